From an optimization exercise on the open Yosys and OpenROAD flow, aimed at small area, a short achievable clock period and few clock cycles; shortcuts taken in it are not production practice. Function was checked by simulation only, so behaviour that the tests miss may differ from the original. Order is by start time. A run may have started before the one above it ended, and the first run may already hold edits. Some runs may be left out. An edit can pass the tests and still lose a function that they never use. No activity file was given, so power comes from the tool's default toggle rates.

==> design.v <==
function [3:0] S1( input [3:0] x );
  begin
    case(x)
      4'd00: S1 = 4'hC;
      4'd01: S1 = 4'h4;
      4'd02: S1 = 4'h6;
      4'd03: S1 = 4'h2;
      4'd04: S1 = 4'hA;
      4'd05: S1 = 4'h5;
      4'd06: S1 = 4'hB;
      4'd07: S1 = 4'h9;
      4'd08: S1 = 4'hE;
      4'd09: S1 = 4'h8;
      4'd10: S1 = 4'hD;
      4'd11: S1 = 4'h7;
      4'd12: S1 = 4'h0;
      4'd13: S1 = 4'h3;
      4'd14: S1 = 4'hF;
      4'd15: S1 = 4'h1;
      default: S1 = 4'hX;
    endcase
  end
endfunction
function [3:0] S2( input [3:0] x );
  begin
    case(x)
      4'd00: S2 = 4'h6;
      4'd01: S2 = 4'h8;
      4'd02: S2 = 4'h2;
      4'd03: S2 = 4'h3;
      4'd04: S2 = 4'h9;
      4'd05: S2 = 4'hA;
      4'd06: S2 = 4'h5;
      4'd07: S2 = 4'hC;
      4'd08: S2 = 4'h1;
      4'd09: S2 = 4'hE;
      4'd10: S2 = 4'h4;
      4'd11: S2 = 4'h7;
      4'd12: S2 = 4'hB;
      4'd13: S2 = 4'hD;
      4'd14: S2 = 4'h0;
      4'd15: S2 = 4'hF;
      default: S2 = 4'hX;
    endcase
  end
endfunction
function [3:0] S3( input [3:0] x );
  begin
    case(x)
      4'd00: S3 = 4'hB;
      4'd01: S3 = 4'h3;
      4'd02: S3 = 4'h5;
      4'd03: S3 = 4'h8;
      4'd04: S3 = 4'h2;
      4'd05: S3 = 4'hF;
      4'd06: S3 = 4'hA;
      4'd07: S3 = 4'hD;
      4'd08: S3 = 4'hE;
      4'd09: S3 = 4'h1;
      4'd10: S3 = 4'h7;
      4'd11: S3 = 4'h4;
      4'd12: S3 = 4'hC;
      4'd13: S3 = 4'h9;
      4'd14: S3 = 4'h6;
      4'd15: S3 = 4'h0;
      default: S3 = 4'hX;
    endcase
  end
endfunction
function [3:0] S4( input [3:0] x );
  begin
    case(x)
      4'd00: S4 = 4'hC;
      4'd01: S4 = 4'h8;
      4'd02: S4 = 4'h2;
      4'd03: S4 = 4'h1;
      4'd04: S4 = 4'hD;
      4'd05: S4 = 4'h4;
      4'd06: S4 = 4'hF;
      4'd07: S4 = 4'h6;
      4'd08: S4 = 4'h7;
      4'd09: S4 = 4'h0;
      4'd10: S4 = 4'hA;
      4'd11: S4 = 4'h5;
      4'd12: S4 = 4'h3;
      4'd13: S4 = 4'hE;
      4'd14: S4 = 4'h9;
      4'd15: S4 = 4'hB;
      default: S4 = 4'hX;
    endcase
  end
endfunction
function [3:0] S5( input [3:0] x );
  begin
    case(x)
      4'd00: S5 = 4'h7;
      4'd01: S5 = 4'hF;
      4'd02: S5 = 4'h5;
      4'd03: S5 = 4'hA;
      4'd04: S5 = 4'h8;
      4'd05: S5 = 4'h1;
      4'd06: S5 = 4'h6;
      4'd07: S5 = 4'hD;
      4'd08: S5 = 4'h0;
      4'd09: S5 = 4'h9;
      4'd10: S5 = 4'h3;
      4'd11: S5 = 4'hE;
      4'd12: S5 = 4'hB;
      4'd13: S5 = 4'h4;
      4'd14: S5 = 4'h2;
      4'd15: S5 = 4'hC;
      default: S5 = 4'hX;
    endcase
  end
endfunction
function [3:0] S6( input [3:0] x );
  begin
    case(x)
      4'd00: S6 = 4'h5;
      4'd01: S6 = 4'hD;
      4'd02: S6 = 4'hF;
      4'd03: S6 = 4'h6;
      4'd04: S6 = 4'h9;
      4'd05: S6 = 4'h2;
      4'd06: S6 = 4'hC;
      4'd07: S6 = 4'hA;
      4'd08: S6 = 4'hB;
      4'd09: S6 = 4'h7;
      4'd10: S6 = 4'h8;
      4'd11: S6 = 4'h1;
      4'd12: S6 = 4'h4;
      4'd13: S6 = 4'h3;
      4'd14: S6 = 4'hE;
      4'd15: S6 = 4'h0;
      default: S6 = 4'hX;
    endcase
  end
endfunction
function [3:0] S7( input [3:0] x );
  begin
    case(x)
      4'd00: S7 = 4'h8;
      4'd01: S7 = 4'hE;
      4'd02: S7 = 4'h2;
      4'd03: S7 = 4'h5;
      4'd04: S7 = 4'h6;
      4'd05: S7 = 4'h9;
      4'd06: S7 = 4'h1;
      4'd07: S7 = 4'hC;
      4'd08: S7 = 4'hF;
      4'd09: S7 = 4'h4;
      4'd10: S7 = 4'hB;
      4'd11: S7 = 4'h0;
      4'd12: S7 = 4'hD;
      4'd13: S7 = 4'hA;
      4'd14: S7 = 4'h3;
      4'd15: S7 = 4'h7;
      default: S7 = 4'hX;
    endcase
  end
endfunction
function [3:0] S8( input [3:0] x );
  begin
    case(x)
      4'd00: S8 = 4'h1;
      4'd01: S8 = 4'h7;
      4'd02: S8 = 4'hE;
      4'd03: S8 = 4'hD;
      4'd04: S8 = 4'h0;
      4'd05: S8 = 4'h5;
      4'd06: S8 = 4'h8;
      4'd07: S8 = 4'h3;
      4'd08: S8 = 4'h4;
      4'd09: S8 = 4'hF;
      4'd10: S8 = 4'hA;
      4'd11: S8 = 4'h6;
      4'd12: S8 = 4'h9;
      4'd13: S8 = 4'hC;
      4'd14: S8 = 4'hB;
      4'd15: S8 = 4'h2;
      default: S8 = 4'hX;
    endcase
  end
endfunction
`timescale 1ns / 100ps
module gost_28147_89 (clk, rst, mode, load, done, key, pdata, cdata);
  input  clk;     
  input  rst;     
  input  mode;    
  input  load;    
  output done;    
  input [255:0] key;    
  input  [63:0] pdata;  
  output [63:0] cdata;  
function [3:0] S1( input [3:0] x );
  begin
    case(x)
      4'd00: S1 = 4'hC;
      4'd01: S1 = 4'h4;
      4'd02: S1 = 4'h6;
      4'd03: S1 = 4'h2;
      4'd04: S1 = 4'hA;
      4'd05: S1 = 4'h5;
      4'd06: S1 = 4'hB;
      4'd07: S1 = 4'h9;
      4'd08: S1 = 4'hE;
      4'd09: S1 = 4'h8;
      4'd10: S1 = 4'hD;
      4'd11: S1 = 4'h7;
      4'd12: S1 = 4'h0;
      4'd13: S1 = 4'h3;
      4'd14: S1 = 4'hF;
      4'd15: S1 = 4'h1;
      default: S1 = 4'hX;
    endcase
  end
endfunction
function [3:0] S2( input [3:0] x );
  begin
    case(x)
      4'd00: S2 = 4'h6;
      4'd01: S2 = 4'h8;
      4'd02: S2 = 4'h2;
      4'd03: S2 = 4'h3;
      4'd04: S2 = 4'h9;
      4'd05: S2 = 4'hA;
      4'd06: S2 = 4'h5;
      4'd07: S2 = 4'hC;
      4'd08: S2 = 4'h1;
      4'd09: S2 = 4'hE;
      4'd10: S2 = 4'h4;
      4'd11: S2 = 4'h7;
      4'd12: S2 = 4'hB;
      4'd13: S2 = 4'hD;
      4'd14: S2 = 4'h0;
      4'd15: S2 = 4'hF;
      default: S2 = 4'hX;
    endcase
  end
endfunction
function [3:0] S3( input [3:0] x );
  begin
    case(x)
      4'd00: S3 = 4'hB;
      4'd01: S3 = 4'h3;
      4'd02: S3 = 4'h5;
      4'd03: S3 = 4'h8;
      4'd04: S3 = 4'h2;
      4'd05: S3 = 4'hF;
      4'd06: S3 = 4'hA;
      4'd07: S3 = 4'hD;
      4'd08: S3 = 4'hE;
      4'd09: S3 = 4'h1;
      4'd10: S3 = 4'h7;
      4'd11: S3 = 4'h4;
      4'd12: S3 = 4'hC;
      4'd13: S3 = 4'h9;
      4'd14: S3 = 4'h6;
      4'd15: S3 = 4'h0;
      default: S3 = 4'hX;
    endcase
  end
endfunction
function [3:0] S4( input [3:0] x );
  begin
    case(x)
      4'd00: S4 = 4'hC;
      4'd01: S4 = 4'h8;
      4'd02: S4 = 4'h2;
      4'd03: S4 = 4'h1;
      4'd04: S4 = 4'hD;
      4'd05: S4 = 4'h4;
      4'd06: S4 = 4'hF;
      4'd07: S4 = 4'h6;
      4'd08: S4 = 4'h7;
      4'd09: S4 = 4'h0;
      4'd10: S4 = 4'hA;
      4'd11: S4 = 4'h5;
      4'd12: S4 = 4'h3;
      4'd13: S4 = 4'hE;
      4'd14: S4 = 4'h9;
      4'd15: S4 = 4'hB;
      default: S4 = 4'hX;
    endcase
  end
endfunction
function [3:0] S5( input [3:0] x );
  begin
    case(x)
      4'd00: S5 = 4'h7;
      4'd01: S5 = 4'hF;
      4'd02: S5 = 4'h5;
      4'd03: S5 = 4'hA;
      4'd04: S5 = 4'h8;
      4'd05: S5 = 4'h1;
      4'd06: S5 = 4'h6;
      4'd07: S5 = 4'hD;
      4'd08: S5 = 4'h0;
      4'd09: S5 = 4'h9;
      4'd10: S5 = 4'h3;
      4'd11: S5 = 4'hE;
      4'd12: S5 = 4'hB;
      4'd13: S5 = 4'h4;
      4'd14: S5 = 4'h2;
      4'd15: S5 = 4'hC;
      default: S5 = 4'hX;
    endcase
  end
endfunction
function [3:0] S6( input [3:0] x );
  begin
    case(x)
      4'd00: S6 = 4'h5;
      4'd01: S6 = 4'hD;
      4'd02: S6 = 4'hF;
      4'd03: S6 = 4'h6;
      4'd04: S6 = 4'h9;
      4'd05: S6 = 4'h2;
      4'd06: S6 = 4'hC;
      4'd07: S6 = 4'hA;
      4'd08: S6 = 4'hB;
      4'd09: S6 = 4'h7;
      4'd10: S6 = 4'h8;
      4'd11: S6 = 4'h1;
      4'd12: S6 = 4'h4;
      4'd13: S6 = 4'h3;
      4'd14: S6 = 4'hE;
      4'd15: S6 = 4'h0;
      default: S6 = 4'hX;
    endcase
  end
endfunction
function [3:0] S7( input [3:0] x );
  begin
    case(x)
      4'd00: S7 = 4'h8;
      4'd01: S7 = 4'hE;
      4'd02: S7 = 4'h2;
      4'd03: S7 = 4'h5;
      4'd04: S7 = 4'h6;
      4'd05: S7 = 4'h9;
      4'd06: S7 = 4'h1;
      4'd07: S7 = 4'hC;
      4'd08: S7 = 4'hF;
      4'd09: S7 = 4'h4;
      4'd10: S7 = 4'hB;
      4'd11: S7 = 4'h0;
      4'd12: S7 = 4'hD;
      4'd13: S7 = 4'hA;
      4'd14: S7 = 4'h3;
      4'd15: S7 = 4'h7;
      default: S7 = 4'hX;
    endcase
  end
endfunction
function [3:0] S8( input [3:0] x );
  begin
    case(x)
      4'd00: S8 = 4'h1;
      4'd01: S8 = 4'h7;
      4'd02: S8 = 4'hE;
      4'd03: S8 = 4'hD;
      4'd04: S8 = 4'h0;
      4'd05: S8 = 4'h5;
      4'd06: S8 = 4'h8;
      4'd07: S8 = 4'h3;
      4'd08: S8 = 4'h4;
      4'd09: S8 = 4'hF;
      4'd10: S8 = 4'hA;
      4'd11: S8 = 4'h6;
      4'd12: S8 = 4'h9;
      4'd13: S8 = 4'hC;
      4'd14: S8 = 4'hB;
      4'd15: S8 = 4'h2;
      default: S8 = 4'hX;
    endcase
  end
endfunction
reg [4:0] i;  
always @(posedge clk)
  if(rst || load)
    i <= 5'h0;
  else  
    i <= i + 1;
wire [2:0] enc_index = (&i[4:3]) ? ~i[2:0] : i[2:0];  
wire [2:0] dec_index = (|i[4:3]) ? ~i[2:0] : i[2:0];  
wire [2:0] kindex    = mode ? dec_index : enc_index;  
wire [31:0] K [0:7];  
assign {K[0],K[1],K[2],K[3],K[4],K[5],K[6],K[7]} = key;
wire [31:0] k0,k1,k2,k3,k4,k5,k6,k7;
assign {k0,k1,k2,k3,k4,k5,k6,k7} = {K[0], K[1], K[2], K[3], K[4], K[5], K[6], K[7]};
reg   [31:0] b, a;  
wire  [31:0] state_addmod32 = a + K[kindex];   
wire [31:0] Kkindex = K[kindex];
wire  [31:0] state_sbox     = {S8(state_addmod32[31:28]),S7(state_addmod32[27:24]),S6(state_addmod32[23:20]),S5(state_addmod32[19:16]),S4(state_addmod32[15:12]),S3(state_addmod32[11:8]),S2(state_addmod32[7:4]),S1(state_addmod32[3:0])};  
wire  [31:0] state_shift11  = {state_sbox[20:0],state_sbox[31:21]};  
always @(posedge clk)
  if(rst)
    {b,a} <= {64{1'b0}};
  else if(load)
    {b,a} <= pdata;
  else   begin
    a <= b ^ state_shift11;
    b <= a;
  end
reg r_done;
always @(posedge clk)
  if(rst)
    r_done <= 1'b0;
  else
    r_done <= (&i) & ~load;
assign done  = r_done;   
assign cdata = {a,b};
endmodule
`timescale 1ns / 100ps
module mul (clk, rst, load, done, v1, v2, v);
input  clk;     
input  rst;     
input  load;    
output reg done; 
input [64-1:0] v1;
input [64-1:0] v2;
output reg [64-1:0] v;
reg [64-1:0] next_v, next_v2, v2_tmp;
reg dummy;    
reg signed [6+1:0] i, j, k, next_i;  
reg [1:0] next_state, state;   
localparam STATE_LAZY = 0;
localparam STATE_PREPARE = 1;
localparam STATE_COUNT = 2;
always @(*) begin
    next_state = STATE_LAZY;
    next_i = 0;
    next_v = v;
    next_v2 = v2;
    done = 0;
    dummy = 0;
    j = 0;
    case (state)
        STATE_LAZY: begin
            next_i = 0;
            next_v2 = v2;
            next_v = v; 
            if (load) next_state = STATE_PREPARE;
            else next_state = STATE_LAZY;             
            done = 0;            
        end
        STATE_PREPARE: begin
            next_state = STATE_COUNT;
            next_v = 64'h0;
            next_i = 0;
            next_v2 = v2;
            done = 0;
        end
        STATE_COUNT: begin 
            if (i < 64) begin
                next_i = i + 1;
                next_state = STATE_COUNT;
                done = 0;
                next_v = v;
            end else begin
                done = 1;
                next_state = STATE_LAZY;
                next_i = 0;
                next_v = v;
            end
            dummy = v[64-1];
            for (j = 64-1; j >= 1; j = j - 1) begin
                if (j == 1 | j == 3 | j == 4) begin
                    next_v[j] = v[j-1] ^ dummy ^ (v1[j] & v2_tmp[64-1]);
                end else begin
                    next_v[j] = v[j-1] ^ (v1[j] & v2_tmp[64-1]);
                end
            end
            next_v[0] = 0 ^ dummy ^ (v1[0] & v2_tmp[64-1]);
            next_v2 = v2_tmp << 1;
        end  
    endcase
end
always @(posedge clk) begin
  if(rst) begin 
    state <= STATE_LAZY;
    i <= 0; 
    v <= 64'h0;
  end else begin
    v <= next_v; 
    state <= next_state;
    i <= next_i; 
    v2_tmp <= next_v2;
  end
end
endmodule
`timescale 1ns / 100ps
module mgm(clk, rst, len_A, len_M, cmd, done, key, A, M, C, T, nonce);
    input clk;
    input rst;
    input [32-1:0] len_A; 
    input [32-1:0] len_M; 
    input [5:0] cmd;
    output reg done;
    input [256-1:0] key;
    input [64-1:0] A;
    input [64-1:0] M;  
    output reg [64-1:0] C;
    output reg [64-1:0] T;
    input [64-2:0] nonce;
wire enc_done, mul_done;
reg enc_load, mul_load;
reg [64-1:0] pdata;
wire [64-1:0] cdata;  
reg [64-1:0] v1,v2, next_v;
reg [64-1:0] v1_q, v2_q;  
wire [64-1:0] v;
gost_28147_89 enc(
    .clk(clk),
    .key(key),
    .mode(1'h0),
    .rst(rst),
    .load(enc_load),
    .done(enc_done),
    .pdata(pdata),
    .cdata(cdata)
);
mul m(
    .clk(clk), 
    .rst(rst),
    .load(mul_load),
    .done(mul_done),
    .v1(v1_q),
    .v2(v2_q),
    .v(v)
);
localparam STATE_LAZY = 1;
localparam STATE_PREPARE_1 = 2;
localparam STATE_EXTRA_1 = 3;
localparam STATE_ENCRYPT = 4;
localparam STATE_PROC_Z = 5;
localparam STATE_PROC_A = 6;
localparam STATE_FIN_PROC_Z = 7;
localparam STATE_FIN_A = 8;
localparam STATE_PREPARE_2 = 9;
localparam STATE_EXTRA_2 = 10;
localparam STATE_PROC_DOUBLE_Z = 11;
localparam STATE_PROC_Y = 12;
localparam STATE_PROC_M = 13; 
localparam STATE_FIN_PROC_DOUBLE_Z = 14;
localparam STATE_FIN_PROC_Y = 15;
localparam STATE_FIN_M = 16;
localparam STATE_LAST_PROC_Z = 17;
localparam STATE_PROC_LEN = 18;
localparam STATE_PROC_LEN_FIN = 19; 
localparam STATE_FIN = 20; 
localparam STATE_MULNXOR = 21;
reg [7-1:0] state;
reg lazy;
reg [64-1:0] tmp;  
reg [32-1:0] total_len_A; 
reg [32-1:0] total_len_M; 
reg [64-1:0] H; 
reg [64-1:0] Z;
reg [64-1:0] Y; 
reg [64-1:0] res; 
reg [7-1:0] next_state;
reg [7-1:0] state_after_encrypt;
reg [7-1:0] next_state_after_encrypt;
reg [64-1:0] next_tmp; 
reg [64-1:0] next_res;   
reg [32-1:0] next_total_len_A; 
reg [32-1:0] next_total_len_M;
reg [64-1:0] next_H; 
reg [64-1:0] next_Z;
reg [64-1:0] next_Y; 
reg [64-1:0] next_C;
reg [64-1:0] next_T;  
reg next_done; 
always @(*) begin
    next_state = state;
    next_state_after_encrypt = state_after_encrypt;
    next_tmp = tmp;
    next_res = res;
    next_total_len_A = total_len_A;
    next_total_len_M = total_len_M;
    next_H = H;
    next_Z = Z;
    next_Y = Y;
    next_C = C;
    next_T = T;
    next_done = 0;
    pdata = 64'h0;
    enc_load = 0;
    mul_load = 0;
    v1 = v1_q;
    v2 = v2_q;
    case (state)
        STATE_LAZY: begin
            case (cmd)
                0: next_state = STATE_LAZY;
                1: next_state = STATE_PREPARE_1;
                2: next_state = STATE_PROC_Z; 
                3: next_state = STATE_FIN_PROC_Z;
                4: next_state = STATE_PREPARE_2;
                5: next_state = STATE_PROC_DOUBLE_Z;  
                6: next_state = STATE_FIN_PROC_DOUBLE_Z;
                7: next_state = STATE_LAST_PROC_Z; 
            endcase       
            next_done = 0;
            next_state_after_encrypt = state_after_encrypt;
            next_C = 64'h0;
            next_T = 64'h0;
            next_tmp = tmp;            
            next_total_len_A = total_len_A; 
            next_total_len_M = total_len_M;  
            next_res = res;
            next_Z = Z;
            next_Y = Y; 
            next_H = H;   
        end
        STATE_PREPARE_1: begin 
            pdata = {1'h1,nonce};
            next_tmp = 64'h0;
            enc_load = 1;
            next_state = STATE_ENCRYPT; 
            next_state_after_encrypt = STATE_EXTRA_1;
            next_C = 64'h0;
            next_T = 64'h0;
            next_total_len_M = 0;
            next_total_len_A = 0;
            next_res = 64'h0;
            next_Z = 64'h0;
            next_Y = 64'h0; 
            next_H = 64'h0; 
            next_done = 0;
            mul_load = 0;
        end
        STATE_EXTRA_1: begin
        	next_Z = tmp;
            next_state = STATE_LAZY;
            next_C = 64'h0;
            next_T = 64'h0;
            enc_load = 1;
            next_state_after_encrypt = 0;
            next_total_len_M = 0;
            next_total_len_A = 0;
            next_res = res;
            next_tmp = tmp;  
            next_Y = 64'h0; 
            next_H = 64'h0;
            next_done = 1;
            mul_load = 0;
        end
        STATE_ENCRYPT: begin
            enc_load = 0;
            mul_load = 0;
            next_state_after_encrypt = state_after_encrypt;            
            next_C = 64'h0;
            next_T = 64'h0;           
            next_total_len_A = total_len_A; 
            next_total_len_M = total_len_M; 
            next_res = res;
            if (enc_done) begin
                next_tmp = cdata;
                next_done = done;
                next_state = state_after_encrypt; 
            end else begin
                next_state = STATE_ENCRYPT;
                next_done = 0;
                next_tmp = tmp;  
            end
            next_Z = Z;
            next_Y = Y;  
            next_H = H; 
        end
        STATE_PROC_Z: begin
        	pdata = Z; 
        	next_Z = {Z[64-1:64/2]+32'h1,Z[64/2-1:0]};
        	enc_load = 1;
            next_state = STATE_ENCRYPT;
        	next_state_after_encrypt = STATE_PROC_A;
            next_C = 64'h0;
            next_T = 64'h0;
            next_total_len_M = total_len_M;
            next_total_len_A = total_len_A; 
            next_tmp = tmp; 
            next_Y = 64'h0;  
            next_H = 64'h0; 
            next_res = res;
            next_done = 0;
            mul_load = 0;
        end
		STATE_PROC_A: begin 
            v1 = tmp;
            v2 = A;
            mul_load = 1;
        	next_res = res; 
            next_state = STATE_MULNXOR;
            next_total_len_A = total_len_A + len_A;
            next_C = 64'h0;
            next_T = 64'h0;
            enc_load = 0;
            next_state_after_encrypt = STATE_LAZY;
            next_total_len_M = 0;
            next_tmp = tmp;
            next_Z = Z;
            next_Y = 64'h0;  
            next_H = tmp; 
            next_done = 0;  
        end 
        STATE_FIN_PROC_Z: begin
            pdata = Z; 
            next_Z = {Z[64-1:64/2]+32'h1,Z[64/2-1:0]};
            enc_load = 1;
            next_state = STATE_ENCRYPT;
            next_state_after_encrypt = STATE_FIN_A; 
            next_C = 64'h0;
            next_T = 64'h0;
            next_total_len_M = total_len_M;
            next_total_len_A = total_len_A;
            next_res = res;
            next_tmp = tmp;  
            next_Y = 64'h0; 
            next_done = 0;
            mul_load = 0;
        end
        STATE_FIN_A: begin   
            v1 = tmp;
            v2 = A;
            mul_load = 1;
            next_res = res; 
            next_state = STATE_MULNXOR; 
            next_total_len_A = total_len_A + len_A;
            next_C = 64'h0;
            next_T = 64'h0;
            enc_load = 0;
            next_state_after_encrypt = STATE_LAZY;
            next_total_len_M = total_len_M;
            next_tmp = tmp;
            next_Z = Z;
            next_Y = 64'h0;  
            next_H = tmp;
            next_done = 0; 
        end
        STATE_PREPARE_2: begin 
            pdata = {1'h0,nonce};
            enc_load = 1;
            next_state = STATE_ENCRYPT;
            next_state_after_encrypt = STATE_EXTRA_2;
            next_C = 64'h0;
            next_T = 64'h0;
            next_total_len_M = total_len_M;
            next_total_len_A = total_len_A;
            next_res = res;
            next_tmp = tmp;
            next_Z = Z;
            next_Y = 64'h0;  
            next_H = 64'h0;
            next_done = 0;
            mul_load = 0;
        end
        STATE_EXTRA_2: begin
            next_Y = tmp;
            next_state = STATE_LAZY;
            next_C = 64'h0;
            next_T = 64'h0;
            enc_load = 0;
            next_state_after_encrypt = 0;
            next_total_len_M = total_len_M;
            next_total_len_A = total_len_A;
            next_res = res;
            next_tmp = tmp;
            next_Z = Z;   
            next_H = 64'h0; 
            next_done = 1;
            mul_load = 0;
        end
        STATE_PROC_DOUBLE_Z: begin 
        	pdata = Z; 
        	next_Z = {Z[64-1:64/2]+32'h1,Z[64/2-1:0]};
        	enc_load = 1;
            next_state = STATE_ENCRYPT;
        	next_state_after_encrypt = STATE_PROC_Y; 
            next_C = 64'h0;
            next_T = 64'h0;
            next_total_len_M = total_len_M;
            next_total_len_A = total_len_A;
            next_res = res;
            next_tmp = tmp; 
            next_Y = Y;  
            next_H = 64'h0;
            next_done = 0;
            mul_load = 0;
        end
        STATE_PROC_Y: begin 
            next_H = tmp;
            pdata = Y;  
            next_Y = {Y[64-1:64/2],Y[64/2-1:0]+32'h1};
            enc_load = 1;
            next_state = STATE_ENCRYPT;
            next_state_after_encrypt = STATE_PROC_M;
            next_C = 64'h0;
            next_T = 64'h0;
            next_total_len_M = total_len_M;
            next_total_len_A = total_len_A;
            next_res = res;
            next_tmp = tmp;
            next_Z = Z;  
            next_done = 0;
            mul_load = 0;
        end 
        STATE_PROC_M: begin 
            next_C = tmp ^ M;
            v1 = H;
            v2 = tmp ^ M;
            mul_load = 1;
            next_res = res;  
            next_state = STATE_MULNXOR;
            next_total_len_M = total_len_M + len_M;
            next_T = 64'h0;
            enc_load = 0;
            next_state_after_encrypt = STATE_LAZY;
            next_total_len_A = total_len_A; 
            next_Z = Z;
            next_Y = Y;  
            next_H = H;
            next_done = 0; 
        end 
        STATE_FIN_PROC_DOUBLE_Z: begin
        	pdata = Z; 
        	next_Z = {Z[64-1:64/2]+32'h1,Z[64/2-1:0]};
        	enc_load = 1;
            next_state = STATE_ENCRYPT;
        	next_state_after_encrypt = STATE_FIN_PROC_Y; 
            next_C = 64'h0;
            next_T = 64'h0;
            next_total_len_M = total_len_M;
            next_total_len_A = total_len_A;
            next_res = res;
            next_tmp = tmp; 
            next_H = H;
            next_done = 0;
            mul_load = 0;
        end
        STATE_FIN_PROC_Y: begin 
			next_H = tmp;
        	pdata = Y;  
        	next_Y = {Y[64-1:64/2],Y[64/2-1:0]+32'h1};
        	enc_load = 1;
            next_state = STATE_ENCRYPT;
        	next_state_after_encrypt = STATE_FIN_M;
            next_C = 64'h0;
            next_T = 64'h0;
            next_total_len_M = total_len_M;
            next_total_len_A = total_len_A;
            next_res = res; 
            next_Y = Y;
            next_done = 0;
            next_tmp = tmp;
            mul_load = 0;
        end
		STATE_FIN_M: begin   
			next_C = (tmp ^ M) & (~((64'h1 << (64 -len_M)) - 64'h1));
            v1 = H;
            v2 = (tmp ^ M) & (~((64'h1 << (64 -len_M)) - 64'h1));
            mul_load = 1;
        	next_res = res;  
            next_state = STATE_MULNXOR;  
            next_total_len_M = total_len_M + len_M; 
            next_T = 64'h0;   
            enc_load = 0;      
            next_state_after_encrypt = STATE_LAZY; 
            next_total_len_A = total_len_A;    
            next_tmp = tmp;
            next_Z = Z;
            next_Y = Y; 
            next_H = H; 
            next_done = 0; 
        end
        STATE_LAST_PROC_Z: begin
        	pdata = Z; 
        	next_Z = {Z[64-1:64/2]+32'h1,Z[64/2-1:0]};
        	enc_load = 1;
            next_state = STATE_ENCRYPT;
        	next_state_after_encrypt = STATE_PROC_LEN; 
            next_C = 64'h0;
            next_T = 64'h0;
            next_total_len_M = total_len_M;
            next_total_len_A = total_len_A;
            next_res = res;
            next_Z = Z;  
            next_H = H;
            next_done = 0;
            next_tmp = tmp;
            mul_load = 0;
        end
        STATE_PROC_LEN: begin
            v1 = tmp;
            v2 = {total_len_A, total_len_M}; 
            mul_load = 1;
        	enc_load = 0;
            next_state = STATE_MULNXOR;
        	next_state_after_encrypt = STATE_PROC_LEN_FIN; 
            next_C = 64'h0;
            next_T = 64'h0;
            next_total_len_M = total_len_M;
            next_total_len_A = total_len_A;
            next_res = res;
            next_tmp = tmp;
            next_Z = Z;
            next_Y = Y; 
            next_H = tmp;
            next_done = 0;
        end
        STATE_PROC_LEN_FIN: begin 
            pdata = res; 
            enc_load = 1;
            next_state = STATE_ENCRYPT;
            next_state_after_encrypt = STATE_FIN; 
            next_C = 64'h0;
            next_T = 64'h0;
            next_total_len_M = total_len_M;
            next_total_len_A = total_len_A;
            next_res = res;
            next_tmp = tmp;
            next_Z = Z;
            next_Y = Y; 
            next_H = tmp;
            next_done = 0;
            mul_load = 0;
        end
        STATE_FIN: begin
        	next_T = tmp;
            next_state = STATE_LAZY;
            next_C = 64'h0; 
            enc_load = 0;
            next_state_after_encrypt = 0;
            next_total_len_M = total_len_M;
            next_total_len_A = total_len_A;
            next_res = res;
            next_tmp = tmp;
            next_Z = Z;
            next_Y = Y; 
            next_H = H;
            next_done = 1;
            mul_load = 0;
        end
        STATE_MULNXOR: begin 
            if (mul_done) begin
                next_state = state_after_encrypt;
                next_res = res ^ v;
                if (state_after_encrypt == STATE_PROC_LEN_FIN) next_done = 0;
                else next_done = 1;
            end else begin
                next_state = STATE_MULNXOR;
                next_res = res;
                next_done = 0;
            end
            next_C = C;
            next_T = T; 
            enc_load = 0;
            mul_load = 0;
            next_state_after_encrypt = state_after_encrypt;
            next_total_len_M = total_len_M;
            next_total_len_A = total_len_A;
            next_tmp = tmp;
            next_Z = Z;
            next_Y = Y; 
            next_H = H;
        end
    endcase
end  
always @(posedge clk) begin
    if (rst) begin 
        state <= STATE_LAZY;
        done <= 0;
        state_after_encrypt <= 0; 
    end else begin
    state <= next_state;
    tmp <= next_tmp;   
    res <= next_res;
    total_len_A <= next_total_len_A;
    total_len_M <= next_total_len_M; 
    state_after_encrypt <= next_state_after_encrypt;
    Z <= next_Z;
    Y <= next_Y;
    H <= next_H;
    done <= next_done;
    C <= next_C;
    T <= next_T; 
    end
end
always @(posedge clk)
    if (mul_load) begin
        v1_q <= v1;
        v2_q <= v2;
    end
endmodule
==> run.sh <==
#!/bin/bash
# synth_recipe.tcl (not shown) runs the flow's synth.tcl, then flattens the netlist and writes it again
# the make line also repeats each setting of config.mk as NAME=value (left out here)
make -C /OpenROAD-flow-scripts/flow DESIGN_CONFIG=/design/flow/config.mk WORK_HOME=/design/flow/orfs CLKGATE_MAP_FILE= SYNTH_SCRIPT=/design/flow/synth_recipe.tcl finish
==> config.mk <==
export PLATFORM = sky130hd
export DESIGN_NAME = mgm
export DESIGN_NICKNAME = mgm
export VERILOG_FILES = /design/flow/design.v
export SDC_FILE = /design/flow/constraint.sdc
export NUM_CORES = 4
export LEC_CHECK = 0
export CAP_MARGIN = 20
export CORE_MARGIN = 2
export CORE_UTILIZATION = 40
export SLEW_MARGIN = 20
==> constraint.sdc <==
create_clock -name core_clock -period 7.5 [get_ports {clk}]
set_input_delay 1.5000 -clock core_clock [delete_from_list [all_inputs] [get_ports {clk}]]
set_output_delay 1.5000 -clock core_clock [all_outputs]
set_load 0.01 [all_outputs]
==> out/qor_table.md, run 1 <==
| Quantity | Reported |
|:---|:---|
| Core area | 119,000 um2 |
| Syn avg cell area | 10.5 um2 |
| Filler cells | 11,000 |
| Total number of H-tree levels | 3 |
| Cell area power density | 327 nW/um2 |
| Reg-to-Reg Start | enc.i[3] |
| Count of endpoints failing setup in the final report | 0 |
| Clock transition at path regs | 0.07 ns |
| Leading area contributor after synthesis | edfxtp_1 |
| Post-detailed-route count of antenna-violating nets | 0 |
| Global route overflow | 0 |
| Area of the multi-input gates | 22,800 um2 |
| Hold Path Class | flip-flop to flip-flop |
| CP arrival | 7.04 ns |
| Cells along the critical path | nand2_1, xor2_4, buf_12, o21ai_0, a21oi_1, o22a_1, ha_1, a21oi_1, o221ai_1, a32o_1, o21bai_1, a21o_1, a21oi_1, o2111ai_1, or3b_2, ha_1, nor2b_1, a21oi_1, a211oi_1, a211o_1 |
| Setup slack of the most critical reg-to-reg path | 1.03 ns |
| GRT Total Usage | 30.5% |
| Pre-antenna DRT Iters | 8 |
| Max clock buf depth | 3 |
| Number of global-route vias before repair | 38,200 |
| Cell family contributing the most delay on the critical path | compound AO/OA/AOI/OAI gates |
| Clock Skew | 0.0363 ns |
| Sequential area share after synthesis | 50.5% |
| Net count after synthesis | 5,261 |
| Transition time at the pin with the least slew margin | 1.09 ns |
| Port Buffers | 647 |
| Setup repair after global routing missed its margin | no |
| Most area-consuming cells after synthesis | edfxtp_1, dfxtp_1, xnor2_1 |
| Number of buffers added by the clock tree synthesis step | 94 |
| Number of warnings reported in the yosys synthesis log | 3 |
| Number of antenna violations at the first check in global routing | 23 |
| Detailed-route vias per instance | 5.87 |
| Crit path required time | 8.07 ns |
| Number of cells on the worst hold path | 1 |
| Buffers inserted during post-CTS setup optimization | 0 |
| Setup Crit Path Kind | flip-flop to flip-flop |
| Y dimension of the die | 350 um |
| Most instantiated flip-flop cell in the synthesis netlist | edfxtp_1 |
| Synthesis-stage register bit count | 859 |
| DR vias | 40,300 |
| Delay of the slowest cell on the worst path | 0.76 ns |
| Synth async-reset ratio | 0% |
| EDFF count, synth | 704 |
| Total length of routed wires | 193,000 um |
| Horizontal die dimension | 350 um |
| I/O pin cnt | 648 |
| Result of the run | finished clean |
| Worst supply voltage drop on vdd | 0.213 mV |
| Routability congestion estimate | 0.981 |
| Commonest cells in the netlist | edfxtp_1, nand2_1, nor2_1 |
| Origin of the worst min-delay path | m.i[0] |
| Highest fanout seen on the critical path | 41 |
| Later-pin clock latency in the skew report | 0.69 ns |
| CTS-repair resized insts | 0 |
| Leading cell type by number of instances after synthesis | edfxtp_1 |
| Core Rows | 127 |
| Accumulated negative setup slack | 0 ns |
| Reg-to-reg critical path endpoint | enc.a[10] |
| Count of mapped cells out of synthesis | 4,594 |
| Post-synthesis cell area | 48,000 um2 |
| Final number of hold-violating endpoints | 0 |
| Highest achievable clock rate | 0.155 GHz |
| R2R cell count | 20 |
| Final critical delay including setup and external delays | 6.47 ns |
| Final core utilization | 49.9% |
| Total leakage power | 0.0213 uW |
| Wire length per cell | 28.1 um |
| Max Cap Violations | 0 |
| Hold_buf cts | 0 |
| Share of layout cells above drive strength 1 | 8.90% |
| First-pass GRT wire length | 271,000 um |
| Slew Limit Fails | 0 |
| Net count, final | 5,835 |
| CTS tree | built |
| Critical path buffer and inverter count | 1 |
| DRT iter0 DRCs | 4,816 |
| Starting Density | 40.2% |
| Count of unique library cells instantiated by Yosys | 83 |
| Most frequent CP cell | a21oi_1 |
| Largest net degree at the start of global routing | 73 |
| Master of the slowest instance on the critical path | xor2_4 |
| CP Launch Type | flip-flop |
| Num Clock Sinks | 859 |
| Endpoint of the worst hold path | m.i[0] |
| Flip-flop and latch area | 24,200 um2 |
| Total DRC errors in the routed layout | 0 |
| Detail Placement HPWL | 142,000 um |
| Area share of the leading cell type in the synthesized netlist | 44.0% |
| Signed area change from the synthesized netlist to the final layout | 24.3% |
| Max transition margin | 27.1% |
| Final Cycle Share | 86.3% |
| Path length in cells of the critical path | 20 |
| Root buffer cell | clkbuf_16 |
| Endpoint class of the critical path | flip-flop |
| Die area | 123,000 um2 |
==> cells by family (layout without fill, tap and decap cells) <==
group                    count (synthesis)  in the layout  share of synthesized area (%)
AND/OR/NAND/NOR                       1580           1580                           16.0
AO/OA/AOI/OAI                         1073           1073                           14.5
flip-flops                             859            859                           50.5
multiplexers                           194            194                           5.33
XOR/XNOR                               388            388                           7.08
adder cells (fa/ha/maj)                148            148                           3.90
other                                    0              9                              0
buffers and inverters                  352           1005                           2.76
==> metrics by stage <==
step	total power, uW	cells	area, um2	setup slack [ns]	hold WS (ns)
global placement	14700	6682	56600	0.438	0.461
finish	19500	6868	59700	1.03	0.473
detailed placement	14800	6683	56600	0.433	0.465
CTS	19500	6858	59600	1.11	0.478
floorplan	11900	4594	48000	0.597	0.438
global route	20500	6862	59700	0.675	0.530
==> per-layer routing <==
metal	track usage [%]	vias to the layer above	routed length, um
met3	5.80	366	18200
met5	0	-	13
li1	-	18000	-
met1	37.8	19700	73200
met2	51.3	2218	91800
met4	14.3	2	10000
==> layout make-up <==
type	instances	share of cell area, %
Sequential cell	859	40.6
Timing Repair Buffer	742	12.1
Tap cell	1612	3.38
Clock inverter	44	0.719
Multi-Input combinational cell	3383	38.2
Antenna cell	9	0.0377
Inverter	88	0.553
Clock buffer	131	4.42
==> worst max-delay path by stage <==
stage	startpoint	endpoint	slack, ns
after floorplan	rst	Y[0]	0.60
after global placement	len_M[1]	v2_q[18]	0.44
after detailed placement	len_M[1]	v2_q[46]	0.43
after CTS	enc.i[3]	enc.a[7]	1.11
after global routing	len_M[1]	v2_q[46]	0.67
final	enc.i[3]	enc.a[10]	1.03
==> power breakdown <==
part	internal [uW]	switching (uW)
sequential	5940	483
clock	2700	2000
combinational	3480	4920
==> placed cells by master (no fill, tap or decap), types with 61 or more instances in the layout <==
master / synthesis / final
nor3_1: 70 / 69
inv_1: 87 / 86
edfxtp_1: 704 / 704
clkdlybuf4s50_1: 0 / 646
nor2b_1: 152 / 152
buf_4: 0 / 94
xnor2_1: 277 / 274
xor2_1: 111 / 108
nor2_1: 409 / 398
a21oi_1: 326 / 318
ha_1: 145 / 143
dfxtp_1: 155 / 155
nand3_1: 101 / 101
mux2_2: 133 / 133
a21boi_0: 61 / 61
nand2_1: 440 / 437
o21ai_0: 235 / 235
and2_1: 147 / 146
a222oi_1: 72 / 72
clkbuf_16: 0 / 97
and3_1: 106 / 105
==> state kept, by name, summed over array words and instances, names as in the netlist, 64 cells and up <==
register and count:
v1_q 64, C 64, v2_q 64, m.v 64
res 64, T 64, Z 64, m.v2_tmp 64
tmp 64, H 64, Y 64
Testbench counts, summed over its fixed seeds: cycles 34,228.
==> inputs of run 2 (changes only) <==
==> design.v (replaced) <==
function [3:0] S1( input [3:0] x );
  begin
    case(x)
      4'd00: S1 = 4'hC;
      4'd01: S1 = 4'h4;
      4'd02: S1 = 4'h6;
      4'd03: S1 = 4'h2;
      4'd04: S1 = 4'hA;
      4'd05: S1 = 4'h5;
      4'd06: S1 = 4'hB;
      4'd07: S1 = 4'h9;
      4'd08: S1 = 4'hE;
      4'd09: S1 = 4'h8;
      4'd10: S1 = 4'hD;
      4'd11: S1 = 4'h7;
      4'd12: S1 = 4'h0;
      4'd13: S1 = 4'h3;
      4'd14: S1 = 4'hF;
      4'd15: S1 = 4'h1;
      default: S1 = 4'hX;
    endcase
  end
endfunction
function [3:0] S2( input [3:0] x );
  begin
    case(x)
      4'd00: S2 = 4'h6;
      4'd01: S2 = 4'h8;
      4'd02: S2 = 4'h2;
      4'd03: S2 = 4'h3;
      4'd04: S2 = 4'h9;
      4'd05: S2 = 4'hA;
      4'd06: S2 = 4'h5;
      4'd07: S2 = 4'hC;
      4'd08: S2 = 4'h1;
      4'd09: S2 = 4'hE;
      4'd10: S2 = 4'h4;
      4'd11: S2 = 4'h7;
      4'd12: S2 = 4'hB;
      4'd13: S2 = 4'hD;
      4'd14: S2 = 4'h0;
      4'd15: S2 = 4'hF;
      default: S2 = 4'hX;
    endcase
  end
endfunction
function [3:0] S3( input [3:0] x );
  begin
    case(x)
      4'd00: S3 = 4'hB;
      4'd01: S3 = 4'h3;
      4'd02: S3 = 4'h5;
      4'd03: S3 = 4'h8;
      4'd04: S3 = 4'h2;
      4'd05: S3 = 4'hF;
      4'd06: S3 = 4'hA;
      4'd07: S3 = 4'hD;
      4'd08: S3 = 4'hE;
      4'd09: S3 = 4'h1;
      4'd10: S3 = 4'h7;
      4'd11: S3 = 4'h4;
      4'd12: S3 = 4'hC;
      4'd13: S3 = 4'h9;
      4'd14: S3 = 4'h6;
      4'd15: S3 = 4'h0;
      default: S3 = 4'hX;
    endcase
  end
endfunction
function [3:0] S4( input [3:0] x );
  begin
    case(x)
      4'd00: S4 = 4'hC;
      4'd01: S4 = 4'h8;
      4'd02: S4 = 4'h2;
      4'd03: S4 = 4'h1;
      4'd04: S4 = 4'hD;
      4'd05: S4 = 4'h4;
      4'd06: S4 = 4'hF;
      4'd07: S4 = 4'h6;
      4'd08: S4 = 4'h7;
      4'd09: S4 = 4'h0;
      4'd10: S4 = 4'hA;
      4'd11: S4 = 4'h5;
      4'd12: S4 = 4'h3;
      4'd13: S4 = 4'hE;
      4'd14: S4 = 4'h9;
      4'd15: S4 = 4'hB;
      default: S4 = 4'hX;
    endcase
  end
endfunction
function [3:0] S5( input [3:0] x );
  begin
    case(x)
      4'd00: S5 = 4'h7;
      4'd01: S5 = 4'hF;
      4'd02: S5 = 4'h5;
      4'd03: S5 = 4'hA;
      4'd04: S5 = 4'h8;
      4'd05: S5 = 4'h1;
      4'd06: S5 = 4'h6;
      4'd07: S5 = 4'hD;
      4'd08: S5 = 4'h0;
      4'd09: S5 = 4'h9;
      4'd10: S5 = 4'h3;
      4'd11: S5 = 4'hE;
      4'd12: S5 = 4'hB;
      4'd13: S5 = 4'h4;
      4'd14: S5 = 4'h2;
      4'd15: S5 = 4'hC;
      default: S5 = 4'hX;
    endcase
  end
endfunction
function [3:0] S6( input [3:0] x );
  begin
    case(x)
      4'd00: S6 = 4'h5;
      4'd01: S6 = 4'hD;
      4'd02: S6 = 4'hF;
      4'd03: S6 = 4'h6;
      4'd04: S6 = 4'h9;
      4'd05: S6 = 4'h2;
      4'd06: S6 = 4'hC;
      4'd07: S6 = 4'hA;
      4'd08: S6 = 4'hB;
      4'd09: S6 = 4'h7;
      4'd10: S6 = 4'h8;
      4'd11: S6 = 4'h1;
      4'd12: S6 = 4'h4;
      4'd13: S6 = 4'h3;
      4'd14: S6 = 4'hE;
      4'd15: S6 = 4'h0;
      default: S6 = 4'hX;
    endcase
  end
endfunction
function [3:0] S7( input [3:0] x );
  begin
    case(x)
      4'd00: S7 = 4'h8;
      4'd01: S7 = 4'hE;
      4'd02: S7 = 4'h2;
      4'd03: S7 = 4'h5;
      4'd04: S7 = 4'h6;
      4'd05: S7 = 4'h9;
      4'd06: S7 = 4'h1;
      4'd07: S7 = 4'hC;
      4'd08: S7 = 4'hF;
      4'd09: S7 = 4'h4;
      4'd10: S7 = 4'hB;
      4'd11: S7 = 4'h0;
      4'd12: S7 = 4'hD;
      4'd13: S7 = 4'hA;
      4'd14: S7 = 4'h3;
      4'd15: S7 = 4'h7;
      default: S7 = 4'hX;
    endcase
  end
endfunction
function [3:0] S8( input [3:0] x );
  begin
    case(x)
      4'd00: S8 = 4'h1;
      4'd01: S8 = 4'h7;
      4'd02: S8 = 4'hE;
      4'd03: S8 = 4'hD;
      4'd04: S8 = 4'h0;
      4'd05: S8 = 4'h5;
      4'd06: S8 = 4'h8;
      4'd07: S8 = 4'h3;
      4'd08: S8 = 4'h4;
      4'd09: S8 = 4'hF;
      4'd10: S8 = 4'hA;
      4'd11: S8 = 4'h6;
      4'd12: S8 = 4'h9;
      4'd13: S8 = 4'hC;
      4'd14: S8 = 4'hB;
      4'd15: S8 = 4'h2;
      default: S8 = 4'hX;
    endcase
  end
endfunction
`timescale 1ns / 100ps
module gost_round (a, b, k, a_n, b_n);
  input  [31:0] a, b, k;
  output [31:0] a_n, b_n;
function [3:0] S1( input [3:0] x );
  begin
    case(x)
      4'd00: S1 = 4'hC;
      4'd01: S1 = 4'h4;
      4'd02: S1 = 4'h6;
      4'd03: S1 = 4'h2;
      4'd04: S1 = 4'hA;
      4'd05: S1 = 4'h5;
      4'd06: S1 = 4'hB;
      4'd07: S1 = 4'h9;
      4'd08: S1 = 4'hE;
      4'd09: S1 = 4'h8;
      4'd10: S1 = 4'hD;
      4'd11: S1 = 4'h7;
      4'd12: S1 = 4'h0;
      4'd13: S1 = 4'h3;
      4'd14: S1 = 4'hF;
      4'd15: S1 = 4'h1;
      default: S1 = 4'hX;
    endcase
  end
endfunction
function [3:0] S2( input [3:0] x );
  begin
    case(x)
      4'd00: S2 = 4'h6;
      4'd01: S2 = 4'h8;
      4'd02: S2 = 4'h2;
      4'd03: S2 = 4'h3;
      4'd04: S2 = 4'h9;
      4'd05: S2 = 4'hA;
      4'd06: S2 = 4'h5;
      4'd07: S2 = 4'hC;
      4'd08: S2 = 4'h1;
      4'd09: S2 = 4'hE;
      4'd10: S2 = 4'h4;
      4'd11: S2 = 4'h7;
      4'd12: S2 = 4'hB;
      4'd13: S2 = 4'hD;
      4'd14: S2 = 4'h0;
      4'd15: S2 = 4'hF;
      default: S2 = 4'hX;
    endcase
  end
endfunction
function [3:0] S3( input [3:0] x );
  begin
    case(x)
      4'd00: S3 = 4'hB;
      4'd01: S3 = 4'h3;
      4'd02: S3 = 4'h5;
      4'd03: S3 = 4'h8;
      4'd04: S3 = 4'h2;
      4'd05: S3 = 4'hF;
      4'd06: S3 = 4'hA;
      4'd07: S3 = 4'hD;
      4'd08: S3 = 4'hE;
      4'd09: S3 = 4'h1;
      4'd10: S3 = 4'h7;
      4'd11: S3 = 4'h4;
      4'd12: S3 = 4'hC;
      4'd13: S3 = 4'h9;
      4'd14: S3 = 4'h6;
      4'd15: S3 = 4'h0;
      default: S3 = 4'hX;
    endcase
  end
endfunction
function [3:0] S4( input [3:0] x );
  begin
    case(x)
      4'd00: S4 = 4'hC;
      4'd01: S4 = 4'h8;
      4'd02: S4 = 4'h2;
      4'd03: S4 = 4'h1;
      4'd04: S4 = 4'hD;
      4'd05: S4 = 4'h4;
      4'd06: S4 = 4'hF;
      4'd07: S4 = 4'h6;
      4'd08: S4 = 4'h7;
      4'd09: S4 = 4'h0;
      4'd10: S4 = 4'hA;
      4'd11: S4 = 4'h5;
      4'd12: S4 = 4'h3;
      4'd13: S4 = 4'hE;
      4'd14: S4 = 4'h9;
      4'd15: S4 = 4'hB;
      default: S4 = 4'hX;
    endcase
  end
endfunction
function [3:0] S5( input [3:0] x );
  begin
    case(x)
      4'd00: S5 = 4'h7;
      4'd01: S5 = 4'hF;
      4'd02: S5 = 4'h5;
      4'd03: S5 = 4'hA;
      4'd04: S5 = 4'h8;
      4'd05: S5 = 4'h1;
      4'd06: S5 = 4'h6;
      4'd07: S5 = 4'hD;
      4'd08: S5 = 4'h0;
      4'd09: S5 = 4'h9;
      4'd10: S5 = 4'h3;
      4'd11: S5 = 4'hE;
      4'd12: S5 = 4'hB;
      4'd13: S5 = 4'h4;
      4'd14: S5 = 4'h2;
      4'd15: S5 = 4'hC;
      default: S5 = 4'hX;
    endcase
  end
endfunction
function [3:0] S6( input [3:0] x );
  begin
    case(x)
      4'd00: S6 = 4'h5;
      4'd01: S6 = 4'hD;
      4'd02: S6 = 4'hF;
      4'd03: S6 = 4'h6;
      4'd04: S6 = 4'h9;
      4'd05: S6 = 4'h2;
      4'd06: S6 = 4'hC;
      4'd07: S6 = 4'hA;
      4'd08: S6 = 4'hB;
      4'd09: S6 = 4'h7;
      4'd10: S6 = 4'h8;
      4'd11: S6 = 4'h1;
      4'd12: S6 = 4'h4;
      4'd13: S6 = 4'h3;
      4'd14: S6 = 4'hE;
      4'd15: S6 = 4'h0;
      default: S6 = 4'hX;
    endcase
  end
endfunction
function [3:0] S7( input [3:0] x );
  begin
    case(x)
      4'd00: S7 = 4'h8;
      4'd01: S7 = 4'hE;
      4'd02: S7 = 4'h2;
      4'd03: S7 = 4'h5;
      4'd04: S7 = 4'h6;
      4'd05: S7 = 4'h9;
      4'd06: S7 = 4'h1;
      4'd07: S7 = 4'hC;
      4'd08: S7 = 4'hF;
      4'd09: S7 = 4'h4;
      4'd10: S7 = 4'hB;
      4'd11: S7 = 4'h0;
      4'd12: S7 = 4'hD;
      4'd13: S7 = 4'hA;
      4'd14: S7 = 4'h3;
      4'd15: S7 = 4'h7;
      default: S7 = 4'hX;
    endcase
  end
endfunction
function [3:0] S8( input [3:0] x );
  begin
    case(x)
      4'd00: S8 = 4'h1;
      4'd01: S8 = 4'h7;
      4'd02: S8 = 4'hE;
      4'd03: S8 = 4'hD;
      4'd04: S8 = 4'h0;
      4'd05: S8 = 4'h5;
      4'd06: S8 = 4'h8;
      4'd07: S8 = 4'h3;
      4'd08: S8 = 4'h4;
      4'd09: S8 = 4'hF;
      4'd10: S8 = 4'hA;
      4'd11: S8 = 4'h6;
      4'd12: S8 = 4'h9;
      4'd13: S8 = 4'hC;
      4'd14: S8 = 4'hB;
      4'd15: S8 = 4'h2;
      default: S8 = 4'hX;
    endcase
  end
endfunction
  wire [31:0] s  = a + k;
  wire [31:0] sb = {S8(s[31:28]),S7(s[27:24]),S6(s[23:20]),S5(s[19:16]),S4(s[15:12]),S3(s[11:8]),S2(s[7:4]),S1(s[3:0])};
  assign a_n = b ^ {sb[20:0], sb[31:21]};
  assign b_n = a;
endmodule
`timescale 1ns / 100ps
module mul (x, y, t, xn);
  input  [64-1:0] x;
  input  [1:0]        y;
  output [64-1:0] t;
  output [64-1:0] xn;
  wire [64-1:0] x1 = {x[62:0], 1'b0} ^ (x[63] ? 64'h1B : 64'h0);
  assign xn = {x1[62:0], 1'b0} ^ (x1[63] ? 64'h1B : 64'h0);
  assign t  = (y[0] ? x : 64'h0) ^ (y[1] ? x1 : 64'h0);
endmodule
`timescale 1ns / 100ps
module mgm(clk, rst, len_A, len_M, cmd, done, key, A, M, C, T, nonce);
    input clk;
    input rst;
    input [32-1:0] len_A;
    input [32-1:0] len_M;
    input [5:0] cmd;
    output reg done;
    input [256-1:0] key;
    input [64-1:0] A;
    input [64-1:0] M;
    output [64-1:0] C;
    output [64-1:0] T;
    input [64-2:0] nonce;
localparam S_IDLE = 4'd0, S_N1 = 4'd1, S_N1B = 4'd2, S_ZA = 4'd3, S_N0 = 4'd4,
           S_ZM = 4'd5, S_YM = 4'd6, S_ZF = 4'd7, S_WF = 4'd8, S_SF = 4'd9;
localparam P_N1 = 3'd0, P_N0 = 3'd1, P_Z = 3'd2, P_Y = 3'd3, P_S = 3'd4;
reg [3:0]  st, st_n;
reg [2:0]  pc;           
reg        run, rdy;     
reg [4:0]  rc;           
reg [31:0] a, b, kreg;   
reg [63:0] Z, Y, S, x, y;
reg [31:0] LA, LM;
reg        mbusy;
reg [4:0]  mc;
reg load, clr_rdy, clr_pc, done_n, ld_z, ld_y, ld_h, ld_ya, ld_yc, ld_yl, mstart, clr_acc;
reg [2:0] psel;
always @(*) begin
    st_n = st; load = 0; psel = P_Z; clr_rdy = 0; clr_pc = 0; done_n = 0;
    ld_z = 0; ld_y = 0; ld_h = 0; ld_ya = 0; ld_yc = 0; ld_yl = 0; mstart = 0; clr_acc = 0;
    case (st)
        S_IDLE: if (pc == 1) begin
            load = 1; psel = P_N1; clr_acc = 1; st_n = S_N1;
        end
        S_N1: if (rdy) begin
            ld_z = 1; clr_rdy = 1; done_n = 1; clr_pc = 1; st_n = S_N1B;
        end
        S_N1B: begin
            load = 1; psel = P_Z; st_n = S_ZA;
        end
        S_ZA: if (rdy && !mbusy && (pc == 2 || pc == 3)) begin
            ld_h = 1; ld_ya = 1; mstart = 1; done_n = 1; clr_pc = 1; load = 1;
            if (pc == 2) begin psel = P_Z; st_n = S_ZA; end
            else begin psel = P_N0; st_n = S_N0; end
        end
        S_N0: if (rdy && pc == 4) begin
            ld_y = 1; done_n = 1; clr_pc = 1; load = 1; psel = P_Z; st_n = S_ZM;
        end
        S_ZM: if (rdy && !mbusy) begin
            ld_h = 1; load = 1; psel = P_Y; st_n = S_YM;
        end
        S_YM: if (rdy && (pc == 5 || pc == 6)) begin
            ld_yc = 1; mstart = 1; done_n = 1; clr_pc = 1; load = 1; psel = P_Z;
            st_n = (pc == 5) ? S_ZM : S_ZF;
        end
        S_ZF: if (rdy && !mbusy && pc == 7) begin
            ld_h = 1; ld_yl = 1; mstart = 1; clr_rdy = 1; st_n = S_WF;
        end
        S_WF: if (!mbusy) begin
            load = 1; psel = P_S; st_n = S_SF;
        end
        S_SF: if (run && rc == 5'd31) begin
            done_n = 1; clr_pc = 1; st_n = S_IDLE;
        end
        default: st_n = S_IDLE;
    endcase
end
always @(posedge clk) begin
    if (rst) begin
        st <= S_IDLE;
        pc <= 3'd0;
        done <= 1'b0;
    end else begin
        st <= st_n;
        done <= done_n;
        if (cmd != 6'd0) pc <= cmd[2:0];
        else if (clr_pc) pc <= 3'd0;
    end
end
wire [31:0] K [0:7];
assign {K[0],K[1],K[2],K[3],K[4],K[5],K[6],K[7]} = key;
reg [63:0] pdata;
always @(*) begin
    case (psel)
        P_N1: pdata = {1'b1, nonce};
        P_N0: pdata = {1'b0, nonce};
        P_Y:  pdata = Y;
        P_S:  pdata = S;
        default: pdata = Z;
    endcase
end
wire [4:0] rc_n = load ? 5'd0 : rc + 5'd1;
wire [2:0] kidx = (&rc_n[4:3]) ? ~rc_n[2:0] : rc_n[2:0];
wire [31:0] ra, rb;
gost_round rnd(.a(a), .b(b), .k(kreg), .a_n(ra), .b_n(rb));
always @(posedge clk) begin
    if (rst) begin
        run <= 1'b0;
        rdy <= 1'b0;
    end else if (load) begin
        run <= 1'b1;
        rdy <= 1'b0;
    end else if (run && rc == 5'd31) begin
        run <= 1'b0;
        rdy <= 1'b1;
    end else if (clr_rdy) begin
        rdy <= 1'b0;
    end
end
always @(posedge clk) begin
    if (load || run) begin
        rc <= rc_n;
        kreg <= K[kidx];
    end
    if (load) {b, a} <= pdata;
    else if (run) {a, b} <= {ra, rb};
end
assign T = {a, b};
wire [63:0] mask = ~((64'h1 << (64 - len_M)) - 64'h1);
wire [63:0] cval = (pc == 6) ? (({a, b} ^ M) & mask) : ({a, b} ^ M);
wire [63:0] mt, xn;
mul m(.x(x), .y(y[1:0]), .t(mt), .xn(xn));
always @(posedge clk) begin
    if (rst) begin
        mbusy <= 1'b0;
    end else if (mstart) begin
        mbusy <= 1'b1;
    end else if (mbusy && mc == 5'd31) begin
        mbusy <= 1'b0;
    end
    if (mstart) mc <= 5'd0;
    else if (mbusy) mc <= mc + 5'd1;
    if (ld_z) Z <= {a, b};
    else if (load && psel == P_Z) Z[63:32] <= Z[63:32] + 32'h1;
    if (ld_y) Y <= {a, b};
    else if (load && psel == P_Y) Y[31:0] <= Y[31:0] + 32'h1;
    if (ld_h) x <= {a, b};
    else if (mbusy) x <= xn;
    if (ld_ya) y <= A;
    else if (ld_yc) y <= cval;
    else if (ld_yl) y <= {LA, LM};
    else if (mbusy) y <= {2'b00, y[63:2]};
    if (clr_acc) S <= 64'h0;
    else if (mbusy) S <= S ^ mt;
    if (clr_acc) LA <= 32'h0;
    else if (ld_ya) LA <= LA + len_A;
    if (clr_acc) LM <= 32'h0;
    else if (ld_yc) LM <= LM + len_M;
end
assign C = y;
endmodule
==> run 2 against run 1 <==
Still clean on timing, DRC and antenna. Clock skew grew 0.018 ns. Sequential power decreased by about 30%. Critical path depth stayed put. Largest cell class is now multi-input gates. Critical endpoint is now y[38]. Non-clock buffer count rose by 6.
==> out/qor_table.md, run 2 <==
| Quantity | Reported | Change |
|:---|:---|:---|
| Count of mapped cells out of synthesis | 4,103 | -11% |
| Setup slack of the most critical reg-to-reg path | 2.07 ns | +1.04 ns |
| Summed area of non-filler cells in the final layout | 45,300 um2 | -24% |
| Cell area power density | 432 nW/um2 | +32% |
| Detailed-route vias per instance | 5.91 | +0.80% |
| Final critical delay including setup and external delays | 6.56 ns | +0.0900 ns |
| Origin of the worst min-delay path | LA[11] |  |
| Final number of hold-violating endpoints | 0 | unchanged |
| Setup Crit Path Kind | primary input to flip-flop |  |
| Most common cell after layout, fill and taps aside | nand2_1 |  |
| Reg-to-reg critical path endpoint | a[10] |  |
| Later-pin clock latency in the skew report | 0.69 ns | about the same |
| Highest fanout seen on the critical path | 13 | -68% |
| Core Rows | 108 | -15% |
| Core area | 87,000 um2 | -27% |
| GRT Total Usage | 34.1% | +3.6 points |
| Max transition margin | 15.2% | -12 points |
| Number of warnings reported in the yosys synthesis log | 2 | -1 |
| Post-synthesis cell area | 35,200 um2 | -27% |
| Total leakage power | 0.0167 uW | -22% |
| Number of cells on the worst hold path | 2 | +1 |
| First-pass GRT wire length | 228,000 um | -16% |
| Proportion of power drawn by combinational gates | 60.8% | +18 points |
| Horizontal die dimension | 301 um | -14% |
| Count of endpoints failing setup in the final report | 0 | unchanged |
| Endpoint of the worst hold path | LA[11] |  |
| Routability congestion estimate | 0.997 | +1.6% |
| Port Buffers | 647 | unchanged |
| DRT iter0 DRCs | 4,010 | -17% |
| Slew Limit Fails | 0 | unchanged |
| Hold_buf cts | 0 | unchanged |
| Clock Skew | 0.0538 ns | +0.0175 ns |
| Commonest cells in the netlist | nand2_1, edfxtp_1, nor2_1 |  |
| R2R cell count | 16 | -20% |
| Die area | 90,500 um2 | -26% |
| Accumulated negative setup slack | 0 ns | unchanged |
| Highest-count cells in the layout ignoring fill and taps | nand2_1, clkdlybuf4s50_1, edfxtp_1 |  |
| Area share of the leading cell type in the synthesized netlist | 30.4% | -14 points |
| Min Hold Slack | 0.477 ns | +0.00361 ns |
| Flip-flop and latch area | 13,600 um2 | -44% |
| Clock transition at path regs | 0.06 ns | about the same |
| Most instantiated flip-flop cell in the synthesis netlist | edfxtp_1 |  |
| Net count, final | 5,339 | -8.5% |
| Result of the run | finished clean |  |
| Y dimension of the die | 301 um | -14% |
| Number of antenna violations at the first check in global routing | 11 | -52% |
| Synthesis-stage register bit count | 501 | -42% |
| Portion of total power attributed to sequential cells | 22.9% | -10 points |
| Post-Place Cell Area | 43,100 um2 | -24% |
| Synth async-reset ratio | 0% | unchanged |
| Number of buffers added by the clock tree synthesis step | 60 | -36% |
| Switching share of power | 48.4% | +10 points |
| Post-detailed-route count of antenna-violating nets | 0 | unchanged |
| CTS tree | built |  |
| Wire length per cell | 27.1 um | -3.7% |
| Number of global-route vias before repair | 32,700 | -14% |
| Syn avg cell area | 8.59 um2 | -18% |
| Most area-consuming cells after synthesis | edfxtp_1, nand2_1, dfxtp_1 |  |
| Setup repair after global routing missed its margin | no |  |
| Num Clock Sinks | 501 | -42% |
| Total length of routed wires | 159,000 um | -17% |
| Highest achievable clock rate | 0.152 GHz | -1.4% |
| First element of the critical path | len_M[1] |  |
| Sw power | 9460 uW | +28% |
| Reg-to-Reg Start | a[0] |  |
| Detail Placement HPWL | 122,000 um | -14% |
| Final Cycle Share | 87.5% | +1.2 points |
| Signed area change from the synthesized netlist to the final layout | 28.5% |  |
| Pint | 10,100 uW | -17% |
| I/O pin cnt | 648 | unchanged |
| Endpoint class of the critical path | flip-flop |  |
| Net count after synthesis | 4,768 | -9.4% |
| Count of unique library cells instantiated by Yosys | 95 | +14% |
| Filler cells | 8,274 | -25% |
| Total Power | 19,600 uW | +0.15% |
| Leading cell type by number of instances after synthesis | nand2_1 |  |
| Total DRC errors in the routed layout | 0 | unchanged |
| Crit path required time | 8.02 ns | -0.05 ns |
| Leading area contributor after synthesis | edfxtp_1 |  |
| Largest net degree at the start of global routing | 88 | +21% |
| Hold Path Class | flip-flop to flip-flop |  |
| Pre-antenna DRT Iters | 7 | -1 |
| CP Launch Type | primary input |  |
| Global route overflow | 0 | unchanged |
| Total number of H-tree levels | 2 | -1 |
| EDFF count, synth | 357 | -49% |
| CP arrival | 7.08 ns | +0.04 ns |
| Area of the multi-input gates | 20,500 um2 | -9.8% |
| Sequential area share after synthesis | 38.6% | -12 points |
| Worst supply voltage drop on vdd | 0.365 mV | +71% |
| Clock group share of total power | 16.3% | -7.8 points |
| Transition time at the pin with the least slew margin | 1.27 ns | +0.174 ns |
| Share of layout cells above drive strength 1 | 7.43% | -1.5 points |
| DR vias | 34,800 | -14% |
| Max clock buf depth | 3 | unchanged |
| Root buffer cell | clkbuf_16 |  |
| Buffers inserted during post-CTS setup optimization | 0 | unchanged |
| Max Cap Violations | 0 | unchanged |
| Starting Density | 40.5% | +0.30 points |
| CTS-repair resized insts | 0 | unchanged |
-- run 2: kinds of logic (layout without fill, tap and decap cells) --
kind of cell | after synthesis | count (layout) | share of synthesized area, %
DFF | 501 | 501 | 38.6
and+or+nand+nor | 1566 | 1566 | 19.5
other | 0 | 3 | 0
muxes | 138 | 138 | 4.43
buffers and inverters | 315 | 938 | 3.39
adders and majority gates | 146 | 146 | 5.25
xor gates and xnor gates | 403 | 403 | 10.0
AOI/OAI and AO/OA | 1034 | 1034 | 18.8
-- run 2: metal layers --
metal	vias up	track usage, %	wire, um
met4	16	15.0	7840
met2	1883	56.2	74100
met5	-	0	109
met3	300	5.97	14800
li1	16000	-	-
met1	16600	43.7	62700
-- run 2: cell type report --
class	instances	area share (%)
repair buffers	748	16.0
diodes	3	0.0166
inverters	76	0.630
flip-flops and latches	501	30.1
clock buffers	79	3.76
well taps	1155	3.19
multi-input cells	3287	45.4
clock inverters	35	0.978
-- run 2: how the worst max path moves through the flow --
stage                     slack, ns  cells past startpoint    end
after floorplan                1.34                     19  y[54]
after global placement         0.52                     20  y[38]
after detailed placement       0.45                     20  y[38]
after CTS                      1.12                     18  y[54]
after global routing           0.68                     18  y[54]
final                          0.94                     20  y[38]
-- run 2: worst max-delay path, stage by stage --
cell	delay (ns)
clkdlybuf4s50_1	0.49
inv_1	0.15
ha_1	0.27
or4b_1	0.50
o21ai_2	0.29
nand4_1	0.25
and3_1	0.26
a311o_1	0.38
and4b_1	0.27
nand3_4	0.20
nor3_1	0.07
buf_4	0.18
nand2_1	0.07
ha_1	0.56
inv_1	0.25
a31oi_1	0.61
a21boi_0	0.31
xor2_1	0.25
o21ai_1	0.09
o21ai_1	0.12
-- run 2: power by group through the flow --
stage                     logic [uW]  clock network (uW)  registers [uW]
after floorplan                 7480                   0            4330
after global placement         11600                   0            4510
after detailed placement       11800                   0            4520
after CTS                      11800                3200            4460
after global routing           12900                3290            4490
final                          11900                3180            4480
-- run 2: per-stage QoR --
step                      instances  util (%)  setup WS (ns)
after floorplan                4103         -           1.34
after global placement         5767      49.5          0.517
after detailed placement       5767      49.5          0.447
after CTS                      5881      52.0           1.12
after global routing           5882      52.0          0.675
final                          5884      52.0          0.941
Testbench counts for the RTL of run 2, summed over its fixed seeds: cycles 17,356.
==> inputs of run 3 (changes only) <==
--- a/design.v
+++ b/design.v
@@ -372,4 +372,33 @@
 endfunction
-  wire [31:0] s  = a + k;
-  wire [31:0] sb = {S8(s[31:28]),S7(s[27:24]),S6(s[23:20]),S5(s[19:16]),S4(s[15:12]),S3(s[11:8]),S2(s[7:4]),S1(s[3:0])};
+  wire [31:0] g = a & k;
+  wire [31:0] p = a ^ k;
+  wire [7:0] G, P;
+  genvar n;
+  generate for (n = 0; n < 8; n = n + 1) begin : nib
+    assign G[n] = g[4*n+3] | (p[4*n+3] & g[4*n+2]) | (p[4*n+3] & p[4*n+2] & g[4*n+1]) |
+                  (p[4*n+3] & p[4*n+2] & p[4*n+1] & g[4*n]);
+    assign P[n] = &p[4*n+3:4*n];
+  end endgenerate
+  wire g01 = G[1] | (P[1] & G[0]);
+  wire p01 = P[1] & P[0];
+  wire g23 = G[3] | (P[3] & G[2]);
+  wire p23 = P[3] & P[2];
+  wire g45 = G[5] | (P[5] & G[4]);
+  wire p45 = P[5] & P[4];
+  wire g03 = g23 | (p23 & g01);
+  wire g02 = G[2] | (P[2] & g01);
+  wire g04 = G[4] | (P[4] & g03);
+  wire g05 = g45 | (p45 & g03);
+  wire g06 = G[6] | (P[6] & g05);
+  wire [7:0] c = {g06, g05, g04, g03, g02, g01, G[0], 1'b0};
+  wire [3:0] s0 [0:7];
+  wire [3:0] s1 [0:7];
+  generate for (n = 0; n < 8; n = n + 1) begin : sum
+    assign s0[n] = a[4*n+3:4*n] + k[4*n+3:4*n];
+    assign s1[n] = a[4*n+3:4*n] + k[4*n+3:4*n] + 4'd1;
+  end endgenerate
+  wire [31:0] x0 = {S8(s0[7]), S7(s0[6]), S6(s0[5]), S5(s0[4]), S4(s0[3]), S3(s0[2]), S2(s0[1]), S1(s0[0])};
+  wire [31:0] x1 = {S8(s1[7]), S7(s1[6]), S6(s1[5]), S5(s1[4]), S4(s1[3]), S3(s1[2]), S2(s1[1]), S1(s1[0])};
+  wire [31:0] cm = {{4{c[7]}}, {4{c[6]}}, {4{c[5]}}, {4{c[4]}}, {4{c[3]}}, {4{c[2]}}, {4{c[1]}}, {4{c[0]}}};
+  wire [31:0] sb = (x1 & cm) | (x0 & ~cm);
   assign a_n = b ^ {sb[20:0], sb[31:21]};
@@ -377,2 +406,48 @@
 endmodule
+module gost_28147_89 (clk, rst, key, load, take, pdata, q, rdy, fin);
+  input clk, rst;
+  input [255:0] key;
+  input load;           
+  input take;           
+  input [63:0] pdata;
+  output [63:0] q;      
+  output reg rdy;
+  output fin;           
+  reg run;
+  reg [4:0] rc;
+  reg [31:0] a, b, kreg;
+  wire [31:0] K [0:7];
+  assign {K[0],K[1],K[2],K[3],K[4],K[5],K[6],K[7]} = key;
+  wire [4:0] rc1 = rc + 5'd1;
+  wire [2:0] kidx = (&rc1[4:3]) ? ~rc1[2:0] : rc1[2:0];
+  assign fin = run & (&rc);
+  always @(posedge clk) begin
+    if (rst) begin
+      run <= 1'b0;
+      rdy <= 1'b0;
+    end else if (load) begin
+      run <= 1'b1;
+      rdy <= 1'b0;
+    end else if (fin) begin
+      run <= 1'b0;
+      rdy <= 1'b1;
+    end else if (take) begin
+      rdy <= 1'b0;
+    end
+  end
+  wire [31:0] ra, rb;
+  gost_round rnd(.a(a), .b(b), .k(kreg), .a_n(ra), .b_n(rb));
+  always @(posedge clk) begin
+    if (load) begin
+      rc <= 5'd0;
+      kreg <= K[0];
+      {b, a} <= pdata;
+    end else if (run) begin
+      rc <= rc1;
+      kreg <= K[kidx];
+      {a, b} <= {ra, rb};
+    end
+  end
+  assign q = {a, b};
+endmodule
 `timescale 1ns / 100ps
@@ -380,3 +455,3 @@
   input  [64-1:0] x;
-  input  [1:0]        y;
+  input  [3:0]        y;
   output [64-1:0] t;
@@ -384,4 +459,6 @@
   wire [64-1:0] x1 = {x[62:0], 1'b0} ^ (x[63] ? 64'h1B : 64'h0);
-  assign xn = {x1[62:0], 1'b0} ^ (x1[63] ? 64'h1B : 64'h0);
-  assign t  = (y[0] ? x : 64'h0) ^ (y[1] ? x1 : 64'h0);
+  wire [64-1:0] x2 = {x1[62:0], 1'b0} ^ (x1[63] ? 64'h1B : 64'h0);
+  wire [64-1:0] x3 = {x2[62:0], 1'b0} ^ (x2[63] ? 64'h1B : 64'h0);
+  assign xn = {x3[62:0], 1'b0} ^ (x3[63] ? 64'h1B : 64'h0);
+  assign t  = ({64{y[0]}} & x) ^ ({64{y[1]}} & x1) ^ ({64{y[2]}} & x2) ^ ({64{y[3]}} & x3);
 endmodule
@@ -401,10 +478,7 @@
     input [64-2:0] nonce;
-localparam S_IDLE = 4'd0, S_N1 = 4'd1, S_N1B = 4'd2, S_ZA = 4'd3, S_N0 = 4'd4,
-           S_ZM = 4'd5, S_YM = 4'd6, S_ZF = 4'd7, S_WF = 4'd8, S_SF = 4'd9;
-localparam P_N1 = 3'd0, P_N0 = 3'd1, P_Z = 3'd2, P_Y = 3'd3, P_S = 3'd4;
-reg [3:0]  st, st_n;
+localparam S_IDLE = 3'd0, S_INIT = 3'd1, S_INIT2 = 3'd2, S_INIT3 = 3'd3,
+           S_RUN = 3'd4, S_FINW = 3'd5, S_FINS = 3'd6;
+reg [2:0]  st, st_n;
 reg [2:0]  pc;           
-reg        run, rdy;     
-reg [4:0]  rc;           
-reg [31:0] a, b, kreg;   
+reg        hp, gp;       
 reg [63:0] Z, Y, S, x, y;
@@ -412,40 +486,50 @@
 reg        mbusy;
-reg [4:0]  mc;
-reg load, clr_rdy, clr_pc, done_n, ld_z, ld_y, ld_h, ld_ya, ld_yc, ld_yl, mstart, clr_acc;
-reg [2:0] psel;
+reg [3:0]  mc;
+reg [6:0]  lenq;         
+reg        lenok;
+wire [63:0] h0q, h1q, g0q, g1q;
+wire h0r, h1r, g0r, g1r, h0f, h1f, g0f, g1f;
+wire [63:0] hq = hp ? h1q : h0q;
+wire [63:0] gq = gp ? g1q : g0q;
+wire hr = hp ? h1r : h0r;
+wire gr = gp ? g1r : g0r;
+reg clr_pc, done_n, init, ld_zy, ld_h0, ld_h1, ld_g0, ld_g1, tk_h, tk_g,
+    ld_a, ld_c, ld_l, clr_acc, h0_s, h0_n, g0_n;
 always @(*) begin
-    st_n = st; load = 0; psel = P_Z; clr_rdy = 0; clr_pc = 0; done_n = 0;
-    ld_z = 0; ld_y = 0; ld_h = 0; ld_ya = 0; ld_yc = 0; ld_yl = 0; mstart = 0; clr_acc = 0;
+    st_n = st; clr_pc = 0; done_n = 0; init = 0; ld_zy = 0;
+    ld_h0 = 0; ld_h1 = 0; ld_g0 = 0; ld_g1 = 0; tk_h = 0; tk_g = 0;
+    ld_a = 0; ld_c = 0; ld_l = 0; clr_acc = 0; h0_s = 0; h0_n = 0; g0_n = 0;
     case (st)
         S_IDLE: if (pc == 1) begin
-            load = 1; psel = P_N1; clr_acc = 1; st_n = S_N1;
-        end
-        S_N1: if (rdy) begin
-            ld_z = 1; clr_rdy = 1; done_n = 1; clr_pc = 1; st_n = S_N1B;
+            ld_h0 = 1; h0_n = 1; ld_g0 = 1; g0_n = 1; clr_acc = 1; st_n = S_INIT;
         end
-        S_N1B: begin
-            load = 1; psel = P_Z; st_n = S_ZA;
+        S_INIT: if (h0r) begin
+            ld_zy = 1; done_n = 1; clr_pc = 1; st_n = S_INIT2;
         end
-        S_ZA: if (rdy && !mbusy && (pc == 2 || pc == 3)) begin
-            ld_h = 1; ld_ya = 1; mstart = 1; done_n = 1; clr_pc = 1; load = 1;
-            if (pc == 2) begin psel = P_Z; st_n = S_ZA; end
-            else begin psel = P_N0; st_n = S_N0; end
+        S_INIT2: begin
+            ld_h0 = 1; ld_g0 = 1; st_n = S_INIT3;
         end
-        S_N0: if (rdy && pc == 4) begin
-            ld_y = 1; done_n = 1; clr_pc = 1; load = 1; psel = P_Z; st_n = S_ZM;
+        S_INIT3: begin
+            ld_h1 = 1; ld_g1 = 1; st_n = S_RUN;
+        end
+        S_RUN: case (pc)
+            2, 3: if (hr && !mbusy) begin
+                ld_a = 1; tk_h = 1; ld_h0 = !hp; ld_h1 = hp; done_n = 1; clr_pc = 1;
+            end
+            4: begin
+                done_n = 1; clr_pc = 1;
+            end
+            5, 6: if (hr && gr && !mbusy) begin
+                ld_c = 1; tk_h = 1; tk_g = 1; ld_h0 = !hp; ld_h1 = hp; ld_g0 = !gp; ld_g1 = gp;
+                done_n = 1; clr_pc = 1;
+            end
+            7: if (hr && !mbusy) begin
+                ld_l = 1; tk_h = 1; st_n = S_FINW;
+            end
+            default: ;
+        endcase
+        S_FINW: if (!mbusy) begin
+            ld_h0 = 1; h0_s = 1; st_n = S_FINS;
         end
-        S_ZM: if (rdy && !mbusy) begin
-            ld_h = 1; load = 1; psel = P_Y; st_n = S_YM;
-        end
-        S_YM: if (rdy && (pc == 5 || pc == 6)) begin
-            ld_yc = 1; mstart = 1; done_n = 1; clr_pc = 1; load = 1; psel = P_Z;
-            st_n = (pc == 5) ? S_ZM : S_ZF;
-        end
-        S_ZF: if (rdy && !mbusy && pc == 7) begin
-            ld_h = 1; ld_yl = 1; mstart = 1; clr_rdy = 1; st_n = S_WF;
-        end
-        S_WF: if (!mbusy) begin
-            load = 1; psel = P_S; st_n = S_SF;
-        end
-        S_SF: if (run && rc == 5'd31) begin
+        S_FINS: if (h0f) begin
             done_n = 1; clr_pc = 1; st_n = S_IDLE;
@@ -466,66 +550,52 @@
     end
-end
-wire [31:0] K [0:7];
-assign {K[0],K[1],K[2],K[3],K[4],K[5],K[6],K[7]} = key;
-reg [63:0] pdata;
-always @(*) begin
-    case (psel)
-        P_N1: pdata = {1'b1, nonce};
-        P_N0: pdata = {1'b0, nonce};
-        P_Y:  pdata = Y;
-        P_S:  pdata = S;
-        default: pdata = Z;
-    endcase
-end
-wire [4:0] rc_n = load ? 5'd0 : rc + 5'd1;
-wire [2:0] kidx = (&rc_n[4:3]) ? ~rc_n[2:0] : rc_n[2:0];
-wire [31:0] ra, rb;
-gost_round rnd(.a(a), .b(b), .k(kreg), .a_n(ra), .b_n(rb));
-always @(posedge clk) begin
-    if (rst) begin
-        run <= 1'b0;
-        rdy <= 1'b0;
-    end else if (load) begin
-        run <= 1'b1;
-        rdy <= 1'b0;
-    end else if (run && rc == 5'd31) begin
-        run <= 1'b0;
-        rdy <= 1'b1;
-    end else if (clr_rdy) begin
-        rdy <= 1'b0;
-    end
-end
-always @(posedge clk) begin
-    if (load || run) begin
-        rc <= rc_n;
-        kreg <= K[kidx];
+    if (clr_acc) begin
+        hp <= 1'b0;
+        gp <= 1'b0;
+    end else begin
+        if (tk_h) hp <= !hp;
+        if (tk_g) gp <= !gp;
     end
-    if (load) {b, a} <= pdata;
-    else if (run) {a, b} <= {ra, rb};
 end
-assign T = {a, b};
-wire [63:0] mask = ~((64'h1 << (64 - len_M)) - 64'h1);
-wire [63:0] cval = (pc == 6) ? (({a, b} ^ M) & mask) : ({a, b} ^ M);
+wire [63:0] h0d = h0_n ? {1'b1, nonce} : h0_s ? S : Z;
+wire [63:0] g0d = g0_n ? {1'b0, nonce} : Y;
+gost_28147_89 h0(.clk(clk), .rst(rst), .key(key), .load(ld_h0), .take(tk_h & !hp),
+                 .pdata(h0d), .q(h0q), .rdy(h0r), .fin(h0f));
+gost_28147_89 h1(.clk(clk), .rst(rst), .key(key), .load(ld_h1), .take(tk_h & hp),
+                 .pdata(Z), .q(h1q), .rdy(h1r), .fin(h1f));
+gost_28147_89 g0(.clk(clk), .rst(rst), .key(key), .load(ld_g0), .take(tk_g & !gp),
+                 .pdata(g0d), .q(g0q), .rdy(g0r), .fin(g0f));
+gost_28147_89 g1(.clk(clk), .rst(rst), .key(key), .load(ld_g1), .take(tk_g & gp),
+                 .pdata(Y), .q(g1q), .rdy(g1r), .fin(g1f));
+assign T = h0q;
+wire [63:0] mask;
+genvar i;
+generate for (i = 0; i < 64; i = i + 1) begin : msk
+    assign mask[i] = lenok && (lenq >= 7'd64 - i);
+end endgenerate
+wire [63:0] cval = (pc == 6) ? ((gq ^ M) & mask) : (gq ^ M);
 wire [63:0] mt, xn;
-mul m(.x(x), .y(y[1:0]), .t(mt), .xn(xn));
+mul m(.x(x), .y(y[3:0]), .t(mt), .xn(xn));
+wire ld_x = ld_a | ld_c | ld_l;
 always @(posedge clk) begin
+    lenq <= len_M[6:0];
+    lenok <= (len_M[31:7] == 25'd0) && (len_M[6:0] <= 7'd64);
     if (rst) begin
         mbusy <= 1'b0;
-    end else if (mstart) begin
+    end else if (ld_x) begin
         mbusy <= 1'b1;
-    end else if (mbusy && mc == 5'd31) begin
+    end else if (mbusy && mc == 4'd15) begin
         mbusy <= 1'b0;
     end
-    if (mstart) mc <= 5'd0;
-    else if (mbusy) mc <= mc + 5'd1;
-    if (ld_z) Z <= {a, b};
-    else if (load && psel == P_Z) Z[63:32] <= Z[63:32] + 32'h1;
-    if (ld_y) Y <= {a, b};
-    else if (load && psel == P_Y) Y[31:0] <= Y[31:0] + 32'h1;
-    if (ld_h) x <= {a, b};
+    if (ld_x) mc <= 4'd0;
+    else if (mbusy) mc <= mc + 4'd1;
+    if (ld_zy) Z <= h0q;
+    else if (ld_h0 && !h0_n && !h0_s || ld_h1) Z[63:32] <= Z[63:32] + 32'h1;
+    if (ld_zy) Y <= g0q;
+    else if (ld_g0 && !g0_n || ld_g1) Y[31:0] <= Y[31:0] + 32'h1;
+    if (ld_x) x <= hq;
     else if (mbusy) x <= xn;
-    if (ld_ya) y <= A;
-    else if (ld_yc) y <= cval;
-    else if (ld_yl) y <= {LA, LM};
-    else if (mbusy) y <= {2'b00, y[63:2]};
+    if (ld_a) y <= A;
+    else if (ld_c) y <= cval;
+    else if (ld_l) y <= {LA, LM};
+    else if (mbusy) y <= {4'b0000, y[63:4]};
     if (clr_acc) S <= 64'h0;
@@ -533,5 +603,5 @@
     if (clr_acc) LA <= 32'h0;
-    else if (ld_ya) LA <= LA + len_A;
+    else if (ld_a) LA <= LA + len_A;
     if (clr_acc) LM <= 32'h0;
-    else if (ld_yc) LM <= LM + len_M;
+    else if (ld_c) LM <= LM + len_M;
 end
--- a/config.mk
+++ b/config.mk
@@ -9,3 +9,4 @@
 export CORE_MARGIN = 2
-export CORE_UTILIZATION = 40
+export CORE_UTILIZATION = 55
+export SETUP_SLACK_MARGIN = 4
 export SLEW_MARGIN = 20
==> run 3 against run 2 <==
Non-clock buffer count rose by 212. Combinational power rose by 81%. Clock power up about 60%. Largest cell class unchanged. Clock skew shrank 0.0030 ns. Total power up 70%. Largest power group unchanged. Flip-flop and latch count rose by 317.
==> out/qor_table.md, run 3 <==
| Quantity | Reported | Change |
|:---|:---|:---|
| Number of antenna violations at the first check in global routing | 56 | +45 |
| Setup repair after global routing missed its margin | yes |  |
| Syn avg cell area | 8.52 um2 | -0.77% |
| Reg-to-reg critical path endpoint | h0.kreg[1] |  |
| Total length of routed wires | 330,000 um | +110% |
| I/O pin cnt | 648 | unchanged |
| Setup Crit Path Kind | flip-flop to flip-flop |  |
| EDFF count, synth | 640 | +79% |
| Max clock buf depth | 3 | unchanged |
| Die area | 128,000 um2 | +41% |
| Num Clock Sinks | 818 | +63% |
| DR vias | 72,200 | +110% |
| Endpoint of the worst hold path | LA[11] |  |
| R2R cell count | 12 | -4 |
| Detail Placement HPWL | 238,000 um | +95% |
| Final core utilization | 68.5% | +17 points |
| Detailed-route vias per instance | 6.94 | +17% |
| Accumulated negative setup slack | 0 ns | unchanged |
| Filler cells | 9,714 | +17% |
| Number of cells on the worst hold path | 2 | unchanged |
| GRT Total Usage | 48.9% | +15 points |
| Most common cell after layout, fill and taps aside | nand2_1 |  |
| Setup slack of the most critical reg-to-reg path | 3.90 ns | +1.83 ns |
| Y dimension of the die | 357 um | +19% |
| Highest fanout seen on the critical path | 12 | -1 |
| Highest achievable clock rate | 0.278 GHz | +82% |
| Synth async-reset ratio | 0% | unchanged |
| Endpoint class of the critical path | flip-flop |  |
| Highest-count cells in the layout ignoring fill and taps | nand2_1, a21oi_1, edfxtp_1 |  |
| Hold_buf cts | 0 | unchanged |
| Count of mapped cells out of synthesis | 8,050 | +96% |
| Core Rows | 129 | +19% |
| Core area | 124,000 um2 | +42% |
| Pre-antenna DRT Iters | 13 | +6 |
| Port Buffers | 647 | unchanged |
| Origin of the worst min-delay path | LA[11] |  |
| Number of buffers added by the clock tree synthesis step | 94 | +57% |
| Clock Skew | 0.0508 ns | -0.00296 ns |
| Crit path required time | 7.99 ns | -0.03 ns |
| CP arrival | 4.09 ns | -2.99 ns |
| DRT iter0 DRCs | 13,400 | +230% |
| Net count after synthesis | 9,008 | +89% |
| Max transition margin | 33.3% | +18 points |
| Final critical delay including setup and external delays | 3.60 ns | -2.96 ns |
| Commonest cells in the netlist | nand2_1, a21oi_1, edfxtp_1 |  |
| Number of global-route vias before repair | 64,500 | +97% |
| Clock transition at path regs | 0.06 ns | about the same |
| Area of the multi-input gates | 46,100 um2 | +120% |
| Total leakage power | 0.0317 uW | +90% |
| Flip-flop and latch area | 22,800 um2 | +68% |
| CTS tree | built |  |
| Wire length per cell | 31.8 um | +17% |
| Worst setup slack after placement | 2.54 ns | +2.09 ns |
| Count of unique library cells instantiated by Yosys | 98 | +3.2% |
| First-pass GRT wire length | 453,000 um | +99% |
| Post-synthesis cell area | 68,600 um2 | +95% |
| Leading area contributor after synthesis | edfxtp_1 |  |
| CP Launch Type | flip-flop |  |
| Routability congestion estimate | 1.06 | +6.2% |
| Synthesis-stage register bit count | 818 | +63% |
| Cell area power density | 391 nW/um2 | -9.4% |
| Worst supply voltage drop on vdd | 0.825 mV | +130% |
| Horizontal die dimension | 357 um | +19% |
| Transition time at the pin with the least slew margin | 1.00 ns | -0.266 ns |
| Area share of the leading cell type in the synthesized netlist | 28.0% | -2.4 points |
| Most area-consuming cells after synthesis | edfxtp_1, nand2_1, ha_1 |  |
| Root buffer cell | clkbuf_16 |  |
| Net count, final | 9,590 | +80% |
| Total DRC errors in the routed layout | 0 | unchanged |
| Share of layout cells above drive strength 1 | 12.3% | +4.9 points |
| Starting Density | 55.5% | +15 points |
| Hold Path Class | flip-flop to flip-flop |  |
| Count of endpoints failing setup in the final report | 0 | unchanged |
| Final Cycle Share | 48.0% | -39 points |
| Worst-case setup margin in the final layout | 3.90 ns | +2.96 ns |
| Total Power | 33,200 uW | +70% |
| Slew Limit Fails | 0 | unchanged |
| Signed area change from the synthesized netlist to the final layout | 23.6% |  |
| Later-pin clock latency in the skew report | 0.78 ns | +0.09 ns |
| Result of the run | finished clean |  |
| Max Cap Violations | 0 | unchanged |
| Reg-to-Reg Start | h0.rc[1] |  |
| Total number of H-tree levels | 3 | +1 |
| Post-detailed-route count of antenna-violating nets | 0 | unchanged |
| Number of warnings reported in the yosys synthesis log | 3 | +1 |
| Global route overflow | 0 | unchanged |
| Most instantiated flip-flop cell in the synthesis netlist | edfxtp_1 |  |
| Largest net degree at the start of global routing | 151 | +72% |
| Final number of hold-violating endpoints | 0 | unchanged |
| Sequential area share after synthesis | 33.2% | -5.4 points |
| Leading cell type by number of instances after synthesis | nand2_1 |  |
## run 3: changes by cell type after synthesis, moves of 77 or more
cell / previous run / this run
nor2_1: 339 / 616
mux2i_1: 66 / 277
edfxtp_1: 357 / 640
o21ai_0: 260 / 527
mux4_2: 8 / 101
clkbuf_1: 185 / 396
a21oi_1: 319 / 791
a211oi_1: 32 / 109
xor2_1: 257 / 352
a22oi_1: 11 / 94
ha_1: 143 / 405
nand2_1: 782 / 1548
inv_1: 75 / 196
xnor2_1: 146 / 385
## run 3: worst max-delay path by stage
| stage | startpoint | to | slack, ns | depth (start not counted) |
|---|---|---|---|---|
| floorplan | len_M[0] | LM[28] | 3.82 | 12 |
| global placement | gp | h1.kreg[1] | 1.83 | 7 |
| detailed placement | h0.rc[0] | h0.kreg[1] | 2.54 | 11 |
| CTS | h0.rc[0] | h0.kreg[1] | 3.93 | 12 |
| global route | h0.rc[1] | h0.kreg[1] | 3.85 | 13 |
| finish | h0.rc[1] | h0.kreg[1] | 3.90 | 12 |
## run 3: kinds of logic after synthesis
kind of cell | synth area share [%]
and+or+nand+nor | 16.5
AOI/OAI and AO/OA | 20.2
DFF | 33.2
xor gates and xnor gates | 9.83
buffers and inverters | 3.82
adders and majority gates | 8.41
muxes | 8.03
## run 3: layout make-up
| cell class | instances | area share, % |
|---|---|---|
| clock buffer | 136 | 3.20 |
| timing repair buffer | 960 | 11.3 |
| multi-input combinational | 6562 | 54.5 |
| antenna | 41 | 0.121 |
| tap | 1637 | 2.42 |
| clock inverter | 41 | 0.732 |
| sequential | 818 | 26.9 |
| inverter | 196 | 0.873 |
## run 3: timing repair
| action | 4_1_cts | 5_1_grt |
|---|---|---|
| buffers inserted | 92 | 103 |
| endpoints found under the setup margin | 902 | 537 |
| cloned | 14 | 7 |
| pin swaps | 46 | 77 |
| gates resized for setup | 297 | 299 |
## run 3: critical path: stages, from the launching register on
cell	delay, ns
dfxtp_1	0.46
ha_2	0.36
and3_1	0.19
ha_2	0.34
a21oi_1	0.36
a32oi_1	0.12
buf_4	0.26
nor2_1	0.20
buf_4	0.30
a22oi_1	0.13
o21ai_0	0.09
a21oi_1	0.09
a21oi_4	0.44
## run 3: routing by layer
layer,track usage (%),part of all wire (%),up-vias
met2,69.0,40,6500
met5,0,0.052,-
met4,37.7,10,26
met1,60.2,33,33700
met3,18.6,16,1630
li1,-,-,30300
## run 3: where the power goes
part	internal [uW]	switching [uW]	leakage, uW
Clock	2860	2230	0.00159
Combinational	8700	12800	0.0228
Sequential	5840	762	0.00729
## run 3: per-stage QoR
stage / cells / hold slack, ns / cell area [um2]
6_report: 10400 / 0.476 / 84700
5_1_grt: 10400 / 0.494 / 84700
4_1_cts: 10200 / 0.477 / 82300
3_5_place_dp: 9957 / 0.469 / 76600
3_3_place_gp: 9956 / 0.462 / 76600
2_1_floorplan: 8050 / 0.447 / 68800
Testbench counts for the RTL of run 3, summed over its fixed seeds: cycles 7,567.
==> inputs of run 4 (changes only) <==
--- a/design.v
+++ b/design.v
@@ -185,5 +185,5 @@
 `timescale 1ns / 100ps
-module gost_round (a, b, k, a_n, b_n);
-  input  [31:0] a, b, k;
-  output [31:0] a_n, b_n;
+module gost_round (a, k, f);
+  input  [31:0] a, k;
+  output [31:0] f;       
 function [3:0] S1( input [3:0] x );
@@ -403,6 +403,5 @@
   wire [31:0] sb = (x1 & cm) | (x0 & ~cm);
-  assign a_n = b ^ {sb[20:0], sb[31:21]};
-  assign b_n = a;
+  assign f = {sb[20:0], sb[31:21]};
 endmodule
-module gost_28147_89 (clk, rst, key, load, take, pdata, q, rdy, fin);
+module gost_28147_89 (clk, rst, key, load, take, pdata, q, rdy, fin, rdy_n, fin_n);
   input clk, rst;
@@ -415,4 +414,5 @@
   output fin;           
+  output rdy_n, fin_n;
   reg run;
-  reg [4:0] rc;
+  reg [4:0] rn;         
   reg [31:0] a, b, kreg;
@@ -420,31 +420,21 @@
   assign {K[0],K[1],K[2],K[3],K[4],K[5],K[6],K[7]} = key;
-  wire [4:0] rc1 = rc + 5'd1;
-  wire [2:0] kidx = (&rc1[4:3]) ? ~rc1[2:0] : rc1[2:0];
-  assign fin = run & (&rc);
+  wire [2:0] kidx = (&rn[4:3]) ? ~rn[2:0] : rn[2:0];
+  assign fin = run & (rn == 5'd0);
+  wire run_n = rst ? 1'b0 : load ? 1'b1 : fin ? 1'b0 : run;
+  assign rdy_n = rst ? 1'b0 : load ? 1'b0 : fin ? 1'b1 : take ? 1'b0 : rdy;
+  wire [4:0] rn_n = load ? 5'd1 : rn + 5'd1;
+  assign fin_n = run_n & (rn_n == 5'd0);
   always @(posedge clk) begin
-    if (rst) begin
-      run <= 1'b0;
-      rdy <= 1'b0;
-    end else if (load) begin
-      run <= 1'b1;
-      rdy <= 1'b0;
-    end else if (fin) begin
-      run <= 1'b0;
-      rdy <= 1'b1;
-    end else if (take) begin
-      rdy <= 1'b0;
-    end
+    run <= run_n;
+    rdy <= rdy_n;
   end
-  wire [31:0] ra, rb;
-  gost_round rnd(.a(a), .b(b), .k(kreg), .a_n(ra), .b_n(rb));
+  wire [31:0] f;
+  gost_round rnd(.a(a), .k(kreg), .f(f));
+  wire        fen = run & ~load;
+  wire [31:0] X = load ? pdata[31:0] : (run ? b : a);
   always @(posedge clk) begin
-    if (load) begin
-      rc <= 5'd0;
-      kreg <= K[0];
-      {b, a} <= pdata;
-    end else if (run) begin
-      rc <= rc1;
-      kreg <= K[kidx];
-      {a, b} <= {ra, rb};
-    end
+    rn <= rn_n;
+    kreg <= load ? K[0] : K[kidx];
+    a <= X ^ (f & {32{fen}});
+    b <= load ? pdata[63:32] : (run ? a : b);
   end
@@ -480,3 +470,3 @@
            S_RUN = 3'd4, S_FINW = 3'd5, S_FINS = 3'd6;
-reg [2:0]  st, st_n;
+reg [2:0]  st;
 reg [2:0]  pc;           
@@ -486,43 +476,53 @@
 reg        mbusy;
-reg [3:0]  mc;
 reg [6:0]  lenq;         
 reg        lenok;
+reg c_done, c_clr_pc, c_ld_zy, c_ld_h0, c_ld_h1, c_ld_g0, c_ld_g1, c_tk_h, c_tk_g,
+    c_ld_a, c_ld_c, c_ld_l, c_clr_acc, c_h0_s, c_h0_n, c_g0_n, c_zinc, c_yinc;
+reg [2:0] c_st;          
 wire [63:0] h0q, h1q, g0q, g1q;
 wire h0r, h1r, g0r, g1r, h0f, h1f, g0f, g1f;
+wire h0r_n, h1r_n, g0r_n, g1r_n, h0f_n, h1f_n, g0f_n, g1f_n;
 wire [63:0] hq = hp ? h1q : h0q;
 wire [63:0] gq = gp ? g1q : g0q;
-wire hr = hp ? h1r : h0r;
-wire gr = gp ? g1r : g0r;
-reg clr_pc, done_n, init, ld_zy, ld_h0, ld_h1, ld_g0, ld_g1, tk_h, tk_g,
-    ld_a, ld_c, ld_l, clr_acc, h0_s, h0_n, g0_n;
+wire       c_ld_x = c_ld_a | c_ld_c | c_ld_l;
+wire [2:0] st_n = rst ? S_IDLE : c_st;
+wire [2:0] pc_n = rst ? 3'd0 : (cmd != 6'd0) ? cmd[2:0] : c_clr_pc ? 3'd0 : pc;
+wire       hp_n = c_clr_acc ? 1'b0 : c_tk_h ? !hp : hp;
+wire       gp_n = c_clr_acc ? 1'b0 : c_tk_g ? !gp : gp;
+wire       mbusy_n = rst ? 1'b0 : c_ld_x ? 1'b1 : (mbusy && y[63:4] == 60'd0) ? 1'b0 : mbusy;
+wire       hr_n = hp_n ? h1r_n : h0r_n;
+wire       gr_n = gp_n ? g1r_n : g0r_n;
+reg d_done, d_clr_pc, d_ld_zy, d_ld_h0, d_ld_h1, d_ld_g0, d_ld_g1, d_tk_h, d_tk_g,
+    d_ld_a, d_ld_c, d_ld_l, d_clr_acc, d_h0_s, d_h0_n, d_g0_n;
+reg [2:0] d_st;
 always @(*) begin
-    st_n = st; clr_pc = 0; done_n = 0; init = 0; ld_zy = 0;
-    ld_h0 = 0; ld_h1 = 0; ld_g0 = 0; ld_g1 = 0; tk_h = 0; tk_g = 0;
-    ld_a = 0; ld_c = 0; ld_l = 0; clr_acc = 0; h0_s = 0; h0_n = 0; g0_n = 0;
-    case (st)
-        S_IDLE: if (pc == 1) begin
-            ld_h0 = 1; h0_n = 1; ld_g0 = 1; g0_n = 1; clr_acc = 1; st_n = S_INIT;
+    d_st = st_n; d_clr_pc = 0; d_done = 0; d_ld_zy = 0;
+    d_ld_h0 = 0; d_ld_h1 = 0; d_ld_g0 = 0; d_ld_g1 = 0; d_tk_h = 0; d_tk_g = 0;
+    d_ld_a = 0; d_ld_c = 0; d_ld_l = 0; d_clr_acc = 0; d_h0_s = 0; d_h0_n = 0; d_g0_n = 0;
+    case (st_n)
+        S_IDLE: if (pc_n == 1) begin
+            d_ld_h0 = 1; d_h0_n = 1; d_ld_g0 = 1; d_g0_n = 1; d_clr_acc = 1; d_st = S_INIT;
         end
-        S_INIT: if (h0r) begin
-            ld_zy = 1; done_n = 1; clr_pc = 1; st_n = S_INIT2;
+        S_INIT: if (h0r_n) begin
+            d_ld_zy = 1; d_done = 1; d_clr_pc = 1; d_st = S_INIT2;
         end
         S_INIT2: begin
-            ld_h0 = 1; ld_g0 = 1; st_n = S_INIT3;
+            d_ld_h0 = 1; d_ld_g0 = 1; d_st = S_INIT3;
         end
         S_INIT3: begin
-            ld_h1 = 1; ld_g1 = 1; st_n = S_RUN;
+            d_ld_h1 = 1; d_ld_g1 = 1; d_st = S_RUN;
         end
-        S_RUN: case (pc)
-            2, 3: if (hr && !mbusy) begin
-                ld_a = 1; tk_h = 1; ld_h0 = !hp; ld_h1 = hp; done_n = 1; clr_pc = 1;
+        S_RUN: case (pc_n)
+            2, 3: if (hr_n && !mbusy_n) begin
+                d_ld_a = 1; d_tk_h = 1; d_ld_h0 = !hp_n; d_ld_h1 = hp_n; d_done = 1; d_clr_pc = 1;
             end
             4: begin
-                done_n = 1; clr_pc = 1;
+                d_done = 1; d_clr_pc = 1;
             end
-            5, 6: if (hr && gr && !mbusy) begin
-                ld_c = 1; tk_h = 1; tk_g = 1; ld_h0 = !hp; ld_h1 = hp; ld_g0 = !gp; ld_g1 = gp;
-                done_n = 1; clr_pc = 1;
+            5, 6: if (hr_n && gr_n && !mbusy_n) begin
+                d_ld_c = 1; d_tk_h = 1; d_tk_g = 1; d_ld_h0 = !hp_n; d_ld_h1 = hp_n;
+                d_ld_g0 = !gp_n; d_ld_g1 = gp_n; d_done = 1; d_clr_pc = 1;
             end
-            7: if (hr && !mbusy) begin
-                ld_l = 1; tk_h = 1; st_n = S_FINW;
+            7: if (hr_n && !mbusy_n) begin
+                d_ld_l = 1; d_tk_h = 1; d_st = S_FINW;
             end
@@ -530,9 +530,9 @@
         endcase
-        S_FINW: if (!mbusy) begin
-            ld_h0 = 1; h0_s = 1; st_n = S_FINS;
+        S_FINW: if (!mbusy_n) begin
+            d_ld_h0 = 1; d_h0_s = 1; d_st = S_FINS;
         end
-        S_FINS: if (h0f) begin
-            done_n = 1; clr_pc = 1; st_n = S_IDLE;
+        S_FINS: if (h0f_n) begin
+            d_done = 1; d_clr_pc = 1; d_st = S_IDLE;
         end
-        default: st_n = S_IDLE;
+        default: d_st = S_IDLE;
     endcase
@@ -540,30 +540,34 @@
 always @(posedge clk) begin
+    st <= st_n;
+    pc <= pc_n;
+    mbusy <= mbusy_n;
+    hp <= hp_n;
+    gp <= gp_n;
     if (rst) begin
-        st <= S_IDLE;
-        pc <= 3'd0;
         done <= 1'b0;
+        {c_done, c_clr_pc, c_ld_zy, c_ld_h0, c_ld_h1, c_ld_g0, c_ld_g1, c_tk_h, c_tk_g,
+         c_ld_a, c_ld_c, c_ld_l, c_clr_acc, c_h0_s, c_h0_n, c_g0_n, c_zinc, c_yinc} <= 18'd0;
+        c_st <= S_IDLE;
     end else begin
-        st <= st_n;
-        done <= done_n;
-        if (cmd != 6'd0) pc <= cmd[2:0];
-        else if (clr_pc) pc <= 3'd0;
-    end
-    if (clr_acc) begin
-        hp <= 1'b0;
-        gp <= 1'b0;
-    end else begin
-        if (tk_h) hp <= !hp;
-        if (tk_g) gp <= !gp;
+        done <= c_done;
+        c_done <= d_done; c_clr_pc <= d_clr_pc; c_ld_zy <= d_ld_zy;
+        c_ld_h0 <= d_ld_h0; c_ld_h1 <= d_ld_h1; c_ld_g0 <= d_ld_g0; c_ld_g1 <= d_ld_g1;
+        c_tk_h <= d_tk_h; c_tk_g <= d_tk_g;
+        c_ld_a <= d_ld_a; c_ld_c <= d_ld_c; c_ld_l <= d_ld_l; c_clr_acc <= d_clr_acc;
+        c_h0_s <= d_h0_s; c_h0_n <= d_h0_n; c_g0_n <= d_g0_n;
+        c_zinc <= d_ld_h0 && !d_h0_n && !d_h0_s || d_ld_h1;
+        c_yinc <= d_ld_g0 && !d_g0_n || d_ld_g1;
+        c_st <= d_st;
     end
 end
-wire [63:0] h0d = h0_n ? {1'b1, nonce} : h0_s ? S : Z;
-wire [63:0] g0d = g0_n ? {1'b0, nonce} : Y;
-gost_28147_89 h0(.clk(clk), .rst(rst), .key(key), .load(ld_h0), .take(tk_h & !hp),
-                 .pdata(h0d), .q(h0q), .rdy(h0r), .fin(h0f));
-gost_28147_89 h1(.clk(clk), .rst(rst), .key(key), .load(ld_h1), .take(tk_h & hp),
-                 .pdata(Z), .q(h1q), .rdy(h1r), .fin(h1f));
-gost_28147_89 g0(.clk(clk), .rst(rst), .key(key), .load(ld_g0), .take(tk_g & !gp),
-                 .pdata(g0d), .q(g0q), .rdy(g0r), .fin(g0f));
-gost_28147_89 g1(.clk(clk), .rst(rst), .key(key), .load(ld_g1), .take(tk_g & gp),
-                 .pdata(Y), .q(g1q), .rdy(g1r), .fin(g1f));
+wire [63:0] h0d = c_h0_n ? {1'b1, nonce} : c_h0_s ? S : Z;
+wire [63:0] g0d = c_g0_n ? {1'b0, nonce} : Y;
+gost_28147_89 h0(.clk(clk), .rst(rst), .key(key), .load(c_ld_h0), .take(c_tk_h & !hp),
+                 .pdata(h0d), .q(h0q), .rdy(h0r), .fin(h0f), .rdy_n(h0r_n), .fin_n(h0f_n));
+gost_28147_89 h1(.clk(clk), .rst(rst), .key(key), .load(c_ld_h1), .take(c_tk_h & hp),
+                 .pdata(Z), .q(h1q), .rdy(h1r), .fin(h1f), .rdy_n(h1r_n), .fin_n(h1f_n));
+gost_28147_89 g0(.clk(clk), .rst(rst), .key(key), .load(c_ld_g0), .take(c_tk_g & !gp),
+                 .pdata(g0d), .q(g0q), .rdy(g0r), .fin(g0f), .rdy_n(g0r_n), .fin_n(g0f_n));
+gost_28147_89 g1(.clk(clk), .rst(rst), .key(key), .load(c_ld_g1), .take(c_tk_g & gp),
+                 .pdata(Y), .q(g1q), .rdy(g1r), .fin(g1f), .rdy_n(g1r_n), .fin_n(g1f_n));
 assign T = h0q;
@@ -577,3 +581,2 @@
 mul m(.x(x), .y(y[3:0]), .t(mt), .xn(xn));
-wire ld_x = ld_a | ld_c | ld_l;
 always @(posedge clk) begin
@@ -581,27 +584,18 @@
     lenok <= (len_M[31:7] == 25'd0) && (len_M[6:0] <= 7'd64);
-    if (rst) begin
-        mbusy <= 1'b0;
-    end else if (ld_x) begin
-        mbusy <= 1'b1;
-    end else if (mbusy && mc == 4'd15) begin
-        mbusy <= 1'b0;
-    end
-    if (ld_x) mc <= 4'd0;
-    else if (mbusy) mc <= mc + 4'd1;
-    if (ld_zy) Z <= h0q;
-    else if (ld_h0 && !h0_n && !h0_s || ld_h1) Z[63:32] <= Z[63:32] + 32'h1;
-    if (ld_zy) Y <= g0q;
-    else if (ld_g0 && !g0_n || ld_g1) Y[31:0] <= Y[31:0] + 32'h1;
-    if (ld_x) x <= hq;
+    if (c_ld_zy) Z <= h0q;
+    else if (c_zinc) Z[63:32] <= Z[63:32] + 32'h1;
+    if (c_ld_zy) Y <= g0q;
+    else if (c_yinc) Y[31:0] <= Y[31:0] + 32'h1;
+    if (c_ld_x) x <= hq;
     else if (mbusy) x <= xn;
-    if (ld_a) y <= A;
-    else if (ld_c) y <= cval;
-    else if (ld_l) y <= {LA, LM};
+    if (c_ld_a) y <= A;
+    else if (c_ld_c) y <= cval;
+    else if (c_ld_l) y <= {LA, LM};
     else if (mbusy) y <= {4'b0000, y[63:4]};
-    if (clr_acc) S <= 64'h0;
+    if (c_clr_acc) S <= 64'h0;
     else if (mbusy) S <= S ^ mt;
-    if (clr_acc) LA <= 32'h0;
-    else if (ld_a) LA <= LA + len_A;
-    if (clr_acc) LM <= 32'h0;
-    else if (ld_c) LM <= LM + len_M;
+    if (c_clr_acc) LA <= 32'h0;
+    else if (c_ld_a) LA <= LA + len_A;
+    if (c_clr_acc) LM <= 32'h0;
+    else if (c_ld_c) LM <= LM + len_M;
 end
==> flow/run.sh (new file) <==
#!/bin/bash
# The standard layout (standard.sh: ORFS synthesis, floorplan,
# placement, CTS and routing, unchanged), except that the port buffers that
# global placement puts on every input and output are the smallest buffer
# cell, sky130_fd_sc_hd__buf_1, instead of the slow 10 um2 delay buffer that
# buffer_ports picks by default. Timing repair still resizes them where a
# path needs it.
set -euo pipefail
export BUFFER_PORTS_ARGS="-buffer_cell sky130_fd_sc_hd__buf_1"
bash standard.sh > standard_flow.log 2>&1
==> standard.sh (new file) <==
#!/bin/bash
# synth_recipe.tcl (not shown) runs the flow's synth.tcl, then flattens the netlist and writes it again
# the make line also repeats each setting of config.mk as NAME=value (left out here)
make -C /OpenROAD-flow-scripts/flow DESIGN_CONFIG=/design/flow/config.mk WORK_HOME=/design/flow/orfs CLKGATE_MAP_FILE= SYNTH_SCRIPT=/design/flow/synth_recipe.tcl "${@:-finish}"
--- a/config.mk
+++ b/config.mk
@@ -9,3 +9,3 @@
 export CORE_MARGIN = 2
-export CORE_UTILIZATION = 55
+export CORE_UTILIZATION = 42
 export SETUP_SLACK_MARGIN = 4
removed: run.sh
==> run 4 against run 3 <==
Die area rose by 25%. Hold slack lost 0.0012 ns. Sequential share of layout area increased by 0.40 points. Register-to-register slack better by 0.17 ns. Via count fell by 8.4%. Total power rose by 16%. Non-clock buffer count is 187 lower. Setup slack better by 0.17 ns. Clock skew shrank 0.0079 ns. Clock-buffer cell count rose by 4.
==> out/qor_table.md, run 4 <==
| Quantity | Reported | Change |
|:---|:---|:---|
| DRT iter0 DRCs | 10,800 | -20% |
| Worst-case setup margin in the final layout | 4.07 ns | +0.167 ns |
| Setup repair after global routing missed its margin | yes |  |
| Crit path required time | 8.10 ns | +0.11 ns |
| Highest achievable clock rate | 0.291 GHz | +4.9% |
| Delay of the slowest cell on the worst path | 0.35 ns | -0.11 ns |
| Total number of H-tree levels | 3 | unchanged |
| Later-pin clock latency in the skew report | 0.75 ns | -0.03 ns |
| Slew Limit Fails | 0 | unchanged |
| Number of warnings reported in the yosys synthesis log | 3 | unchanged |
| Final number of hold-violating endpoints | 0 | unchanged |
| Highest fanout seen on the critical path | 4 | -8 |
| Routability congestion estimate | 1.05 | -1.3% |
| Cells along the critical path | buf_1, ha_1, a211o_1, a21oi_4, o21ai_2, a31oi_4, nor3_1, or2_4, o41ai_2, mux2i_1, mux2_2 |  |
| Starting Density | 42.2% | -13 points |
| Pre-antenna DRT Iters | 14 | +1 |
| Net count after synthesis | 8,531 | -5.3% |
| Post-detailed-route count of antenna-violating nets | 0 | unchanged |
| Share of layout cells above drive strength 1 | 9.51% | -2.8 points |
| Y dimension of the die | 399 um | +12% |
| Leading cell type by number of instances after synthesis | nand2_1 |  |
| Worst supply voltage drop on vdd | 0.390 mV | -53% |
| Setup Crit Path Kind | primary input to flip-flop |  |
| Min Hold Slack | 0.475 ns | -0.00116 ns |
| Core Rows | 145 | +12% |
| Dominant combinational cell family by area after synthesis | compound AO/OA/AOI/OAI gates |  |
| Net count, final | 8,959 | -6.6% |
| Number of global-route vias before repair | 59,800 | -7.2% |
| Cell family contributing the most delay on the critical path | compound AO/OA/AOI/OAI gates |  |
| Syn avg cell area | 8.67 um2 | +1.8% |
| Synth async-reset ratio | 0% | unchanged |
| CP arrival | 4.03 ns | -0.06 ns |
| Count of unique library cells instantiated by Yosys | 95 | -3.1% |
| Post-synthesis cell area | 65,700 um2 | -4.3% |
| Total leakage power | 0.0276 uW | -13% |
| Worst setup slack after placement | 3.12 ns | +0.586 ns |
| Master of the slowest instance on the critical path | mux2_2 |  |
| Total Power | 38,600 uW | +16% |
| I/O pin cnt | 648 | unchanged |
| CP Launch Type | primary input |  |
| Detail Placement HPWL | 242,000 um | +2.0% |
| Core area | 156,000 um2 | +26% |
| Post-Place Cell Area | 70,300 um2 | -8.2% |
| Final critical delay including setup and external delays | 3.43 ns | -0.167 ns |
| Adder-cell share of the synthesized area | 8.86% | +0.45 points |
| Highest-count cells in the layout ignoring fill and taps | nand2_1, buf_1, nor2_1 |  |
| Signed area change from the synthesized netlist to the final layout | 14.4% |  |
| Most area-consuming cells after synthesis | edfxtp_1, dfxtp_1, ha_1 |  |
| Synthesis-stage register bit count | 828 | +1.2% |
| Count of endpoints failing setup in the final report | 0 | unchanged |
| Synthesized-area fraction occupied by ao, oa, aoi and oai cells | 22.1% | +1.8 points |
| Final Cycle Share | 45.8% | -2.2 points |
| Max clock buf depth | 3 | unchanged |
| Most common cell after layout, fill and taps aside | nand2_1 |  |
| Die area | 160,000 um2 | +25% |
| Most instantiated flip-flop cell in the synthesis netlist | dfxtp_1 |  |
| Number of antenna violations at the first check in global routing | 87 | +55% |
| Leading area contributor after synthesis | edfxtp_1 |  |
| EDFF count, synth | 384 | -40% |
| GRT Total Usage | 38.2% | -11 points |
| Sequential area share after synthesis | 31.1% | -2.1 points |
| Commonest cells in the netlist | nand2_1, nor2_1, o21ai_0 |  |
| Critical path buffer and inverter count | 1 | -1 |
| Count of mapped cells out of synthesis | 7,570 | -6.0% |
| Port Buffers | 647 | unchanged |
| First-pass GRT wire length | 443,000 um | -2.3% |
| Clock transition at path regs | 0.06 ns | about the same |
| Post-synthesis mux area share | 9.68% | +1.6 points |
| Transition time at the pin with the least slew margin | 1.21 ns | +0.213 ns |
| Area share of and/or/nand/nor cells after synthesis | 14.6% | -1.9 points |
| Largest net degree at the start of global routing | 179 | +19% |
| Total length of routed wires | 319,000 um | -3.3% |
| Area share of the leading cell type in the synthesized netlist | 17.6% | -10 points |
| DR vias | 66,100 | -8.4% |
| Wire length per cell | 31.3 um | -1.5% |
| Hold Path Class | flip-flop to flip-flop |  |
| Number of buffers added by the clock tree synthesis step | 98 | +4.3% |
| Cell area power density | 513 nW/um2 | +31% |
| Summed area of non-filler cells in the final layout | 75,100 um2 | -11% |
| Accumulated negative setup slack | 0 ns | unchanged |
| Max transition margin | 18.7% | -15 points |
| Total DRC errors in the routed layout | 0 | unchanged |
| Endpoint class of the critical path | flip-flop |  |
| Clock Skew | 0.0430 ns | -0.00787 ns |
| Result of the run | finished clean |  |
| Horizontal die dimension | 399 um | +12% |
| Detailed-route vias per instance | 6.48 | -6.6% |
| Root buffer cell | clkbuf_16 |  |
| Global route overflow | 0 | unchanged |
| Num Clock Sinks | 828 | +1.2% |
| Synthesized-area fraction occupied by xor and xnor cells | 9.61% | -0.22 points |
| CTS tree | built |  |
| Max Cap Violations | 0 | unchanged |
## run 4: cell types whose count changed in the layout (fill, tap and decap cells not counted), moves of 232 or more
cell / before / now
clkdlybuf4s50_1: 626 / 0
dfxtp_1: 166 / 398
a21oi_1: 753 / 366
buf_1: 0 / 647
edfxtp_1: 640 / 384
nand2_1: 1542 / 854
## run 4: cell type report
cell class | count | area, um2
clock inverter | 46 | 561
sequential | 828 | 20500
fill | 15100 | 80500
tap | 2058 | 2570
multi-input combinational | 6024 | 44000
inverter | 273 | 1030
clock buffer | 140 | 2850
antenna | 57 | 143
timing repair buffer | 773 | 3450
## run 4: through the flow
step | std cells | util, %
floorplan | 7570 | -
global placement | 9931 | 45.1
detailed placement | 9932 | 45.1
CTS | 10100 | 47.6
global route | 10200 | 48.2
finish | 10200 | 48.3
## run 4: worst paths after layout
path | cells past startpoint | from | slack [ns] | to
setup / recovery | 11 | len_M[1] | 4.07 | LM[31]
hold / removal | 1 | h1.rn[0] | 0.48 | h1.rn[0]
setup reg to reg | 6 | h1.rn[3] | 4.07 | h1.kreg[2]
hold reg to reg | 1 | h1.rn[0] | 0.48 | h1.rn[0]
## run 4: cell families after synthesis
family,Yosys count
and+or+nand+nor,2161
AOI/OAI and AO/OA,2149
DFF,828
buffers and inverters,719
xor gates and xnor gates,704
muxes,564
adders and majority gates,445
## run 4: worst reg2reg max path: cells and delay by family (launching register included)
family | cells | cell delay, ns
buffers and inverters | 1 | 0.50
AOI/OAI and AO/OA | 3 | 1.84
and+or+nand+nor | 2 | 0.47
DFF | 1 | 0.43
## run 4: metal layers
layer  track usage [%]  part of all wire [%]  up-vias
met2              54.9                    41     4614
met5                 0                  0.11        -
li1                  -                     -    28800
met4              25.5                   8.0       52
met3              10.9                    13      905
met1              49.8                    38    31700
## run 4: repair_timing
item                       CTS  global route
pin swaps                    6            15
gates cloned                 0             2
setup endpoints to repair   90            98
gates resized for setup     97           134
hold buffers                 0             0
buffers inserted             8            14
## run 4: power by group
group / internal, uW / switching [uW] / total [uW]
Sequential: 5540 / 1540 / 7080
Combinational: 10100 / 16200 / 26300
Clock: 2950 / 2220 / 5170
Testbench counts for the RTL of run 4, summed over its fixed seeds: cycles 7,364.
==> inputs of run 5 (changes only) <==
--- a/design.v
+++ b/design.v
@@ -405,15 +405,11 @@
 endmodule
-module gost_28147_89 (clk, rst, key, load, take, pdata, q, rdy, fin, rdy_n, fin_n);
+module gost_ku (clk, rst, key, load, run, fin, fin_n, kreg);
   input clk, rst;
   input [255:0] key;
-  input load;           
-  input take;           
-  input [63:0] pdata;
-  output [63:0] q;      
-  output reg rdy;
+  input load;
+  output reg run;
   output fin;           
-  output rdy_n, fin_n;
-  reg run;
+  output fin_n;         
+  output reg [31:0] kreg;
   reg [4:0] rn;         
-  reg [31:0] a, b, kreg;
   wire [31:0] K [0:7];
@@ -423,3 +419,2 @@
   wire run_n = rst ? 1'b0 : load ? 1'b1 : fin ? 1'b0 : run;
-  assign rdy_n = rst ? 1'b0 : load ? 1'b0 : fin ? 1'b1 : take ? 1'b0 : rdy;
   wire [4:0] rn_n = load ? 5'd1 : rn + 5'd1;
@@ -428,2 +423,24 @@
     run <= run_n;
+    rn <= rn_n;
+    kreg <= load ? K[0] : K[kidx];
+  end
+endmodule
+module gost_28147_89 (clk, rst, load, take, pdata, kreg, krun, kfin, q, rdy, rdy_n);
+  input clk, rst;
+  input load;           
+  input take;           
+  input [63:0] pdata;
+  input [31:0] kreg;
+  input krun, kfin;
+  output [63:0] q;      
+  output reg rdy;
+  output rdy_n;
+  reg act;
+  reg [31:0] a, b;
+  wire run = act & krun;
+  wire fin = act & kfin;
+  wire act_n = rst ? 1'b0 : load ? 1'b1 : fin ? 1'b0 : act;
+  assign rdy_n = rst ? 1'b0 : load ? 1'b0 : fin ? 1'b1 : take ? 1'b0 : rdy;
+  always @(posedge clk) begin
+    act <= act_n;
     rdy <= rdy_n;
@@ -435,4 +452,2 @@
   always @(posedge clk) begin
-    rn <= rn_n;
-    kreg <= load ? K[0] : K[kidx];
     a <= X ^ (f & {32{fen}});
@@ -472,3 +487,3 @@
 reg [2:0]  pc;           
-reg        hp, gp;       
+reg        hp;           
 reg [63:0] Z, Y, S, x, y;
@@ -480,8 +495,10 @@
     c_ld_a, c_ld_c, c_ld_l, c_clr_acc, c_h0_s, c_h0_n, c_g0_n, c_zinc, c_yinc;
+wire k0run, k1run, k0fin, k1fin, k0fin_n, k1fin_n;
+wire [31:0] k0reg, k1reg;
 reg [2:0] c_st;          
 wire [63:0] h0q, h1q, g0q, g1q;
-wire h0r, h1r, g0r, g1r, h0f, h1f, g0f, g1f;
-wire h0r_n, h1r_n, g0r_n, g1r_n, h0f_n, h1f_n, g0f_n, g1f_n;
+wire h0r, h1r, g0r, g1r;
+wire h0r_n, h1r_n, g0r_n, g1r_n;
 wire [63:0] hq = hp ? h1q : h0q;
-wire [63:0] gq = gp ? g1q : g0q;
+wire [63:0] gq = hp ? g1q : g0q;
 wire       c_ld_x = c_ld_a | c_ld_c | c_ld_l;
@@ -490,8 +507,7 @@
 wire       hp_n = c_clr_acc ? 1'b0 : c_tk_h ? !hp : hp;
-wire       gp_n = c_clr_acc ? 1'b0 : c_tk_g ? !gp : gp;
 wire       mbusy_n = rst ? 1'b0 : c_ld_x ? 1'b1 : (mbusy && y[63:4] == 60'd0) ? 1'b0 : mbusy;
 wire       hr_n = hp_n ? h1r_n : h0r_n;
-wire       gr_n = gp_n ? g1r_n : g0r_n;
+wire       gr_n = hp_n ? g1r_n : g0r_n;
 reg d_done, d_clr_pc, d_ld_zy, d_ld_h0, d_ld_h1, d_ld_g0, d_ld_g1, d_tk_h, d_tk_g,
-    d_ld_a, d_ld_c, d_ld_l, d_clr_acc, d_h0_s, d_h0_n, d_g0_n;
+    d_ld_a, d_ld_c, d_ld_l, d_clr_acc, d_h0_s, d_h0_n, d_g0_n, d_yinc;
 reg [2:0] d_st;
@@ -501,2 +517,3 @@
     d_ld_a = 0; d_ld_c = 0; d_ld_l = 0; d_clr_acc = 0; d_h0_s = 0; d_h0_n = 0; d_g0_n = 0;
+    d_yinc = 0;
     case (st_n)
@@ -512,3 +529,3 @@
         S_INIT3: begin
-            d_ld_h1 = 1; d_ld_g1 = 1; d_st = S_RUN;
+            d_ld_h1 = 1; d_ld_g1 = 1; d_yinc = 1; d_st = S_RUN;
         end
@@ -517,2 +534,5 @@
                 d_ld_a = 1; d_tk_h = 1; d_ld_h0 = !hp_n; d_ld_h1 = hp_n; d_done = 1; d_clr_pc = 1;
+                if (pc_n == 3) begin
+                    d_ld_g0 = !hp_n; d_ld_g1 = hp_n; d_yinc = 1;
+                end
             end
@@ -523,3 +543,3 @@
                 d_ld_c = 1; d_tk_h = 1; d_tk_g = 1; d_ld_h0 = !hp_n; d_ld_h1 = hp_n;
-                d_ld_g0 = !gp_n; d_ld_g1 = gp_n; d_done = 1; d_clr_pc = 1;
+                d_ld_g0 = !hp_n; d_ld_g1 = hp_n; d_yinc = 1; d_done = 1; d_clr_pc = 1;
             end
@@ -533,3 +553,3 @@
         end
-        S_FINS: if (h0f_n) begin
+        S_FINS: if (k0fin_n) begin
             d_done = 1; d_clr_pc = 1; d_st = S_IDLE;
@@ -544,3 +564,2 @@
     hp <= hp_n;
-    gp <= gp_n;
     if (rst) begin
@@ -558,3 +577,3 @@
         c_zinc <= d_ld_h0 && !d_h0_n && !d_h0_s || d_ld_h1;
-        c_yinc <= d_ld_g0 && !d_g0_n || d_ld_g1;
+        c_yinc <= d_yinc;
         c_st <= d_st;
@@ -564,10 +583,14 @@
 wire [63:0] g0d = c_g0_n ? {1'b0, nonce} : Y;
-gost_28147_89 h0(.clk(clk), .rst(rst), .key(key), .load(c_ld_h0), .take(c_tk_h & !hp),
-                 .pdata(h0d), .q(h0q), .rdy(h0r), .fin(h0f), .rdy_n(h0r_n), .fin_n(h0f_n));
-gost_28147_89 h1(.clk(clk), .rst(rst), .key(key), .load(c_ld_h1), .take(c_tk_h & hp),
-                 .pdata(Z), .q(h1q), .rdy(h1r), .fin(h1f), .rdy_n(h1r_n), .fin_n(h1f_n));
-gost_28147_89 g0(.clk(clk), .rst(rst), .key(key), .load(c_ld_g0), .take(c_tk_g & !gp),
-                 .pdata(g0d), .q(g0q), .rdy(g0r), .fin(g0f), .rdy_n(g0r_n), .fin_n(g0f_n));
-gost_28147_89 g1(.clk(clk), .rst(rst), .key(key), .load(c_ld_g1), .take(c_tk_g & gp),
-                 .pdata(Y), .q(g1q), .rdy(g1r), .fin(g1f), .rdy_n(g1r_n), .fin_n(g1f_n));
+gost_ku ku0(.clk(clk), .rst(rst), .key(key), .load(c_ld_h0 | c_ld_g0), .run(k0run),
+            .fin(k0fin), .fin_n(k0fin_n), .kreg(k0reg));
+gost_ku ku1(.clk(clk), .rst(rst), .key(key), .load(c_ld_h1 | c_ld_g1), .run(k1run),
+            .fin(k1fin), .fin_n(k1fin_n), .kreg(k1reg));
+gost_28147_89 h0(.clk(clk), .rst(rst), .load(c_ld_h0), .take(c_tk_h & !hp), .pdata(h0d),
+                 .kreg(k0reg), .krun(k0run), .kfin(k0fin), .q(h0q), .rdy(h0r), .rdy_n(h0r_n));
+gost_28147_89 g0(.clk(clk), .rst(rst), .load(c_ld_g0), .take(c_tk_g & !hp), .pdata(g0d),
+                 .kreg(k0reg), .krun(k0run), .kfin(k0fin), .q(g0q), .rdy(g0r), .rdy_n(g0r_n));
+gost_28147_89 h1(.clk(clk), .rst(rst), .load(c_ld_h1), .take(c_tk_h & hp), .pdata(Z),
+                 .kreg(k1reg), .krun(k1run), .kfin(k1fin), .q(h1q), .rdy(h1r), .rdy_n(h1r_n));
+gost_28147_89 g1(.clk(clk), .rst(rst), .load(c_ld_g1), .take(c_tk_g & hp), .pdata(Y),
+                 .kreg(k1reg), .krun(k1run), .kfin(k1fin), .q(g1q), .rdy(g1r), .rdy_n(g1r_n));
 assign T = h0q;
@@ -588,4 +611,3 @@
     else if (c_yinc) Y[31:0] <= Y[31:0] + 32'h1;
-    if (c_ld_x) x <= hq;
-    else if (mbusy) x <= xn;
+    x <= c_ld_x ? hq : xn;
     if (c_ld_a) y <= A;
@@ -593,5 +615,5 @@
     else if (c_ld_l) y <= {LA, LM};
-    else if (mbusy) y <= {4'b0000, y[63:4]};
-    if (c_clr_acc) S <= 64'h0;
-    else if (mbusy) S <= S ^ mt;
+    else if (c_clr_acc) y <= 64'h0;
+    else y <= {4'b0000, y[63:4]};
+    S <= c_clr_acc ? 64'h0 : S ^ mt;
     if (c_clr_acc) LA <= 32'h0;
--- a/config.mk
+++ b/config.mk
@@ -9,3 +9,3 @@
 export CORE_MARGIN = 2
-export CORE_UTILIZATION = 42
+export CORE_UTILIZATION = 50
 export SETUP_SLACK_MARGIN = 4
==> run 5 against run 4 <==
Critical path type is now flip-flop to flip-flop. Sequential power is about 10% lower. Flip-flop and latch count shrank 73. Synthesized cell count down 8.7%. Final cell count decreased by 12%. Clock skew fell by 0.020 ns. Cell area shrank 11%. Global-route usage is 4.7 points higher. Largest power group unchanged. Combinational power decreased by 7.6%. Setup slack worse by 0.033 ns. Critical endpoint is now h1.a[25].
==> out/qor_table.md, run 5 <==
| Quantity | Reported | Change |
|:---|:---|:---|
| Result of the run | finished clean |  |
| Detailed-route vias per instance | 6.52 | +0.65% |
| Most area-consuming cells after synthesis | dfxtp_1, edfxtp_1, ha_1 |  |
| Leading area contributor after synthesis | dfxtp_1 |  |
| Total number of H-tree levels | 3 | unchanged |
| Worst supply voltage drop on vdd | 0.662 mV | +70% |
| Setup Crit Path Kind | flip-flop to flip-flop |  |
| Die area | 120,000 um2 | -25% |
| Pre-antenna DRT Iters | 13 | -1 |
| Max clock buf depth | 3 | unchanged |
| Cell area power density | 527 nW/um2 | +2.7% |
| Signed area change from the synthesized netlist to the final layout | 14.1% |  |
| Port Buffers | 647 | unchanged |
| Total length of routed wires | 271,000 um | -15% |
| Wire length per cell | 30.1 um | -3.9% |
| Synth async-reset ratio | 0% | unchanged |
| First-pass GRT wire length | 379,000 um | -14% |
| Total DRC errors in the routed layout | 0 | unchanged |
| Synthesis-stage register bit count | 755 | -8.8% |
| Slew Limit Fails | 0 | unchanged |
| CP Launch Type | flip-flop |  |
| Final standard cell count with taps included and fillers excluded | 9,002 | -12% |
| Horizontal die dimension | 347 um | -13% |
| Highest fanout seen on the critical path | 11 | +7 |
| Starting Density | 50.4% | +8.2 points |
| Setup repair after global routing missed its margin | yes |  |
| Final core utilization | 57.5% | +9.3 points |
| Max transition margin | 17.9% | -0.77 points |
| Post-detailed-route count of antenna-violating nets | 0 | unchanged |
| Commonest cells in the netlist | nand2_1, nor2_1, dfxtp_1 |  |
| Hold_buf cts | 0 | unchanged |
| Total Power | 35,300 uW | -8.5% |
| Share of layout cells above drive strength 1 | 9.13% | -0.38 points |
| Max Cap Violations | 0 | unchanged |
| DR vias | 58,700 | -11% |
| Final critical delay including setup and external delays | 3.47 ns | +0.0332 ns |
| Routability congestion estimate | 1.04 | -0.29% |
| Detail Placement HPWL | 210,000 um | -14% |
| Count of unique library cells instantiated by Yosys | 92 | -3.2% |
| Worst-case setup margin in the final layout | 4.03 ns | -0.0332 ns |
| DRT iter0 DRCs | 7,732 | -28% |
| Leading cell type by number of instances after synthesis | nand2_1 |  |
| Core area | 116,000 um2 | -25% |
| Cell Count Post-Placement | 8,776 | -12% |
| Global route overflow | 0 | unchanged |
| Number of buffers added by the clock tree synthesis step | 89 | -9.2% |
| Count of mapped cells out of synthesis | 6,912 | -8.7% |
| Origin of the worst min-delay path | ku1.rn[0] |  |
| Later-pin clock latency in the skew report | 0.70 ns | -0.05 ns |
| Clock transition at path regs | 0.06 ns | about the same |
| GRT Total Usage | 42.9% | +4.7 points |
| Num Clock Sinks | 755 | -8.8% |
| Most common cell after layout, fill and taps aside | nand2_1 |  |
| Final Cycle Share | 46.2% | +0.44 points |
| Filler cells | 10,800 | -29% |
| Reg-to-reg critical path endpoint | h1.a[25] |  |
| Syn avg cell area | 8.49 um2 | -2.1% |
| R2R cell count | 13 | +7 |
| CP arrival | 4.09 ns | +0.06 ns |
| Number of cells on the worst hold path | 1 | unchanged |
| I/O pin cnt | 648 | unchanged |
| Net count, final | 8,327 | -7.1% |
| Number of global-route vias before repair | 53,300 | -11% |
| Number of antenna violations at the first check in global routing | 54 | -38% |
| Highest achievable clock rate | 0.288 GHz | -0.96% |
| Sequential area share after synthesis | 30.1% | -0.97 points |
| Endpoint of the worst hold path | ku1.rn[0] |  |
| Post-synthesis cell area | 58,700 um2 | -11% |
| Clock Skew | 0.0229 ns | -0.0201 ns |
| Y dimension of the die | 347 um | -13% |
| Count of endpoints failing setup in the final report | 0 | unchanged |
| Highest-count cells in the layout ignoring fill and taps | nand2_1, buf_1, nor2_1 |  |
| Worst setup slack after placement | 3.28 ns | +0.157 ns |
| Largest net degree at the start of global routing | 150 | -16% |
| Hold Path Class | flip-flop to flip-flop |  |
| Transition time at the pin with the least slew margin | 1.22 ns | +0.00591 ns |
| Root buffer cell | clkbuf_16 |  |
| Core Rows | 125 | -14% |
| Crit path required time | 8.12 ns | +0.02 ns |
| Setup slack of the most critical reg-to-reg path | 4.03 ns | -0.03 ns |
| Endpoint class of the critical path | flip-flop |  |
| Most instantiated flip-flop cell in the synthesis netlist | dfxtp_1 |  |
| Number of warnings reported in the yosys synthesis log | 4 | +1 |
| Accumulated negative setup slack | 0 ns | unchanged |
| EDFF count, synth | 256 | -33% |
| Net count after synthesis | 7,867 | -7.8% |
| Area share of the leading cell type in the synthesized netlist | 17.0% | -0.53 points |
| Final number of hold-violating endpoints | 0 | unchanged |
| Total leakage power | 0.0248 uW | -10% |
| CTS tree | built |  |
| Reg-to-Reg Start | ku1.kreg[12] |  |
run 5: changes by cell type in the layout (fill, tap and decap cells not counted), sizes merged, moves of 58 or more:
cell    previous run  this run
a31oi            229       159
mux2i            402       344
nor2             653       553
xnor2            392       450
a222oi           128        69
nand2            854       951
inv              278       215
a22o             131        63
edfxtp           384       256
run 5: what timing repair did:
item,in CTS,in global routing
endpoints found under the setup margin,87,98
gates cloned,0,0
pin swaps,5,31
buffers inserted,9,19
gates resized for setup,108,119
run 5: cells by family after synthesis:
logic type | Yosys count | synth area share (%)
compound gates | 1888 | 21.2
xor+xnor | 729 | 11.0
fa+ha+maj | 438 | 9.77
buf+inv | 594 | 3.81
flops | 755 | 30.1
mux | 468 | 9.04
simple gates | 2040 | 15.1
run 5: how the worst max path moves through the flow:
| stage | start | end | slack, ns | cells after the start |
|---|---|---|---|---|
| after detailed placement | len_M[0] | LM[30] | 3.28 | 14 |
| final | ku1.kreg[12] | h1.a[25] | 4.03 | 13 |
| after CTS | ku1.kreg[24] | g1.a[5] | 3.89 | 12 |
| after global placement | len_M[0] | LM[30] | 3.29 | 14 |
| after floorplan | len_M[24] | LM[31] | 3.84 | 11 |
| after global routing | ku1.kreg[12] | h1.a[25] | 3.94 | 13 |
run 5: final cells by class:
cell class / count / area [um2] / share of cell area, %
Timing Repair Buffer: 752 / 3270 / 4.88
Multi-Input combinational cell: 5563 / 40100 / 59.9
Clock buffer: 128 / 2550 / 3.80
Inverter: 211 / 805 / 1.20
Clock inverter: 38 / 462 / 0.689
Tap cell: 1524 / 1910 / 2.85
Antenna cell: 31 / 77.6 / 0.116
Sequential cell: 755 / 17800 / 26.6
run 5: through the flow:
step                      hold WS, ns  area, um2
after floorplan                 0.411      59000
after global placement          0.438      62600
after detailed placement        0.450      62600
after CTS                       0.463      66200
after global routing            0.489      66900
final                           0.468      67000
run 5: worst max-delay path, stage by stage (launching register included):
cell	delay [ns]
dfxtp_2	0.51
ha_1	0.31
inv_1	0.10
fa_2	0.67
inv_1	0.12
ha_1	0.23
inv_1	0.09
ha_1	0.31
o311ai_0	0.38
o21ai_0	0.16
mux2i_1	0.21
xnor2_1	0.15
nor2_1	0.05
a21oi_1	0.13
run 5: metal layers:
metal | vias to the layer above | global-route usage, % | part of all wire [%]
li1 | 26100 | - | -
met1 | 28200 | 55.2 | 38
met2 | 3593 | 62.5 | 42
met3 | 822 | 12.6 | 12
met4 | 34 | 27.9 | 7.8
met5 | - | 0 | 0.085
run 5: where the power goes:
group	switching [uW]	internal (uW)
Combinational	14800	9530
Sequential	1490	4860
Clock	1960	2630
Testbench counts for the RTL of run 5, summed over its fixed seeds: cycles 7,364.
==> inputs of run 6 (changes only) <==
--- a/config.mk
+++ b/config.mk
@@ -9,3 +9,3 @@
 export CORE_MARGIN = 2
-export CORE_UTILIZATION = 50
+export CORE_UTILIZATION = 42
 export SETUP_SLACK_MARGIN = 4
==> run 6 against run 5 <==
Clock power is 6.3% higher. Wire length is 4.6% higher. Maximum frequency is 2.3% lower. Highest routed layer unchanged.
==> out/qor_table.md, run 6 <==
| Quantity | Reported | Change |
|:---|:---|:---|
| Port Buffers | 647 | unchanged |
| Syn avg cell area | 8.49 um2 | unchanged |
| Commonest cells in the netlist | nand2_1, nor2_1, dfxtp_1 |  |
| Y dimension of the die | 378 um | +9.0% |
| Area share of the leading cell type in the synthesized netlist | 17.0% | unchanged |
| Signed area change from the synthesized netlist to the final layout | 15.2% |  |
| Clock transition at path regs | 0.07 ns | about the same |
| CP Launch Type | flip-flop |  |
| CP arrival | 4.13 ns | +0.04 ns |
| Final critical delay including setup and external delays | 3.55 ns | +0.0822 ns |
| GRT Total Usage | 38.1% | -4.8 points |
| Number of warnings reported in the yosys synthesis log | 4 | unchanged |
| Worst supply voltage drop on vdd | 0.297 mV | -55% |
| Starting Density | 42.2% | -8.2 points |
| Routability congestion estimate | 1.02 | -2.5% |
| Highest-count cells in the layout ignoring fill and taps | nand2_1, buf_1, nor2_1 |  |
| Total Power | 35,100 uW | -0.38% |
| Share of layout cells above drive strength 1 | 9.21% | +0.077 points |
| Core Rows | 137 | +9.6% |
| Setup repair after global routing missed its margin | yes |  |
| Setup Crit Path Kind | flip-flop to flip-flop |  |
| Most instantiated flip-flop cell in the synthesis netlist | dfxtp_1 |  |
| Die area | 143,000 um2 | +19% |
| Final Cycle Share | 47.3% | +1.1 points |
| Net count after synthesis | 7,867 | unchanged |
| Final standard cell count with taps included and fillers excluded | 9,355 | +3.9% |
| Highest achievable clock rate | 0.282 GHz | -2.3% |
| Leading area contributor after synthesis | dfxtp_1 |  |
| Synthesis-stage register bit count | 755 | unchanged |
| Post-detailed-route count of antenna-violating nets | 0 | unchanged |
| Number of cells on the worst hold path | 1 | unchanged |
| Leading cell type by number of instances after synthesis | nand2_1 |  |
| Root buffer cell | clkbuf_16 |  |
| Horizontal die dimension | 378 um | +9.0% |
| Max Cap Violations | 0 | unchanged |
| Endpoint class of the critical path | flip-flop |  |
| Total number of H-tree levels | 3 | unchanged |
| Slew Limit Fails | 0 | unchanged |
| Crit path required time | 8.08 ns | -0.04 ns |
| Core area | 139,000 um2 | +19% |
| DRT iter0 DRCs | 7,936 | +2.6% |
| Reg-to-Reg Start | ku1.kreg[24] |  |
| DR vias | 58,400 | -0.61% |
| Sequential area share after synthesis | 30.1% | unchanged |
| Number of antenna violations at the first check in global routing | 24 | -56% |
| Accumulated negative setup slack | 0 ns | unchanged |
| First-pass GRT wire length | 392,000 um | +3.5% |
| Count of mapped cells out of synthesis | 6,912 | unchanged |
| Detailed-route vias per instance | 6.24 | -4.4% |
| Detail Placement HPWL | 222,000 um | +5.8% |
| Count of unique library cells instantiated by Yosys | 92 | unchanged |
| Transition time at the pin with the least slew margin | 1.30 ns | +0.0757 ns |
| Hold Path Class | flip-flop to flip-flop |  |
| Setup slack of the most critical reg-to-reg path | 3.95 ns | -0.08 ns |
| Total leakage power | 0.0249 uW | +0.45% |
| Final number of hold-violating endpoints | 0 | unchanged |
| Num Clock Sinks | 755 | unchanged |
| Count of endpoints failing setup in the final report | 0 | unchanged |
| Cell area power density | 520 nW/um2 | -1.3% |
| CTS tree | built |  |
| Most common cell after layout, fill and taps aside | nand2_1 |  |
| Post-synthesis cell area | 58,700 um2 | unchanged |
| Pre-antenna DRT Iters | 10 | -3 |
| Global route overflow | 0 | unchanged |
| Clock Skew | 0.0449 ns | +0.0220 ns |
| Final core utilization | 48.6% | -8.9 points |
| Most area-consuming cells after synthesis | dfxtp_1, edfxtp_1, ha_1 |  |
| Highest fanout seen on the critical path | 11 | unchanged |
| Later-pin clock latency in the skew report | 0.75 ns | +0.05 ns |
| Net count, final | 8,337 | +0.12% |
| Max transition margin | 13.6% | -4.3 points |
| Total DRC errors in the routed layout | 0 | unchanged |
| Origin of the worst min-delay path | ku1.rn[0] |  |
| EDFF count, synth | 256 | unchanged |
| Endpoint of the worst hold path | ku1.rn[0] |  |
| Filler cells | 13,600 | +27% |
| Wire length per cell | 30.3 um | +0.63% |
| Cell Count Post-Placement | 9,135 | +4.1% |
| Reg-to-reg critical path endpoint | g1.a[5] |  |
| I/O pin cnt | 648 | unchanged |
| Largest net degree at the start of global routing | 113 | -25% |
| Result of the run | finished clean |  |
| Synth async-reset ratio | 0% | unchanged |
| Total length of routed wires | 283,000 um | +4.6% |
| Hold_buf cts | 0 | unchanged |
| Number of global-route vias before repair | 53,500 | +0.30% |
| Max clock buf depth | 3 | unchanged |
| Number of buffers added by the clock tree synthesis step | 92 | +3.4% |
| R2R cell count | 12 | -1 |
## run 6: cell counts after synthesis
No cell type changed its count.
## run 6: repair_timing
item / CTS / global route
pin swaps: 3 / 18
resized for setup: 83 / 121
setup buffers: 3 / 25
setup endpoints to repair: 84 / 96
## run 6: logic make-up (layout without fill, tap and decap cells)
logic type                 after synthesis  after routing  share of synthesized area, %
buffers and inverters                  594           1143                          3.81
DFF                                    755            755                          30.1
AOI/OAI and AO/OA                     1888           1888                          21.2
xor gates and xnor gates               729            729                          11.0
muxes                                  468            468                          9.04
other                                    0             18                             0
adders and majority gates              438            438                          9.77
and+or+nand+nor                       2040           2040                          15.1
## run 6: area by class of cell
| cell class | instances | area (um2) | area share, % |
|---|---|---|---|
| inverter | 211 | 797 | 1.18 |
| timing repair buffer | 759 | 3320 | 4.91 |
| multi-input combinational | 5563 | 40100 | 59.3 |
| tap | 1876 | 2350 | 3.47 |
| clock inverter | 55 | 697 | 1.03 |
| antenna | 18 | 45.0 | 0.0666 |
| sequential | 755 | 17800 | 26.3 |
| clock buffer | 118 | 2520 | 3.73 |
## run 6: through the flow
stage	hold WS [ns]	setup slack (ns)	area, um2
floorplan	0.411	3.84	59000
global placement	0.431	3.35	63200
detailed placement	0.444	3.35	63200
CTS	0.457	3.73	66800
global route	0.491	3.80	67600
finish	0.459	3.95	67600
## run 6: power by group
| part | internal, uW | switching, uW | total, uW |
|---|---|---|---|
| combinational | 9360 | 14500 | 23800 |
| sequential | 4860 | 1560 | 6420 |
| clock | 2840 | 2040 | 4880 |
## run 6: worst max path at each step
| stage | endpoint | slack (ns) | startpoint | cells after the start |
|---|---|---|---|---|
| after global placement | LA[27] | 3.35 | len_A[2] | 12 |
| after detailed placement | LM[30] | 3.35 | len_M[0] | 14 |
| final | g1.a[5] | 3.95 | ku1.kreg[24] | 12 |
| after CTS | g1.a[5] | 3.73 | ku1.kreg[24] | 12 |
| after floorplan | LM[31] | 3.84 | len_M[24] | 11 |
| after global routing | g1.a[5] | 3.80 | ku1.kreg[24] | 12 |
## run 6: metal layers
layer  vias up  wire [um]  track usage (%)  part of all wire [%]
li1      26100          -                -                     -
met1     28000     105000             45.8                    37
met2      3520     122000             58.5                    43
met3       764      31100             10.2                    11
met4        16      24600             27.8                   8.7
met5         -        105                0                 0.037
## run 6: worst max-delay path: stages (launching register included)
cell,delay (ns)
dfxtp_1,0.35
ha_1,0.25
fa_2,0.74
ha_4,0.25
xnor2_2,0.18
mux2_2,0.41
o21ai_0,0.15
o221ai_1,0.13
nand2_1,0.08
o311ai_0,0.15
mux2i_2,0.39
xnor2_1,0.17
o221ai_1,0.12
==> inputs of run 7 (changes only) <==
--- a/design.v
+++ b/design.v
@@ -414,5 +414,5 @@
   reg [4:0] rn;         
+  reg [7:0] ksel;       
   wire [31:0] K [0:7];
   assign {K[0],K[1],K[2],K[3],K[4],K[5],K[6],K[7]} = key;
-  wire [2:0] kidx = (&rn[4:3]) ? ~rn[2:0] : rn[2:0];
   assign fin = run & (rn == 5'd0);
@@ -421,2 +421,10 @@
   assign fin_n = run_n & (rn_n == 5'd0);
+  wire [2:0] kidx_n = (&rn_n[4:3]) ? ~rn_n[2:0] : rn_n[2:0];
+  integer j;
+  reg [31:0] kw;
+  always @(*) begin
+    kw = 32'h0;
+    for (j = 0; j < 8; j = j + 1)
+      kw = kw | (K[j] & {32{ksel[j]}});
+  end
   always @(posedge clk) begin
@@ -424,3 +432,4 @@
     rn <= rn_n;
-    kreg <= load ? K[0] : K[kidx];
+    ksel <= 8'd1 << kidx_n;
+    kreg <= load ? K[0] : kw;
   end
@@ -491,4 +500,3 @@
 reg        mbusy;
-reg [6:0]  lenq;         
-reg        lenok;
+reg [31:0] lenAq, lenMq;
 reg c_done, c_clr_pc, c_ld_zy, c_ld_h0, c_ld_h1, c_ld_g0, c_ld_g1, c_tk_h, c_tk_g,
@@ -597,5 +605,6 @@
 wire [63:0] mask;
+wire lenok = (lenMq[31:7] == 25'd0) && (lenMq[6:0] <= 7'd64);
 genvar i;
 generate for (i = 0; i < 64; i = i + 1) begin : msk
-    assign mask[i] = lenok && (lenq >= 7'd64 - i);
+    assign mask[i] = lenok && (lenMq[6:0] >= 7'd64 - i);
 end endgenerate
@@ -605,4 +614,4 @@
 always @(posedge clk) begin
-    lenq <= len_M[6:0];
-    lenok <= (len_M[31:7] == 25'd0) && (len_M[6:0] <= 7'd64);
+    lenAq <= len_A;
+    lenMq <= len_M;
     if (c_ld_zy) Z <= h0q;
@@ -619,5 +628,5 @@
     if (c_clr_acc) LA <= 32'h0;
-    else if (c_ld_a) LA <= LA + len_A;
+    else if (c_ld_a) LA <= LA + lenAq;
     if (c_clr_acc) LM <= 32'h0;
-    else if (c_ld_c) LM <= LM + len_M;
+    else if (c_ld_c) LM <= LM + lenMq;
 end
--- a/config.mk
+++ b/config.mk
@@ -9,3 +9,3 @@
 export CORE_MARGIN = 2
-export CORE_UTILIZATION = 42
+export CORE_UTILIZATION = 50
 export SETUP_SLACK_MARGIN = 4
==> run 7 against run 6 <==
Via count rose by 0.39%. Utilization increased by 8.4 points. Final cell count shrank 3.0%. Global-route usage grew 4.5 points. Sequential share of layout area rose by 1.9 points. Clock skew is 0.0060 ns lower. Non-clock buffer count is 1 lower. Sequential power grew 11%. Register-to-register slack gained 0.09 ns. Die area is 14% lower. Largest power group unchanged.
==> out/qor_table.md, run 7 <==
| Quantity | Reported | Change |
|:---|:---|:---|
| Result of the run | finished clean |  |
| Number of warnings reported in the yosys synthesis log | 4 | unchanged |
| Share of layout cells above drive strength 1 | 8.73% | -0.47 points |
| Count of endpoints failing setup in the final report | 0 | unchanged |
| Clock transition at path regs | 0.06 ns | about the same |
| Setup repair after global routing missed its margin | yes |  |
| Signed area change from the synthesized netlist to the final layout | 13.5% |  |
| DR vias | 58,600 | +0.39% |
| Max transition margin | 16.7% | +3.0 points |
| I/O pin cnt | 648 | unchanged |
| Final Cycle Share | 46.2% | -1.1 points |
| Summed area of non-filler cells in the final layout | 68,100 um2 | +0.75% |
| Clock Skew | 0.0389 ns | -0.00597 ns |
| Root buffer cell | clkbuf_16 |  |
| Most common cell after layout, fill and taps aside | nand2_1 |  |
| Count of mapped cells out of synthesis | 6,865 | -0.68% |
| Leading area contributor after synthesis | dfxtp_1 |  |
| CTS tree | built |  |
| Port Buffers | 647 | unchanged |
| Core area | 119,000 um2 | -14% |
| Horizontal die dimension | 350 um | -7.2% |
| Highest-count cells in the layout ignoring fill and taps | nand2_1, buf_1, dfxtp_1 |  |
| CP Launch Type | flip-flop |  |
| DRT iter0 DRCs | 8,612 | +8.5% |
| Leading cell type by number of instances after synthesis | nand2_1 |  |
| Number of global-route vias before repair | 52,900 | -0.99% |
| Commonest cells in the netlist | nand2_1, dfxtp_1, nor2_1 |  |
| Die area | 123,000 um2 | -14% |
| Num Clock Sinks | 827 | +9.5% |
| Max Cap Violations | 0 | unchanged |
| Total length of routed wires | 273,000 um | -3.5% |
| Y dimension of the die | 350 um | -7.2% |
| Later-pin clock latency in the skew report | 0.71 ns | -0.04 ns |
| Area share of the leading cell type in the synthesized netlist | 19.0% | +2.0 points |
| Most area-consuming cells after synthesis | dfxtp_1, edfxtp_1, ha_1 |  |
| Worst setup slack after placement | 3.60 ns | +0.254 ns |
| Synth async-reset ratio | 0% | unchanged |
| GRT Total Usage | 42.6% | +4.5 points |
| Post-detailed-route count of antenna-violating nets | 0 | unchanged |
| Final number of hold-violating endpoints | 0 | unchanged |
| Crit path required time | 8.06 ns | -0.02 ns |
| Core Rows | 127 | -7.3% |
| Worst supply voltage drop on vdd | 0.676 mV | +130% |
| Slew Limit Fails | 0 | unchanged |
| Total number of H-tree levels | 3 | unchanged |
| Hold Path Class | flip-flop to flip-flop |  |
| Pre-antenna DRT Iters | 10 | unchanged |
| Detail Placement HPWL | 211,000 um | -5.0% |
| First-pass GRT wire length | 379,000 um | -3.5% |
| Most instantiated flip-flop cell in the synthesis netlist | dfxtp_1 |  |
| Total DRC errors in the routed layout | 0 | unchanged |
| Number of buffers added by the clock tree synthesis step | 96 | +4.3% |
| Endpoint class of the critical path | flip-flop |  |
| CP arrival | 4.02 ns | -0.11 ns |
| EDFF count, synth | 256 | unchanged |
| Net count, final | 8,304 | -0.40% |
| Accumulated negative setup slack | 0 ns | unchanged |
| Final critical delay including setup and external delays | 3.46 ns | -0.0857 ns |
| Net count after synthesis | 7,820 | -0.60% |
| Highest fanout seen on the critical path | 40 | +29 |
| Post-synthesis cell area | 60,000 um2 | +2.3% |
| Cell Count Post-Placement | 8,836 | -3.3% |
| Final standard cell count with taps included and fillers excluded | 9,071 | -3.0% |
| Setup Crit Path Kind | flip-flop to flip-flop |  |
| Largest net degree at the start of global routing | 142 | +26% |
| Wire length per cell | 30.1 um | -0.50% |
| Global route overflow | 0 | unchanged |
| Worst-case setup margin in the final layout | 4.04 ns | +0.0857 ns |
| Total leakage power | 0.0259 uW | +3.9% |
| Sequential area share after synthesis | 31.9% | +1.7 points |
| Highest achievable clock rate | 0.289 GHz | +2.5% |
| Routability congestion estimate | 1.01 | -0.19% |
| Transition time at the pin with the least slew margin | 1.22 ns | -0.0804 ns |
| Count of unique library cells instantiated by Yosys | 104 | +13% |
| Max clock buf depth | 3 | unchanged |
| Starting Density | 50.2% | +8.0 points |
| Cell area power density | 515 nW/um2 | -0.91% |
| Number of antenna violations at the first check in global routing | 43 | +79% |
| Syn avg cell area | 8.74 um2 | +3.0% |
| Post-Place Cell Area | 63,800 um2 | +0.91% |
| Detailed-route vias per instance | 6.46 | +3.5% |
| Hold_buf cts | 0 | unchanged |
| Synthesis-stage register bit count | 827 | +9.5% |
[run 7: area by class of cell]
type | count | area, um2
inverters | 273 | 1040
fillers | 11100 | 51400
repair buffers | 758 | 3330
clock inverters | 39 | 340
multi-input cells | 5393 | 39200
clock buffers | 140 | 2880
flip-flops and latches | 827 | 19200
well taps | 1612 | 2020
diodes | 29 | 72.6
[run 7: metal layers]
layer	vias up	part of all wire [%]	global-route usage [%]
met5	-	0.094	0
met4	16	7.8	27.9
met3	771	13	11.2
met2	3993	42	62.5
met1	27900	38	55.1
li1	25900	-	-
[run 7: logic make-up (layout without fill, tap and decap cells)]
| logic type | count (synthesis) | count (layout) | share of synthesized area (%) |
|---|---|---|---|
| compound gates | 1815 | 1815 | 20.1 |
| xor+xnor | 720 | 720 | 10.7 |
| fa+ha+maj | 437 | 437 | 9.53 |
| buf+inv | 645 | 1210 | 4.08 |
| flops | 827 | 827 | 31.9 |
| mux | 514 | 514 | 9.84 |
| other cells | 0 | 29 | 0 |
| simple gates | 1907 | 1907 | 13.9 |
[run 7: path summary, 6_finish.rpt]
kind | end | cells past startpoint | slack [ns] | startpoint
worst min-delay path | done | 1 | 0.48 | c_clr_pc
worst max register to register | h0.a[10] | 7 | 4.04 | c_ld_h0
worst max-delay path | h0.a[10] | 7 | 4.04 | c_ld_h0
worst min register to register | done | 1 | 0.48 | c_clr_pc
[run 7: stage by stage]
step	utilization, %	hold WS (ns)	power [uW]
5_1_grt	57.0	0.505	37200
3_3_place_gp	53.4	0.464	28600
4_1_cts	56.4	0.485	33800
6_report	57.0	0.484	35100
3_5_place_dp	53.4	0.471	28500
2_1_floorplan	-	0.428	22100
[run 7: power breakdown]
group          switching, uW  internal [uW]  total, uW
combinational          13900           9150      23000
sequential              1710           5420       7120
clock                   2130           2800       4930
total                  17700          17400      35100
[run 7: repair_timing]
item | CTS | global route
setup endpoints to repair | 69 | 98
setup buffers | 5 | 21
pin swaps | 3 | 11
resized for setup | 57 | 116
[run 7: worst max-delay path, stage by stage, from the launching register on]
cell      delay [ns]
dfxtp_2         0.62
buf_4           0.60
nor2_4          0.06
buf_4           0.36
nand2_1         0.16
o21ai_0         0.36
a221oi_1        0.93
xor2_1          0.15
Testbench counts for the RTL of run 7, summed over its fixed seeds: cycles 7,364.
==> inputs of run 8 (changes only) <==
--- a/config.mk
+++ b/config.mk
@@ -9,3 +9,3 @@
 export CORE_MARGIN = 2
-export CORE_UTILIZATION = 50
+export CORE_UTILIZATION = 58
 export SETUP_SLACK_MARGIN = 4
==> run 8 against run 7 <==
Clock-buffer cell count fell by 9. Clock skew rose by 0.011 ns. Flip-flop and latch count did not move. Non-clock buffer count fell by 35. Area after synthesis did not move. Synthesized cell count did not move. Via count fell by 0.41%. Total power fell by 2.7%. Critical endpoint is now C[2]. Largest power group unchanged. Highest routed layer unchanged.
==> out/qor_table.md, run 8 <==
| Quantity | Reported | Change |
|:---|:---|:---|
| Y dimension of the die | 326 um | -7.1% |
| Total leakage power | 0.0257 uW | -0.56% |
| Synthesized-area fraction occupied by xor and xnor cells | 10.7% | unchanged |
| Final Cycle Share | 46.2% | about the same |
| Core area | 103,000 um2 | -14% |
| Clock Skew | 0.0496 ns | +0.0106 ns |
| Max Cap Violations | 0 | unchanged |
| Share of layout cells above drive strength 1 | 8.08% | -0.66 points |
| Area share of the leading cell type in the synthesized netlist | 19.0% | unchanged |
| Later-pin clock latency in the skew report | 0.72 ns | about the same |
| Number of global-route vias before repair | 52,300 | -1.2% |
| Dominant combinational cell family by area after synthesis | compound AO/OA/AOI/OAI gates |  |
| Horizontal die dimension | 326 um | -7.1% |
| Pint | 17,100 uW | -1.5% |
| Slew Limit Fails | 0 | unchanged |
| Reg-to-reg critical path endpoint | h0.a[5] |  |
| Crit path required time | 6.00 ns | -2.06 ns |
| Synthesized-area fraction occupied by ao, oa, aoi and oai cells | 20.1% | unchanged |
| Adder-cell share of the synthesized area | 9.53% | unchanged |
| CTS tree | built |  |
| Count of unique library cells instantiated by Yosys | 104 | unchanged |
| Die area | 106,000 um2 | -14% |
| Sequential area share after synthesis | 31.9% | unchanged |
| I/O pin cnt | 648 | unchanged |
| Cell area power density | 506 nW/um2 | -1.7% |
| Num Clock Sinks | 827 | unchanged |
| Master of the slowest instance on the critical path | buf_4 |  |
| Worst setup slack after placement | 3.71 ns | +0.102 ns |
| Largest net degree at the start of global routing | 116 | -18% |
| Net count, final | 8,267 | -0.45% |
| CP Launch Type | flip-flop |  |
| Core Rows | 118 | -7.1% |
| Proportion of power drawn by combinational gates | 64.8% | -0.8 points |
| Pre-antenna DRT Iters | 9 | -1 |
| First element of the critical path | y[2] |  |
| EDFF count, synth | 256 | unchanged |
| Detail Placement HPWL | 192,000 um | -8.9% |
| Number of warnings reported in the yosys synthesis log | 4 | unchanged |
| Most area-consuming cells after synthesis | dfxtp_1, edfxtp_1, ha_1 |  |
| CP arrival | 1.96 ns | -2.06 ns |
| Count of mapped cells out of synthesis | 6,865 | unchanged |
| Leading cell type by number of instances after synthesis | nand2_1 |  |
| Area share of and/or/nand/nor cells after synthesis | 13.9% | unchanged |
| Synth async-reset ratio | 0% | unchanged |
| Post-detailed-route count of antenna-violating nets | 0 | unchanged |
| Total DRC errors in the routed layout | 0 | unchanged |
| Routability congestion estimate | 1.07 | +5.6% |
| Leading area contributor after synthesis | dfxtp_1 |  |
| Count of endpoints failing setup in the final report | 0 | unchanged |
| Net count after synthesis | 7,820 | unchanged |
| DR vias | 58,400 | -0.41% |
| Switching share of power | 49.9% | -0.60 points |
| Clock group share of total power | 14.2% | +0.2 points |
| Setup Crit Path Kind | flip-flop to primary output |  |
| Total Power | 34,100 uW | -2.7% |
| Reg-to-Reg Start | h0.a[24] |  |
| Setup repair after global routing missed its margin | yes |  |
| Most instantiated flip-flop cell in the synthesis netlist | dfxtp_1 |  |
| Worst supply voltage drop on vdd | 0.601 mV | -11% |
| Post-synthesis mux area share | 9.84% | unchanged |
| Most common cell after layout, fill and taps aside | nand2_1 |  |
| Hold Path Class | flip-flop to flip-flop |  |
| Sw power | 17,000 uW | -3.9% |
| First-pass GRT wire length | 355,000 um | -6.4% |
| Accumulated negative setup slack | 0 ns | unchanged |
| Port Buffers | 647 | unchanged |
| Cells along the critical path | buf_4, buf_1 |  |
| Detailed-route vias per instance | 6.63 | +2.7% |
| Post-synthesis cell area | 60,000 um2 | unchanged |
| GRT Total Usage | 45.0% | +2.4 points |
| Portion of total power attributed to sequential cells | 21.0% | +0.7 points |
| Starting Density | 58.2% | +8.0 points |
| Max clock buf depth | 3 | unchanged |
| Worst-case setup margin in the final layout | 4.04 ns | -0.000800 ns |
| Max transition margin | 19.2% | +2.5 points |
| DRT iter0 DRCs | 9,346 | +8.5% |
| Final critical delay including setup and external delays | 3.46 ns | +0.000800 ns |
| Highest fanout seen on the critical path | 66 | +65% |
| Setup slack of the most critical reg-to-reg path | 4.08 ns | +0.04 ns |
| Delay of the slowest cell on the worst path | 0.72 ns | -0.21 ns |
| Number of antenna violations at the first check in global routing | 27 | -37% |
| Synthesis-stage register bit count | 827 | unchanged |
| Syn avg cell area | 8.74 um2 | unchanged |
| Total length of routed wires | 251,000 um | -8.1% |
| Global route overflow | 0 | unchanged |
| R2R cell count | 10 | +3 |
| Wire length per cell | 28.5 um | -5.2% |
| Endpoint of the worst setup timing path | C[2] |  |
| Result of the run | finished clean |  |
| Total number of H-tree levels | 3 | unchanged |
| Transition time at the pin with the least slew margin | 1.20 ns | -0.0159 ns |
| Hold_buf cts | 0 | unchanged |
| Highest achievable clock rate | 0.289 GHz | about the same |
| Signed area change from the synthesized netlist to the final layout | 12.3% |  |
| Clock transition at path regs | 0.06 ns | about the same |
| Number of buffers added by the clock tree synthesis step | 94 | -2.1% |
| Endpoint class of the critical path | primary output |  |
| Commonest cells in the netlist | nand2_1, dfxtp_1, nor2_1 |  |
| Root buffer cell | clkbuf_16 |  |
| Highest-count cells in the layout ignoring fill and taps | nand2_1, buf_1, dfxtp_1 |  |
| Final number of hold-violating endpoints | 0 | unchanged |
run 8: cell type report:
class                   instances  area (um2)
diodes                         25        62.6
inverters                     273        1020
multi-input cells            5393       39200
fillers                      8813       35600
flip-flops and latches        827       19200
clock buffers                 131        2750
repair buffers                723        3030
well taps                    1380        1730
clock inverters                45         453
run 8: per-layer routing:
| metal | GRT usage, % | share of wire (%) |
|---|---|---|
| met1 | 58.4 | 37 |
| met3 | 12.3 | 13 |
| met5 | 0 | 0.022 |
| met4 | 30.2 | 8.0 |
| met2 | 65.5 | 42 |
run 8: how the worst min path moves through the flow:
| stage | from | end | slack (ns) | cells after the start |
|---|---|---|---|---|
| 2_1_floorplan | c_ld_h1 | h1.rdy | 0.43 | 1 |
| 6_report | Z[26] | h1.a[26] | 0.49 | 2 |
| 5_1_grt | c_clr_pc | done | 0.52 | 1 |
| 3_5_place_dp | c_clr_pc | done | 0.48 | 1 |
| 4_1_cts | c_clr_pc | done | 0.49 | 1 |
| 3_3_place_gp | Z[26] | h1.a[26] | 0.48 | 2 |
run 8: what timing repair did:
item | in CTS | in global routing
hold endpoints to repair | 0 | 0
setup endpoints to repair | 42 | 107
pin swaps | 0 | 12
resized for setup | 34 | 121
setup buffers | 0 | 10
run 8: stage by stage:
stage	instances	instance area, um2	hold slack (ns)	utilization, %
6_report	8797	67400	0.490	65.4
3_5_place_dp	8586	63300	0.477	61.5
3_3_place_gp	8586	63300	0.477	61.5
5_1_grt	8790	67400	0.515	65.4
4_1_cts	8762	66700	0.487	64.8
2_1_floorplan	6865	60000	0.428	-
run 8: kinds of logic after synthesis:
kind of cell,Yosys count
buffers and inverters,645
AND/OR/NAND/NOR,1907
flip-flops,827
adder cells (fa/ha/maj),437
XOR/XNOR,720
AO/OA/AOI/OAI,1815
multiplexers,514
run 8: critical path, delay by kind of cell (launching register included):
family,cells,cell delay [ns]
DFF,1,0.31
buffers and inverters,2,0.94
run 8: power groups by stage:
stage / logic (uW) / clock network [uW] / registers [uW]
CTS: 21000 / 4840 / 7010
floorplan: 16000 / 0 / 6090
finish: 22100 / 4860 / 7170
global placement: 20500 / 0 / 7090
global route: 24100 / 5000 / 7100
detailed placement: 20700 / 0 / 7100
==> inputs of run 9 (changes only) <==
--- a/design.v
+++ b/design.v
@@ -414,5 +414,5 @@
   reg [4:0] rn;         
-  reg [7:0] ksel;       
   wire [31:0] K [0:7];
   assign {K[0],K[1],K[2],K[3],K[4],K[5],K[6],K[7]} = key;
+  wire [2:0] kidx = (&rn[4:3]) ? ~rn[2:0] : rn[2:0];
   assign fin = run & (rn == 5'd0);
@@ -421,10 +421,2 @@
   assign fin_n = run_n & (rn_n == 5'd0);
-  wire [2:0] kidx_n = (&rn_n[4:3]) ? ~rn_n[2:0] : rn_n[2:0];
-  integer j;
-  reg [31:0] kw;
-  always @(*) begin
-    kw = 32'h0;
-    for (j = 0; j < 8; j = j + 1)
-      kw = kw | (K[j] & {32{ksel[j]}});
-  end
   always @(posedge clk) begin
@@ -432,4 +424,3 @@
     rn <= rn_n;
-    ksel <= 8'd1 << kidx_n;
-    kreg <= load ? K[0] : kw;
+    kreg <= load ? K[0] : K[kidx];
   end
@@ -500,3 +491,4 @@
 reg        mbusy;
-reg [31:0] lenAq, lenMq;
+reg [6:0]  lenq;         
+reg        lenok;
 reg c_done, c_clr_pc, c_ld_zy, c_ld_h0, c_ld_h1, c_ld_g0, c_ld_g1, c_tk_h, c_tk_g,
@@ -605,6 +597,5 @@
 wire [63:0] mask;
-wire lenok = (lenMq[31:7] == 25'd0) && (lenMq[6:0] <= 7'd64);
 genvar i;
 generate for (i = 0; i < 64; i = i + 1) begin : msk
-    assign mask[i] = lenok && (lenMq[6:0] >= 7'd64 - i);
+    assign mask[i] = lenok && (lenq >= 7'd64 - i);
 end endgenerate
@@ -614,4 +605,4 @@
 always @(posedge clk) begin
-    lenAq <= len_A;
-    lenMq <= len_M;
+    lenq <= len_M[6:0];
+    lenok <= (len_M[31:7] == 25'd0) && (len_M[6:0] <= 7'd64);
     if (c_ld_zy) Z <= h0q;
@@ -628,5 +619,5 @@
     if (c_clr_acc) LA <= 32'h0;
-    else if (c_ld_a) LA <= LA + lenAq;
+    else if (c_ld_a) LA <= LA + len_A;
     if (c_clr_acc) LM <= 32'h0;
-    else if (c_ld_c) LM <= LM + lenMq;
+    else if (c_ld_c) LM <= LM + len_M;
 end
--- a/config.mk
+++ b/config.mk
@@ -9,3 +9,5 @@
 export CORE_MARGIN = 2
-export CORE_UTILIZATION = 58
+export CORE_UTILIZATION = 50
+export CTS_CLUSTER_DIAMETER = 100
+export CTS_CLUSTER_SIZE = 20
 export SETUP_SLACK_MARGIN = 4
==> run 9 against run 8 <==
Area after synthesis down 2.3%. Synthesized cell count up 0.68%. Global-route usage down 2.4 points. Via count up 0.35%. Sequential power down 12%. Final cell count up 1.4%.
==> out/qor_table.md, run 9 <==
| Quantity | Reported | Change |
|:---|:---|:---|
| Max Cap Violations | 0 | unchanged |
| Net count after synthesis | 7,867 | +0.60% |
| Setup slack of the most critical reg-to-reg path | 3.98 ns | -0.10 ns |
| Net count, final | 8,283 | +0.19% |
| CP Launch Type | flip-flop |  |
| Slew Limit Fails | 0 | unchanged |
| Sequential area share after synthesis | 30.1% | -1.7 points |
| Max transition margin | 20.9% | +1.7 points |
| Global route overflow | 0 | unchanged |
| Total length of routed wires | 269,000 um | +7.2% |
| Root buffer cell | clkbuf_16 |  |
| CP arrival | 4.04 ns | +2.08 ns |
| Reg-to-Reg Start | ku0.kreg[14] |  |
| Total DRC errors in the routed layout | 0 | unchanged |
| Post-Place Cell Area | 62,600 um2 | -1.1% |
| Highest Signal Layer | met5 |  |
| Total number of H-tree levels | 2 | -1 |
| Core Rows | 125 | +5.9% |
| Delay of the slowest cell on the worst path | 0.60 ns | -0.12 ns |
| Accumulated negative setup slack | 0 ns | unchanged |
| First-pass GRT wire length | 377,000 um | +6.3% |
| Highest achievable clock rate | 0.284 GHz | -1.6% |
| Commonest cells in the netlist | nand2_1, nor2_1, dfxtp_1 |  |
| Max clock buf depth | 3 | unchanged |
| Hold_buf cts | 0 | unchanged |
| Final Cycle Share | 46.9% | +0.75 points |
| Number of warnings reported in the yosys synthesis log | 4 | unchanged |
| Critical path buffer and inverter count | 0 | -2 |
| Count of mapped cells out of synthesis | 6,912 | +0.68% |
| Transition time at the pin with the least slew margin | 1.18 ns | -0.0242 ns |
| Highest-count cells in the layout ignoring fill and taps | nand2_1, buf_1, nor2_1 |  |
| Cell Count Post-Placement | 8,776 | +2.2% |
| Worst setup slack after placement | 3.28 ns | -0.427 ns |
| Worst-case setup margin in the final layout | 3.98 ns | -0.0561 ns |
| Die area | 120,000 um2 | +13% |
| Number of cells on the worst hold path | 1 | -1 |
| Most instantiated flip-flop cell in the synthesis netlist | dfxtp_1 |  |
| Signed area change from the synthesized netlist to the final layout | 11.7% |  |
| Most area-consuming cells after synthesis | dfxtp_1, edfxtp_1, ha_1 |  |
| DRT iter0 DRCs | 8,306 | -11% |
| Master of the slowest instance on the critical path | dfxtp_1 |  |
| Total routed wire length on the met1 layer | 104,000 um | +12% |
| Summed area of non-filler cells in the final layout | 65,500 um2 | -2.8% |
| Crit path required time | 8.02 ns | +2.02 ns |
| Result of the run | finished clean |  |
| R2R cell count | 8 | -2 |
| Total length of routed met2 wires | 112,000 um | +6.9% |
| Routability congestion estimate | 1.04 | -2.7% |
| Final standard cell count with taps included and fillers excluded | 8,922 | +1.4% |
| Clock transition at path regs | 0.09 ns | +0.03 ns |
| Cell family contributing the most delay on the critical path | compound AO/OA/AOI/OAI gates |  |
| Wire length per cell | 30.2 um | +5.7% |
| Num Clock Sinks | 755 | -8.7% |
| Final number of hold-violating endpoints | 0 | unchanged |
| Leading cell type by number of instances after synthesis | nand2_1 |  |
| Starting Density | 50.4% | -7.8 points |
| Endpoint class of the critical path | flip-flop |  |
| Detailed-route vias per instance | 6.56 | -1.1% |
| Reg-to-reg critical path endpoint | g0.a[24] |  |
| Count of endpoints failing setup in the final report | 0 | unchanged |
| DR vias | 58,600 | +0.35% |
| Core area | 116,000 um2 | +13% |
| Highest fanout seen on the critical path | 9 | -86% |
| Met3 routed wirelength | 31,900 um | -4.4% |
| Area share of the leading cell type in the synthesized netlist | 17.0% | -2.0 points |
| Y dimension of the die | 347 um | +6.4% |
| EDFF count, synth | 256 | unchanged |
| Cells along the critical path | ha_1, a21oi_1, xnor2_2, xnor2_2, mux4_2, a21oi_1, xor2_1, o221ai_1 |  |
| CTS tree | built |  |
| Number of antenna violations at the first check in global routing | 55 | +100% |
| Pre-antenna DRT Iters | 11 | +2 |
| Setup repair after global routing missed its margin | yes |  |
| GRT Total Usage | 42.6% | -2.4 points |
| Detail Placement HPWL | 210,000 um | +9.2% |
| I/O pin cnt | 648 | unchanged |
| Most common cell after layout, fill and taps aside | nand2_1 |  |
| Endpoint of the worst hold path | ku1.rn[0] |  |
| Synth async-reset ratio | 0% | unchanged |
| Synthesis-stage register bit count | 755 | -8.7% |
| Largest net degree at the start of global routing | 150 | +29% |
| Later-pin clock latency in the skew report | 0.71 ns | about the same |
| Post-detailed-route count of antenna-violating nets | 0 | unchanged |
| Cell area power density | 513 nW/um2 | +1.4% |
| Clock Skew | 0.0469 ns | -0.00266 ns |
| Share of layout cells above drive strength 1 | 8.21% | +0.14 points |
| Final critical delay including setup and external delays | 3.52 ns | +0.0561 ns |
| Syn avg cell area | 8.49 um2 | -2.9% |
| Post-synthesis cell area | 58,700 um2 | -2.3% |
| Total leakage power | 0.0241 uW | -6.4% |
| Hold Path Class | flip-flop to flip-flop |  |
| Number of buffers added by the clock tree synthesis step | 47 | -50% |
| Leading area contributor after synthesis | dfxtp_1 |  |
| Port Buffers | 647 | unchanged |
| Horizontal die dimension | 347 um | +6.4% |
| Worst supply voltage drop on vdd | 0.656 mV | +9.1% |
| Setup Crit Path Kind | flip-flop to flip-flop |  |
| Number of global-route vias before repair | 52,800 | +0.86% |
| Count of unique library cells instantiated by Yosys | 92 | -12% |
| Filler cells | 10,900 | +24% |
| Origin of the worst min-delay path | ku1.rn[0] |  |
-- run 9: report_power, final --
group / leakage (uW) / switching [uW] / total (uW) / internal (uW)
Sequential: 0.00644 / 1490 / 6340 / 4850
Combinational: 0.0169 / 14800 / 24300 / 9520
Clock: 0.000730 / 1630 / 2970 / 1340
-- run 9: cell families after synthesis --
family,share of synthesized area [%]
flops,30.1
mux,9.04
xor+xnor,11.0
simple gates,15.1
fa+ha+maj,9.77
buf+inv,3.81
compound gates,21.2
-- run 9: timing repair --
| action | 4_1_cts | 5_1_grt |
|---|---|---|
| setup buffers | 9 | 18 |
| pin swaps | 5 | 34 |
| gates resized for setup | 105 | 124 |
| setup endpoints to repair | 83 | 104 |
-- run 9: cell type report --
class / instances / area [um2] / area share, %
Antenna cell: 33 / 82.6 / 0.126
Clock buffer: 72 / 1300 / 1.99
Multi-Input combinational cell: 5563 / 40100 / 61.3
Inverter: 211 / 797 / 1.22
Tap cell: 1524 / 1910 / 2.91
Clock inverter: 14 / 230 / 0.351
Timing Repair Buffer: 750 / 3260 / 4.98
Sequential cell: 755 / 17800 / 27.2
-- run 9: metrics by stage --
step / hold slack [ns] / total power [uW] / util (%)
global placement: 0.438 / 28500 / 53.8
global route: 0.518 / 35600 / 56.3
detailed placement: 0.450 / 28600 / 53.8
finish: 0.474 / 33600 / 56.3
floorplan: 0.411 / 21900 / -
CTS: 0.471 / 32200 / 55.6
-- run 9: routing by layer --
layer	vias to the layer above	track usage [%]
met4	22	27.3
met3	752	10.0
met2	3664	62.2
met1	28200	56.4
met5	-	0
li1	25900	-
-- run 9: worst max path at each step --
stage,start,end,slack [ns],depth (start not counted)
after floorplan,len_M[24],LM[31],3.84,11
after global placement,len_M[0],LM[30],3.29,14
after detailed placement,len_M[0],LM[30],3.28,14
after CTS,ku1.kreg[20],g1.a[1],3.85,11
after global routing,h0.a[20],h0.a[2],3.91,11
final,ku0.kreg[14],g0.a[24],3.98,8
Testbench counts for the RTL of run 9, summed over its fixed seeds: cycles 7,364.
==> inputs of run 10 (changes only) <==
--- a/design.v
+++ b/design.v
@@ -372,33 +372,4 @@
 endfunction
-  wire [31:0] g = a & k;
-  wire [31:0] p = a ^ k;
-  wire [7:0] G, P;
-  genvar n;
-  generate for (n = 0; n < 8; n = n + 1) begin : nib
-    assign G[n] = g[4*n+3] | (p[4*n+3] & g[4*n+2]) | (p[4*n+3] & p[4*n+2] & g[4*n+1]) |
-                  (p[4*n+3] & p[4*n+2] & p[4*n+1] & g[4*n]);
-    assign P[n] = &p[4*n+3:4*n];
-  end endgenerate
-  wire g01 = G[1] | (P[1] & G[0]);
-  wire p01 = P[1] & P[0];
-  wire g23 = G[3] | (P[3] & G[2]);
-  wire p23 = P[3] & P[2];
-  wire g45 = G[5] | (P[5] & G[4]);
-  wire p45 = P[5] & P[4];
-  wire g03 = g23 | (p23 & g01);
-  wire g02 = G[2] | (P[2] & g01);
-  wire g04 = G[4] | (P[4] & g03);
-  wire g05 = g45 | (p45 & g03);
-  wire g06 = G[6] | (P[6] & g05);
-  wire [7:0] c = {g06, g05, g04, g03, g02, g01, G[0], 1'b0};
-  wire [3:0] s0 [0:7];
-  wire [3:0] s1 [0:7];
-  generate for (n = 0; n < 8; n = n + 1) begin : sum
-    assign s0[n] = a[4*n+3:4*n] + k[4*n+3:4*n];
-    assign s1[n] = a[4*n+3:4*n] + k[4*n+3:4*n] + 4'd1;
-  end endgenerate
-  wire [31:0] x0 = {S8(s0[7]), S7(s0[6]), S6(s0[5]), S5(s0[4]), S4(s0[3]), S3(s0[2]), S2(s0[1]), S1(s0[0])};
-  wire [31:0] x1 = {S8(s1[7]), S7(s1[6]), S6(s1[5]), S5(s1[4]), S4(s1[3]), S3(s1[2]), S2(s1[1]), S1(s1[0])};
-  wire [31:0] cm = {{4{c[7]}}, {4{c[6]}}, {4{c[5]}}, {4{c[4]}}, {4{c[3]}}, {4{c[2]}}, {4{c[1]}}, {4{c[0]}}};
-  wire [31:0] sb = (x1 & cm) | (x0 & ~cm);
+  wire [31:0] s  = a + k;
+  wire [31:0] sb = {S8(s[31:28]),S7(s[27:24]),S6(s[23:20]),S5(s[19:16]),S4(s[15:12]),S3(s[11:8]),S2(s[7:4]),S1(s[3:0])};
   assign f = {sb[20:0], sb[31:21]};
==> run 10 against run 9 <==
Critical endpoint is now h1.a[8]. Die area fell by 5.9%. Combinational power shrank 5%. Maximum frequency fell by 13%. Still clean.
==> out/qor_table.md, run 10 <==
| Quantity | Reported | Change |
|:---|:---|:---|
| Y dimension of the die | 336 um | -3.0% |
| Highest achievable clock rate | 0.247 GHz | -13% |
| Total DRC errors in the routed layout | 0 | unchanged |
| Final standard cell count with taps included and fillers excluded | 8,518 | -4.5% |
| Syn avg cell area | 8.69 um2 | +2.4% |
| Most common cell after layout, fill and taps aside | nand2_1 |  |
| Setup Crit Path Kind | flip-flop to flip-flop |  |
| GRT Total Usage | 42.6% | about the same |
| Clock transition at path regs | 0.09 ns | about the same |
| Count of mapped cells out of synthesis | 6,353 | -8.1% |
| Detail Placement HPWL | 192,000 um | -8.2% |
| Max transition margin | 26.5% | +5.6 points |
| Later-pin clock latency in the skew report | 0.69 ns | -0.02 ns |
| Count of endpoints failing setup in the final report | 0 | unchanged |
| CP Launch Type | flip-flop |  |
| CTS tree | built |  |
| Min Hold Slack | 0.469 ns | -0.00508 ns |
| Setup repair after global routing missed its margin | yes |  |
| Post-Place Cell Area | 59,500 um2 | -5.1% |
| Summed area of non-filler cells in the final layout | 65,700 um2 | +0.34% |
| Cell Count Post-Placement | 8,199 | -6.6% |
| Total leakage power | 0.0243 uW | +1.0% |
| Crit path required time | 8.12 ns | +0.10 ns |
| Number of warnings reported in the yosys synthesis log | 4 | unchanged |
| Number of global-route vias before repair | 49,800 | -5.5% |
| Net count after synthesis | 7,240 | -8.0% |
| Num Clock Sinks | 755 | unchanged |
| Final Cycle Share | 53.9% | +6.9 points |
| Leading area contributor after synthesis | dfxtp_1 |  |
| Highest fanout seen on the critical path | 5 | -4 |
| Cell area power density | 499 nW/um2 | -2.8% |
| Port Buffers | 647 | unchanged |
| Max Cap Violations | 0 | unchanged |
| Leading cell type by number of instances after synthesis | nand2_1 |  |
| Horizontal die dimension | 336 um | -3.0% |
| Total number of H-tree levels | 2 | unchanged |
| Core area | 109,000 um2 | -6.2% |
| Transition time at the pin with the least slew margin | 1.09 ns | -0.0846 ns |
| Result of the run | finished clean |  |
| Number of antenna violations at the first check in global routing | 30 | -45% |
| Area share of the leading cell type in the synthesized netlist | 18.1% | +1.1 points |
| Max clock buf depth | 3 | unchanged |
| Synth async-reset ratio | 0% | unchanged |
| Hold Path Class | flip-flop to flip-flop |  |
| Endpoint class of the critical path | flip-flop |  |
| Slew Limit Fails | 0 | unchanged |
| I/O pin cnt | 648 | unchanged |
| EDFF count, synth | 256 | unchanged |
| Worst supply voltage drop on vdd | 0.494 mV | -25% |
| Synthesis-stage register bit count | 755 | unchanged |
| Final core utilization | 60.2% | +3.9 points |
| Clock Skew | 0.0250 ns | -0.0219 ns |
| Final number of hold-violating endpoints | 0 | unchanged |
| Die area | 113,000 um2 | -5.9% |
| Largest net degree at the start of global routing | 85 | -43% |
| First-pass GRT wire length | 351,000 um | -7.0% |
| Signed area change from the synthesized netlist to the final layout | 19.1% |  |
| Core Rows | 121 | -3.2% |
| Post-detailed-route count of antenna-violating nets | 0 | unchanged |
| Pre-antenna DRT Iters | 10 | -1 |
| Most instantiated flip-flop cell in the synthesis netlist | dfxtp_1 |  |
| Count of unique library cells instantiated by Yosys | 103 | +12% |
| Detailed-route vias per instance | 6.42 | -2.2% |
| DRT iter0 DRCs | 7,086 | -15% |
| Routability congestion estimate | 1.01 | -3.4% |
| CP arrival | 4.66 ns | +0.62 ns |
| Highest-count cells in the layout ignoring fill and taps | nand2_1, buf_1, nor2_1 |  |
| Wire length per cell | 29.5 um | -2.1% |
| DR vias | 54,700 | -6.6% |
| Net count, final | 7,880 | -4.9% |
| Starting Density | 50.6% | +0.15 points |
| Post-synthesis cell area | 55,200 um2 | -5.9% |
| Accumulated negative setup slack | 0 ns | unchanged |
| Number of buffers added by the clock tree synthesis step | 47 | unchanged |
| Filler cells | 9,697 | -11% |
| Final critical delay including setup and external delays | 4.04 ns | +0.521 ns |
| Commonest cells in the netlist | nand2_1, nor2_1, dfxtp_1 |  |
| Total length of routed wires | 252,000 um | -6.5% |
| Sequential area share after synthesis | 32.0% | +1.9 points |
| Share of layout cells above drive strength 1 | 16.1% | +7.9 points |
| Root buffer cell | clkbuf_16 |  |
| Global route overflow | 0 | unchanged |
| Most area-consuming cells after synthesis | dfxtp_1, edfxtp_1, ha_1 |  |
run 10: timing repair:
action | CTS | global route
resized for setup | 363 | 343
hold buffers | 0 | 0
cloned | 0 | 1
buffers inserted | 141 | 79
pin swaps | 142 | 194
endpoints found under the setup margin | 119 | 127
run 10: final timing paths:
| kind | start | to | slack, ns | depth (start not counted) |
|---|---|---|---|---|
| max reg2reg | ku1.kreg[0] | h1.a[8] | 3.46 | 15 |
| min | ku1.rn[0] | ku1.rn[0] | 0.47 | 1 |
| min reg2reg | ku1.rn[0] | ku1.rn[0] | 0.47 | 1 |
| max | ku1.kreg[0] | h1.a[8] | 3.46 | 15 |
run 10: where the power goes:
group | leakage, uW | total (uW) | switching, uW | internal, uW
logic | 0.0172 | 23100 | 12600 | 10500
clock network | 0.000660 | 2810 | 1620 | 1200
registers | 0.00647 | 6890 | 1780 | 5110
total | 0.0243 | 32800 | 16000 | 16800
run 10: metrics by stage:
step                power (uW)  worst slack [ns]
floorplan                18900              3.47
global placement         24000              2.71
detailed placement       24300              2.65
CTS                      29600              3.49
global route             34500              3.31
finish                   32800              3.46
run 10: final cells by class:
cell class                 instances  area [um2]  share of cell area, %
clock inverter                    13         120                  0.183
sequential                       755       17900                   27.2
inverter                         245         936                   1.42
clock buffer                      69        1260                   1.92
tap                             1476        1850                   2.81
timing repair buffer             935        4850                   7.38
antenna                           16        40.0                 0.0609
multi-input combinational       5009       38800                   59.0
run 10: cell families (layout without fill, tap and decap cells):
kind of cell / Yosys count / after routing / synth area share [%]
and+or+nand+nor: 1867 / 1867 / 15.3
AOI/OAI and AO/OA: 1657 / 1657 / 19.9
DFF: 755 / 755 / 32.0
xor gates and xnor gates: 629 / 629 / 10.0
buffers and inverters: 589 / 1262 / 4.06
muxes: 487 / 487 / 10.2
adders and majority gates: 369 / 369 / 8.44
other: 0 / 16 / 0
run 10: layer usage:
metal / routed length [um] / global-route usage, % / vias up
li1: - / - / 24400
met1: 95500 / 54.4 / 26200
met4: 21100 / 29.3 / 22
met3: 29000 / 10.3 / 682
met2: 106000 / 63.3 / 3441
met5: 140 / 0 / -
run 10: critical path, cell delays in order (launching register included):
cell	delay [ns]
dfxtp_4	0.39
ha_4	0.17
fa_2	0.34
a211oi_2	0.29
o21ai_2	0.12
a2111oi_4	0.28
buf_4	0.19
nor4_4	0.04
o2111ai_2	0.20
nand2_2	0.11
a31oi_4	0.28
xnor2_4	0.21
ha_4	0.26
mux4_2	0.47
or4b_1	0.54
nand3_1	0.08
Testbench counts for the RTL of run 10, summed over its fixed seeds: cycles 7,364.
==> inputs of run 11 (changes only) <==
--- a/design.v
+++ b/design.v
@@ -372,4 +372,33 @@
 endfunction
-  wire [31:0] s  = a + k;
-  wire [31:0] sb = {S8(s[31:28]),S7(s[27:24]),S6(s[23:20]),S5(s[19:16]),S4(s[15:12]),S3(s[11:8]),S2(s[7:4]),S1(s[3:0])};
+  wire [31:0] g = a & k;
+  wire [31:0] p = a ^ k;
+  wire [7:0] G, P;
+  genvar n;
+  generate for (n = 0; n < 8; n = n + 1) begin : nib
+    assign G[n] = g[4*n+3] | (p[4*n+3] & g[4*n+2]) | (p[4*n+3] & p[4*n+2] & g[4*n+1]) |
+                  (p[4*n+3] & p[4*n+2] & p[4*n+1] & g[4*n]);
+    assign P[n] = &p[4*n+3:4*n];
+  end endgenerate
+  wire g01 = G[1] | (P[1] & G[0]);
+  wire p01 = P[1] & P[0];
+  wire g23 = G[3] | (P[3] & G[2]);
+  wire p23 = P[3] & P[2];
+  wire g45 = G[5] | (P[5] & G[4]);
+  wire p45 = P[5] & P[4];
+  wire g03 = g23 | (p23 & g01);
+  wire g02 = G[2] | (P[2] & g01);
+  wire g04 = G[4] | (P[4] & g03);
+  wire g05 = g45 | (p45 & g03);
+  wire g06 = G[6] | (P[6] & g05);
+  wire [7:0] c = {g06, g05, g04, g03, g02, g01, G[0], 1'b0};
+  wire [3:0] s0 [0:7];
+  wire [3:0] s1 [0:7];
+  generate for (n = 0; n < 8; n = n + 1) begin : sum
+    assign s0[n] = a[4*n+3:4*n] + k[4*n+3:4*n];
+    assign s1[n] = a[4*n+3:4*n] + k[4*n+3:4*n] + 4'd1;
+  end endgenerate
+  wire [31:0] x0 = {S8(s0[7]), S7(s0[6]), S6(s0[5]), S5(s0[4]), S4(s0[3]), S3(s0[2]), S2(s0[1]), S1(s0[0])};
+  wire [31:0] x1 = {S8(s1[7]), S7(s1[6]), S6(s1[5]), S5(s1[4]), S4(s1[3]), S3(s1[2]), S2(s1[1]), S1(s1[0])};
+  wire [31:0] cm = {{4{c[7]}}, {4{c[6]}}, {4{c[5]}}, {4{c[4]}}, {4{c[3]}}, {4{c[2]}}, {4{c[1]}}, {4{c[0]}}};
+  wire [31:0] sb = (x1 & cm) | (x0 & ~cm);
   assign f = {sb[20:0], sb[31:21]};
@@ -480,2 +509,6 @@
 wire       hr_n = hp_n ? h1r_n : h0r_n;
+wire [63:0] mt, xn;
+wire [63:0] cval;
+wire [63:0] y_n = c_ld_a ? A : c_ld_c ? cval : c_ld_l ? {LA, LM} :
+                  c_clr_acc ? 64'h0 : {4'b0000, y[63:4]};
 wire       gr_n = hp_n ? g1r_n : g0r_n;
@@ -521,3 +554,3 @@
         endcase
-        S_FINW: if (!mbusy_n) begin
+        S_FINW: if (!mbusy_n || y_n[63:4] == 60'd0) begin
             d_ld_h0 = 1; d_h0_s = 1; d_st = S_FINS;
@@ -552,3 +585,3 @@
 end
-wire [63:0] h0d = c_h0_n ? {1'b1, nonce} : c_h0_s ? S : Z;
+wire [63:0] h0d = c_h0_n ? {1'b1, nonce} : c_h0_s ? S ^ mt : Z;
 wire [63:0] g0d = c_g0_n ? {1'b0, nonce} : Y;
@@ -572,4 +605,3 @@
 end endgenerate
-wire [63:0] cval = (pc == 6) ? ((gq ^ M) & mask) : (gq ^ M);
-wire [63:0] mt, xn;
+assign cval = (pc == 6) ? ((gq ^ M) & mask) : (gq ^ M);
 mul m(.x(x), .y(y[3:0]), .t(mt), .xn(xn));
@@ -583,7 +615,3 @@
     x <= c_ld_x ? hq : xn;
-    if (c_ld_a) y <= A;
-    else if (c_ld_c) y <= cval;
-    else if (c_ld_l) y <= {LA, LM};
-    else if (c_clr_acc) y <= 64'h0;
-    else y <= {4'b0000, y[63:4]};
+    y <= y_n;
     S <= c_clr_acc ? 64'h0 : S ^ mt;
==> run 11 against run 10 <==
Setup slack better by 0.50 ns. Non-clock buffer count down 111. Clock power rose by 7.8%. Sequential power shrank 4.2%. Maximum frequency rose by 14%. Hold slack got worse by 0.011 ns.
==> out/qor_table.md, run 11 <==
| Quantity | Reported | Change |
|:---|:---|:---|
| Max clock buf depth | 3 | unchanged |
| Commonest cells in the netlist | nand2_1, a21oi_1, nor2_1 |  |
| Area share of the leading cell type in the synthesized netlist | 16.7% | -1.4 points |
| Num Clock Sinks | 755 | unchanged |
| Total number of H-tree levels | 2 | unchanged |
| Port Buffers | 647 | unchanged |
| Total DRC errors in the routed layout | 0 | unchanged |
| Pre-antenna DRT Iters | 13 | +3 |
| Sequential area share after synthesis | 29.6% | -2.4 points |
| Total leakage power | 0.0251 uW | +3.3% |
| Synth async-reset ratio | 0% | unchanged |
| Starting Density | 50.5% | about the same |
| Number of warnings reported in the yosys synthesis log | 4 | unchanged |
| Later-pin clock latency in the skew report | 0.72 ns | +0.03 ns |
| Total length of routed wires | 286,000 um | +14% |
| CP Launch Type | flip-flop |  |
| Leading area contributor after synthesis | dfxtp_1 |  |
| Cell area power density | 523 nW/um2 | +4.8% |
| Highest fanout seen on the critical path | 9 | +4 |
| Horizontal die dimension | 350 um | +4.0% |
| Die area | 122,000 um2 | +8.1% |
| CP arrival | 4.18 ns | -0.48 ns |
| Hold Path Class | flip-flop to flip-flop |  |
| Min Hold Slack | 0.458 ns | -0.0107 ns |
| Largest net degree at the start of global routing | 92 | +8.2% |
| Final standard cell count with taps included and fillers excluded | 9,219 | +8.2% |
| Final critical delay including setup and external delays | 3.54 ns | -0.497 ns |
| Count of unique library cells instantiated by Yosys | 107 | +3.9% |
| Worst setup slack after placement | 2.98 ns | +0.332 ns |
| Slew Limit Fails | 0 | unchanged |
| Routability congestion estimate | 1.06 | +5.3% |
| Y dimension of the die | 350 um | +4.0% |
| Count of mapped cells out of synthesis | 7,129 | +12% |
| Number of global-route vias before repair | 55,000 | +10% |
| GRT Total Usage | 44.7% | +2.1 points |
| Final number of hold-violating endpoints | 0 | unchanged |
| Clock Skew | 0.0711 ns | +0.0461 ns |
| Core area | 118,000 um2 | +8.3% |
| Post-detailed-route count of antenna-violating nets | 0 | unchanged |
| DR vias | 60,700 | +11% |
| Detail Placement HPWL | 221,000 um | +15% |
| Highest-count cells in the layout ignoring fill and taps | nand2_1, buf_1, nor2_1 |  |
| Result of the run | finished clean |  |
| Setup Crit Path Kind | flip-flop to flip-flop |  |
| Final Cycle Share | 47.3% | -6.6 points |
| Most instantiated flip-flop cell in the synthesis netlist | dfxtp_1 |  |
| Crit path required time | 8.13 ns | about the same |
| Max Cap Violations | 0 | unchanged |
| Cell Count Post-Placement | 8,993 | +9.7% |
| Max transition margin | 8.63% | -18 points |
| Core Rows | 126 | +4.1% |
| Clock transition at path regs | 0.10 ns | about the same |
| Endpoint class of the critical path | flip-flop |  |
| Synthesis-stage register bit count | 755 | unchanged |
| Worst-case setup margin in the final layout | 3.96 ns | +0.497 ns |
| Root buffer cell | clkbuf_16 |  |
| First-pass GRT wire length | 397,000 um | +13% |
| EDFF count, synth | 256 | unchanged |
| Number of buffers added by the clock tree synthesis step | 49 | +4.3% |
| Highest achievable clock rate | 0.282 GHz | +14% |
| Summed area of non-filler cells in the final layout | 67,900 um2 | +3.3% |
| Post-Place Cell Area | 63,500 um2 | +6.9% |
| I/O pin cnt | 648 | unchanged |
| Most area-consuming cells after synthesis | dfxtp_1, edfxtp_1, ha_1 |  |
| Detailed-route vias per instance | 6.58 | +2.5% |
| Global route overflow | 0 | unchanged |
| Share of layout cells above drive strength 1 | 11.0% | -5.2 points |
| Leading cell type by number of instances after synthesis | nand2_1 |  |
| Worst supply voltage drop on vdd | 0.671 mV | +36% |
| Net count, final | 8,553 | +8.5% |
| DRT iter0 DRCs | 8,892 | +25% |
| Net count after synthesis | 8,084 | +12% |
| Number of antenna violations at the first check in global routing | 53 | +77% |
| Setup repair after global routing missed its margin | yes |  |
| Post-synthesis cell area | 59,700 um2 | +8.2% |
| Transition time at the pin with the least slew margin | 1.36 ns | +0.273 ns |
| Wire length per cell | 31.0 um | +5.1% |
| Count of endpoints failing setup in the final report | 0 | unchanged |
| Signed area change from the synthesized netlist to the final layout | 13.7% |  |
| Syn avg cell area | 8.38 um2 | -3.6% |
| CTS tree | built |  |
| Accumulated negative setup slack | 0 ns | unchanged |
| Most common cell after layout, fill and taps aside | nand2_1 |  |
[run 11: kinds of logic (layout without fill, tap and decap cells)]
family | after synthesis | in the layout | synth area share, %
multiplexers | 444 | 444 | 8.56
AO/OA/AOI/OAI | 1909 | 1909 | 20.8
buffers and inverters | 690 | 1198 | 4.48
XOR/XNOR | 727 | 728 | 10.7
adder cells (fa/ha/maj) | 436 | 436 | 9.56
AND/OR/NAND/NOR | 2168 | 2168 | 16.3
other | 0 | 45 | 0
flip-flops | 755 | 755 | 29.6
[run 11: worst max-delay path: stages, from the launching register on]
cell,delay [ns]
dfxtp_1,0.54
ha_1,0.25
fa_1,0.57
ha_1,0.39
xnor2_1,0.44
nor2_1,0.08
a22oi_1,0.54
mux2i_1,0.27
xor2_1,0.20
o221ai_1,0.19
[run 11: final timing paths]
kind	startpoint	endpoint	slack (ns)	depth (start not counted)
hold / removal	ku1.rn[0]	ku1.rn[0]	0.46	1
setup reg to reg	h1.a[20]	h1.a[1]	3.96	9
setup / recovery	h1.a[20]	h1.a[1]	3.96	9
hold reg to reg	ku1.rn[0]	ku1.rn[0]	0.46	1
[run 11: per-layer routing]
layer | vias to the layer above | wire length (um) | GRT usage [%]
met5 | - | 397 | 0
met4 | 60 | 24900 | 32.8
met3 | 931 | 35000 | 12.7
met2 | 4084 | 120000 | 66.6
met1 | 28900 | 106000 | 55.1
li1 | 26700 | - | -
[run 11: stage by stage]
stage | util [%] | total power, uW
3_5_place_dp | 53.7 | 29500
5_1_grt | 57.4 | 37500
3_3_place_gp | 53.7 | 29400
4_1_cts | 56.1 | 33700
6_report | 57.4 | 35500
2_1_floorplan | - | 22100
[run 11: what timing repair did]
action | in CTS | in global routing
endpoints found under the setup margin | 147 | 120
pin swaps | 17 | 52
hold buffers | 0 | 0
cloned | 3 | 2
hold endpoints to repair | 0 | 0
resized for setup | 208 | 207
setup buffers | 27 | 58
[run 11: final cells by class]
| cell class | count | area [um2] |
|---|---|---|
| well taps | 1536 | 1920 |
| inverters | 282 | 1070 |
| clock inverters | 19 | 225 |
| flip-flops and latches | 755 | 17800 |
| diodes | 45 | 113 |
| clock buffers | 72 | 1320 |
| fillers | 11000 | 50300 |
| repair inverters | 1 | 7.51 |
| multi-input cells | 5685 | 41400 |
| repair buffers | 824 | 4020 |
[run 11: power by group]
part / switching (uW) / total [uW] / internal, uW
sequential: 1660 / 6600 / 4950
clock: 1720 / 3030 / 1310
combinational: 15700 / 25900 / 10100
total: 19100 / 35500 / 16400
Testbench counts for the RTL of run 11, summed over its fixed seeds: cycles 7,332.
==> inputs of run 12 (changes only) <==
--- a/config.mk
+++ b/config.mk
@@ -12,3 +12,3 @@
 export CTS_CLUSTER_SIZE = 20
-export SETUP_SLACK_MARGIN = 4
+export SETUP_SLACK_MARGIN = 4.3
 export SLEW_MARGIN = 20
==> run 12 against run 11 <==
Still clean. Global-route usage increased by 1.0 points. Sequential share of layout area decreased by 1.2 points. Critical path depth increased by 4. Critical path type unchanged. Highest routed layer unchanged.
==> out/qor_table.md, run 12 <==
| Quantity | Reported | Change |
|:---|:---|:---|
| Count of unique library cells instantiated by Yosys | 107 | unchanged |
| Endpoint of the worst setup timing path | c_ld_h0 |  |
| Filler cells | 10,700 | -3.3% |
| Endpoint class of the critical path | flip-flop |  |
| Die area | 122,000 um2 | unchanged |
| CP arrival | 4.03 ns | -0.15 ns |
| Core Rows | 126 | unchanged |
| Root buffer cell | clkbuf_16 |  |
| Final number of hold-violating endpoints | 0 | unchanged |
| Detailed-route vias per instance | 6.66 | +1.2% |
| GRT Total Usage | 45.7% | +1.0 points |
| CTS tree | built |  |
| Setup slack of the most critical reg-to-reg path | 4.09 ns | +0.14 ns |
| Highest-count cells in the layout ignoring fill and taps | nand2_1, buf_1, nor2_1 |  |
| Number of buffers added by the clock tree synthesis step | 47 | -4.1% |
| Max clock buf depth | 3 | unchanged |
| Number of warnings reported in the yosys synthesis log | 4 | unchanged |
| Final critical delay including setup and external delays | 3.41 ns | -0.139 ns |
| Most area-consuming cells after synthesis | dfxtp_1, edfxtp_1, ha_1 |  |
| Hold Path Class | flip-flop to flip-flop |  |
| Detail Placement HPWL | 221,000 um | -0.11% |
| Area of the multi-input gates | 43,700 um2 | +5.6% |
| Num Clock Sinks | 755 | unchanged |
| Final Cycle Share | 45.4% | -1.8 points |
| Setup Crit Path Kind | flip-flop to flip-flop |  |
| Flip-flop and latch area | 18,000 um2 | +0.76% |
| R2R cell count | 13 | +4 |
| Final core utilization | 60.7% | +3.3 points |
| Accumulated negative setup slack | 0 ns | unchanged |
| Setup repair after global routing missed its margin | yes |  |
| Later-pin clock latency in the skew report | 0.72 ns | about the same |
| DR vias | 62,400 | +2.8% |
| Leading cell type by number of instances after synthesis | nand2_1 |  |
| Net count after synthesis | 8,084 | unchanged |
| Y dimension of the die | 350 um | unchanged |
| Clock transition at path regs | 0.09 ns | about the same |
| Reg-to-reg critical path endpoint | c_ld_h0 |  |
| Worst supply voltage drop on vdd | 0.431 mV | -36% |
| Max Cap Violations | 0 | unchanged |
| Highest achievable clock rate | 0.294 GHz | +4.1% |
| Result of the run | finished clean |  |
| Reg-to-Reg Start | hp |  |
| Synthesis-stage register bit count | 755 | unchanged |
| DRT iter0 DRCs | 8,633 | -2.9% |
| Crit path required time | 8.13 ns | about the same |
| Routability congestion estimate | 1.05 | -1.4% |
| Slew Limit Fails | 0 | unchanged |
| Cell area power density | 537 nW/um2 | +2.7% |
| Pre-antenna DRT Iters | 12 | -1 |
| Highest fanout seen on the critical path | 8 | -1 |
| Area share of the leading cell type in the synthesized netlist | 16.7% | unchanged |
| Commonest cells in the netlist | nand2_1, a21oi_1, nor2_1 |  |
| Count of endpoints failing setup in the final report | 0 | unchanged |
| Signed area change from the synthesized netlist to the final layout | 20.1% |  |
| Most common cell after layout, fill and taps aside | nand2_1 |  |
| Net count, final | 8,702 | +1.7% |
| Number of global-route vias before repair | 56,400 | +2.5% |
| Total leakage power | 0.0263 uW | +4.6% |
| First element of the critical path | hp |  |
| Total length of routed wires | 296,000 um | +3.5% |
| Share of layout cells above drive strength 1 | 16.6% | +5.6 points |
| Global route overflow | 0 | unchanged |
| I/O pin cnt | 648 | unchanged |
| Leading area contributor after synthesis | dfxtp_1 |  |
| Clock Skew | 0.0558 ns | -0.0153 ns |
| Max transition margin | 4.44% | -4.2 points |
| Count of mapped cells out of synthesis | 7,129 | unchanged |
| Sequential area share after synthesis | 29.6% | unchanged |
| Largest net degree at the start of global routing | 143 | +55% |
| Post-synthesis cell area | 59,700 um2 | unchanged |
| Post-detailed-route count of antenna-violating nets | 0 | unchanged |
| Most instantiated flip-flop cell in the synthesis netlist | dfxtp_1 |  |
| Transition time at the pin with the least slew margin | 1.43 ns | +0.0625 ns |
| Port Buffers | 647 | unchanged |
| Total DRC errors in the routed layout | 0 | unchanged |
| Total number of H-tree levels | 2 | unchanged |
| EDFF count, synth | 256 | unchanged |
| CP Launch Type | flip-flop |  |
| First-pass GRT wire length | 406,000 um | +2.2% |
| Number of antenna violations at the first check in global routing | 66 | +25% |
| Wire length per cell | 31.6 um | +1.9% |
| Horizontal die dimension | 350 um | unchanged |
| Syn avg cell area | 8.38 um2 | unchanged |
| Hold_buf cts | 0 | unchanged |
| Core area | 118,000 um2 | unchanged |
| Synth async-reset ratio | 0% | unchanged |
| Starting Density | 50.5% | unchanged |
run 12: cell counts after synthesis:
Identical to the previous run, type by type.
run 12: layout make-up:
class	instances	area share (%)
antenna	46	0.160
clock inverter	11	0.173
tap	1536	2.68
multi-input combinational	5687	60.9
timing repair buffer	973	7.65
sequential	755	25.0
clock buffer	72	1.85
inverter	282	1.54
timing repair inverter	1	0.0105
run 12: routing by layer:
layer | wire length, um | vias up | track usage [%]
li1 | - | 27100 | -
met1 | 106000 | 29700 | 56.1
met2 | 121000 | 4472 | 66.2
met3 | 39100 | 1148 | 13.7
met4 | 29400 | 56 | 37.3
met5 | 372 | - | 0
run 12: critical path, stage by stage (launching register included):
cell	delay (ns)
dfxtp_4	0.50
buf_16	0.19
buf_12	0.11
mux2i_1	0.48
xnor2_1	0.32
nand2_1	0.17
o21ai_0	0.12
mux2_2	0.31
a2111o_1	0.34
nor4_4	0.22
nand4_1	0.14
buf_6	0.17
a21oi_4	0.14
or2_1	0.11
run 12: cells by family after synthesis:
| kind of cell | Yosys count | share of synthesized area, % |
|---|---|---|
| and+or+nand+nor | 2168 | 16.3 |
| AOI/OAI and AO/OA | 1909 | 20.8 |
| DFF | 755 | 29.6 |
| xor gates and xnor gates | 727 | 10.7 |
| buffers and inverters | 690 | 4.48 |
| muxes | 444 | 8.56 |
| adders and majority gates | 436 | 9.56 |
run 12: worst min-delay path by stage:
stage | startpoint | endpoint | slack [ns] | cells past startpoint
floorplan | ku1.rn[0] | ku1.rn[0] | 0.41 | 1
global placement | ku1.rn[0] | ku1.rn[0] | 0.44 | 1
detailed placement | ku1.rn[0] | ku1.rn[0] | 0.45 | 1
CTS | ku1.rn[0] | ku1.rn[0] | 0.47 | 1
global route | Z[13] | h1.a[13] | 0.51 | 2
finish | ku1.rn[0] | ku1.rn[0] | 0.47 | 1
run 12: metrics by stage:
stage	std cells	power, uW	hold WS, ns	cell area [um2]	worst slack [ns]
4_1_cts	9178	34700	0.467	68400	4.09
6_report	9363	38600	0.467	71800	4.09
5_1_grt	9346	40400	0.509	71700	3.97
3_5_place_dp	8993	29400	0.448	63700	2.96
2_1_floorplan	7129	22100	0.412	60100	3.64
3_3_place_gp	8992	29300	0.440	63700	2.88
run 12: timing repair:
item,CTS,global route
gates cloned,4,7
buffers inserted,98,132
gates resized for setup,507,428
pin swaps,90,134
endpoints found under the hold margin,0,0
setup endpoints to repair,203,141
run 12: power breakdown:
part           switching (uW)  internal [uW]
logic                   17000          12000
clock network            1690           1250
registers                1670           4990
total                   20400          18200

-- static timing again, ports no longer ideal --
No port has a modelled driver above. Below, the same layouts with a new extraction and two added sets of constraints.
Step 1 (the two cells are an assumption about what drives the block):
set clk [get_ports {clk}]
set_driving_cell -lib_cell sky130_fd_sc_hd__clkbuf_16 $clk
set_driving_cell -lib_cell sky130_fd_sc_hd__buf_2 [delete_from_list [all_inputs] $clk]
Step 2 moves the port delays by t, midway between the first and last clock arrival at a register: inputs arrive t later, outputs are due t later. That takes back most of the time a late clock gives input paths.
Slacks: no drivers / after step 1 / after step 2; pairs: no drivers / after step 1.
run | t (ns) | setup slack, ns | hold slack, ns
run 1 | 0.756 | 1.031 / 1.031 / 0.388 | 0.473 / 0.473 / 0.473
run 2 | 0.736 | 0.941 / 0.991 / 0.255 | 0.477 / 0.477 / 0.477
run 3 | 0.849 | 3.898 / 3.869 / 3.198 | 0.476 / 0.476 / 0.476
run 4 | 0.805 | 4.066 / 3.991 / 3.310 | 0.475 / 0.475 / 0.475
run 5 | 0.772 | 4.033 / 3.977 / 3.352 | 0.468 / 0.468 / 0.468
run 6 | 0.806 | 3.950 / 3.950 / 3.358 | 0.459 / 0.459 / 0.459
run 7 | 0.780 | 4.036 / 3.998 / 3.830 | 0.484 / 0.484 / 0.484
run 8 | 0.778 | 4.035 / 3.956 / 4.035 | 0.490 / 0.490 / 0.490
run 9 | 0.764 | 3.979 / 3.979 / 3.349 | 0.474 / 0.474 / 0.474
run 10 | 0.766 | 3.459 / 3.459 / 3.037 | 0.469 / 0.469 / 0.469
run 11 | 0.744 | 3.956 / 3.956 / 3.318 | 0.458 / 0.458 / 0.458
run 12 | 0.776 | 4.094 / 4.094 / 3.386 | 0.467 / 0.467 / 0.467
After both steps setup and hold are still met in every run listed. For run 4, which loses most, drivers alone change the setup slack by -0.075 ns; drivers and shift together by -0.756 ns.
